Source: an optimization exercise on an open RTL-to-GDS flow (aim: small area). Production flows keep margins and buffers that such runs may drop.
Where RTL was checked, it was by simulation tests only, not by an equivalence proof against the original.
The runs stand in the order in which they began. Some may have run side by side, so a run need not build on the results above it, and the first need not be the original design.
The series may have gaps, and a smaller design here may also do less where the tests do not look.
No functional check of the RTL was part of run 9.

==> flow/design.v <==
module PKT_Detector #(
    parameter   DATA_WIDTH    = 8   ,
                PKT_CNT_WIDTH = 4   ,
                OUT_PKT_WIDTH = 160 
) (
    	input   logic                           reset     ,                                                      
    	input   logic                           clk       ,                                                     
    	input   logic   [DATA_WIDTH - 1 : 0]    data_in   ,                                                      
    	input   logic   			dataK     ,                                                      
   	output  logic   [PKT_CNT_WIDTH - 1 : 0] PKT_count ,                                                      
    	output  logic   [OUT_PKT_WIDTH - 1 : 0] PKT       ,                                                      
    	output  logic                           MRd	  , 
	output 	logic 				MWr	  , 
	output 	logic				IORd	  , 
	output	logic				IOWr	  , 
	output	logic				CfgRd0    , 
	output	logic				CfgWr0    , 
	output	logic				CfgRd1    , 
	output	logic				CfgWr1    , 
	output	logic				Cpl	  , 
	output	logic				Cp1D        
);
logic [DATA_WIDTH    - 1 : 0] data_counter ;
logic [OUT_PKT_WIDTH - 1 : 0] PKT_REG;
typedef enum logic {
    	IDLE    ,
	active
} state_t;
state_t current_state , next_state;
always_ff @( posedge clk or negedge reset ) begin : data_count
    if (!reset) 
    begin
        	data_counter <= 'b0;
		PKT_REG <= 'b0;
    end 
    else 
    begin
	if(next_state == IDLE)
	begin
        	data_counter <= 'b0;	
		PKT_REG <= PKT_REG;	
	end
	else
	begin
        	data_counter <= data_counter + 1;	
		PKT_REG <= {data_in, PKT_REG[159:8]};
	end
    end
end
always_ff @(posedge clk or negedge reset) begin : current_State_Logic
    if(!reset)
    begin
        current_state <= IDLE;
    end
    else
    begin
        current_state <= next_state;
    end
end
always_comb begin : Next_State_Logic 
    	case (current_state)
        IDLE   : begin
                    if((data_in == 'hFB) && (dataK == 1'b1))
                    begin
                        next_state = active;
                    end
                    else
                    begin
                        next_state = IDLE;
                    end
                end
        active: begin
			if(data_counter == 20)
			begin
				next_state = IDLE;
			end
			else
			begin
				next_state = active;
			end		
		end
	default: next_state = IDLE;
   endcase 
end
always_ff @(posedge clk or negedge reset) begin : Output
    if(!reset)
    begin
        PKT       <= 'b0;
        PKT_count <= 'b0;
        MRd       <= 'b0;
        MWr       <= 'b0;
        IORd      <= 'b0;     
        IOWr      <= 'b0; 
        CfgRd0    <= 'b0; 
        CfgWr0    <= 'b0; 
        CfgRd1    <= 'b0;   
        CfgWr1    <= 'b0; 
        Cpl       <= 'b0; 
        Cp1D      <= 'b0;
    end
    else
    begin
		if((data_counter == 20) && (PKT_REG[159:152] == 8'hFD))
		begin
			PKT <= PKT_REG;
			PKT_count <= PKT_count + 1;
			case(PKT_REG[31:24])
				8'h00: MRd    <= 1'b1;
				8'h01: MWr    <= 1'b1;
				8'h02: IORd   <= 1'b1; 
				8'h42: IOWr   <= 1'b1;
				8'h04: CfgRd0 <= 1'b1;
				8'h44: CfgWr0 <= 1'b1; 
				8'h05: CfgRd1 <= 1'b1;
				8'h45: CfgWr1 <= 1'b1;
				8'h0a: Cpl    <= 1'b1;
				8'h4a: Cp1D   <= 1'b1;
				default: begin
					MRd    <= 1'b0;
					MWr    <= 1'b0;
					IORd   <= 1'b0; 
					IOWr   <= 1'b0;
					CfgRd0 <= 1'b0;
					CfgWr0 <= 1'b0; 
					CfgRd1 <= 1'b0;
					CfgWr1 <= 1'b0;
					Cpl    <= 1'b0;
					Cp1D   <= 1'b0;
				end
			endcase
		end 
		else
		begin
			PKT 	  <= PKT;
			PKT_count <= PKT_count;
			IORd      <= 1'b0;
			MRd       <= 1'b0;
			MWr       <= 1'b0;
			IORd      <= 1'b0; 
			IOWr      <= 1'b0;
			CfgRd0    <= 1'b0;
			CfgWr0    <= 1'b0; 
			CfgRd1    <= 1'b0;
			CfgWr1    <= 1'b0;
			Cpl       <= 1'b0;
			Cp1D      <= 1'b0;
		end
    end
end
endmodule
==> flow/run.sh <==
#!/bin/bash
# synth_recipe.tcl (not shown) runs the flow's synth.tcl, then flattens the netlist and writes it again
# the make line also repeats each setting of config.mk as NAME=value (left out here)
make -C /OpenROAD-flow-scripts/flow DESIGN_CONFIG=/design/flow/config.mk WORK_HOME=/design/flow/orfs CLKGATE_MAP_FILE= SYNTH_SCRIPT=/design/flow/synth_recipe.tcl finish
==> flow/config.mk <==
export PLATFORM = sky130hd
export DESIGN_NAME = PKT_Detector
export DESIGN_NICKNAME = PKT_Detector
export VERILOG_FILES = /design/flow/design.v
export SDC_FILE = /design/flow/constraint.sdc
export NUM_CORES = 4
export LEC_CHECK = 0
export CAP_MARGIN = 20
export CORE_MARGIN = 2
export CORE_UTILIZATION = 40
export SLEW_MARGIN = 20
==> flow/constraint.sdc <==
create_clock -name core_clock -period 5.0 [get_ports {clk}]
set_input_delay 1.0000 -clock core_clock [delete_from_list [all_inputs] [get_ports {clk}]]
set_output_delay 1.0000 -clock core_clock [all_outputs]
set_load 0.01 [all_outputs]
==> results.yml, run 1 <==
drt:
  drc: 0
  wire_per_inst_um: 17.4
  drt_iter0_markers: 280
  firstDrtPassIters: 4
  drtAntennaViolNets: 0
  viasPerCell: 4.82
  vias: 6968
  wl_um: 25200
floorplan:
  io_pins: 185
  start_util_pct: 40.8
  num_rows: 65
  die_w_um: 184
  die_y_um: 184
  core_sq_um: 31800
  die_area_sq_um: 33900
worst_setup_path:
  slowest_stage: "buf_4"
  crit_fanout: 66
  worstPathArrival_ns: 3.31
  critPathRequiredTime_ns: 5.41
  crit_type: "reg2reg"
  critical-path-top-delay-family: "simple AND/OR/NAND/NOR gates"
  critPathCaptureType: "flip-flop"
  startpoint_type: "flip-flop"
  critPathMaxStageDelay_ns: 0.69
  crit_chain: "inv_1, ha_1, or3b_1, nor4_4, buf_4, nand3_2, nor2_1"
  cp_num_buf_inv: 2
clock_network:
  clk_pin_slew_ns: 0.05
  clock_sinks: 343
  cts_root_buf: "clkbuf_16"
  ctsHoldBuffers: 0
  cts_tree: "built"
  cts_max_level: 2
  clk_latency_ns: 0.51
  postCtsSetupRepairBufs: 0
  cts_max_path_buffers: 3
  cts_made_buffers: 38
  cts.repair.resized: 0
sta:
  tns_ns: 0
  final_hold_viol_count: 0
  fmax_mhz: 346
  slew_headroom_pct: 41.6
  skew_ns: 0.0111
  grt_setup_unrepaired: "false"
  tightest_slew_ns: 0.876
  timing.final.crit_share_pct: 57.9
  finalSetupViolCount: 0
  slew_violations: 0
  min_period_ns: 2.89
placed_design:
  dpl.hpwl_um: 15500
  place_area_sq_um: 15200
  gp_congestion: 0.740
  dp_cells: 1378
  port_buffers: 184
layout:
  drive_above_1_share_pct: 38.2
  num_antenna_cells: 0
  area_growth_pct: 27.3
  fin_nets: 997
  design_area_sq_um: 16500
  instances_no_fill: 1446
synth:
  synth_top_family_by_area: "multiplexers"
  synth_xor_area_share_pct: 0.607
  yosysUniqueCellTypes: 37
  ys_async_sr_fraction_pct: 100
  synth_edf_count: 0
  synth_warnings: 1
  netlist_area_sq_um: 13000
  seq_area_frac_synth_pct: 66.1
  synthAdderAreaFrac_pct: 0.289
  yosys-mux-area-fraction_pct: 27.3
  syn-instance-count: 793
  synthSimpleGateAreaFrac_pct: 2.48
  ys.flop_type: "dfrtp_1"
  synth-compound-area-share_pct: 0.935
  synth-seq-cells: 343
  avgSynthCellArea_sq_um: 16.4
run:
  maxCapViolations: 0
global_routing:
  antenna_found_initial: 0
  grt_max_degree: 141
  grt-ovfl-total: 0
  grt_pass1_vias: 7315
  track_usage_pct: 15.2
  grt_pass1_wl_um: 41300
worst_hold_path:
  hold_class: "reg2reg"
status:
  outcome: "complete, no violations"
==> state kept, by name (all words and copies together), names as in the netlist <==
register,count
PKT,160
PKT_REG,160
data_counter,8
PKT_count,4
CfgRd0,1
CfgRd1,1
CfgWr0,1
CfgWr1,1
Cp1D,1
Cpl,1
IORd,1
IOWr,1
MRd,1
MWr,1
current_state,1
==> path summary, 6_finish.rpt <==
path / startpoint / end / slack, ns / depth (start not counted)
worst max-delay path: data_counter[0] / CfgWr1 / 2.11 / 7
worst min-delay path: PKT[155] / PKT[155] / 0.46 / 1
worst max register to register: data_counter[0] / CfgWr1 / 2.11 / 7
worst min register to register: PKT[155] / PKT[155] / 0.46 / 1
max in group asynchronous: reset / PKT[134] / 3.36 / 2
min in group asynchronous: reset / PKT_REG[14] / 0.54 / 1
==> layout by cell type, fill, tap and decap left out, types with 2 or more instances in the layout <==
master and instances:
nor2_1 21, nor2b_1 3, xnor2_1 3, o21ai_0 5
clkdlybuf4s50_1 183, a21oi_1 9, clkbuf_1 10, bufinv_16 3
dfrtp_1 343, nand2_1 5, buf_4 3, clkbuf_16 41
nand3_1 2, clkinv_2 3, mux2_4 7, and2_1 4
xor2_1 6, mux2_1 4, buf_12 4, or2_2 7
ha_1 3, nand4_1 5, mux2_2 301, clkbuf_8 11
nand2b_1 4, inv_1 5
==> cell type report <==
class / count / area, sq um
inverter: 6 / 22.5
timing repair buffer: 191 / 1950
clock inverter: 6 / 105
multi-input combinational: 403 / 4110
tap: 435 / 544
clock buffer: 62 / 1210
sequential: 343 / 8580
fill: 2700 / 15300
==> metrics by stage <==
stage                     hold slack (ns)  setup WS, ns  util (%)
after CTS                           0.466          2.10      52.0
after global routing                0.488          1.92      52.0
final                               0.463          2.11      52.0
after floorplan                     0.463          2.61         -
after detailed placement            0.452          1.75      47.8
after global placement              0.455          1.78      47.8
==> cell families (layout without fill, tap and decap cells) <==
logic type                 Yosys count  count (layout)
AOI/OAI and AO/OA                   20              20
xor gates and xnor gates             9               9
adders and majority gates            3               3
buffers and inverters               47             265
DFF                                343             343
muxes                              312             312
and+or+nand+nor                     59              59
==> worst reg2reg max path: cells and delay by family (launching register included) <==
| family | cells | cell delay (ns) |
|---|---|---|
| fa+ha+maj | 1 | 0.13 |
| simple gates | 4 | 1.50 |
| flops | 1 | 0.41 |
| buf+inv | 2 | 0.76 |
==> routing by layer <==
metal  vias to the layer above  GRT usage [%]  share of wire, %
met5                         -              0                 0
met4                         0           3.71               1.6
met1                      3610           22.2                48
met2                       156           22.9                45
li1                       3169              -                 -
met3                        33           3.91               5.7
==> synthesized netlist by cell type, types with 4 or more instances <==
cell type	n	area, sq um
nand2b_1	4	25.0
mux2_1	4	45.0
xor2_1	6	52.6
mux2_4	7	105
nor2_1	21	78.8
inv_1	5	18.8
and2_1	4	25.0
buf_2	6	30.0
nand4_1	5	31.3
dfrtp_1	343	8580
a21oi_1	9	45.0
buf_4	28	210
nand2_1	5	18.8
mux2_2	301	3390
or2_2	7	43.8
clkbuf_1	5	18.8
o21ai_0	5	25.0
Power of run 1 is not shown: the default activity estimate is doubtful for this run.
==> run 2, diff against run 1 <==
==> flow/design.v (replaced) <==
module PKT_Detector #(
    parameter   DATA_WIDTH    = 8   ,
                PKT_CNT_WIDTH = 4   ,
                OUT_PKT_WIDTH = 160
) (
    input   logic                           reset     ,
    input   logic                           clk       ,
    input   logic   [DATA_WIDTH - 1 : 0]    data_in   ,
    input   logic                           dataK     ,
    output  logic   [PKT_CNT_WIDTH - 1 : 0] PKT_count ,
    output  logic   [OUT_PKT_WIDTH - 1 : 0] PKT       ,
    output  logic                           MRd       ,
    output  logic                           MWr       ,
    output  logic                           IORd      ,
    output  logic                           IOWr      ,
    output  logic                           CfgRd0    ,
    output  logic                           CfgWr0    ,
    output  logic                           CfgRd1    ,
    output  logic                           CfgWr1    ,
    output  logic                           Cpl       ,
    output  logic                           Cp1D
);
logic [151:0] dl;
logic [4:0]   cnt;
logic [143:0] body;       
logic         valid;      
logic         pulse;      
wire last = (cnt == 5'd20);
wire good = last && (dl[7:0] == 8'hFD);
always_ff @(posedge clk) dl <= {dl[143:0], data_in};
always_ff @(posedge clk or negedge reset) begin
    if (!reset)
        cnt <= 5'd0;
    else if (cnt == 5'd0)
        cnt <= {4'd0, (data_in == 8'hFB) && dataK};
    else if (last)
        cnt <= 5'd0;
    else
        cnt <= cnt + 5'd1;
end
logic [143:0] incoming;
always_comb
    for (int k = 1; k <= 18; k++)
        incoming[8*(k-1) +: 8] = dl[8*(19-k) +: 8];
always_ff @(posedge clk or negedge reset) begin
    if (!reset) begin
        body      <= '0;
        valid     <= 1'b0;
        pulse     <= 1'b0;
        PKT_count <= '0;
    end else begin
        pulse <= good;
        if (good) begin
            body      <= incoming;
            valid     <= 1'b1;
            PKT_count <= PKT_count + 4'd1;
        end
    end
end
assign PKT = {valid ? 8'hFD : 8'h00, body, valid ? 8'hFB : 8'h00};
wire [7:0] ty = body[23:16];    
assign MRd    = pulse && ty == 8'h00;
assign MWr    = pulse && ty == 8'h01;
assign IORd   = pulse && ty == 8'h02;
assign IOWr   = pulse && ty == 8'h42;
assign CfgRd0 = pulse && ty == 8'h04;
assign CfgWr0 = pulse && ty == 8'h44;
assign CfgRd1 = pulse && ty == 8'h05;
assign CfgWr1 = pulse && ty == 8'h45;
assign Cpl    = pulse && ty == 8'h0a;
assign Cp1D   = pulse && ty == 8'h4a;
endmodule
==> run 2 against run 1 <==
Against the previous run: flip-flop and latch count down 36; synthesized cell count decreased by 31%; die area shrank 24%; final area shrank 23%; worst setup slack got worse by 0.94 ns; critical endpoint is now MWr; critical path type is now reg2out; highest routed layer unchanged; largest cell class unchanged; still clean; cell count down 25%; via count decreased by 31%; global-route usage fell by 1.1 points.
==> results.yml, run 2 <==
sta:
  tightest_slew_ns: 0.906
  slew_violations: 0
  min_period_ns: 3.83
  fmax_mhz: 261
  slew_headroom_pct: 39.6
  timing.final.crit_share_pct: 76.7
  tns_ns: 0
  final_hold_viol_count: 0
  skew_ns: 0.0178
  grt_setup_unrepaired: "false"
  finalSetupViolCount: 0
layout:
  fin_nets: 748
  final_cell_mix: "clkdlybuf4s50_1 (181), dfrtp_1 (155), dfxtp_1 (152), mux2_4 (100), clkbuf_16 (31)"
  largest_register_ffs: 152
  fillers: 2031
  regMostFlops: "dl"
  instances_no_fill: 1083
  area_growth_pct: 30.0
  top_regs: "dl: 152 flops, body: 144 flops, cnt: 5 flops"
  final_common_cell: "clkdlybuf4s50_1"
  drive_above_1_share_pct: 23.6
  num_antenna_cells: 0
clock_network:
  clk_pin_slew_ns: 0.06
  clk_latency_ns: 0.55
  cts_max_path_buffers: 3
  postCtsSetupRepairBufs: 0
  cts.repair.resized: 0
  cts_made_buffers: 31
  clock_sinks: 307
  cts_tree: "built"
  cts_root_buf: "clkbuf_16"
  cts_max_level: 1
  ctsHoldBuffers: 0
floorplan:
  core_sq_um: 24100
  die_y_um: 160
  die_area_sq_um: 25700
  die_w_um: 160
  start_util_pct: 40.5
  num_rows: 57
  io_pins: 185
worst_setup_path:
  crit_fanout: 4
  startpoint_type: "flip-flop"
  worstPathArrival_ns: 2.83
  critPathCaptureType: "output port"
  critPathRequiredTime_ns: 4.00
  crit_type: "reg2out"
drt:
  firstDrtPassIters: 4
  vias: 4841
  drtAntennaViolNets: 0
  drc: 0
  drt_iter0_markers: 174
  wl_um: 18100
  viasPerCell: 4.47
  wire_per_inst_um: 16.8
synth:
  ys.flop_type: "dfrtp_1"
  synth_warnings: 1
  synth_commonest_cells: "dfrtp_1 (155), dfxtp_1 (152), mux2_4 (100)"
  synth_edf_count: 0
  avgSynthCellArea_sq_um: 17.8
  netlist_area_sq_um: 9760
  synth_top_area_share_pct: 39.8
  ys_async_sr_fraction_pct: 50.5
  synth.largest_area_cell: "dfrtp_1"
  syn-instance-count: 548
  seq_area_frac_synth_pct: 71.0
  yosysUniqueCellTypes: 37
  synth-seq-cells: 307
  yosys-top-cells-area: "dfrtp_1 (40%), dfxtp_1 (31%), mux2_4 (15%)"
  synth_most_common_cell: "dfrtp_1"
run:
  maxCapViolations: 0
global_routing:
  grt_max_degree: 120
  grt_pass1_wl_um: 29300
  grt-ovfl-total: 0
  grt_pass1_vias: 5199
  track_usage_pct: 14.2
  antenna_found_initial: 1
placed_design:
  port_buffers: 182
  dpl.hpwl_um: 11900
  dp_cells: 1025
  gp_congestion: 0.758
worst_hold_path:
  hold_class: "reg2reg"
status:
  outcome: "complete, no violations"
## run 2: cell types whose count changed after synthesis, moves of 4 or more
| cell | change |
|---|---|
| mux2_2 | -284 |
| dfrtp_1 | -188 |
| dfxtp_1 | +152 |
| mux2_4 | +93 |
| mux2_1 | +24 |
| buf_12 | +11 |
| nor2_1 | -11 |
| buf_4 | -10 |
| a21oi_1 | -9 |
| buf_2 | -5 |
| clkbuf_1 | -5 |
| or2_2 | -5 |
| and2_1 | -4 |
## run 2: layout make-up
| class | instances | area [sq um] | area share, % |
|---|---|---|---|
| Multi-Input combinational cell | 203 | 2410 | 19.0 |
| Clock buffer | 44 | 895 | 7.05 |
| Inverter | 5 | 18.8 | 0.148 |
| Timing Repair Buffer | 186 | 1870 | 14.7 |
| Sequential cell | 307 | 6920 | 54.6 |
| Clock inverter | 14 | 161 | 1.27 |
| Tap cell | 324 | 405 | 3.20 |
## run 2: worst max-delay path: stages (launching register included)
cell and delay, ns:
dfrtp_1 0.40, or4b_1 0.58, or3_1 0.40, nor4b_1 0.31, clkdlybuf4s50_1 0.60
## run 2: logic make-up after synthesis
kind of cell / Yosys count / synth area share (%)
other cells: 1 / 0.0384
fa+ha+maj: 3 / 0.385
mux: 145 / 20.6
xor+xnor: 4 / 0.359
simple gates: 41 / 2.81
compound gates: 8 / 0.526
buf+inv: 39 / 4.35
flops: 307 / 71.0
## run 2: metal layers
| metal | vias to the layer above | GRT usage (%) | part of all wire, % |
|---|---|---|---|
| li1 | 2220 | - | - |
| met1 | 2437 | 19.0 | 45 |
| met4 | 0 | 3.81 | 2.0 |
| met5 | - | 0 | 0 |
| met2 | 154 | 22.0 | 45 |
| met3 | 30 | 4.96 | 8.2 |
## run 2: worst paths after layout
path                           from        to  slack, ns  depth (start not counted)
setup / recovery           body[21]       MWr       1.17                          4
hold / removal              dl[139]   dl[147]       0.35                          0
setup reg to reg             cnt[0]   body[7]       2.51                          6
hold reg to reg             dl[139]   dl[147]       0.35                          0
max in group asynchronous     reset  body[41]       3.46                          2
min in group asynchronous     reset  body[56]       0.44                          1
## run 2: stage by stage
| stage | cell area (sq um) | worst slack [ns] | util, % | hold WS, ns |
|---|---|---|---|---|
| after floorplan | 9760 | 2.24 | - | 0.326 |
| after global placement | 11600 | 1.82 | 48.2 | 0.333 |
| after detailed placement | 11600 | 1.73 | 48.2 | 0.335 |
| after CTS | 12700 | 1.14 | 52.6 | 0.349 |
| after global routing | 12700 | 1.03 | 52.6 | 0.354 |
| final | 12700 | 1.17 | 52.6 | 0.348 |
Power of run 2 is not shown: the default activity estimate is doubtful for this run.
==> run 3, diff against run 2 <==
--- a/flow/design.v
+++ b/flow/design.v
@@ -23,11 +23,13 @@
 logic [151:0] dl;
 logic [4:0]   cnt;
 logic [143:0] body;       
-logic         valid;      
+logic         valid_n;    
 logic         pulse;      
 wire last = (cnt == 5'd20);
 wire good = last && (dl[7:0] == 8'hFD);
-always_ff @(posedge clk) dl <= {dl[143:0], data_in};
+logic [151:0] dl_n;
+always_ff @(posedge clk) dl_n <= {dl_n[143:0], ~data_in};
+assign dl = ~dl_n;
 always_ff @(posedge clk or negedge reset) begin
     if (!reset)
         cnt <= 5'd0;
@@ -42,22 +44,24 @@
 always_comb
     for (int k = 1; k <= 18; k++)
         incoming[8*(k-1) +: 8] = dl[8*(19-k) +: 8];
+logic [143:0] body_n;     
+always_ff @(posedge clk)
+    if (good) body_n <= ~incoming;    
+assign body = ~body_n;
 always_ff @(posedge clk or negedge reset) begin
     if (!reset) begin
-        body      <= '0;
-        valid     <= 1'b0;
+        valid_n   <= 1'b1;
         pulse     <= 1'b0;
         PKT_count <= '0;
     end else begin
         pulse <= good;
         if (good) begin
-            body      <= incoming;
-            valid     <= 1'b1;
+            valid_n   <= 1'b0;
             PKT_count <= PKT_count + 4'd1;
         end
     end
 end
-assign PKT = {valid ? 8'hFD : 8'h00, body, valid ? 8'hFB : 8'h00};
+assign PKT = {!valid_n ? 8'hFD : 8'h00, body & ~{144{valid_n}}, !valid_n ? 8'hFB : 8'h00};
 wire [7:0] ty = body[23:16];    
 assign MRd    = pulse && ty == 8'h00;
 assign MWr    = pulse && ty == 8'h01;
==> run 3 against run 2 <==
Against the previous run: still clean; synthesized cell count rose by 0.91%; cell count is 4.1% lower; critical path depth shrank 1; final area decreased by 6.7%; die area is 9.3% lower; flip-flop and latch count did not move; sequential share of layout area up 10 points; worst hold slack worse by 0.012 ns; clock skew fell by 0.0053 ns; critical path type unchanged.
==> results.yml, run 3 <==
status:
  outcome: "complete, no violations"
clock_network:
  cts_made_buffers: 29
  cts_max_path_buffers: 3
  clk_latency_ns: 0.52
  cts.repair.resized: 0
  ctsHoldBuffers: 0
  clk_pin_slew_ns: 0.06
  postCtsSetupRepairBufs: 0
  cts_root_buf: "clkbuf_16"
  clock_sinks: 307
  cts_tree: "built"
  cts_max_level: 1
sta:
  slew_violations: 0
  grt_setup_unrepaired: "false"
  fmax_mhz: 282
  finalSetupViolCount: 0
  final_hold_viol_count: 0
  tightest_slew_ns: 0.794
  min_period_ns: 3.54
  tns_ns: 0
  slew_headroom_pct: 47.1
  skew_ns: 0.0125
  timing.final.crit_share_pct: 70.9
layout:
  final_cell_mix: "clkdlybuf4s50_1 (182), nor2_1 (152), dfxtp_1 (152), edfxtp_1 (144), clkbuf_16 (29)"
  drive_above_1_share_pct: 7.38
  instances_no_fill: 1039
  largest_register_ffs: 152
  regMostFlops: "dl_n"
  register_area_sq_um: 7650
  post-route-util_pct: 54.4
  num_antenna_cells: 0
  fin_nets: 752
  multi_input_area_sq_um: 947
  area_growth_pct: 34.0
  top_regs: "dl_n: 152 flops, body_n: 144 flops, cnt: 5 flops"
  final_common_cell: "clkdlybuf4s50_1"
  fillers: 1777
drt:
  firstDrtPassIters: 4
  vias: 4585
  drc: 0
  drtAntennaViolNets: 0
  viasPerCell: 4.41
  drt_iter0_markers: 200
  wl_um: 15600
  wire_per_inst_um: 15.0
global_routing:
  track_usage_pct: 13.1
  grt-ovfl-total: 0
  antenna_found_initial: 0
  grt_pass1_vias: 4754
  grt_max_degree: 101
  grt_pass1_wl_um: 24800
synth:
  yosys-top-cells-area: "edfxtp_1 (49%), dfxtp_1 (34%), nor2_1 (6.5%)"
  synth_top_area_share_pct: 49.0
  seq_area_frac_synth_pct: 86.6
  synth_commonest_cells: "dfxtp_1 (152), nor2_1 (152), edfxtp_1 (144)"
  ys.flop_type: "dfxtp_1"
  synth.largest_area_cell: "edfxtp_1"
  avgSynthCellArea_sq_um: 16.0
  synth-seq-cells: 307
  synth_edf_count: 144
  syn-instance-count: 553
  yosysUniqueCellTypes: 40
  netlist_area_sq_um: 8830
  synth_warnings: 1
  ys_async_sr_fraction_pct: 3.58
worst_setup_path:
  critPathRequiredTime_ns: 4.00
  critPathMaxStageDelay_ns: 0.90
  crit_type: "reg2out"
  crit_chain: "buf_12, nor2_1, clkdlybuf4s50_1"
  crit_fanout: 100
  slowest_stage: "dfstp_4"
  critPathCaptureType: "output port"
  critical-path-top-delay-family: "flip-flops"
  cp_num_buf_inv: 2
  worstPathArrival_ns: 2.54
  startpoint_type: "flip-flop"
worst_hold_path:
  hold_class: "reg2reg"
floorplan:
  start_util_pct: 40.6
  die_w_um: 153
  die_y_um: 153
  num_rows: 54
  core_sq_um: 21800
  die_area_sq_um: 23300
  io_pins: 185
placed_design:
  dp_cells: 987
  dpl.hpwl_um: 10300
  port_buffers: 182
  gp_congestion: 0.769
run:
  maxCapViolations: 0
run 3: cell types whose count changed after synthesis, sizes merged, moves of 3 or more:
cell | previous run | this run
clkbuf | 0 | 10
xor2 | 4 | 1
nor2 | 10 | 152
dfrtp | 155 | 10
nor4 | 4 | 1
inv | 5 | 14
edfxtp | 0 | 144
mux2 | 145 | 1
buf | 34 | 22
run 3: per-stage QoR:
stage	area (sq um)	worst slack, ns	hold slack (ns)
detailed placement	10900	2.01	0.333
CTS	11800	1.43	0.337
finish	11800	1.46	0.336
global route	11800	1.31	0.342
floorplan	8830	2.66	0.323
global placement	10900	2.03	0.329
run 3: metal layers:
metal | share of wire (%) | global-route usage [%]
met3 | 8.5 | 4.61
met4 | 2.4 | 3.92
met5 | 0 | 0
met2 | 47 | 22.1
met1 | 42 | 16.1
run 3: logic make-up (layout without fill, tap and decap cells):
family                     after synthesis  after routing  synth area share [%]
AOI/OAI and AO/OA                       12             12                 0.879
xor gates and xnor gates                 3              3                 0.298
adders and majority gates                3              3                 0.425
buffers and inverters                   46            251                  2.76
DFF                                    307            307                  86.6
muxes                                    1              1                 0.170
other                                    1              2                0.0425
and+or+nand+nor                        180            180                  8.82
run 3: worst paths after layout:
| kind | endpoint | slack, ns | depth (start not counted) | from |
|---|---|---|---|---|
| max in group asynchronous | PKT_count[0] | 3.79 | 1 | reset |
| setup / recovery | PKT[53] | 1.46 | 3 | valid_n |
| min in group asynchronous | cnt[4] | 0.84 | 1 | reset |
| setup reg to reg | body_n[34] | 2.39 | 5 | cnt[0] |
| hold reg to reg | dl_n[76] | 0.34 | 0 | dl_n[68] |
| hold / removal | dl_n[76] | 0.34 | 0 | dl_n[68] |
run 3: area by class of cell:
cell class / instances / share of cell area, %
multi-input cells: 201 / 8.01
inverters: 14 / 0.444
flip-flops and latches: 307 / 64.6
clock buffers: 35 / 6.49
well taps: 280 / 2.96
repair buffers: 185 / 15.8
clock inverters: 17 / 1.65
Power of run 3 is not shown: the default activity estimate is doubtful for this run.
==> run 4, diff against run 3 <==
==> flow/flow/run.sh (new file) <==
#!/bin/bash
# The standard ORFS layout (standard.sh), with two changes:
#  - port buffers are the smallest buffer (buf_1) instead of the default clkdlybuf4s50_1;
#  - clock tree: small clock buffers, large sink clusters, no dummy loads.
set -euo pipefail
bash standard.sh \
  "BUFFER_PORTS_ARGS=-buffer_cell sky130_fd_sc_hd__buf_1" \
  "CTS_ARGS=-sink_clustering_enable -repair_clock_nets -dont_use_dummy_load -buf_list sky130_fd_sc_hd__clkbuf_8 -sink_clustering_size 20 -sink_clustering_max_diameter 60" \
  finish > standard_flow.log 2>&1
==> flow/standard.sh (new file) <==
#!/bin/bash
# synth_recipe.tcl (not shown) runs the flow's synth.tcl, then flattens the netlist and writes it again
# the make line also repeats each setting of config.mk as NAME=value (left out here)
make -C /OpenROAD-flow-scripts/flow DESIGN_CONFIG=/design/flow/config.mk WORK_HOME=/design/flow/orfs CLKGATE_MAP_FILE= SYNTH_SCRIPT=/design/flow/synth_recipe.tcl "${@:-finish}"
--- a/flow/config.mk
+++ b/flow/config.mk
@@ -5,7 +5,8 @@
 export SDC_FILE = /design/flow/constraint.sdc
 export NUM_CORES = 4
 export LEC_CHECK = 0
+export ABC_AREA = 1
 export CAP_MARGIN = 20
 export CORE_MARGIN = 2
-export CORE_UTILIZATION = 40
+export CORE_UTILIZATION = 65
 export SLEW_MARGIN = 20
removed: flow/run.sh
==> run 4 against run 3 <==
Against the previous run: cell count shrank 8.2%; final area shrank 16%; worst setup slack gained 0.31 ns; still clean; register-to-register slack gained 0.03 ns; non-clock buffer count grew 1; clock skew grew 0.032 ns; worst hold slack lost 0.021 ns; largest cell class unchanged; critical endpoint is now PKT[32]; critical path type unchanged.
==> results.yml, run 4 <==
floorplan:
  core_sq_um: 13300
  io_pins: 185
  die_y_um: 121
  num_rows: 42
  start_util_pct: 67.0
  die_area_sq_um: 14700
  die_w_um: 121
worst_hold_path:
  hold_class: "reg2reg"
layout:
  regMostFlops: "dl_n"
  design_area_sq_um: 9980
  area_growth_pct: 11.5
  post-route-util_pct: 74.8
  instances_no_fill: 954
  largest_register_ffs: 152
  top_regs: "dl_n: 152 flops, body_n: 144 flops, cnt: 5 flops"
  drive_above_1_share_pct: 3.86
  num_antenna_cells: 0
  fin_nets: 794
  final_cell_mix: "buf_1 (182), nor2_1 (174), dfxtp_1 (152), edfxtp_1 (144)"
  final_common_cell: "buf_1"
synth:
  synth_top_family_by_area: "simple AND/OR/NAND/NOR gates"
  synth.largest_area_cell: "edfxtp_1"
  synth_edf_count: 144
  seq_area_frac_synth_pct: 85.4
  synth_top_area_share_pct: 48.3
  synth_xor_area_share_pct: 0.392
  synthAdderAreaFrac_pct: 0.420
  yosys-mux-area-fraction_pct: 0
  syn-instance-count: 603
  synth-compound-area-share_pct: 0.0559
  yosysUniqueCellTypes: 21
  yosys-top-cells-area: "edfxtp_1 (48%), dfxtp_1 (34%), nor2_1 (7.3%)"
  netlist_area_sq_um: 8950
  synth_commonest_cells: "nor2_1 (174), dfxtp_1 (152), edfxtp_1 (144)"
  synth_warnings: 1
  ys.flop_type: "dfxtp_1"
  synthSimpleGateAreaFrac_pct: 10.2
  avgSynthCellArea_sq_um: 14.8
  ys_async_sr_fraction_pct: 3.58
  synth_most_common_cell: "nor2_1"
  synth-seq-cells: 307
placed_design:
  place_area_sq_um: 9690
  port_buffers: 182
  dp_cells: 934
  gp_congestion: 0.810
  dpl.hpwl_um: 9240
worst_setup_path:
  critPathCaptureType: "output port"
  startpoint_type: "flip-flop"
  slowest_stage: "dfstp_4"
  critPathRequiredTime_ns: 4.00
  worstPathArrival_ns: 2.23
  crit_fanout: 85
  crit_chain: "buf_16, buf_4, nor2_1, buf_1"
  critPathMaxStageDelay_ns: 0.85
  crit_type: "reg2out"
clock_network:
  ctsHoldBuffers: 0
  cts_max_path_buffers: 3
  clk_latency_ns: 0.51
  postCtsSetupRepairBufs: 0
  cts_made_buffers: 19
  cts_max_level: 1
  clk_pin_slew_ns: 0.11
  clock_sinks: 307
  cts.repair.resized: 0
  cts_root_buf: "clkbuf_8"
  cts_tree: "built"
drt:
  viasPerCell: 4.81
  firstDrtPassIters: 5
  drtAntennaViolNets: 0
  drt_iter0_markers: 293
  vias: 4585
  drc: 0
  wire_per_inst_um: 14.5
  wl_um: 13900
global_routing:
  grt-ovfl-total: 0
  track_usage_pct: 18.6
  grt_pass1_wl_um: 21400
  grt_pass1_vias: 4388
  grt_max_degree: 121
  antenna_found_initial: 0
run:
  maxCapViolations: 0
status:
  outcome: "complete, no violations"
sta:
  tns_ns: 0
  slew_headroom_pct: 49.8
  skew_ns: 0.0445
  tightest_slew_ns: 0.753
  slew_violations: 0
  final_hold_viol_count: 0
  timing.final.crit_share_pct: 64.6
  fmax_mhz: 310
  grt_setup_unrepaired: "false"
  finalSetupViolCount: 0
  min_period_ns: 3.23
run 4: cell types whose count changed in the layout (fill, tap and decap cells not counted), moves of 4 or more:
cell             change
buf_1              +182
clkdlybuf4s50_1    -182
clkbuf_16           -29
nand2_1             +25
nor2_1              +22
clkbuf_8            +17
inv_1               +15
nand3_1              +9
clkinv_2             -7
bufinv_16            -4
clkbuf_1             -4
nand2b_1             -4
o21ai_0              -4
run 4: logic make-up after synthesis:
group,after synthesis
AOI/OAI and AO/OA,1
xor gates and xnor gates,4
buffers and inverters,62
and+or+nand+nor,225
adders and majority gates,3
DFF,307
other,1
run 4: path summary, 6_finish.rpt:
path | from | endpoint | slack, ns | cells after the start
worst min register to register | dl_n[49] | dl_n[57] | 0.31 | 0
min in group asynchronous | reset | pulse | 0.50 | 1
worst min-delay path | dl_n[49] | dl_n[57] | 0.31 | 0
max in group asynchronous | reset | cnt[0] | 4.07 | 1
worst max register to register | cnt[0] | body_n[81] | 2.42 | 7
worst max-delay path | valid_n | PKT[32] | 1.77 | 4
run 4: final cells by class:
| class | instances | area [sq um] |
|---|---|---|
| clock buffer | 19 | 262 |
| multi-input combinational | 235 | 995 |
| tap | 176 | 220 |
| inverter | 31 | 121 |
| sequential | 307 | 7650 |
| timing repair buffer | 186 | 733 |
| fill | 893 | 3370 |
run 4: layer usage:
metal	track usage, %	share of wire (%)
met5	0	0
met4	4.24	1.3
met3	4.46	6.5
met2	31.1	50
met1	25.2	42
run 4: through the flow:
stage / hold WS [ns] / setup WS [ns]
after detailed placement: 0.334 / 1.99
final: 0.315 / 1.77
after global placement: 0.330 / 2.06
after floorplan: 0.327 / 2.01
after global routing: 0.320 / 1.61
after CTS: 0.322 / 1.46
run 4: critical path: cells and delay by family (launching register included):
family                 cells  cell delay [ns]
and+or+nand+nor            1             0.08
buffers and inverters      3             0.79
DFF                        1             0.85
Power of run 4 is not shown: the default activity estimate is doubtful for this run.
==> run 5, diff against run 4 <==
--- a/flow/design.v
+++ b/flow/design.v
@@ -24,7 +24,6 @@
 logic [4:0]   cnt;
 logic [143:0] body;       
 logic         valid_n;    
-logic         pulse;      
 wire last = (cnt == 5'd20);
 wire good = last && (dl[7:0] == 8'hFD);
 logic [151:0] dl_n;
@@ -33,10 +32,10 @@
 always_ff @(posedge clk or negedge reset) begin
     if (!reset)
         cnt <= 5'd0;
-    else if (cnt == 5'd0)
+    else if (cnt == 5'd0 || cnt == 5'd21)
         cnt <= {4'd0, (data_in == 8'hFB) && dataK};
     else if (last)
-        cnt <= 5'd0;
+        cnt <= good ? 5'd21 : 5'd0;
     else
         cnt <= cnt + 5'd1;
 end
@@ -51,10 +50,8 @@
 always_ff @(posedge clk or negedge reset) begin
     if (!reset) begin
         valid_n   <= 1'b1;
-        pulse     <= 1'b0;
         PKT_count <= '0;
     end else begin
-        pulse <= good;
         if (good) begin
             valid_n   <= 1'b0;
             PKT_count <= PKT_count + 4'd1;
@@ -62,6 +59,7 @@
     end
 end
 assign PKT = {!valid_n ? 8'hFD : 8'h00, body & ~{144{valid_n}}, !valid_n ? 8'hFB : 8'h00};
+wire       pulse = (cnt == 5'd21);
 wire [7:0] ty = body[23:16];    
 assign MRd    = pulse && ty == 8'h00;
 assign MWr    = pulse && ty == 8'h01;
==> flow/flow/run.sh (replaced) <==
#!/bin/bash
# The standard ORFS layout (standard.sh), with two changes:
#  - port buffers are the smallest buffer (buf_1) instead of the default clkdlybuf4s50_1;
#  - clock tree: small clock buffers, large sink clusters, no dummy loads.
set -euo pipefail
bash standard.sh \
  "BUFFER_PORTS_ARGS=-buffer_cell sky130_fd_sc_hd__buf_1" \
  "CTS_ARGS=-sink_clustering_enable -repair_clock_nets -dont_use_dummy_load -buf_list sky130_fd_sc_hd__clkbuf_8 -sink_clustering_size 22 -sink_clustering_max_diameter 50" \
  finish > standard_flow.log 2>&1
==> run 5 against run 4 <==
Against the previous run: largest cell class unchanged; clock skew increased by 0.0082 ns; global-route usage decreased by 0.86 points; non-clock buffer count decreased by 1; worst setup slack got worse by 0.075 ns; synthesized cell count decreased by 0.83%; utilization decreased by 0.24 points; cell count decreased by 0.63%; maximum frequency decreased by 2.3%; critical path depth decreased by 1; via count increased by 0.11%; worst hold slack improved by 0.015 ns; sequential share of layout area about the same; highest routed layer unchanged; critical endpoint is now PKT[130].
==> results.yml, run 5 <==
synth:
  synth_top_area_share_pct: 48.5
  yosys-top-cells-area: "edfxtp_1 (48%), dfxtp_1 (34%), nor2_1 (6.9%)"
  synth_commonest_cells: "nor2_1 (164), dfxtp_1 (152), edfxtp_1 (144)"
  synth_edf_count: 144
  synth.largest_area_cell: "edfxtp_1"
  syn-instance-count: 598
  seq_area_frac_synth_pct: 85.4
  netlist_area_sq_um: 8920
  ys_async_sr_fraction_pct: 3.27
  ys.flop_type: "dfxtp_1"
  synth_warnings: 1
  avgSynthCellArea_sq_um: 14.9
  yosysUniqueCellTypes: 24
  synth-seq-cells: 306
  synth_most_common_cell: "nor2_1"
drt:
  drc: 0
  wire_per_inst_um: 14.0
  vias: 4590
  wl_um: 13300
  drt_iter0_markers: 335
  viasPerCell: 4.84
  drtAntennaViolNets: 0
  firstDrtPassIters: 4
status:
  outcome: "complete, no violations"
sta:
  tns_ns: 0
  grt_setup_unrepaired: "false"
  tightest_slew_ns: 0.757
  setup_slack_ns: 1.69
  final_hold_viol_count: 0
  finalSetupViolCount: 0
  slew_headroom_pct: 49.6
  slew_violations: 0
  timing.final.crit_share_pct: 66.1
  fmax_mhz: 303
  skew_ns: 0.0527
  min_period_ns: 3.31
global_routing:
  grt-ovfl-total: 0
  antenna_found_initial: 0
  grt_pass1_wl_um: 20200
  track_usage_pct: 17.7
  grt_pass1_vias: 4172
  grt_max_degree: 137
floorplan:
  start_util_pct: 66.8
  core_sq_um: 13300
  die_w_um: 121
  io_pins: 185
  die_y_um: 121
  die_area_sq_um: 14700
  num_rows: 42
layout:
  top_regs: "dl_n: 152 flops, body_n: 144 flops, cnt: 5 flops"
  regMostFlops: "dl_n"
  final_common_cell: "buf_1"
  area_growth_pct: 11.5
  fin_nets: 789
  largest_register_ffs: 152
  final_cell_mix: "buf_1 (182), nor2_1 (164), dfxtp_1 (152), edfxtp_1 (144), nand2_1 (32)"
  num_antenna_cells: 0
  drive_above_1_share_pct: 4.02
worst_setup_path:
  r2r_end: "body_n[23]"
  crit_fanout: 72
  worstPathArrival_ns: 2.31
  crit_type: "reg2out"
  critPathRequiredTime_ns: 4.00
  r2r_start: "cnt[0]"
  startpoint_type: "flip-flop"
  critPathCaptureType: "output port"
  worstRegToRegCells: 5
  regToRegSetupSlack_ns: 2.67
worst_hold_path:
  hold_end: "dl_n[56]"
  hold_class: "reg2reg"
  hold_path_depth: 0
  hp-start: "dl_n[48]"
placed_design:
  gp_congestion: 0.790
  dpl.hpwl_um: 8720
  dp_slack_ns: 2.19
  port_buffers: 182
clock_network:
  cts_made_buffers: 19
  cts.repair.resized: 0
  cts_tree: "built"
  clk_latency_ns: 0.52
  ctsHoldBuffers: 0
  clk_pin_slew_ns: 0.11
  cts_max_path_buffers: 3
  cts_root_buf: "clkbuf_8"
  clock_sinks: 306
  postCtsSetupRepairBufs: 0
  cts_max_level: 1
run:
  maxCapViolations: 0
-- run 5: area by class of cell --
type | instances | area (sq um)
clock buffers | 19 | 262
fillers | 865 | 3400
inverters | 32 | 120
multi-input cells | 230 | 1000
flip-flops and latches | 306 | 7620
well taps | 176 | 220
repair buffers | 185 | 718
-- run 5: worst max-delay path, cell delays in order, from the launching register on --
cell,delay [ns]
dfstp_4,1.05
buf_4,0.46
nor2_1,0.12
buf_1,0.15
-- run 5: worst max path at each step --
stage / to / from / slack [ns] / cells past startpoint
finish: PKT[130] / valid_n / 1.69 / 3
global route: PKT[130] / valid_n / 1.52 / 3
CTS: PKT[130] / valid_n / 1.63 / 3
detailed placement: PKT[130] / valid_n / 2.19 / 3
global placement: PKT[79] / valid_n / 2.27 / 3
floorplan: body_n[0] / cnt[0] / 1.52 / 4
-- run 5: kinds of logic (layout without fill, tap and decap cells) --
kind of cell / Yosys count / count (layout) / share of synthesized area [%]
flops: 306 / 306 / 85.4
simple gates: 219 / 219 / 10.2
buf+inv: 63 / 236 / 3.38
fa+ha+maj: 4 / 4 / 0.561
xor+xnor: 4 / 4 / 0.393
other cells: 1 / 2 / 0.0420
compound gates: 1 / 1 / 0.0561
-- run 5: metal layers --
metal | routed length, um | global-route usage [%]
met1 | 5920 | 24.8
met2 | 6230 | 28.1
met3 | 876 | 4.28
met4 | 277 | 5.53
met5 | 0 | 0
-- run 5: stage by stage --
step | hold slack, ns | utilization, % | cells | instance area, sq um
2_1_floorplan | 0.327 | - | 599 | 8920
3_3_place_gp | 0.329 | 72.6 | 929 | 9680
3_5_place_dp | 0.333 | 72.6 | 929 | 9680
4_1_cts | 0.333 | 74.5 | 948 | 9950
5_1_grt | 0.331 | 74.5 | 948 | 9950
6_report | 0.330 | 74.5 | 948 | 9950
Power of run 5 is not shown: the default activity estimate is doubtful for this run.
==> run 6, diff against run 5 <==
==> flow/flow/run.sh (replaced) <==
#!/bin/bash
# The standard ORFS layout (standard.sh), with two changes:
#  - port buffers are the smallest buffer (buf_1) instead of the default clkdlybuf4s50_1;
#  - clock tree: small clock buffers, large sink clusters, no dummy loads.
set -euo pipefail
bash standard.sh \
  "BUFFER_PORTS_ARGS=-buffer_cell sky130_fd_sc_hd__buf_1" \
  "CTS_ARGS=-sink_clustering_enable -repair_clock_nets -dont_use_dummy_load -buf_list sky130_fd_sc_hd__clkbuf_8 -sink_clustering_size 20 -sink_clustering_max_diameter 60" \
  finish > standard_flow.log 2>&1
--- a/flow/config.mk
+++ b/flow/config.mk
@@ -6,7 +6,7 @@
 export NUM_CORES = 4
 export LEC_CHECK = 0
 export ABC_AREA = 1
-export CAP_MARGIN = 20
+export CAP_MARGIN = 0
 export CORE_MARGIN = 2
-export CORE_UTILIZATION = 65
-export SLEW_MARGIN = 20
+export CORE_UTILIZATION = 68
+export SLEW_MARGIN = 0
==> run 6 against run 5 <==
Against the previous run: worst hold slack got worse by 0.014 ns; largest cell class unchanged; clock-buffer cell count stayed put; non-clock buffer count grew 1; die area is 4.3% lower; cell count is 0.32% lower; register-to-register slack lost 0.19 ns; worst setup slack improved by 0.018 ns; utilization grew 3.7 points.
==> results.yml, run 6 <==
synth:
  synth_top_area_share_pct: 48.5
  seq_area_frac_synth_pct: 85.4
  ys.flop_type: "dfxtp_1"
  synthAdderAreaFrac_pct: 0.561
  synth_commonest_cells: "nor2_1 (164), dfxtp_1 (152), edfxtp_1 (144)"
  synth_most_common_cell: "nor2_1"
  synthSimpleGateAreaFrac_pct: 10.2
  netlist_area_sq_um: 8920
  synth_xor_area_share_pct: 0.393
  synth_top_family_by_area: "simple AND/OR/NAND/NOR gates"
  yosysUniqueCellTypes: 24
  synth-seq-cells: 306
  synth-compound-area-share_pct: 0.0561
  avgSynthCellArea_sq_um: 14.9
  syn-instance-count: 598
  ys_async_sr_fraction_pct: 3.27
  yosys-top-cells-area: "edfxtp_1 (48%), dfxtp_1 (34%), nor2_1 (6.9%)"
  synth.largest_area_cell: "edfxtp_1"
  synth_edf_count: 144
  yosys-mux-area-fraction_pct: 0
  synth_warnings: 1
drt:
  vias: 4562
  wire_per_inst_um: 14.2
  drtAntennaViolNets: 0
  viasPerCell: 4.83
  firstDrtPassIters: 4
  drt_iter0_markers: 285
  wl_um: 13500
  drc: 0
worst_setup_path:
  crit_fanout: 82
  worstPathArrival_ns: 2.29
  critPathMaxStageDelay_ns: 1.09
  critPathCaptureType: "output port"
  slowest_stage: "dfstp_4"
  crit_type: "reg2out"
  worstRegToRegCells: 5
  path_depth: 3
  startpoint_type: "flip-flop"
  cp_num_buf_inv: 2
  crit_chain: "buf_4, nor2_1, buf_1"
  critical-path-top-delay-family: "flip-flops"
  critPathRequiredTime_ns: 4.00
floorplan:
  die_w_um: 119
  die_area_sq_um: 14000
  io_pins: 185
  start_util_pct: 70.1
  core_sq_um: 12700
  num_rows: 41
  die_y_um: 119
clock_network:
  cts_max_level: 1
  postCtsSetupRepairBufs: 0
  cts_made_buffers: 19
  clk_latency_ns: 0.51
  cts_tree: "built"
  cts_max_path_buffers: 3
  cts_root_buf: "clkbuf_8"
  ctsHoldBuffers: 0
  clock_sinks: 306
  cts.repair.resized: 0
  clk_pin_slew_ns: 0.10
sta:
  final_hold_viol_count: 0
  min_period_ns: 3.29
  finalSetupViolCount: 0
  tightest_slew_ns: 0.707
  slew_violations: 0
  timing.final.crit_share_pct: 65.7
  slew_headroom_pct: 52.9
  skew_ns: 0.0474
  fmax_mhz: 304
  setup_slack_ns: 1.71
  grt_setup_unrepaired: "false"
  holdWs_ns: 0.316
  tns_ns: 0
global_routing:
  track_usage_pct: 18.6
  use_met1_pct: 25.2
  antenna_found_initial: 0
  grt_pass1_wl_um: 20700
  grt-ovfl-total: 0
  grt_max_degree: 83
  use_met3_pct: 3.52
  grt-busiest-layer: "met2"
  grt_pass1_vias: 4230
  gr-usage-met2_pct: 31.5
status:
  outcome: "complete, no violations"
layout:
  final_cell_mix: "buf_1 (182), nor2_1 (164), dfxtp_1 (152), edfxtp_1 (144), nand2_1 (32)"
  design_area_sq_um: 9950
  top_regs: "dl_n: 152 flops, body_n: 144 flops, cnt: 5 flops"
  num_antenna_cells: 0
  drive_above_1_share_pct: 4.14
  largest_register_ffs: 152
  regMostFlops: "dl_n"
  final_common_cell: "buf_1"
  fin_nets: 790
  area_growth_pct: 11.5
placed_design:
  dp_slack_ns: 2.17
  port_buffers: 182
  gp_congestion: 0.799
  place_area_sq_um: 9690
  dpl.hpwl_um: 9320
run:
  maxCapViolations: 0
worst_hold_path:
  hold_path_depth: 0
  hold_class: "reg2reg"
-- run 6: changes by cell type in the layout (fill, tap and decap cells not counted), sizes merged --
cell | before | now
buf | 185 | 186
-- run 6: worst register-to-register path: cells and delay by family (launching register included) --
kind                       cells  cell delay, ns
buffers and inverters          2            0.72
DFF                            1            0.44
adders and majority gates      1            0.24
and+or+nand+nor                2            0.73
-- run 6: routing by layer --
metal,share of wire (%),up-vias
met4,1.4,0
li1,-,2270
met3,6.2,22
met5,0,-
met1,42,2123
met2,50,147
-- run 6: cell type report --
| type | instances | area [sq um] |
|---|---|---|
| clock buffer | 19 | 262 |
| fill | 808 | 2770 |
| inverter | 32 | 120 |
| multi-input combinational | 230 | 1000 |
| sequential | 306 | 7620 |
| tap | 172 | 215 |
| timing repair buffer | 186 | 726 |
-- run 6: metrics by stage --
stage / util, % / cells
6_report: 78.2 / 945
5_1_grt: 78.2 / 945
4_1_cts: 78.2 / 945
3_5_place_dp: 76.1 / 926
3_3_place_gp: 76.1 / 926
2_1_floorplan: - / 599
-- run 6: worst paths after layout --
kind	slack, ns	start	endpoint
worst max-delay path	1.71	valid_n	PKT[83]
worst min-delay path	0.32	dl_n[40]	dl_n[48]
worst max register to register	2.48	cnt[0]	body_n[122]
worst min register to register	0.32	dl_n[40]	dl_n[48]
max in group asynchronous	4.14	reset	PKT_count[1]
min in group asynchronous	0.47	reset	cnt[3]
-- run 6: kinds of logic after synthesis --
group,count (synthesis)
buf+inv,63
flops,306
fa+ha+maj,4
other cells,1
compound gates,1
xor+xnor,4
simple gates,219
Power of run 6 is not shown: the default activity estimate is doubtful for this run.
==> run 7, diff against run 6 <==
==> flow/flow/run.sh (replaced) <==
#!/bin/bash
# The standard ORFS layout (standard.sh), with two changes:
#  - port buffers are the smallest buffer (buf_1) instead of the default clkdlybuf4s50_1;
#  - clock tree: small clock buffers, large sink clusters, no dummy loads.
set -euo pipefail
bash standard.sh \
  "BUFFER_PORTS_ARGS=-buffer_cell sky130_fd_sc_hd__buf_1" \
  "CTS_ARGS=-sink_clustering_enable -repair_clock_nets -dont_use_dummy_load -buf_list sky130_fd_sc_hd__clkbuf_8 -sink_clustering_size 22 -sink_clustering_max_diameter 50" \
  finish > standard_flow.log 2>&1
--- a/flow/config.mk
+++ b/flow/config.mk
@@ -6,7 +6,8 @@
 export NUM_CORES = 4
 export LEC_CHECK = 0
 export ABC_AREA = 1
-export CAP_MARGIN = 0
+export CAP_MARGIN = 20
 export CORE_MARGIN = 2
-export CORE_UTILIZATION = 68
-export SLEW_MARGIN = 0
+export CORE_UTILIZATION = 65
+export PLACE_DENSITY = 0.85
+export SLEW_MARGIN = 20
==> run 7 against run 6 <==
Against the previous run: still clean on timing, DRC and antenna; register-to-register slack better by 0.42 ns; non-clock buffer count down 1; global-route usage is 0.93 points higher; worst setup slack lost 0.27 ns; flip-flop and latch count is the same; critical endpoint is now PKT[26]; highest routed layer unchanged.
==> results.yml, run 7 <==
status:
  outcome: "complete, no violations"
clock_network:
  postCtsSetupRepairBufs: 0
  cts_root_buf: "clkbuf_8"
  ctsHoldBuffers: 0
  cts_max_path_buffers: 3
  clock_sinks: 306
  cts_made_buffers: 19
  cts_max_level: 1
  cts.repair.resized: 0
  clk_pin_slew_ns: 0.12
  clk_latency_ns: 0.53
  cts_tree: "built"
floorplan:
  io_pins: 185
  die_area_sq_um: 14700
  die_w_um: 121
  num_rows: 42
  start_util_pct: 66.8
  core_sq_um: 13300
  die_y_um: 121
sta:
  timing.final.crit_share_pct: 71.2
  slew_violations: 0
  grt_setup_unrepaired: "false"
  tns_ns: 0
  skew_ns: 0.0703
  min_period_ns: 3.56
  final_hold_viol_count: 0
  finalSetupViolCount: 0
  fmax_mhz: 281
  slew_headroom_pct: 45.8
  tightest_slew_ns: 0.813
layout:
  final_common_cell: "buf_1"
  num_antenna_cells: 0
  post-route-util_pct: 74.4
  top_regs: "dl_n: 152 flops, body_n: 144 flops, cnt: 5 flops"
  regMostFlops: "dl_n"
  final_cell_mix: "buf_1 (182), nor2_1 (164), dfxtp_1 (152), edfxtp_1 (144), nand2_1 (32)"
  fin_nets: 789
  drive_above_1_share_pct: 4.02
  largest_register_ffs: 152
  fillers: 852
  area_growth_pct: 11.4
synth:
  netlist_area_sq_um: 8920
  syn-instance-count: 598
  ys.flop_type: "dfxtp_1"
  synth_edf_count: 144
  synth_most_common_cell: "nor2_1"
  synth_warnings: 1
  yosysUniqueCellTypes: 24
  ys_async_sr_fraction_pct: 3.27
  synth.largest_area_cell: "edfxtp_1"
  synth_commonest_cells: "nor2_1 (164), dfxtp_1 (152), edfxtp_1 (144)"
  synth_top_area_share_pct: 48.5
  synth-seq-cells: 306
  avgSynthCellArea_sq_um: 14.9
  seq_area_frac_synth_pct: 85.4
  yosys-top-cells-area: "edfxtp_1 (48%), dfxtp_1 (34%), nor2_1 (6.9%)"
worst_setup_path:
  r2r_end: "body_n[23]"
  crit_type: "reg2out"
  crit_chain: "buf_4, nor2_1, buf_1"
  slowest_stage: "dfstp_4"
  r2r_start: "cnt[0]"
  critPathRequiredTime_ns: 4.00
  cp_num_buf_inv: 2
  path_depth: 3
  critical-path-top-delay-family: "flip-flops"
  worstRegToRegCells: 5
  crit_fanout: 78
  critPathMaxStageDelay_ns: 1.05
  setup.worst_path.end: "PKT[26]"
  critPathLaunch: "valid_n"
  critPathCaptureType: "output port"
  startpoint_type: "flip-flop"
  worstPathArrival_ns: 2.56
  regToRegSetupSlack_ns: 2.90
drt:
  vias: 4657
  wire_per_inst_um: 15.3
  drt_iter0_markers: 328
  drc: 0
  firstDrtPassIters: 5
  wl_um: 14500
  drtAntennaViolNets: 0
  viasPerCell: 4.91
global_routing:
  antenna_found_initial: 0
  track_usage_pct: 19.5
  grt_max_degree: 89
  grt-ovfl-total: 0
  grt_pass1_vias: 4422
  grt_pass1_wl_um: 22100
worst_hold_path:
  hold_class: "reg2reg"
run:
  maxCapViolations: 0
placed_design:
  gp_congestion: 0.800
  port_buffers: 182
  dpl.hpwl_um: 9820
[run 7: metal layers]
| metal | vias up | global-route usage, % | wire, um |
|---|---|---|---|
| met5 | - | 0 | 0 |
| met4 | 0 | 4.89 | 230 |
| met3 | 22 | 4.61 | 978 |
| met2 | 174 | 33.9 | 7340 |
| met1 | 2193 | 25.0 | 5910 |
| li1 | 2268 | - | - |
[run 7: cells by family (layout without fill, tap and decap cells)]
| logic type | after synthesis | after routing | synth area share [%] |
|---|---|---|---|
| AND/OR/NAND/NOR | 219 | 219 | 10.2 |
| XOR/XNOR | 4 | 4 | 0.393 |
| other | 1 | 2 | 0.0420 |
| flip-flops | 306 | 306 | 85.4 |
| buffers and inverters | 63 | 236 | 3.38 |
| adder cells (fa/ha/maj) | 4 | 4 | 0.561 |
| AO/OA/AOI/OAI | 1 | 1 | 0.0561 |
[run 7: worst min path at each step]
| stage | start | end | slack, ns | depth (start not counted) |
|---|---|---|---|---|
| after floorplan | dl_n[92] | dl_n[100] | 0.33 | 0 |
| after detailed placement | dl_n[62] | dl_n[70] | 0.33 | 0 |
| final | dl_n[19] | dl_n[27] | 0.32 | 0 |
| after global placement | dl_n[23] | dl_n[31] | 0.33 | 0 |
| after global routing | dl_n[19] | dl_n[27] | 0.32 | 0 |
| after CTS | dl_n[19] | dl_n[27] | 0.32 | 0 |
[run 7: per-stage QoR]
step           worst slack, ns  cells  hold slack (ns)  cell area (sq um)
6_report                  1.44    948            0.316               9940
5_1_grt                   1.27    948            0.319               9940
4_1_cts                   1.44    948            0.319               9930
3_5_place_dp              1.98    929            0.333               9670
3_3_place_gp              2.03    929            0.328               9670
2_1_floorplan             1.52    599            0.327               8920
[run 7: area by class of cell]
cell class                 instances  area (sq um)  share of cell area (%)
clock buffer                      19           262                    2.63
sequential                       306          7620                    76.7
timing repair buffer             185           709                    7.14
tap                              176           220                    2.22
multi-input combinational        230          1000                    10.1
inverter                          32           120                    1.21
Power of run 7 is not shown: the default activity estimate is doubtful for this run.
==> run 8, diff against run 7 <==
==> flow/flow/run.sh (replaced) <==
#!/bin/bash
# The standard ORFS layout (standard.sh), with two changes:
#  - port buffers are the smallest buffer (buf_1) instead of the default clkdlybuf4s50_1;
#  - clock tree: small clock buffers, large sink clusters, no dummy loads.
set -euo pipefail
bash standard.sh \
  "BUFFER_PORTS_ARGS=-buffer_cell sky130_fd_sc_hd__buf_1" \
  "CTS_ARGS=-sink_clustering_enable -repair_clock_nets -dont_use_dummy_load -buf_list sky130_fd_sc_hd__clkbuf_8" \
  finish > standard_flow.log 2>&1
--- a/flow/config.mk
+++ b/flow/config.mk
@@ -9,5 +9,4 @@
 export CAP_MARGIN = 20
 export CORE_MARGIN = 2
 export CORE_UTILIZATION = 65
-export PLACE_DENSITY = 0.85
 export SLEW_MARGIN = 20
==> run 8 against run 7 <==
Against the previous run: still clean on timing, DRC and antenna; sequential share of layout area decreased by 2.6 points; via count grew 1.5%; routed wire length down 5.6%; critical path type unchanged.
==> results.yml, run 8 <==
status:
  outcome: "complete, no violations"
synth:
  synth_warnings: 1
  synth_edf_count: 144
  ys.flop_type: "dfxtp_1"
  avgSynthCellArea_sq_um: 14.9
  seq_area_frac_synth_pct: 85.4
  synth_commonest_cells: "nor2_1 (164), dfxtp_1 (152), edfxtp_1 (144)"
  ys_async_sr_fraction_pct: 3.27
  syn-instance-count: 598
  synth_top_area_share_pct: 48.5
  synth-seq-cells: 306
  synth_most_common_cell: "nor2_1"
  yosysUniqueCellTypes: 24
  synth.largest_area_cell: "edfxtp_1"
  netlist_area_sq_um: 8920
  yosys-top-cells-area: "edfxtp_1 (48%), dfxtp_1 (34%), nor2_1 (6.9%)"
sta:
  grt_setup_unrepaired: "false"
  tightest_slew_ns: 0.757
  fmax_mhz: 304
  skew_ns: 0.0486
  slew_headroom_pct: 49.5
  final_hold_viol_count: 0
  finalSetupViolCount: 0
  slew_violations: 0
  tns_ns: 0
  timing.final.crit_share_pct: 65.8
  min_period_ns: 3.29
worst_setup_path:
  setup.worst_path.end: "PKT[130]"
  startpoint_type: "flip-flop"
  worstPathArrival_ns: 2.29
  worstRegToRegCells: 5
  r2r_end: "body_n[69]"
  crit_type: "reg2out"
  crit_fanout: 72
  critPathLaunch: "valid_n"
  regToRegSetupSlack_ns: 2.68
  critPathCaptureType: "output port"
  r2r_start: "cnt[0]"
  critPathRequiredTime_ns: 4.00
placed_design:
  port_buffers: 182
  place_area_sq_um: 9680
  dpl.hpwl_um: 8720
  gp_congestion: 0.790
layout:
  drive_above_1_share_pct: 7.03
  final_cell_mix: "buf_1 (182), nor2_1 (164), dfxtp_1 (152), edfxtp_1 (144), clkbuf_8 (44)"
  largest_register_ffs: 152
  fin_nets: 814
  regMostFlops: "dl_n"
  top_regs: "dl_n: 152 flops, body_n: 144 flops, cnt: 5 flops"
  fillers: 847
  design_area_sq_um: 10300
  area_growth_pct: 15.4
  num_antenna_cells: 0
  final_common_cell: "buf_1"
drt:
  highest_layer: "met4"
  wl_met3_um: 898
  drc: 0
  firstDrtPassIters: 5
  dr_wl_met2_um: 6570
  wl_met1_um: 5820
  wl_um: 13700
  drtAntennaViolNets: 0
  vias: 4725
  viasPerCell: 4.86
  wire_per_inst_um: 14.0
  drt_iter0_markers: 291
clock_network:
  cts.repair.resized: 0
  clock_sinks: 306
  cts_max_level: 2
  cts_root_buf: "clkbuf_8"
  clk_pin_slew_ns: 0.06
  clk_latency_ns: 0.53
  ctsHoldBuffers: 0
  postCtsSetupRepairBufs: 0
  cts_tree: "built"
  cts_made_buffers: 44
  cts_max_path_buffers: 3
floorplan:
  die_w_um: 121
  start_util_pct: 66.8
  io_pins: 185
  core_sq_um: 13300
  num_rows: 42
  die_y_um: 121
  die_area_sq_um: 14700
global_routing:
  grt_pass1_vias: 4471
  grt-ovfl-total: 0
  track_usage_pct: 18.8
  antenna_found_initial: 0
  grt_max_degree: 137
  grt_pass1_wl_um: 21000
worst_hold_path:
  hold_class: "reg2reg"
  hp-start: "dl_n[46]"
run:
  maxCapViolations: 0
==> run 8: cell counts after synthesis <==
No cell type changed its count.
==> run 8: per-stage QoR <==
step,utilization (%),worst slack [ns],hold slack (ns),instances
after CTS,77.1,1.65,0.299,973
after global routing,77.1,1.54,0.305,973
after global placement,72.6,2.27,0.329,929
final,77.1,1.71,0.310,973
after floorplan,-,1.52,0.327,599
after detailed placement,72.6,2.19,0.333,929
==> run 8: layer usage <==
layer | vias to the layer above | GRT usage (%)
met4 | 0 | 9.91
met1 | 2186 | 24.3
met2 | 183 | 29.2
li1 | 2325 | -
met5 | - | 0
met3 | 31 | 5.26
==> run 8: worst min path at each step <==
| stage | end | slack (ns) | cells after the start |
|---|---|---|---|
| finish | dl_n[54] | 0.31 | 0 |
| global route | dl_n[54] | 0.31 | 0 |
| CTS | dl_n[54] | 0.30 | 0 |
| detailed placement | dl_n[103] | 0.33 | 0 |
| global placement | dl_n[39] | 0.33 | 0 |
| floorplan | dl_n[100] | 0.33 | 0 |
==> run 8: worst max-delay path: stages (launching register included) <==
cell     delay [ns]
dfstp_4        1.02
buf_4          0.46
nor2_1         0.13
buf_1          0.15
==> run 8: final cells by class <==
type | count | area (sq um) | share of cell area, %
timing repair buffer | 185 | 718 | 6.98
clock buffer | 44 | 606 | 5.89
sequential | 306 | 7620 | 74.1
tap | 176 | 220 | 2.14
multi-input combinational | 230 | 1000 | 9.75
inverter | 32 | 120 | 1.17
==> run 8: kinds of logic (layout without fill, tap and decap cells) <==
group | count (synthesis) | after routing | synth area share (%)
buf+inv | 63 | 261 | 3.38
simple gates | 219 | 219 | 10.2
xor+xnor | 4 | 4 | 0.393
other cells | 1 | 2 | 0.0420
flops | 306 | 306 | 85.4
fa+ha+maj | 4 | 4 | 0.561
compound gates | 1 | 1 | 0.0561
Power of run 8 is not shown: the default activity estimate is doubtful for this run.
==> run 9, diff against run 8 <==
--- a/flow/design.v
+++ b/flow/design.v
@@ -24,20 +24,19 @@
 logic [4:0]   cnt;
 logic [143:0] body;       
 logic         valid_n;    
-wire last = (cnt == 5'd20);
+logic         pulse;      
+wire idle = (cnt == 5'd0);
+wire last = (cnt == 5'b00110);
 wire good = last && (dl[7:0] == 8'hFD);
+wire stp  = idle && (data_in == 8'hFB) && dataK;
 logic [151:0] dl_n;
 always_ff @(posedge clk) dl_n <= {dl_n[143:0], ~data_in};
 assign dl = ~dl_n;
 always_ff @(posedge clk or negedge reset) begin
     if (!reset)
         cnt <= 5'd0;
-    else if (cnt == 5'd0 || cnt == 5'd21)
-        cnt <= {4'd0, (data_in == 8'hFB) && dataK};
-    else if (last)
-        cnt <= good ? 5'd21 : 5'd0;
     else
-        cnt <= cnt + 5'd1;
+        cnt <= (last ? 5'd0 : {cnt[3:0], cnt[4] ^ cnt[2]}) | {4'd0, stp};
 end
 logic [143:0] incoming;
 always_comb
@@ -50,8 +49,10 @@
 always_ff @(posedge clk or negedge reset) begin
     if (!reset) begin
         valid_n   <= 1'b1;
+        pulse     <= 1'b0;
         PKT_count <= '0;
     end else begin
+        pulse <= good;
         if (good) begin
             valid_n   <= 1'b0;
             PKT_count <= PKT_count + 4'd1;
@@ -59,7 +60,6 @@
     end
 end
 assign PKT = {!valid_n ? 8'hFD : 8'h00, body & ~{144{valid_n}}, !valid_n ? 8'hFB : 8'h00};
-wire       pulse = (cnt == 5'd21);
 wire [7:0] ty = body[23:16];    
 assign MRd    = pulse && ty == 8'h00;
 assign MWr    = pulse && ty == 8'h01;
==> flow/flow/run.sh (replaced) <==
#!/bin/bash
# The standard ORFS layout (standard.sh), with these changes:
#  - synthesis maps the logic with a plain area-oriented ABC script (no buffering or
#    upsizing, which the later repair steps redo where needed) and no half/full-adder
#    cells; the registers and their names are those of the standard synthesis;
#  - port buffers are the smallest buffer (buf_1) instead of clkdlybuf4s50_1;
#  - clock tree: clkbuf_8 buffers, sink clusters of up to 22, no dummy loads.
# Each tool's full output stays in orfs/logs/; make's output goes to standard_flow.log.
set -euo pipefail
rm -rf scripts_area
cp -r "$FLOW_HOME/scripts" scripts_area
printf 'strash\ndch\nmap -a\ntopo\n' > scripts_area/abc_area.script
bash standard.sh \
  "SCRIPTS_DIR=$PWD/scripts_area" \
  "ADDER_MAP_FILE=" \
  "BUFFER_PORTS_ARGS=-buffer_cell sky130_fd_sc_hd__buf_1" \
  "CTS_ARGS=-sink_clustering_enable -repair_clock_nets -dont_use_dummy_load -buf_list sky130_fd_sc_hd__clkbuf_8 -sink_clustering_size 22 -sink_clustering_max_diameter 50" \
  finish > standard_flow.log 2>&1
--- a/flow/config.mk
+++ b/flow/config.mk
@@ -9,4 +9,5 @@
 export CAP_MARGIN = 20
 export CORE_MARGIN = 2
 export CORE_UTILIZATION = 65
+export PLACE_DENSITY = 0.85
 export SLEW_MARGIN = 20
==> run 9 against run 8 <==
Against the previous run: still clean; register-to-register slack lost 0.31 ns; clock-buffer cell count fell by 26; flip-flop and latch count up 1; via count down 6.0%; maximum frequency decreased by 7.8%; first-iteration DRC count down 3.4%; die area shrank 3.2%; non-clock buffer count did not move; clock skew shrank 0.0023 ns; worst setup slack worse by 0.28 ns; sequential share of layout area up 4.6 points; cell count shrank 7.5%; critical path type unchanged; critical endpoint is now PKT[74]; largest cell class unchanged; highest routed layer unchanged.
==> results.yml, run 9 <==
status:
  outcome: "complete, no violations"
worst_setup_path:
  critPathMaxStageDelay_ns: 1.18
  crit_type: "reg2out"
  worstRegToRegCells: 4
  startpoint_type: "flip-flop"
  slowest_stage: "dfstp_4"
  r2r_end: "body_n[120]"
  r2r_start: "cnt[0]"
  crit_fanout: 96
  crit_chain: "buf_4, nor2_1, buf_1"
  critPathCaptureType: "output port"
  worstPathArrival_ns: 2.57
  critPathRequiredTime_ns: 4.00
  regToRegSetupSlack_ns: 2.37
synth:
  yosysUniqueCellTypes: 20
  synth-seq-cells: 307
  synth_warnings: 1
  yosys-top-cells-area: "edfxtp_1 (50%), dfxtp_1 (35%), nor2_1 (7.0%)"
  synth_top_area_share_pct: 50.1
  syn-instance-count: 537
  synthSimpleGateAreaFrac_pct: 8.41
  synth_edf_count: 144
  ys_async_sr_fraction_pct: 3.58
  seq_area_frac_synth_pct: 88.6
  synthAdderAreaFrac_pct: 0
  synth_commonest_cells: "nor2_1 (161), dfxtp_1 (152), edfxtp_1 (144)"
  netlist_area_sq_um: 8630
  ys.flop_type: "dfxtp_1"
  synth.largest_area_cell: "edfxtp_1"
  synth_most_common_cell: "nor2_1"
  avgSynthCellArea_sq_um: 16.1
  synth_top_family_by_area: "simple AND/OR/NAND/NOR gates"
  synth_xor_area_share_pct: 0.304
  yosys-mux-area-fraction_pct: 0.130
  synth-compound-area-share_pct: 0.275
worst_hold_path:
  hold_class: "reg2reg"
  hold_end: "dl_n[56]"
  hold_path_depth: 0
  hp-start: "dl_n[48]"
sta:
  final_hold_viol_count: 0
  holdWs_ns: 0.297
  min_period_ns: 3.57
  setup_slack_ns: 1.43
  slew_headroom_pct: 32.5
  tightest_slew_ns: 1.01
  timing.final.crit_share_pct: 71.4
  slew_violations: 0
  tns_ns: 0
  grt_setup_unrepaired: "false"
  finalSetupViolCount: 0
  fmax_mhz: 280
  skew_ns: 0.0463
placed_design:
  gp_congestion: 0.808
  dpl.hpwl_um: 8880
  port_buffers: 182
  dp_slack_ns: 2.02
  dp_cells: 882
clock_network:
  cts.repair.resized: 0
  cts_max_level: 1
  cts_root_buf: "clkbuf_8"
  clock_sinks: 307
  clk_pin_slew_ns: 0.11
  clk_latency_ns: 0.49
  ctsHoldBuffers: 0
  cts_max_path_buffers: 3
  postCtsSetupRepairBufs: 0
  cts_made_buffers: 18
  cts_tree: "built"
layout:
  regMostFlops: "dl_n"
  area_growth_pct: 12.7
  largest_register_ffs: 152
  fin_nets: 737
  instances_no_fill: 900
  num_antenna_cells: 0
  fillers: 802
  final_common_cell: "buf_1"
  top_regs: "dl_n: 152 flops, body_n: 144 flops, cnt: 5 flops"
  final_cell_mix: "buf_1 (182), nor2_1 (160), dfxtp_1 (152), edfxtp_1 (144), clkinv_1 (20)"
  drive_above_1_share_pct: 3.31
drt:
  drtAntennaViolNets: 0
  wl_um: 13000
  viasPerCell: 4.94
  drc: 0
  vias: 4442
  wire_per_inst_um: 14.5
  drt_iter0_markers: 281
  firstDrtPassIters: 5
global_routing:
  track_usage_pct: 18.1
  grt_pass1_vias: 4279
  grt-ovfl-total: 0
  grt_max_degree: 97
  antenna_found_initial: 0
  grt_pass1_wl_um: 20300
floorplan:
  die_area_sq_um: 14200
  num_rows: 42
  core_sq_um: 13100
  start_util_pct: 65.9
  io_pins: 185
  die_w_um: 119
  die_y_um: 119
run:
  maxCapViolations: 0
run 9: critical path, delay by kind of cell (launching register included):
kind	cells	cell delay, ns
buf+inv	2	0.68
flops	1	1.18
simple gates	1	0.13
run 9: cell type report:
| type | count | area [sq um] | share of cell area, % |
|---|---|---|---|
| tap | 176 | 220 | 2.26 |
| sequential | 307 | 7650 | 78.7 |
| multi-input combinational | 194 | 802 | 8.25 |
| timing repair buffer | 185 | 731 | 7.52 |
| inverter | 20 | 75.1 | 0.772 |
| clock buffer | 18 | 248 | 2.55 |
run 9: cell families (layout without fill, tap and decap cells):
logic type	after synthesis	after routing
flip-flops	307	307
AND/OR/NAND/NOR	184	184
buffers and inverters	37	223
AO/OA/AOI/OAI	4	4
XOR/XNOR	3	3
other	1	2
multiplexers	1	1
run 9: worst max-delay path by stage:
stage               slack [ns]     from  endpoint  depth (start not counted)
global placement          2.07  valid_n    PKT[0]                          2
global route              1.25  valid_n   PKT[74]                          3
floorplan                 1.17  valid_n  PKT[152]                          2
detailed placement        2.02  valid_n  PKT[111]                          3
finish                    1.43  valid_n   PKT[74]                          3
CTS                       1.47  valid_n    PKT[3]                          2
run 9: layer usage:
metal | part of all wire [%] | GRT usage [%] | vias to the layer above
li1 | - | - | 2151
met1 | 38 | 22.5 | 2096
met2 | 53 | 32.5 | 177
met3 | 7.2 | 3.45 | 18
met4 | 1.8 | 5.13 | 0
met5 | 0 | 0 | -
run 9: stage by stage:
step                util (%)  cell area, sq um
global placement        72.4              9480
detailed placement      72.4              9480
global route            74.3              9720
finish                  74.3              9720
floorplan                  -              8640
CTS                     74.3              9720
Power of run 9 is not shown: the default activity estimate is doubtful for this run.
==> run 10, diff against run 9 <==
--- a/flow/design.v
+++ b/flow/design.v
@@ -24,19 +24,20 @@
 logic [4:0]   cnt;
 logic [143:0] body;       
 logic         valid_n;    
-logic         pulse;      
-wire idle = (cnt == 5'd0);
-wire last = (cnt == 5'b00110);
+wire last = (cnt == 5'd20);
 wire good = last && (dl[7:0] == 8'hFD);
-wire stp  = idle && (data_in == 8'hFB) && dataK;
 logic [151:0] dl_n;
 always_ff @(posedge clk) dl_n <= {dl_n[143:0], ~data_in};
 assign dl = ~dl_n;
 always_ff @(posedge clk or negedge reset) begin
     if (!reset)
         cnt <= 5'd0;
+    else if (cnt == 5'd0 || cnt == 5'd21)
+        cnt <= {4'd0, (data_in == 8'hFB) && dataK};
+    else if (last)
+        cnt <= good ? 5'd21 : 5'd0;
     else
-        cnt <= (last ? 5'd0 : {cnt[3:0], cnt[4] ^ cnt[2]}) | {4'd0, stp};
+        cnt <= cnt + 5'd1;
 end
 logic [143:0] incoming;
 always_comb
@@ -49,10 +50,8 @@
 always_ff @(posedge clk or negedge reset) begin
     if (!reset) begin
         valid_n   <= 1'b1;
-        pulse     <= 1'b0;
         PKT_count <= '0;
     end else begin
-        pulse <= good;
         if (good) begin
             valid_n   <= 1'b0;
             PKT_count <= PKT_count + 4'd1;
@@ -60,6 +59,7 @@
     end
 end
 assign PKT = {!valid_n ? 8'hFD : 8'h00, body & ~{144{valid_n}}, !valid_n ? 8'hFB : 8'h00};
+wire       pulse = (cnt == 5'd21);
 wire [7:0] ty = body[23:16];    
 assign MRd    = pulse && ty == 8'h00;
 assign MWr    = pulse && ty == 8'h01;
==> run 10 against run 9 <==
Against the previous run: routed wire length increased by 5.5%; synthesized cell count down 0.37%; worst hold slack got worse by 0.036 ns; utilization shrank 0.20 points.
==> results.yml, run 10 <==
clock_network:
  cts_tree: "built"
  cts_max_level: 1
  postCtsSetupRepairBufs: 0
  cts_root_buf: "clkbuf_8"
  clk_latency_ns: 0.50
  cts_made_buffers: 18
  cts_max_path_buffers: 3
  cts.repair.resized: 0
  ctsHoldBuffers: 0
  clk_pin_slew_ns: 0.12
  clock_sinks: 306
floorplan:
  die_area_sq_um: 14200
  die_y_um: 119
  num_rows: 42
  die_w_um: 119
  start_util_pct: 65.9
  core_sq_um: 13100
  io_pins: 185
worst_setup_path:
  critPathCaptureType: "output port"
  crit_type: "reg2out"
  critPathRequiredTime_ns: 4.00
  startpoint_type: "flip-flop"
  crit_fanout: 88
  worstPathArrival_ns: 2.60
synth:
  syn-instance-count: 535
  ys_async_sr_fraction_pct: 3.27
  synth.largest_area_cell: "edfxtp_1"
  yosysUniqueCellTypes: 20
  yosys-top-cells-area: "edfxtp_1 (50%), dfxtp_1 (35%), nor2_1 (6.7%)"
  synth_top_area_share_pct: 50.1
  avgSynthCellArea_sq_um: 16.1
  synth_warnings: 1
  synth_most_common_cell: "nor2_1"
  ys.flop_type: "dfxtp_1"
  synth_commonest_cells: "nor2_1 (154), dfxtp_1 (152), edfxtp_1 (144)"
  seq_area_frac_synth_pct: 88.3
  synth_edf_count: 144
  netlist_area_sq_um: 8620
  synth-seq-cells: 306
placed_design:
  gp_congestion: 0.782
  port_buffers: 182
  dpl.hpwl_um: 9180
  place_area_sq_um: 9450
layout:
  regMostFlops: "dl_n"
  final_common_cell: "buf_1"
  final_cell_mix: "buf_1 (182), nor2_1 (154), dfxtp_1 (152), edfxtp_1 (144), clkbuf_8 (18)"
  drive_above_1_share_pct: 3.31
  largest_register_ffs: 152
  top_regs: "dl_n: 152 flops, body_n: 144 flops, cnt: 5 flops"
  fin_nets: 737
  design_area_sq_um: 9700
  num_antenna_cells: 0
  area_growth_pct: 12.4
sta:
  finalSetupViolCount: 0
  fmax_mhz: 278
  min_period_ns: 3.60
  tightest_slew_ns: 0.804
  grt_setup_unrepaired: "false"
  slew_headroom_pct: 46.4
  slew_violations: 0
  skew_ns: 0.0717
  tns_ns: 0
  final_hold_viol_count: 0
  timing.final.crit_share_pct: 72.0
global_routing:
  antenna_found_initial: 0
  grt-ovfl-total: 0
  grt_max_degree: 89
  grt_pass1_vias: 4410
  grt_pass1_wl_um: 21400
  track_usage_pct: 18.9
drt:
  drtAntennaViolNets: 0
  viasPerCell: 5.01
  drc: 0
  wire_per_inst_um: 15.3
  drt_iter0_markers: 309
  firstDrtPassIters: 5
  vias: 4513
  wl_um: 13800
run:
  maxCapViolations: 0
worst_hold_path:
  hold_class: "reg2reg"
status:
  outcome: "complete, no violations"
## run 10: changes by cell type after synthesis, moves of 2 or more
cell,previous run,this run
buf_1,2,0
clkinv_1,20,16
nand2_1,4,8
nand4_1,6,0
nor2_1,161,154
nor3_1,5,7
nor4_1,3,12
xor2_1,1,3
## run 10: area by class of cell
cell class,count,area (sq um)
fillers,819,3390
flip-flops and latches,306,7620
clock buffers,18,248
well taps,176,220
multi-input cells,199,836
inverters,16,65.1
repair buffers,185,706
## run 10: worst paths after layout
| kind | start | end | cells after the start | slack [ns] |
|---|---|---|---|---|
| max in group asynchronous | reset | PKT_count[0] | 1 | 4.15 |
| hold reg to reg | dl_n[26] | dl_n[34] | 0 | 0.26 |
| setup reg to reg | dl_n[4] | body_n[46] | 4 | 2.08 |
| hold / removal | dl_n[26] | dl_n[34] | 0 | 0.26 |
| min in group asynchronous | reset | cnt[1] | 1 | 0.45 |
| setup / recovery | valid_n | PKT[140] | 3 | 1.40 |
## run 10: critical path, stage by stage, from the launching register on
cell and delay, ns:
dfstp_4 1.17, buf_4 0.58, nor2_1 0.13, buf_1 0.15
## run 10: per-layer routing
layer	routed length [um]	vias to the layer above	global-route usage (%)	part of all wire [%]
met5	0	-	0	0
met4	193	0	4.02	1.4
met3	1050	20	4.12	7.6
met2	6760	179	32.8	49
met1	5760	2154	25.0	42
li1	-	2160	-	-
## run 10: kinds of logic after synthesis
logic type / count (synthesis) / share of synthesized area (%)
buffers and inverters: 31 / 2.00
AO/OA/AOI/OAI: 3 / 0.203
flip-flops: 306 / 88.3
other: 1 / 0.0435
AND/OR/NAND/NOR: 189 / 8.89
XOR/XNOR: 5 / 0.508
## run 10: per-stage QoR
| step | cells | util, % | setup slack, ns | hold WS (ns) |
|---|---|---|---|---|
| 6_report | 900 | 74.1 | 1.40 | 0.261 |
| 3_5_place_dp | 882 | 72.2 | 1.96 | 0.332 |
| 2_1_floorplan | 536 | - | 0.257 | 0.323 |
| 3_3_place_gp | 882 | 72.2 | 2.00 | 0.326 |
| 5_1_grt | 900 | 74.1 | 1.23 | 0.263 |
| 4_1_cts | 900 | 74.1 | 1.39 | 0.262 |
Power of run 10 is not shown: the default activity estimate is doubtful for this run.
==> run 11, diff against run 10 <==
--- a/flow/config.mk
+++ b/flow/config.mk
@@ -6,8 +6,9 @@
 export NUM_CORES = 4
 export LEC_CHECK = 0
 export ABC_AREA = 1
-export CAP_MARGIN = 20
+export CAP_MARGIN = 5
 export CORE_MARGIN = 2
 export CORE_UTILIZATION = 65
+export GPL_TIMING_DRIVEN = 0
 export PLACE_DENSITY = 0.85
-export SLEW_MARGIN = 20
+export SLEW_MARGIN = 5
==> run 11 against run 10 <==
Against the previous run: first-iteration DRC count is 25% lower; via count up 1.0%; synthesized cell count unchanged; worst hold slack improved by 0.042 ns; area after synthesis unchanged; flip-flop and latch count stayed put; critical path depth unchanged; routed wire length shrank 3.9%; die area stayed put; critical path type unchanged.
==> results.yml, run 11 <==
status:
  outcome: "complete, no violations"
drt:
  wire_per_inst_um: 14.5
  firstDrtPassIters: 6
  drtAntennaViolNets: 0
  vias: 4558
  drc: 0
  drt_iter0_markers: 231
  wl_um: 13200
  viasPerCell: 4.99
clock_network:
  cts_made_buffers: 18
  postCtsSetupRepairBufs: 0
  cts.repair.resized: 0
  clock_sinks: 306
  cts_tree: "built"
  clk_latency_ns: 0.50
  cts_max_level: 1
  cts_root_buf: "clkbuf_8"
  ctsHoldBuffers: 0
  cts_max_path_buffers: 3
  clk_pin_slew_ns: 0.12
sta:
  grt_setup_unrepaired: "false"
  min_period_ns: 3.45
  slew_violations: 0
  finalSetupViolCount: 0
  holdWs_ns: 0.304
  skew_ns: 0.0569
  fmax_mhz: 290
  final_hold_viol_count: 0
  tightest_slew_ns: 0.804
  slew_headroom_pct: 45.7
  timing.final.crit_share_pct: 69.0
synth:
  yosys-top-cells-area: "edfxtp_1 (50%), dfxtp_1 (35%), nor2_1 (6.7%)"
  synth_edf_count: 144
  synth_top_area_share_pct: 50.1
  synth_commonest_cells: "nor2_1 (154), dfxtp_1 (152), edfxtp_1 (144)"
  synth_warnings: 1
  ys.flop_type: "dfxtp_1"
  avgSynthCellArea_sq_um: 16.1
  syn-instance-count: 535
  synth.largest_area_cell: "edfxtp_1"
  synth_most_common_cell: "nor2_1"
  netlist_area_sq_um: 8620
  seq_area_frac_synth_pct: 88.3
  yosysUniqueCellTypes: 20
  ys_async_sr_fraction_pct: 3.27
  synth-seq-cells: 306
layout:
  final_cell_mix: "buf_1 (182), nor2_1 (154), dfxtp_1 (152), edfxtp_1 (144), clkbuf_8 (18)"
  largest_register_ffs: 152
  fin_nets: 751
  num_antenna_cells: 0
  top_regs: "dl_n: 152 flops, body_n: 144 flops, cnt: 5 flops"
  regMostFlops: "dl_n"
  area_growth_pct: 14.1
  final_common_cell: "buf_1"
  post-route-util_pct: 75.2
  drive_above_1_share_pct: 5.15
worst_setup_path:
  critPathMaxStageDelay_ns: 0.96
  crit_fanout: 55
  startpoint_type: "flip-flop"
  critPathRequiredTime_ns: 4.00
  crit_chain: "clkinv_1, buf_4, buf_1"
  critical-path-top-delay-family: "flip-flops"
  cp_num_buf_inv: 3
  slowest_stage: "dfstp_4"
  worstPathArrival_ns: 2.45
  crit_type: "reg2out"
  critPathCaptureType: "output port"
run:
  maxCapViolations: 0
global_routing:
  grt_max_degree: 92
  antenna_found_initial: 0
  use_met3_pct: 5.27
  gr-usage-met2_pct: 30.7
  grt-ovfl-total: 0
  grt_pass1_wl_um: 20000
  track_usage_pct: 17.6
  grt_pass1_vias: 4346
  grt-busiest-layer: "met2"
  use_met1_pct: 21.5
placed_design:
  dpl.hpwl_um: 8910
  port_buffers: 182
  gp_congestion: 0.788
floorplan:
  start_util_pct: 65.9
  io_pins: 185
  die_w_um: 119
  num_rows: 42
  die_area_sq_um: 14200
  die_y_um: 119
  core_sq_um: 13100
worst_hold_path:
  hold_class: "reg2reg"
run 11: cells by family after synthesis:
group / synth area share (%)
AO/OA/AOI/OAI: 0.203
XOR/XNOR: 0.508
buffers and inverters: 2.00
flip-flops: 88.3
other: 0.0435
AND/OR/NAND/NOR: 8.89
run 11: layout make-up:
cell class	count	area, sq um
timing repair buffer	184	738
fill	788	3240
multi-input combinational	199	836
inverter	16	65.1
clock buffer	18	248
buffer	15	113
sequential	306	7620
tap	176	220
run 11: per-stage QoR:
| step | cells | cell area (sq um) | setup TNS [ns] | setup WS, ns |
|---|---|---|---|---|
| floorplan | 536 | 8630 | 0 | 0.257 |
| global placement | 894 | 9530 | -175.94 | -1.21 |
| detailed placement | 896 | 9590 | 0 | 2.10 |
| CTS | 914 | 9840 | 0 | 1.53 |
| global route | 914 | 9840 | 0 | 1.42 |
| finish | 914 | 9840 | 0 | 1.55 |
run 11: worst register-to-register path, cell delays in order (launching register included):
cell      delay, ns
dfxtp_1        0.35
nor4b_1        0.73
nand3_1        0.39
clkinv_4       0.57
buf_16         0.40
run 11: worst paths after layout:
| path | slack, ns | cells after the start | end | start |
|---|---|---|---|---|
| min in group asynchronous | 0.45 | 1 | cnt[1] | reset |
| max reg2reg | 2.16 | 4 | body_n[139] | dl_n[0] |
| min | 0.30 | 0 | dl_n[69] | dl_n[61] |
| min reg2reg | 0.30 | 0 | dl_n[69] | dl_n[61] |
| max | 1.55 | 3 | PKT[1] | valid_n |
| max in group asynchronous | 4.16 | 1 | PKT_count[2] | reset |
run 11: metal layers:
metal	vias to the layer above	routed length (um)
li1	2184	-
met1	2174	5250
met2	175	6560
met3	25	1160
met4	0	249
met5	-	0
Power of run 11 is not shown: the default activity estimate is doubtful for this run.
==> run 12, diff against run 11 <==
--- a/flow/config.mk
+++ b/flow/config.mk
@@ -6,9 +6,8 @@
 export NUM_CORES = 4
 export LEC_CHECK = 0
 export ABC_AREA = 1
-export CAP_MARGIN = 5
+export CAP_MARGIN = 20
 export CORE_MARGIN = 2
-export CORE_UTILIZATION = 65
-export GPL_TIMING_DRIVEN = 0
+export CORE_UTILIZATION = 70
 export PLACE_DENSITY = 0.85
-export SLEW_MARGIN = 5
+export SLEW_MARGIN = 20
==> run 12 against run 11 <==
Against the previous run: global-route usage up 2.1 points; via count down 1.8%; cell count down 4.7%; flip-flop and latch count unchanged; sequential share of layout area up 1.5 points; maximum frequency down 3.5%; critical path type unchanged.
==> results.yml, run 12 <==
status:
  outcome: "complete, no violations"
global_routing:
  grt_pass1_vias: 4234
  grt_pass1_wl_um: 20300
  grt-ovfl-total: 0
  antenna_found_initial: 0
  grt_max_degree: 101
  track_usage_pct: 19.7
floorplan:
  num_rows: 40
  io_pins: 185
  start_util_pct: 71.8
  die_w_um: 115
  die_y_um: 115
  die_area_sq_um: 13200
  core_sq_um: 12000
synth:
  seq_area_frac_synth_pct: 88.3
  synth.largest_area_cell: "edfxtp_1"
  yosys-top-cells-area: "edfxtp_1 (50%), dfxtp_1 (35%), nor2_1 (6.7%)"
  ys.flop_type: "dfxtp_1"
  synth_edf_count: 144
  avgSynthCellArea_sq_um: 16.1
  synth_warnings: 1
  synth_most_common_cell: "nor2_1"
  syn-instance-count: 535
  yosysUniqueCellTypes: 20
  synth-seq-cells: 306
  ys_async_sr_fraction_pct: 3.27
  synth_commonest_cells: "nor2_1 (154), dfxtp_1 (152), edfxtp_1 (144)"
  synth_top_area_share_pct: 50.1
  netlist_area_sq_um: 8620
worst_setup_path:
  worstPathArrival_ns: 2.57
  crit_type: "reg2out"
  critPathCaptureType: "output port"
  crit_fanout: 100
  startpoint_type: "flip-flop"
  critPathRequiredTime_ns: 4.00
placed_design:
  port_buffers: 182
  dpl.hpwl_um: 9050
  gp_congestion: 0.745
sta:
  grt_setup_unrepaired: "false"
  fmax_mhz: 280
  skew_ns: 0.0671
  slew_violations: 0
  tightest_slew_ns: 0.877
  holdWs_ns: 0.259
  min_period_ns: 3.57
  tns_ns: 0
  timing.final.crit_share_pct: 71.5
  final_hold_viol_count: 0
  slew_headroom_pct: 41.5
  finalSetupViolCount: 0
clock_network:
  cts_made_buffers: 18
  clock_sinks: 306
  cts_tree: "built"
  clk_latency_ns: 0.50
  cts_max_path_buffers: 3
  cts.repair.resized: 0
  cts_root_buf: "clkbuf_8"
  postCtsSetupRepairBufs: 0
  clk_pin_slew_ns: 0.12
  ctsHoldBuffers: 0
  cts_max_level: 1
layout:
  largest_register_ffs: 152
  top_regs: "dl_n: 152 flops, body_n: 144 flops, cnt: 5 flops"
  final_cell_mix: "buf_1 (182), nor2_1 (154), dfxtp_1 (152), edfxtp_1 (144), clkbuf_8 (18)"
  post-route-util_pct: 80.4
  final_common_cell: "buf_1"
  register_area_sq_um: 7620
  fillers: 674
  multi_input_area_sq_um: 836
  fin_nets: 737
  drive_above_1_share_pct: 3.31
  area_growth_pct: 12.0
  num_antenna_cells: 0
  regMostFlops: "dl_n"
drt:
  dr_wl_met2_um: 6740
  wire_per_inst_um: 15.4
  highest_layer: "met4"
  wl_met3_um: 881
  drc: 0
  vias: 4477
  wl_met1_um: 5650
  viasPerCell: 5.14
  firstDrtPassIters: 4
  drt_iter0_markers: 316
  drtAntennaViolNets: 0
  wl_um: 13400
run:
  maxCapViolations: 0
worst_hold_path:
  hold_class: "reg2reg"
-- run 12: cell counts after synthesis --
No cell type changed its count.
-- run 12: per-layer routing --
layer	vias to the layer above	GRT usage [%]
li1	2161	-
met1	2129	25.8
met2	169	35.0
met3	18	3.80
met4	0	4.26
met5	-	0
-- run 12: layout make-up --
cell class | instances | area share, %
multi-input combinational | 199 | 8.65
tap | 147 | 1.90
inverter | 16 | 0.673
clock buffer | 18 | 2.56
timing repair buffer | 185 | 7.30
sequential | 306 | 78.9
-- run 12: worst max-delay path, stage by stage, from the launching register on --
cell and delay, ns:
dfstp_4 1.21, buf_4 0.53, nor2_1 0.12, buf_1 0.15
-- run 12: logic make-up (layout without fill, tap and decap cells) --
family	Yosys count	in the layout	share of synthesized area [%]
flops	306	306	88.3
simple gates	189	189	8.89
buf+inv	31	219	2.00
xor+xnor	5	5	0.508
compound gates	3	3	0.203
other cells	1	2	0.0435
-- run 12: path summary, 6_finish.rpt --
path	from	slack (ns)	to	cells past startpoint
setup / recovery	valid_n	1.43	PKT[96]	3
max in group asynchronous	reset	4.13	cnt[3]	1
setup reg to reg	dl_n[0]	2.07	body_n[42]	4
min in group asynchronous	reset	0.47	PKT_count[1]	1
hold reg to reg	dl_n[58]	0.26	dl_n[66]	0
hold / removal	dl_n[58]	0.26	dl_n[66]	0
-- run 12: stage by stage --
step | cells | setup slack (ns) | instance area [sq um]
CTS | 871 | 1.37 | 9660
floorplan | 536 | 0.257 | 8630
global placement | 853 | 2.02 | 9410
global route | 871 | 1.23 | 9660
detailed placement | 853 | 1.95 | 9410
finish | 871 | 1.43 | 9660
Power of run 12 is not shown: the default activity estimate is doubtful for this run.
==> run 13, diff against run 12 <==
--- a/flow/config.mk
+++ b/flow/config.mk
@@ -8,6 +8,6 @@
 export ABC_AREA = 1
 export CAP_MARGIN = 20
 export CORE_MARGIN = 2
-export CORE_UTILIZATION = 70
+export CORE_UTILIZATION = 55
 export PLACE_DENSITY = 0.85
 export SLEW_MARGIN = 20
==> run 13 against run 12 <==
Against the previous run: via count shrank 1.2%; utilization shrank 16 points; final area grew 1.0%; still clean on timing, DRC and antenna; largest cell class unchanged; die area grew 26%; clock skew shrank 0.0091 ns; first-iteration DRC count shrank 19%; global-route usage shrank 4.7 points; register-to-register slack gained 0.07 ns.
==> results.yml, run 13 <==
clock_network:
  cts_root_buf: "clkbuf_8"
  cts.repair.resized: 0
  clk_pin_slew_ns: 0.11
  cts_tree: "built"
  cts_max_level: 1
  cts_made_buffers: 19
  ctsHoldBuffers: 0
  clk_latency_ns: 0.52
  clock_sinks: 306
  postCtsSetupRepairBufs: 0
  cts_max_path_buffers: 3
sta:
  finalSetupViolCount: 0
  tns_ns: 0
  grt_setup_unrepaired: "false"
  final_hold_viol_count: 0
  slew_headroom_pct: 34.7
  slew_violations: 0
  min_period_ns: 3.26
  timing.final.crit_share_pct: 65.3
  skew_ns: 0.0580
  tightest_slew_ns: 0.980
  fmax_mhz: 307
layout:
  final_common_cell: "buf_1"
  fin_nets: 739
  largest_register_ffs: 152
  regMostFlops: "dl_n"
  drive_above_1_share_pct: 3.58
  fillers: 1114
  area_growth_pct: 13.2
  top_regs: "dl_n: 152 flops, body_n: 144 flops, cnt: 5 flops"
  final_cell_mix: "buf_1 (182), nor2_1 (154), dfxtp_1 (152), edfxtp_1 (144), clkbuf_8 (19)"
  num_antenna_cells: 0
synth:
  ys_async_sr_fraction_pct: 3.27
  synth_commonest_cells: "nor2_1 (154), dfxtp_1 (152), edfxtp_1 (144)"
  yosysUniqueCellTypes: 20
  netlist_area_sq_um: 8620
  syn-instance-count: 535
  synth_warnings: 1
  synth_top_area_share_pct: 50.1
  seq_area_frac_synth_pct: 88.3
  yosys-top-cells-area: "edfxtp_1 (50%), dfxtp_1 (35%), nor2_1 (6.7%)"
  synth-seq-cells: 306
  synth_edf_count: 144
  synth.largest_area_cell: "edfxtp_1"
  avgSynthCellArea_sq_um: 16.1
  ys.flop_type: "dfxtp_1"
  synth_most_common_cell: "nor2_1"
global_routing:
  antenna_found_initial: 0
  grt_max_degree: 107
  use_met1_pct: 19.6
  grt-busiest-layer: "met2"
  track_usage_pct: 15.0
  gr-usage-met2_pct: 24.6
  use_met3_pct: 5.24
  grt_pass1_vias: 4081
  grt_pass1_wl_um: 19600
  grt-ovfl-total: 0
placed_design:
  dpl.hpwl_um: 8770
  gp_congestion: 0.756
  port_buffers: 182
floorplan:
  start_util_pct: 56.5
  die_area_sq_um: 16700
  die_y_um: 129
  io_pins: 185
  die_w_um: 129
  core_sq_um: 15300
  num_rows: 45
drt:
  firstDrtPassIters: 6
  drtAntennaViolNets: 0
  wire_per_inst_um: 14.0
  wl_um: 13100
  drt_iter0_markers: 255
  vias: 4423
  drc: 0
  viasPerCell: 4.72
worst_hold_path:
  hold_path_depth: 0
  hold_class: "reg2reg"
worst_setup_path:
  startpoint_type: "flip-flop"
  worstRegToRegCells: 6
  critPathRequiredTime_ns: 4.00
  critPathCaptureType: "output port"
  worstPathArrival_ns: 2.26
  crit_type: "reg2out"
  crit_fanout: 56
status:
  outcome: "complete, no violations"
run:
  maxCapViolations: 0
-- run 13: logic make-up after synthesis --
kind of cell | Yosys count | share of synthesized area, %
AO/OA/AOI/OAI | 3 | 0.203
XOR/XNOR | 5 | 0.508
other | 1 | 0.0435
buffers and inverters | 31 | 2.00
flip-flops | 306 | 88.3
AND/OR/NAND/NOR | 189 | 8.89
-- run 13: routing by layer --
layer,vias to the layer above,wire (um)
li1,2164,-
met1,2077,5680
met2,163,6040
met3,19,1140
met4,0,268
met5,-,0
-- run 13: cell type report --
type	instances	area, sq um	area share, %
tap	211	264	2.70
inverter	16	65.1	0.666
multi-input combinational	199	836	8.56
timing repair buffer	186	713	7.31
clock buffer	19	262	2.68
sequential	306	7620	78.1
-- run 13: stage by stage --
stage	util, %	hold WS, ns	setup slack, ns	std cells	cell area (sq um)
finish	64.0	0.302	1.74	937	9760
global route	64.0	0.311	1.56	937	9760
CTS	64.0	0.310	1.69	937	9760
detailed placement	62.3	0.333	2.18	918	9500
global placement	62.3	0.327	2.20	918	9500
floorplan	-	0.323	0.257	536	8630
-- run 13: critical path: stages, from the launching register on --
cell and delay, ns:
dfstp_4 0.97, clkinv_1 0.51, buf_1 0.25
-- run 13: final timing paths --
| kind | from | end | slack [ns] |
|---|---|---|---|
| worst max-delay path | valid_n | PKT[1] | 1.74 |
| worst min-delay path | dl_n[127] | dl_n[135] | 0.30 |
| worst max register to register | cnt[3] | body_n[139] | 2.14 |
| worst min register to register | dl_n[127] | dl_n[135] | 0.30 |
| max in group asynchronous | reset | cnt[2] | 4.13 |
| min in group asynchronous | reset | PKT_count[0] | 0.44 |
Power of run 13 is not shown: the default activity estimate is doubtful for this run.
==> run 14, diff against run 13 <==
--- a/flow/config.mk
+++ b/flow/config.mk
@@ -8,6 +8,6 @@
 export ABC_AREA = 1
 export CAP_MARGIN = 20
 export CORE_MARGIN = 2
-export CORE_UTILIZATION = 55
-export PLACE_DENSITY = 0.85
+export CORE_UTILIZATION = 65
+export PLACE_DENSITY = 0.95
 export SLEW_MARGIN = 20
==> run 14 against run 13 <==
Against the previous run: still clean; register-to-register slack worse by 0.13 ns; critical path depth increased by 1; final area shrank 0.67%; clock-buffer cell count fell by 1; cell count fell by 3.9%; non-clock buffer count is 1 lower; flip-flop and latch count stayed put; synthesized cell count stayed put; clock skew fell by 0.012 ns; largest cell class unchanged.
==> results.yml, run 14 <==
layout:
  fillers: 811
  instances_no_fill: 900
  fin_nets: 737
  area_growth_pct: 12.4
  num_antenna_cells: 0
  regMostFlops: "dl_n"
  top_regs: "dl_n: 152 flops, body_n: 144 flops, cnt: 5 flops"
  design_area_sq_um: 9700
  final_common_cell: "buf_1"
  drive_above_1_share_pct: 3.31
  final_cell_mix: "buf_1 (182), nor2_1 (154), dfxtp_1 (152), edfxtp_1 (144), clkbuf_8 (18)"
  largest_register_ffs: 152
drt:
  drc: 0
  drtAntennaViolNets: 0
  wl_um: 13800
  vias: 4475
  viasPerCell: 4.97
  wire_per_inst_um: 15.4
  drt_iter0_markers: 293
  firstDrtPassIters: 5
synth:
  ys.flop_type: "dfxtp_1"
  synth-seq-cells: 306
  synth_commonest_cells: "nor2_1 (154), dfxtp_1 (152), edfxtp_1 (144)"
  synth_most_common_cell: "nor2_1"
  synth_warnings: 1
  ys_async_sr_fraction_pct: 3.27
  yosys-top-cells-area: "edfxtp_1 (50%), dfxtp_1 (35%), nor2_1 (6.7%)"
  synth_top_area_share_pct: 50.1
  syn-instance-count: 535
  synth_edf_count: 144
  avgSynthCellArea_sq_um: 16.1
  netlist_area_sq_um: 8620
  yosysUniqueCellTypes: 20
  synth.largest_area_cell: "edfxtp_1"
  seq_area_frac_synth_pct: 88.3
global_routing:
  use_met1_pct: 24.8
  use_met3_pct: 4.31
  grt_max_degree: 83
  antenna_found_initial: 0
  track_usage_pct: 19.2
  grt-busiest-layer: "met2"
  grt_pass1_wl_um: 21400
  grt-ovfl-total: 0
  grt_pass1_vias: 4338
  gr-usage-met2_pct: 33.3
placed_design:
  dpl.hpwl_um: 9410
  dp_cells: 882
  gp_congestion: 0.780
  place_area_sq_um: 9450
  port_buffers: 182
worst_setup_path:
  r2r_start: "dl_n[4]"
  crit_chain: "buf_4, nor2_1, buf_1"
  r2r_end: "body_n[52]"
  critPathMaxStageDelay_ns: 1.11
  worstRegToRegCells: 4
  regToRegSetupSlack_ns: 2.01
  crit_type: "reg2out"
  slowest_stage: "dfstp_4"
  startpoint_type: "flip-flop"
  critPathRequiredTime_ns: 4.00
  crit_fanout: 82
  critPathCaptureType: "output port"
  worstPathArrival_ns: 2.55
  critical-path-top-delay-family: "flip-flops"
  cp_num_buf_inv: 2
clock_network:
  cts_made_buffers: 18
  cts.repair.resized: 0
  clk_latency_ns: 0.50
  clock_sinks: 306
  cts_root_buf: "clkbuf_8"
  cts_max_path_buffers: 3
  ctsHoldBuffers: 0
  cts_max_level: 1
  clk_pin_slew_ns: 0.11
  cts_tree: "built"
  postCtsSetupRepairBufs: 0
sta:
  grt_setup_unrepaired: "false"
  min_period_ns: 3.55
  skew_ns: 0.0464
  final_hold_viol_count: 0
  timing.final.crit_share_pct: 71.0
  finalSetupViolCount: 0
  slew_headroom_pct: 49.9
  slew_violations: 0
  holdWs_ns: 0.301
  tightest_slew_ns: 0.751
  fmax_mhz: 282
  tns_ns: 0
floorplan:
  core_sq_um: 13100
  start_util_pct: 65.9
  die_y_um: 119
  io_pins: 185
  num_rows: 42
  die_area_sq_um: 14200
  die_w_um: 119
worst_hold_path:
  hold_class: "reg2reg"
  hold_end: "dl_n[66]"
  hold_path_depth: 0
  hp-start: "dl_n[58]"
status:
  outcome: "complete, no violations"
run:
  maxCapViolations: 0
==> run 14: changes by cell type in the layout (fill, tap and decap cells not counted) <==
| cell | previous run | this run |
|---|---|---|
| buf_4 | 4 | 3 |
| clkbuf_8 | 19 | 18 |
==> run 14: cell families after synthesis <==
family	count (synthesis)	share of synthesized area, %
other	1	0.0435
buffers and inverters	31	2.00
AOI/OAI and AO/OA	3	0.203
and+or+nand+nor	189	8.89
DFF	306	88.3
xor gates and xnor gates	5	0.508
==> run 14: metrics by stage <==
stage	utilization, %	worst slack [ns]
final	74.1	1.45
after global routing	74.1	1.28
after CTS	74.1	1.43
after detailed placement	72.2	1.99
after global placement	72.2	2.05
after floorplan	-	0.257
==> run 14: cell type report <==
class / count / area [sq um] / share of cell area (%)
repair buffers: 185 / 706 / 7.28
clock buffers: 18 / 248 / 2.55
flip-flops and latches: 306 / 7620 / 78.6
well taps: 176 / 220 / 2.27
inverters: 16 / 65.1 / 0.671
multi-input cells: 199 / 836 / 8.62
==> run 14: worst max path at each step <==
stage	depth (start not counted)	from	endpoint	slack, ns
3_5_place_dp	3	valid_n	PKT[34]	1.99
3_3_place_gp	2	valid_n	PKT[0]	2.05
4_1_cts	3	valid_n	PKT[34]	1.43
2_1_floorplan	6	cnt[2]	body_n[0]	0.26
6_report	3	valid_n	PKT[14]	1.45
5_1_grt	3	valid_n	PKT[54]	1.28
==> run 14: per-layer routing <==
metal	vias to the layer above	routed length [um]
li1	2157	-
met1	2114	5600
met2	186	6990
met3	18	1080
met4	0	161
met5	-	0
Power of run 14 is not shown: the default activity estimate is doubtful for this run.
==> run 15, diff against run 14 <==
==> flow/flow/run.sh (replaced) <==
#!/bin/bash
# The standard ORFS layout (standard.sh), with these changes:
#  - synthesis maps the logic with a plain area-oriented ABC script (no buffering or
#    upsizing, which the later repair steps redo where needed) and no half/full-adder
#    cells; the registers and their names are those of the standard synthesis;
#  - port buffers are the smallest buffer (buf_1) instead of clkdlybuf4s50_1;
#  - clock tree: clkbuf_8 buffers, sink clusters of up to 20, no dummy loads.
# Each tool's full output stays in orfs/logs/; make's output goes to standard_flow.log.
set -euo pipefail
rm -rf scripts_area
cp -r "$FLOW_HOME/scripts" scripts_area
printf 'strash\ndch\nmap -a\ntopo\n' > scripts_area/abc_area.script
bash standard.sh \
  "SCRIPTS_DIR=$PWD/scripts_area" \
  "ADDER_MAP_FILE=" \
  "BUFFER_PORTS_ARGS=-buffer_cell sky130_fd_sc_hd__buf_1" \
  "CTS_ARGS=-sink_clustering_enable -repair_clock_nets -dont_use_dummy_load -buf_list sky130_fd_sc_hd__clkbuf_8 -sink_clustering_size 20 -sink_clustering_max_diameter 45" \
  finish > standard_flow.log 2>&1
--- a/flow/config.mk
+++ b/flow/config.mk
@@ -9,5 +9,5 @@
 export CAP_MARGIN = 20
 export CORE_MARGIN = 2
 export CORE_UTILIZATION = 65
-export PLACE_DENSITY = 0.95
+export PLACE_DENSITY = 0.85
 export SLEW_MARGIN = 20
==> run 15 against run 14 <==
Against the previous run: highest routed layer unchanged; final area is 0.28% higher; still clean on timing, DRC and antenna; flip-flop and latch count stayed put; non-clock buffer count stayed put; critical path depth stayed put; cell count is 0.22% higher; global-route usage is 0.33 points lower; maximum frequency is 0.71% lower; die area stayed put; sequential share of layout area is 0.22 points lower.
==> results.yml, run 15 <==
status:
  outcome: "complete, no violations"
worst_hold_path:
  hold_class: "reg2reg"
  hold_path_depth: 0
layout:
  top_regs: "dl_n: 152 flops, body_n: 144 flops, cnt: 5 flops"
  area_growth_pct: 12.8
  num_antenna_cells: 0
  drive_above_1_share_pct: 3.58
  fillers: 805
  fin_nets: 739
  final_cell_mix: "buf_1 (182), nor2_1 (154), dfxtp_1 (152), edfxtp_1 (144), clkbuf_8 (20)"
  regMostFlops: "dl_n"
  final_common_cell: "buf_1"
  largest_register_ffs: 152
synth:
  synthSimpleGateAreaFrac_pct: 8.89
  yosys-mux-area-fraction_pct: 0
  yosys-top-cells-area: "edfxtp_1 (50%), dfxtp_1 (35%), nor2_1 (6.7%)"
  synth_edf_count: 144
  seq_area_frac_synth_pct: 88.3
  netlist_area_sq_um: 8620
  syn-instance-count: 535
  synth_most_common_cell: "nor2_1"
  synth_top_family_by_area: "simple AND/OR/NAND/NOR gates"
  synth_commonest_cells: "nor2_1 (154), dfxtp_1 (152), edfxtp_1 (144)"
  synth.largest_area_cell: "edfxtp_1"
  ys_async_sr_fraction_pct: 3.27
  synth_xor_area_share_pct: 0.508
  avgSynthCellArea_sq_um: 16.1
  synth_top_area_share_pct: 50.1
  synth_warnings: 1
  yosysUniqueCellTypes: 20
  synth-seq-cells: 306
  synthAdderAreaFrac_pct: 0
  ys.flop_type: "dfxtp_1"
  synth-compound-area-share_pct: 0.203
floorplan:
  start_util_pct: 65.9
  die_w_um: 119
  num_rows: 42
  die_y_um: 119
  die_area_sq_um: 14200
  io_pins: 185
  core_sq_um: 13100
placed_design:
  gp_congestion: 0.782
  port_buffers: 182
  dpl.hpwl_um: 9180
  dp_slack_ns: 1.96
worst_setup_path:
  slowest_stage: "dfstp_4"
  worstPathArrival_ns: 2.58
  crit_type: "reg2out"
  startpoint_type: "flip-flop"
  crit_fanout: 88
  crit_chain: "buf_4, nor2_1, buf_1"
  critPathCaptureType: "output port"
  critPathMaxStageDelay_ns: 1.14
  critPathRequiredTime_ns: 4.00
  worstRegToRegCells: 4
drt:
  wl_um: 13600
  drtAntennaViolNets: 0
  viasPerCell: 4.96
  firstDrtPassIters: 4
  drt_iter0_markers: 331
  vias: 4471
  wire_per_inst_um: 15.1
  drc: 0
sta:
  tns_ns: 0
  tightest_slew_ns: 0.802
  grt_setup_unrepaired: "false"
  slew_headroom_pct: 46.6
  timing.final.crit_share_pct: 71.5
  holdWs_ns: 0.317
  setup_slack_ns: 1.42
  final_hold_viol_count: 0
  fmax_mhz: 280
  finalSetupViolCount: 0
  skew_ns: 0.0416
  min_period_ns: 3.58
  slew_violations: 0
global_routing:
  grt_pass1_wl_um: 21300
  track_usage_pct: 18.9
  grt_max_degree: 89
  grt_pass1_vias: 4387
  antenna_found_initial: 0
  grt-ovfl-total: 0
clock_network:
  cts_max_path_buffers: 3
  clk_pin_slew_ns: 0.11
  cts_made_buffers: 20
  clock_sinks: 306
  cts_root_buf: "clkbuf_8"
  cts.repair.resized: 0
  postCtsSetupRepairBufs: 0
  ctsHoldBuffers: 0
  clk_latency_ns: 0.51
  cts_tree: "built"
  cts_max_level: 1
run:
  maxCapViolations: 0
==> run 15: cell type report <==
type | instances | area [sq um] | share of cell area (%)
flip-flops and latches | 306 | 7620 | 78.4
clock buffers | 20 | 275 | 2.83
inverters | 16 | 65.1 | 0.669
multi-input cells | 199 | 836 | 8.59
repair buffers | 185 | 706 | 7.26
well taps | 176 | 220 | 2.26
==> run 15: logic make-up (layout without fill, tap and decap cells) <==
kind of cell,after synthesis,count (layout)
AO/OA/AOI/OAI,3,3
XOR/XNOR,5,5
buffers and inverters,31,221
flip-flops,306,306
other,1,2
AND/OR/NAND/NOR,189,189
==> run 15: path summary, 6_finish.rpt <==
path | end | from | slack, ns
min in group asynchronous | PKT_count[2] | reset | 0.44
worst min-delay path | dl_n[120] | dl_n[112] | 0.32
worst min register to register | dl_n[120] | dl_n[112] | 0.32
max in group asynchronous | cnt[3] | reset | 4.15
worst max register to register | body_n[49] | dl_n[4] | 2.06
worst max-delay path | PKT[140] | valid_n | 1.42
==> run 15: stage by stage <==
stage / instance area [sq um] / util [%] / cells
floorplan: 8630 / - / 536
global placement: 9450 / 72.2 / 882
detailed placement: 9450 / 72.2 / 882
CTS: 9720 / 74.3 / 902
global route: 9720 / 74.3 / 902
finish: 9720 / 74.3 / 902
==> run 15: metal layers <==
metal,GRT usage [%],vias to the layer above,share of wire [%]
li1,-,2168,-
met1,25.3,2120,42
met2,31.9,166,49
met3,4.50,17,8.2
met4,4.02,0,1.0
met5,0,-,0
==> run 15: worst max-delay path, delay by kind of cell (launching register included) <==
family | cells | cell delay, ns
AND/OR/NAND/NOR | 1 | 0.13
flip-flops | 1 | 1.14
buffers and inverters | 2 | 0.73
Power of run 15 is not shown: the default activity estimate is doubtful for this run.
==> run 16, diff against run 15 <==
--- a/flow/design.v
+++ b/flow/design.v
@@ -24,20 +24,20 @@
 logic [4:0]   cnt;
 logic [143:0] body;       
 logic         valid_n;    
-wire last = (cnt == 5'd20);
+wire pulse = (cnt == 5'b10000);    
+wire idle = (cnt == 5'd0) || pulse;
+wire last = (cnt == 5'b00110);
 wire good = last && (dl[7:0] == 8'hFD);
+wire stp  = idle && (data_in == 8'hFB) && dataK;
 logic [151:0] dl_n;
 always_ff @(posedge clk) dl_n <= {dl_n[143:0], ~data_in};
 assign dl = ~dl_n;
 always_ff @(posedge clk or negedge reset) begin
     if (!reset)
         cnt <= 5'd0;
-    else if (cnt == 5'd0 || cnt == 5'd21)
-        cnt <= {4'd0, (data_in == 8'hFB) && dataK};
-    else if (last)
-        cnt <= good ? 5'd21 : 5'd0;
     else
-        cnt <= cnt + 5'd1;
+        cnt <= last ? (good ? 5'b10000 : 5'd0) :
+               idle ? {4'd0, stp} : {cnt[3:0], cnt[4] ^ cnt[2]};
 end
 logic [143:0] incoming;
 always_comb
@@ -59,7 +59,6 @@
     end
 end
 assign PKT = {!valid_n ? 8'hFD : 8'h00, body & ~{144{valid_n}}, !valid_n ? 8'hFB : 8'h00};
-wire       pulse = (cnt == 5'd21);
 wire [7:0] ty = body[23:16];    
 assign MRd    = pulse && ty == 8'h00;
 assign MWr    = pulse && ty == 8'h01;
==> flow/flow/run.sh (replaced) <==
#!/bin/bash
# The standard ORFS layout (standard.sh), with these changes:
#  - synthesis maps the logic with a plain area-oriented ABC script (no buffering or
#    upsizing, which the later repair steps redo where needed) and no half/full-adder
#    cells; the registers and their names are those of the standard synthesis;
#  - port buffers are the smallest buffer (buf_1) instead of clkdlybuf4s50_1;
#  - clock tree: clkbuf_8 buffers, sink clusters of up to 22, no dummy loads.
# Each tool's full output stays in orfs/logs/; make's output goes to standard_flow.log.
set -euo pipefail
rm -rf scripts_area
cp -r "$FLOW_HOME/scripts" scripts_area
printf 'strash\ndch\nmap -a\ntopo\n' > scripts_area/abc_area.script
bash standard.sh \
  "SCRIPTS_DIR=$PWD/scripts_area" \
  "ADDER_MAP_FILE=" \
  "BUFFER_PORTS_ARGS=-buffer_cell sky130_fd_sc_hd__buf_1" \
  "CTS_ARGS=-sink_clustering_enable -repair_clock_nets -dont_use_dummy_load -buf_list sky130_fd_sc_hd__clkbuf_8 -sink_clustering_size 22 -sink_clustering_max_diameter 50 -distance_between_buffers 500 -branching_point_buffers_distance 500" \
  finish > standard_flow.log 2>&1
==> run 16 against run 15 <==
Against the previous run: still clean on timing, DRC and antenna; register-to-register slack better by 0.16 ns; worst setup slack better by 0.33 ns; utilization up 1.2 points; routed wire length down 5.9%; worst hold slack worse by 0.025 ns; flip-flop and latch count unchanged; critical path depth up 3; area after synthesis down 0.48%; first-iteration DRC count unchanged; critical endpoint is now CfgRd0; highest routed layer unchanged.
==> results.yml, run 16 <==
floorplan:
  die_w_um: 119
  num_rows: 41
  io_pins: 185
  die_y_um: 119
  die_area_sq_um: 14100
  start_util_pct: 67.2
  core_sq_um: 12800
synth:
  synthAdderAreaFrac_pct: 0
  avgSynthCellArea_sq_um: 16.3
  synth_xor_area_share_pct: 0.306
  synth_warnings: 1
  synth-compound-area-share_pct: 0.248
  yosysUniqueCellTypes: 21
  synth_most_common_cell: "nor2_1"
  synth-seq-cells: 306
  synth_commonest_cells: "nor2_1 (153), dfxtp_1 (152), edfxtp_1 (144)"
  synth.largest_area_cell: "edfxtp_1"
  synth_top_family_by_area: "simple AND/OR/NAND/NOR gates"
  ys_async_sr_fraction_pct: 3.27
  yosys-top-cells-area: "edfxtp_1 (50%), dfxtp_1 (35%), nor2_1 (6.7%)"
  syn-instance-count: 527
  seq_area_frac_synth_pct: 88.8
  ys.flop_type: "dfxtp_1"
  yosys-mux-area-fraction_pct: 0
  synthSimpleGateAreaFrac_pct: 8.49
  synth_top_area_share_pct: 50.4
  netlist_area_sq_um: 8580
  synth_edf_count: 144
drt:
  highest_layer: "met4"
  drt_iter0_markers: 331
  dr_wl_met2_um: 6400
  vias: 4327
  firstDrtPassIters: 4
  wl_met1_um: 5330
  wl_met3_um: 974
  wl_um: 12800
  wire_per_inst_um: 14.5
  drc: 0
  drtAntennaViolNets: 0
  viasPerCell: 4.88
clock_network:
  postCtsSetupRepairBufs: 0
  clk_latency_ns: 0.49
  cts_max_path_buffers: 3
  clk_pin_slew_ns: 0.12
  clock_sinks: 306
  cts_max_level: 1
  cts_tree: "built"
  cts_root_buf: "clkbuf_8"
  cts_made_buffers: 18
  cts.repair.resized: 0
  ctsHoldBuffers: 0
layout:
  drive_above_1_share_pct: 3.50
  fin_nets: 728
  final_cell_mix: "buf_1 (182), nor2_1 (153), dfxtp_1 (152), edfxtp_1 (144), clkbuf_8 (18)"
  num_antenna_cells: 0
  area_growth_pct: 12.4
  final_common_cell: "buf_1"
  largest_register_ffs: 152
  top_regs: "dl_n: 152 flops, body_n: 144 flops, cnt: 5 flops"
  regMostFlops: "dl_n"
worst_setup_path:
  startpoint_type: "flip-flop"
  worstPathArrival_ns: 2.25
  critPathRequiredTime_ns: 4.00
  crit_fanout: 4
  crit_type: "reg2out"
  critPathCaptureType: "output port"
global_routing:
  grt_pass1_vias: 4129
  grt_max_degree: 114
  grt_pass1_wl_um: 19900
  antenna_found_initial: 0
  grt-ovfl-total: 0
  track_usage_pct: 17.6
sta:
  tightest_slew_ns: 1.00
  tns_ns: 0
  min_period_ns: 3.25
  final_hold_viol_count: 0
  slew_headroom_pct: 33.1
  finalSetupViolCount: 0
  skew_ns: 0.0503
  grt_setup_unrepaired: "false"
  fmax_mhz: 308
  timing.final.crit_share_pct: 64.9
  slew_violations: 0
placed_design:
  gp_congestion: 0.808
  port_buffers: 182
  dpl.hpwl_um: 8580
run:
  maxCapViolations: 0
status:
  outcome: "complete, no violations"
worst_hold_path:
  hold_class: "reg2reg"
-- run 16: cell types whose count changed in the layout (fill, tap and decap cells not counted), moves of 2 or more --
cell,change
nand4_1,+5
clkinv_1,+2
clkbuf_8,-2
nor3_1,-6
xor2_1,-2
nand2_1,-6
or2_2,+2
-- run 16: cells by family (layout without fill, tap and decap cells) --
logic type	after synthesis	after routing
flops	306	306
buf+inv	34	221
simple gates	179	179
other cells	1	2
compound gates	4	4
xor+xnor	3	3
-- run 16: layer usage --
layer  vias to the layer above  GRT usage, %
li1                       2133             -
met1                      2013          23.1
met2                       170          30.1
met3                        11          4.41
met4                         0          3.65
met5                         -             0
-- run 16: path summary, 6_finish.rpt --
path | from | slack, ns | cells after the start | to
worst max-delay path | cnt[0] | 1.75 | 6 | CfgRd0
worst min-delay path | dl_n[101] | 0.29 | 0 | dl_n[109]
worst max register to register | cnt[4] | 2.22 | 6 | body_n[80]
worst min register to register | dl_n[101] | 0.29 | 0 | dl_n[109]
max in group asynchronous | reset | 4.18 | 1 | valid_n
min in group asynchronous | reset | 0.45 | 1 | cnt[1]
-- run 16: critical path, cell delays in order, from the launching register on --
cell and delay [ns]:
dfrtp_1 0.40, nor2_1 0.15, nand3_1 0.25, clkinv_1 0.16, nand4_1 0.18, nor4_1 0.41, buf_1 0.20
-- run 16: layout make-up --
type,count,area [sq um]
Inverter,18,72.6
Timing Repair Buffer,185,706
Fill cell,810,3130
Sequential cell,306,7620
Tap cell,172,215
Multi-Input combinational cell,188,783
Clock buffer,18,248
-- run 16: per-stage QoR --
stage | utilization, % | hold WS [ns] | instances | cell area [sq um] | worst slack (ns)
2_1_floorplan | - | 0.323 | 528 | 8590 | 0.0251
6_report | 75.5 | 0.292 | 887 | 9650 | 1.75
3_3_place_gp | 73.6 | 0.327 | 869 | 9400 | 2.34
5_1_grt | 75.5 | 0.297 | 887 | 9650 | 1.57
4_1_cts | 75.5 | 0.298 | 887 | 9650 | 1.71
3_5_place_dp | 73.6 | 0.333 | 869 | 9400 | 2.22
Power of run 16 is not shown: the default activity estimate is doubtful for this run.
==> run 17, diff against run 16 <==
--- a/flow/flow/run.sh
+++ b/flow/flow/run.sh
@@ -14,5 +14,5 @@
   "SCRIPTS_DIR=$PWD/scripts_area" \
   "ADDER_MAP_FILE=" \
   "BUFFER_PORTS_ARGS=-buffer_cell sky130_fd_sc_hd__buf_1" \
-  "CTS_ARGS=-sink_clustering_enable -repair_clock_nets -dont_use_dummy_load -buf_list sky130_fd_sc_hd__clkbuf_8 -sink_clustering_size 22 -sink_clustering_max_diameter 50 -distance_between_buffers 500 -branching_point_buffers_distance 500" \
+  "CTS_ARGS=-sink_clustering_enable -repair_clock_nets -dont_use_dummy_load -buf_list sky130_fd_sc_hd__clkbuf_8 -sink_clustering_size 22 -sink_clustering_max_diameter 50" \
   finish > standard_flow.log 2>&1
==> run 17 against run 16 <==
Against the previous run: still clean on timing, DRC and antenna; cell count is the same; maximum frequency is the same; global-route usage is the same; worst hold slack is the same; non-clock buffer count is the same; first-iteration DRC count is the same; utilization is the same; final area is the same; register-to-register slack is essentially flat; largest cell class unchanged.
==> results.yml, run 17 <==
synth:
  yosys-top-cells-area: "edfxtp_1 (50%), dfxtp_1 (35%), nor2_1 (6.7%)"
  avgSynthCellArea_sq_um: 16.3
  ys_async_sr_fraction_pct: 3.27
  synth.largest_area_cell: "edfxtp_1"
  netlist_area_sq_um: 8580
  synth_edf_count: 144
  synth_most_common_cell: "nor2_1"
  synth_top_area_share_pct: 50.4
  synth-seq-cells: 306
  ys.flop_type: "dfxtp_1"
  yosysUniqueCellTypes: 21
  syn-instance-count: 527
  synth_commonest_cells: "nor2_1 (153), dfxtp_1 (152), edfxtp_1 (144)"
  seq_area_frac_synth_pct: 88.8
  synth_warnings: 1
clock_network:
  postCtsSetupRepairBufs: 0
  cts_root_buf: "clkbuf_8"
  cts.repair.resized: 0
  clock_sinks: 306
  clk_latency_ns: 0.49
  clk_pin_slew_ns: 0.12
  cts_made_buffers: 18
  cts_tree: "built"
  ctsHoldBuffers: 0
  cts_max_path_buffers: 3
  cts_max_level: 1
floorplan:
  die_w_um: 119
  start_util_pct: 67.2
  io_pins: 185
  die_area_sq_um: 14100
  num_rows: 41
  core_sq_um: 12800
  die_y_um: 119
drt:
  wl_um: 12800
  drtAntennaViolNets: 0
  drt_iter0_markers: 331
  vias: 4327
  wire_per_inst_um: 14.5
  drc: 0
  firstDrtPassIters: 4
  viasPerCell: 4.88
worst_setup_path:
  startpoint_type: "flip-flop"
  critPathRequiredTime_ns: 4.00
  critPathCaptureType: "output port"
  crit_type: "reg2out"
  crit_fanout: 4
  worstPathArrival_ns: 2.25
  worstRegToRegCells: 6
layout:
  final_cell_mix: "buf_1 (182), nor2_1 (153), dfxtp_1 (152), edfxtp_1 (144), clkbuf_8 (18)"
  area_growth_pct: 12.4
  top_regs: "dl_n: 152 flops, body_n: 144 flops, cnt: 5 flops"
  largest_register_ffs: 152
  final_common_cell: "buf_1"
  num_antenna_cells: 0
  drive_above_1_share_pct: 3.50
  instances_no_fill: 887
  fin_nets: 728
  regMostFlops: "dl_n"
placed_design:
  dp_cells: 869
  gp_congestion: 0.808
  dpl.hpwl_um: 8580
  port_buffers: 182
sta:
  timing.final.crit_share_pct: 64.9
  final_hold_viol_count: 0
  finalSetupViolCount: 0
  fmax_mhz: 308
  min_period_ns: 3.25
  grt_setup_unrepaired: "false"
  skew_ns: 0.0503
  tns_ns: 0
  slew_violations: 0
  slew_headroom_pct: 33.1
  tightest_slew_ns: 1.00
global_routing:
  grt_pass1_vias: 4129
  grt_pass1_wl_um: 19900
  grt_max_degree: 114
  grt-ovfl-total: 0
  antenna_found_initial: 0
  track_usage_pct: 17.6
run:
  maxCapViolations: 0
worst_hold_path:
  hold_path_depth: 0
  hold_class: "reg2reg"
status:
  outcome: "complete, no violations"
==> run 17: cell counts after synthesis <==
Identical to the previous run, type by type.
==> run 17: kinds of logic after synthesis <==
logic type                Yosys count  synth area share (%)
and+or+nand+nor                   179                  8.49
DFF                               306                  88.8
AOI/OAI and AO/OA                   4                 0.248
buffers and inverters              34                  2.14
other                               1                0.0437
xor gates and xnor gates            3                 0.306
==> run 17: metrics by stage <==
| step | hold WS, ns | area, sq um | utilization [%] | setup WS, ns |
|---|---|---|---|---|
| after floorplan | 0.323 | 8590 | - | 0.0251 |
| final | 0.292 | 9650 | 75.5 | 1.75 |
| after detailed placement | 0.333 | 9400 | 73.6 | 2.22 |
| after global routing | 0.297 | 9650 | 75.5 | 1.57 |
| after CTS | 0.298 | 9650 | 75.5 | 1.71 |
| after global placement | 0.327 | 9400 | 73.6 | 2.34 |
==> run 17: layer usage <==
metal | track usage (%) | wire length (um)
met5 | 0 | 0
met4 | 3.65 | 131
met3 | 4.41 | 974
met2 | 30.1 | 6400
met1 | 23.1 | 5330
==> run 17: critical path, stage by stage (launching register included) <==
cell	delay [ns]
dfrtp_1	0.40
nor2_1	0.15
nand3_1	0.25
clkinv_1	0.16
nand4_1	0.18
nor4_1	0.41
buf_1	0.20
==> run 17: cell type report <==
| cell class | instances | area [sq um] |
|---|---|---|
| Clock buffer | 18 | 248 |
| Fill cell | 810 | 3130 |
| Inverter | 18 | 72.6 |
| Multi-Input combinational cell | 188 | 783 |
| Sequential cell | 306 | 7620 |
| Tap cell | 172 | 215 |
| Timing Repair Buffer | 185 | 706 |
==> run 17: path summary, 6_finish.rpt <==
kind / slack (ns) / startpoint / end
setup / recovery: 1.75 / cnt[0] / CfgRd0
hold / removal: 0.29 / dl_n[101] / dl_n[109]
setup reg to reg: 2.22 / cnt[4] / body_n[80]
hold reg to reg: 0.29 / dl_n[101] / dl_n[109]
max in group asynchronous: 4.18 / reset / valid_n
min in group asynchronous: 0.45 / reset / cnt[1]
Power of run 17 is not shown: the default activity estimate is doubtful for this run.
==> run 18, diff against run 17 <==
--- a/flow/flow/run.sh
+++ b/flow/flow/run.sh
@@ -14,5 +14,5 @@
   "SCRIPTS_DIR=$PWD/scripts_area" \
   "ADDER_MAP_FILE=" \
   "BUFFER_PORTS_ARGS=-buffer_cell sky130_fd_sc_hd__buf_1" \
-  "CTS_ARGS=-sink_clustering_enable -repair_clock_nets -dont_use_dummy_load -buf_list sky130_fd_sc_hd__clkbuf_8 -sink_clustering_size 22 -sink_clustering_max_diameter 50" \
+  "CTS_ARGS=-sink_clustering_enable -repair_clock_nets -dont_use_dummy_load -buf_list sky130_fd_sc_hd__clkbuf_8 -root_buf sky130_fd_sc_hd__clkbuf_4 -tree_buf sky130_fd_sc_hd__clkbuf_8 -sink_clustering_size 22 -sink_clustering_max_diameter 50" \
   finish > standard_flow.log 2>&1
==> run 18 against run 17 <==
Against the previous run: critical path type unchanged; largest cell class unchanged; critical path depth unchanged; die area unchanged; worst setup slack worse by 0.10 ns; via count up 1.2%.
==> results.yml, run 18 <==
worst_setup_path:
  startpoint_type: "flip-flop"
  critPathRequiredTime_ns: 4.00
  worstRegToRegCells: 6
  crit_type: "reg2out"
  worstPathArrival_ns: 2.35
  critPathCaptureType: "output port"
  crit_fanout: 4
clock_network:
  clk_latency_ns: 0.58
  cts_tree: "built"
  cts_max_level: 1
  cts_max_path_buffers: 3
  clock_sinks: 306
  cts_root_buf: "clkbuf_4"
  clk_pin_slew_ns: 0.12
  postCtsSetupRepairBufs: 0
  cts.repair.resized: 0
  cts_made_buffers: 18
  ctsHoldBuffers: 0
layout:
  largest_register_ffs: 152
  top_regs: "dl_n: 152 flops, body_n: 144 flops, cnt: 5 flops"
  num_antenna_cells: 0
  fin_nets: 728
  regMostFlops: "dl_n"
  final_cell_mix: "buf_1 (182), nor2_1 (153), dfxtp_1 (152), edfxtp_1 (144), clkinv_1 (17)"
  drive_above_1_share_pct: 3.50
  area_growth_pct: 12.2
  design_area_sq_um: 9630
  final_common_cell: "buf_1"
drt:
  firstDrtPassIters: 4
  drtAntennaViolNets: 0
  viasPerCell: 4.94
  wl_um: 12900
  wire_per_inst_um: 14.5
  drc: 0
  vias: 4379
  drt_iter0_markers: 327
global_routing:
  antenna_found_initial: 0
  grt_max_degree: 114
  grt-ovfl-total: 0
  grt_pass1_wl_um: 19900
  use_met1_pct: 23.1
  track_usage_pct: 17.6
  grt_pass1_vias: 4126
  grt-busiest-layer: "met2"
  use_met3_pct: 4.26
  gr-usage-met2_pct: 30.1
sta:
  min_period_ns: 3.35
  grt_setup_unrepaired: "false"
  slew_headroom_pct: 33.3
  skew_ns: 0.0516
  finalSetupViolCount: 0
  slew_violations: 0
  final_hold_viol_count: 0
  tightest_slew_ns: 1.00
  timing.final.crit_share_pct: 67.0
  tns_ns: 0
  fmax_mhz: 299
synth:
  synth_warnings: 1
  synth-seq-cells: 306
  ys_async_sr_fraction_pct: 3.27
  synth.largest_area_cell: "edfxtp_1"
  ys.flop_type: "dfxtp_1"
  synth_most_common_cell: "nor2_1"
  yosysUniqueCellTypes: 21
  avgSynthCellArea_sq_um: 16.3
  synth_top_area_share_pct: 50.4
  synth_commonest_cells: "nor2_1 (153), dfxtp_1 (152), edfxtp_1 (144)"
  syn-instance-count: 527
  synth_edf_count: 144
  yosys-top-cells-area: "edfxtp_1 (50%), dfxtp_1 (35%), nor2_1 (6.7%)"
  seq_area_frac_synth_pct: 88.8
  netlist_area_sq_um: 8580
worst_hold_path:
  hold_path_depth: 0
  hold_class: "reg2reg"
placed_design:
  port_buffers: 182
  dpl.hpwl_um: 8580
  gp_congestion: 0.808
  place_area_sq_um: 9400
floorplan:
  die_w_um: 119
  core_sq_um: 12800
  num_rows: 41
  io_pins: 185
  die_y_um: 119
  die_area_sq_um: 14100
  start_util_pct: 67.2
status:
  outcome: "complete, no violations"
run:
  maxCapViolations: 0
-- run 18: cell count changes in the layout (fill, tap and decap cells not counted) --
cell / before / now
clkbuf_8: 18 / 15
clkbuf_4: 0 / 3
-- run 18: path summary, 6_finish.rpt --
| check | startpoint | end | slack, ns |
|---|---|---|---|
| max | cnt[0] | CfgRd0 | 1.65 |
| min | dl_n[101] | dl_n[109] | 0.29 |
| max reg2reg | cnt[4] | body_n[60] | 2.23 |
| min reg2reg | dl_n[101] | dl_n[109] | 0.29 |
| max in group asynchronous | reset | valid_n | 4.26 |
| min in group asynchronous | reset | PKT_count[1] | 0.37 |
-- run 18: cell type report --
class | instances | area (sq um)
fillers | 814 | 3150
well taps | 172 | 215
flip-flops and latches | 306 | 7620
multi-input cells | 188 | 783
clock buffers | 18 | 229
repair buffers | 185 | 706
inverters | 18 | 72.6
-- run 18: cells by family after synthesis --
| group | synth area share [%] |
|---|---|
| AOI/OAI and AO/OA | 0.248 |
| xor gates and xnor gates | 0.306 |
| buffers and inverters | 2.14 |
| DFF | 88.8 |
| other | 0.0437 |
| and+or+nand+nor | 8.49 |
-- run 18: metal layers --
metal  part of all wire (%)  wire length, um
met5                      0                0
met4                    1.0              131
met1                     41             5310
met2                     50             6410
met3                    7.7              995
-- run 18: worst max-delay path, cell delays in order, from the launching register on --
cell	delay, ns
dfrtp_1	0.41
nor2_1	0.16
nand3_1	0.24
clkinv_1	0.15
nand4_1	0.20
nor4_1	0.42
buf_1	0.20
-- run 18: metrics by stage --
stage	utilization [%]	hold slack, ns	std cells	worst slack (ns)
after detailed placement	73.6	0.333	869	2.22
after global routing	75.4	0.297	887	1.46
after CTS	75.4	0.298	887	1.60
final	75.4	0.293	887	1.65
after floorplan	-	0.323	528	0.0251
after global placement	73.6	0.327	869	2.34
Power of run 18 is not shown: the default activity estimate is doubtful for this run.
==> run 19, diff against run 18 <==
--- a/flow/flow/run.sh
+++ b/flow/flow/run.sh
@@ -14,5 +14,5 @@
   "SCRIPTS_DIR=$PWD/scripts_area" \
   "ADDER_MAP_FILE=" \
   "BUFFER_PORTS_ARGS=-buffer_cell sky130_fd_sc_hd__buf_1" \
-  "CTS_ARGS=-sink_clustering_enable -repair_clock_nets -dont_use_dummy_load -buf_list sky130_fd_sc_hd__clkbuf_8 -root_buf sky130_fd_sc_hd__clkbuf_4 -tree_buf sky130_fd_sc_hd__clkbuf_8 -sink_clustering_size 22 -sink_clustering_max_diameter 50" \
+  "CTS_ARGS=-sink_clustering_enable -repair_clock_nets -dont_use_dummy_load -buf_list sky130_fd_sc_hd__clkbuf_8 -root_buf sky130_fd_sc_hd__clkbuf_4 -tree_buf sky130_fd_sc_hd__clkbuf_4 -sink_clustering_size 22 -sink_clustering_max_diameter 45" \
   finish > standard_flow.log 2>&1
==> run 19 against run 18 <==
Against the previous run: clock skew increased by 0.020 ns; clock-buffer cell count increased by 3; via count increased by 0.46%; largest cell class unchanged; global-route usage increased by 0.19 points; non-clock buffer count unchanged; flip-flop and latch count unchanged; area after synthesis unchanged.
==> results.yml, run 19 <==
status:
  outcome: "complete, no violations"
synth:
  synth_most_common_cell: "nor2_1"
  syn-instance-count: 527
  synth_warnings: 1
  synth_commonest_cells: "nor2_1 (153), dfxtp_1 (152), edfxtp_1 (144)"
  yosys-top-cells-area: "edfxtp_1 (50%), dfxtp_1 (35%), nor2_1 (6.7%)"
  synth.largest_area_cell: "edfxtp_1"
  yosysUniqueCellTypes: 21
  ys.flop_type: "dfxtp_1"
  synth-seq-cells: 306
  synth_edf_count: 144
  seq_area_frac_synth_pct: 88.8
  netlist_area_sq_um: 8580
  ys_async_sr_fraction_pct: 3.27
  avgSynthCellArea_sq_um: 16.3
  synth_top_area_share_pct: 50.4
floorplan:
  core_sq_um: 12800
  num_rows: 41
  die_area_sq_um: 14100
  start_util_pct: 67.2
  die_w_um: 119
  die_y_um: 119
  io_pins: 185
layout:
  fin_nets: 731
  largest_register_ffs: 152
  drive_above_1_share_pct: 3.90
  area_growth_pct: 12.7
  final_cell_mix: "buf_1 (182), nor2_1 (153), dfxtp_1 (152), edfxtp_1 (144), clkbuf_8 (18)"
  design_area_sq_um: 9670
  final_common_cell: "buf_1"
  register_area_sq_um: 7620
  regMostFlops: "dl_n"
  top_regs: "dl_n: 152 flops, body_n: 144 flops, cnt: 5 flops"
  num_antenna_cells: 0
  fillers: 801
  multi_input_area_sq_um: 783
clock_network:
  cts_root_buf: "clkbuf_4"
  clk_latency_ns: 0.62
  clock_sinks: 306
  ctsHoldBuffers: 0
  cts_max_path_buffers: 3
  clk_pin_slew_ns: 0.12
  postCtsSetupRepairBufs: 0
  cts_max_level: 1
  cts_tree: "built"
  cts_made_buffers: 21
  cts.repair.resized: 0
drt:
  wl_um: 12900
  vias: 4399
  drt_iter0_markers: 293
  wire_per_inst_um: 14.5
  drc: 0
  viasPerCell: 4.94
  firstDrtPassIters: 4
  drtAntennaViolNets: 0
worst_setup_path:
  critPathRequiredTime_ns: 4.00
  critPathCaptureType: "output port"
  worstRegToRegCells: 6
  startpoint_type: "flip-flop"
  regToRegSetupSlack_ns: 2.20
  crit_type: "reg2out"
  worstPathArrival_ns: 2.37
  r2r_end: "body_n[55]"
  crit_fanout: 51
  r2r_start: "cnt[4]"
global_routing:
  grt-ovfl-total: 0
  gr-usage-met2_pct: 30.5
  antenna_found_initial: 0
  grt_pass1_vias: 4151
  use_met3_pct: 4.36
  track_usage_pct: 17.8
  grt_max_degree: 114
  grt-busiest-layer: "met2"
  use_met1_pct: 22.9
  grt_pass1_wl_um: 20000
placed_design:
  port_buffers: 182
  gp_congestion: 0.808
  place_area_sq_um: 9400
  dpl.hpwl_um: 8580
worst_hold_path:
  hold_end: "dl_n[42]"
  hp-start: "dl_n[34]"
  hold_path_depth: 0
  hold_class: "reg2reg"
sta:
  slew_violations: 0
  timing.final.crit_share_pct: 67.5
  skew_ns: 0.0716
  final_hold_viol_count: 0
  finalSetupViolCount: 0
  tns_ns: 0
  min_period_ns: 3.37
  fmax_mhz: 296
  tightest_slew_ns: 1.02
  slew_headroom_pct: 31.9
  grt_setup_unrepaired: "false"
  holdWs_ns: 0.271
run:
  maxCapViolations: 0
[run 19: cell counts after synthesis]
Identical to the previous run, type by type.
[run 19: layout make-up]
class,count,area share (%)
clock buffers,21,2.80
inverters,18,0.751
multi-input cells,188,8.10
flip-flops and latches,306,78.8
well taps,172,2.23
repair buffers,185,7.30
[run 19: per-stage QoR]
| step | setup slack [ns] | std cells | util, % |
|---|---|---|---|
| 6_report | 1.63 | 890 | 75.7 |
| 3_5_place_dp | 2.22 | 869 | 73.6 |
| 2_1_floorplan | 0.0251 | 528 | - |
| 5_1_grt | 1.41 | 890 | 75.7 |
| 3_3_place_gp | 2.34 | 869 | 73.6 |
| 4_1_cts | 1.57 | 890 | 75.7 |
[run 19: kinds of logic after synthesis]
family / Yosys count / synth area share [%]
compound gates: 4 / 0.248
xor+xnor: 3 / 0.306
buf+inv: 34 / 2.14
flops: 306 / 88.8
other cells: 1 / 0.0437
simple gates: 179 / 8.49
[run 19: metal layers]
| metal | vias to the layer above | part of all wire, % |
|---|---|---|
| met3 | 19 | 7.8 |
| met1 | 2054 | 41 |
| met2 | 188 | 50 |
| li1 | 2138 | - |
| met5 | - | 0 |
| met4 | 0 | 1.6 |
[run 19: worst max-delay path by stage]
stage | start | depth (start not counted) | to
2_1_floorplan | cnt[2] | 7 | cnt[4]
3_3_place_gp | valid_n | 3 | PKT[93]
3_5_place_dp | cnt[4] | 6 | body_n[47]
4_1_cts | valid_n | 3 | PKT[94]
5_1_grt | valid_n | 3 | PKT[94]
6_report | valid_n | 3 | PKT[94]
[run 19: critical path, cell delays in order, from the launching register on]
cell     delay (ns)
dfstp_4        0.94
buf_4          0.50
nor2_1         0.13
buf_1          0.16
Power of run 19 is not shown: the default activity estimate is doubtful for this run.
==> run 20, diff against run 19 <==
--- a/flow/flow/run.sh
+++ b/flow/flow/run.sh
@@ -14,5 +14,5 @@
   "SCRIPTS_DIR=$PWD/scripts_area" \
   "ADDER_MAP_FILE=" \
   "BUFFER_PORTS_ARGS=-buffer_cell sky130_fd_sc_hd__buf_1" \
-  "CTS_ARGS=-sink_clustering_enable -repair_clock_nets -dont_use_dummy_load -buf_list sky130_fd_sc_hd__clkbuf_8 -root_buf sky130_fd_sc_hd__clkbuf_4 -tree_buf sky130_fd_sc_hd__clkbuf_4 -sink_clustering_size 22 -sink_clustering_max_diameter 45" \
+  "CTS_ARGS=-sink_clustering_enable -repair_clock_nets -dont_use_dummy_load -buf_list sky130_fd_sc_hd__clkbuf_8 -root_buf sky130_fd_sc_hd__clkbuf_4 -tree_buf sky130_fd_sc_hd__clkbuf_4 -sink_clustering_size 22 -sink_clustering_max_diameter 50" \
   finish > standard_flow.log 2>&1
==> run 20 against run 19 <==
Against the previous run: still clean on timing, DRC and antenna; final area is 0.43% lower; area after synthesis stayed put; highest routed layer unchanged; routed wire length is 0.29% lower.
==> results.yml, run 20 <==
layout:
  fin_nets: 728
  final_common_cell: "buf_1"
  regMostFlops: "dl_n"
  final_cell_mix: "buf_1 (182), nor2_1 (153), dfxtp_1 (152), edfxtp_1 (144), clkinv_1 (17)"
  drive_above_1_share_pct: 3.50
  num_antenna_cells: 0
  area_growth_pct: 12.2
  top_regs: "dl_n: 152 flops, body_n: 144 flops, cnt: 5 flops"
  largest_register_ffs: 152
global_routing:
  grt_max_degree: 114
  antenna_found_initial: 0
  grt_pass1_wl_um: 19900
  grt-ovfl-total: 0
  grt_pass1_vias: 4126
  track_usage_pct: 17.6
clock_network:
  cts_max_level: 1
  cts_tree: "built"
  clk_pin_slew_ns: 0.12
  clock_sinks: 306
  cts_root_buf: "clkbuf_4"
  ctsHoldBuffers: 0
  cts_max_path_buffers: 3
  postCtsSetupRepairBufs: 0
  clk_latency_ns: 0.58
  cts_made_buffers: 18
  cts.repair.resized: 0
drt:
  vias: 4379
  drtAntennaViolNets: 0
  drc: 0
  drt_iter0_markers: 327
  wire_per_inst_um: 14.5
  firstDrtPassIters: 4
  wl_um: 12900
  viasPerCell: 4.94
sta:
  grt_setup_unrepaired: "false"
  finalSetupViolCount: 0
  slew_headroom_pct: 33.3
  tightest_slew_ns: 1.00
  timing.final.crit_share_pct: 67.0
  final_hold_viol_count: 0
  fmax_mhz: 299
  slew_violations: 0
  skew_ns: 0.0516
  tns_ns: 0
  min_period_ns: 3.35
worst_setup_path:
  worstPathArrival_ns: 2.35
  startpoint_type: "flip-flop"
  slowest_stage: "nor4_1"
  crit_type: "reg2out"
  crit_fanout: 4
  critPathRequiredTime_ns: 4.00
  crit_chain: "nor2_1, nand3_1, clkinv_1, nand4_1, nor4_1, buf_1"
  critPathCaptureType: "output port"
  critPathMaxStageDelay_ns: 0.42
synth:
  ys_async_sr_fraction_pct: 3.27
  ys.flop_type: "dfxtp_1"
  synth_warnings: 1
  synth_most_common_cell: "nor2_1"
  synth_top_area_share_pct: 50.4
  avgSynthCellArea_sq_um: 16.3
  netlist_area_sq_um: 8580
  synth-seq-cells: 306
  seq_area_frac_synth_pct: 88.8
  yosysUniqueCellTypes: 21
  yosys-top-cells-area: "edfxtp_1 (50%), dfxtp_1 (35%), nor2_1 (6.7%)"
  synth_edf_count: 144
  synth_commonest_cells: "nor2_1 (153), dfxtp_1 (152), edfxtp_1 (144)"
  synth.largest_area_cell: "edfxtp_1"
  syn-instance-count: 527
placed_design:
  dpl.hpwl_um: 8580
  port_buffers: 182
  gp_congestion: 0.808
floorplan:
  start_util_pct: 67.2
  num_rows: 41
  die_y_um: 119
  core_sq_um: 12800
  io_pins: 185
  die_area_sq_um: 14100
  die_w_um: 119
run:
  maxCapViolations: 0
status:
  outcome: "complete, no violations"
worst_hold_path:
  hold_class: "reg2reg"
## run 20: per-layer routing
layer  share of wire (%)  track usage (%)  up-vias  wire, um
li1                    -                -     2135         -
met1                  41             23.1     2053      5310
met2                  50             30.1      180      6410
met3                 7.7             4.26       11       995
met4                 1.0             3.65        0       131
met5                   0                0        -         0
## run 20: worst max-delay path: cells and delay by family, from the launching register on
kind | cells | cell delay [ns]
simple gates | 4 | 1.02
buf+inv | 2 | 0.35
flops | 1 | 0.41
## run 20: final timing paths
path / start / end / slack, ns / cells after the start
worst min-delay path: dl_n[101] / dl_n[109] / 0.29 / 0
worst max-delay path: cnt[0] / CfgRd0 / 1.65 / 6
max in group asynchronous: reset / valid_n / 4.26 / 1
worst min register to register: dl_n[101] / dl_n[109] / 0.29 / 0
min in group asynchronous: reset / PKT_count[1] / 0.37 / 1
worst max register to register: cnt[4] / body_n[60] / 2.23 / 6
## run 20: area by class of cell
| type | instances | area [sq um] |
|---|---|---|
| Tap cell | 172 | 215 |
| Inverter | 18 | 72.6 |
| Multi-Input combinational cell | 188 | 783 |
| Fill cell | 814 | 3150 |
| Clock buffer | 18 | 229 |
| Sequential cell | 306 | 7620 |
| Timing Repair Buffer | 185 | 706 |
## run 20: stage by stage
stage / instance area (sq um) / instances / setup slack [ns] / utilization (%) / hold slack (ns)
after CTS: 9630 / 887 / 1.60 / 75.4 / 0.298
after detailed placement: 9400 / 869 / 2.22 / 73.6 / 0.333
final: 9630 / 887 / 1.65 / 75.4 / 0.293
after floorplan: 8590 / 528 / 0.0251 / - / 0.323
after global routing: 9630 / 887 / 1.46 / 75.4 / 0.297
after global placement: 9400 / 869 / 2.34 / 73.6 / 0.327
## run 20: cell families (layout without fill, tap and decap cells)
family,count (synthesis),after routing,synth area share [%]
DFF,306,306,88.8
and+or+nand+nor,179,179,8.49
buffers and inverters,34,221,2.14
other,1,2,0.0437
AOI/OAI and AO/OA,4,4,0.248
xor gates and xnor gates,3,3,0.306
Power of run 20 is not shown: the default activity estimate is doubtful for this run.

-- static timing again, ports no longer ideal --
The results above use ideal ports. As a check the final layouts listed here were re-extracted and re-timed, cells and wires unchanged. Step 1: set_driving_cell puts a clkbuf_16 on clk and a buf_2 on each other input, an assumption about the parent block. Step 2 moves the port delays by t, midway between the first and last clock arrival at a register: inputs arrive t later, outputs are due t later. That takes back most of the time a late clock gives input paths. a / b / c = ideal / step 1 / step 2; a / b = the first two.
| run | t, ns | setup WS [ns] | pins driven straight from the clock port |
|---|---|---|---|
| run 1 | 0.550 | 2.107 / 2.107 / 1.782 | 1 |
| run 2 | 0.585 | 1.167 / 1.125 / 1.710 | 1 |
| run 3 | 0.559 | 1.457 / 1.415 / 1.974 | 1 |
| run 4 | 0.526 | 1.770 / 1.735 / 2.260 | 1 |
| run 5 | 0.528 | 1.695 / 1.661 / 2.188 | 1 |
| run 6 | 0.520 | 1.713 / 1.678 / 2.198 | 1 |
| run 7 | 0.530 | 1.442 / 1.410 / 1.940 | 1 |
| run 8 | 0.539 | 1.709 / 1.672 / 2.212 | 1 |
| run 9 | 0.498 | 1.431 / 1.397 / 1.896 | 1 |
| run 10 | 0.495 | 1.400 / 1.368 / 1.862 | 1 |
| run 11 | 0.508 | 1.552 / 1.519 / 2.027 | 1 |
| run 12 | 0.500 | 1.426 / 1.393 / 1.892 | 1 |
| run 13 | 0.526 | 1.737 / 1.704 / 2.136 | 1 |
| run 14 | 0.510 | 1.449 / 1.416 / 1.926 | 1 |
| run 15 | 0.526 | 1.423 / 1.390 / 1.916 | 1 |
| run 16 | 0.500 | 1.753 / 1.723 / 2.223 | 1 |
| run 17 | 0.500 | 1.753 / 1.723 / 2.223 | 1 |
| run 18 | 0.580 | 1.652 / 1.624 / 2.204 | 1 |
| run 19 | 0.612 | 1.627 / 1.599 / 2.203 | 1 |
| run 20 | 0.580 | 1.652 / 1.624 / 2.204 | 1 |
After both steps every run listed still meets setup and hold. The setup slack of run 1, which loses most, moves by 0.000 ns with the drivers and by -0.325 ns with both steps.
